Context: an optimization exercise on an open-source flow, tuned for small area. The choices shown serve that exercise and are no tape-out recipe.
Where RTL was checked, it was by simulation tests only, not by an equivalence proof against the original.
The runs stand in the order in which they began. Some may have run side by side, so a run need not build on the results above it, and the first need not be the original design.
The series may have gaps, and a smaller design here may also do less where the tests do not look.
For runs 5 to 10, 15 and 16, only the layout was checked, not whether the RTL still works.
No driver is modelled on the clock port, so clocking that relies on it looks cheaper here than on a real chip.
Power is estimated from default activity; no workload was simulated.

===== constraint.sdc =====
create_clock -name core_clock -period 10.0 [get_ports {clk}]
set_input_delay 2.0000 -clock core_clock [delete_from_list [all_inputs] [get_ports {clk}]]
set_output_delay 2.0000 -clock core_clock [all_outputs]
set_load 0.01 [all_outputs]

===== run.sh =====
#!/bin/bash
# synth_recipe.tcl (not shown) runs the flow's synth.tcl, then flattens the netlist and writes it again
# the make line also repeats each setting of config.mk as NAME=value (left out here)
make -C /OpenROAD-flow-scripts/flow DESIGN_CONFIG=/design/flow/config.mk WORK_HOME=/design/flow/orfs CLKGATE_MAP_FILE= SYNTH_SCRIPT=/design/flow/synth_recipe.tcl finish

===== design.v =====
`timescale 1ns / 1ps
module rise_detect(
    input clk,
    input rst,
    input d,
    output rise
);
reg d_q;
always @(posedge clk) begin
    if(rst)
        d_q <= 0;
    else
        d_q <= d;
end
assign rise = d & ~d_q;
endmodule
`timescale 1ns / 1ps
module divider
#(parameter COUNT = 32'd499)
(
	input clk,
    input rst,
    input en,
    output divided_clk
    );
reg [31:0] count;
reg div_temp;
always @(posedge clk) begin
    if(rst) begin
        count <= 0;
        div_temp <= 0;
    end else if(en) begin
        count <= count + 1;
	    if(count == COUNT)
	    begin
	       count <= 0;
	       div_temp <= ~div_temp;
	    end
    end
end 
assign divided_clk = div_temp;
endmodule
`timescale 1ns / 1ps
module eight_bit_counter
#(parameter COUNT = 5)
(
    input wire clk,
    input wire rst,
    input wire tick,
    input wire reset_count,
    output wire rollover,
    output wire [7:0] count_out
);
reg int_rollover;
reg [7:0] int_count;
always @(posedge clk) begin
    if(rst || reset_count) begin
        int_count <= 0;
        int_rollover <= 0;
    end else if(tick) begin
        if(int_count == COUNT) begin
            int_count <= 0;
            int_rollover <= 1;
        end else begin
            int_count <= int_count + 1;
            int_rollover <= 0;
        end
    end 
end
assign rollover = int_rollover;
assign count_out = int_count;
endmodule
`timescale 1ns / 1ps
module bin_to_decimal(
	input [15:0] B,
	output reg [19:0] bcdout
	);
	reg [35:0] z;
	integer i;
always @(*)
  begin
    for(i = 0; i <= 35; i = i+1)
	z[i] = 0;
    z[18:3] = B;  
    repeat(13)
	 begin
	if(z[19:16] > 4)	
		z[19:16] = z[19:16] + 3;
	if(z[23:20] > 4) 	
		z[23:20] = z[23:20] + 3;
	if(z[27:24] > 4) 	
		z[27:24] = z[27:24] + 3;
	if(z[31:28] > 4) 	
		z[31:28] = z[31:28] + 3;
	if(z[35:32] > 4) 	
		z[35:32] = z[35:32] + 3;
	z[35:1] = z[34:0];
    end      
    bcdout = z[35:16]; 
  end         
endmodule
`timescale 1ns / 1ps
module increment_selector(
input selector,
input in_0,
input in_1,
output signal
    );
reg signal_temp;
always @(*) begin
    if(selector) begin
        signal_temp <= in_0;
    end else begin
        signal_temp <= in_1;
    end
end
assign signal = signal_temp;
endmodule
`timescale 1ns / 1ps
module count_time(
input master_clock,
input rst,
input set_time,
input increment_hours,
input increment_minutes,
output [5:0] raw_value_mins,
output [5:0] raw_value_hrs,
output [7:0] hours_bcd,
output [7:0] minutes_bcd,
output [7:0] seconds_bcd
    );
wire minutes_increment;
wire hours_increment;
wire seconds_ticker;
wire minutes_ticker;
wire hours_ticker;
wire [7:0] seconds_raw_value;
wire [7:0] minutes_raw_value;
wire [7:0] hours_raw_value;
wire seconds_tick;
wire minutes_tick;
wire hours_tick;
assign raw_value_hrs = hours_raw_value[5:0];
assign raw_value_mins = minutes_raw_value[5:0];
divider u1(
.clk(master_clock),
.rst(rst),
.en(1'b1),
.divided_clk(seconds_ticker)
);
rise_detect u1_edge(
.clk(master_clock),
.rst(rst),
.d(seconds_ticker),
.rise(seconds_tick)
);
eight_bit_counter #(.COUNT(59)) u2 (
.clk(master_clock),
.rst(rst),
.tick(seconds_tick),
.reset_count(1'b0),
.rollover(minutes_ticker),
.count_out(seconds_raw_value[7:0])
);
increment_selector u3(
.selector(set_time),
.in_0(increment_minutes),
.in_1(minutes_ticker),
.signal(minutes_increment)
);
rise_detect u3_edge(
.clk(master_clock),
.rst(rst),
.d(minutes_increment),
.rise(minutes_tick)
);
eight_bit_counter #(.COUNT(59)) u4 (
.clk(master_clock),
.rst(rst),
.tick(minutes_tick),
.reset_count(1'b0),
.count_out(minutes_raw_value[7:0]),
.rollover(hours_ticker)
);
increment_selector u5(
.selector(set_time),
.in_0(increment_hours),
.in_1(hours_ticker),
.signal(hours_increment)
);
rise_detect u5_edge(
.clk(master_clock),
.rst(rst),
.d(hours_increment),
.rise(hours_tick)
);
eight_bit_counter #(.COUNT(23)) u6 (
.clk(master_clock),
.rst(rst),
.tick(hours_tick),
.reset_count(1'b0),
.rollover(),
.count_out(hours_raw_value)
);
bin_to_decimal u7(
.B(seconds_raw_value[7:0]),
.bcdout(seconds_bcd)
);
bin_to_decimal u8(
.B(minutes_raw_value[7:0]),
.bcdout(minutes_bcd)
);
bin_to_decimal u9(
.B(hours_raw_value[7:0]),
.bcdout(hours_bcd)
);
endmodule
`timescale 1ns / 1ps
module debounce_button(
input clk,
input rst,
input debounce_in,
output debounce_out
    );
wire q_temp1;
wire q_temp2;
wire q_temp3;
wire q_temp3_bar;
wire slow_clk;
wire slow_tick;
assign q_temp3_bar = ~q_temp3;
assign debounce_out = q_temp3_bar & q_temp2;
d_flipflop u1(
.clk(clk),
.rst(rst),
.en(slow_tick),
.D(debounce_in),
.Q(q_temp1)
);
d_flipflop u2(
.clk(clk),
.rst(rst),
.en(slow_tick),
.D(q_temp1),
.Q(q_temp2)
);
d_flipflop u3(
.clk(clk),
.rst(rst),
.en(slow_tick),
.D(q_temp2),
.Q(q_temp3)
);
divider #(.COUNT(32'd15)) u4(
.clk(clk),
.rst(rst),
.en(1'b1),
.divided_clk(slow_clk)
);
rise_detect u4_edge(
.clk(clk),
.rst(rst),
.d(slow_clk),
.rise(slow_tick)
);
endmodule
module d_flipflop(
input clk,
input rst,
input en,
input D,
output reg Q
);
always @(posedge clk)begin
    if(rst)
        Q <= 0;
    else if(en)
        Q <= D;
end
endmodule
`timescale 1ns / 1ps
module set_time(
input master_clk,
input rst,
input change_selection,
input increment_selection,
output reg set_minutes,
output reg set_hours
    );
reg previous_change_selection_state;
reg previous_increment_selection_state;
reg mode;
always @(posedge master_clk) begin
    if(rst) begin
        mode <= 0;
        previous_change_selection_state <= 0;
    end else if(change_selection && !previous_change_selection_state) begin
        mode <= ~mode;
        previous_change_selection_state <= 1;
    end else if (!change_selection && previous_change_selection_state) begin
        mode <= mode;
        previous_change_selection_state <= 0;
    end else begin
        mode <= mode;
        previous_change_selection_state <= previous_change_selection_state;
    end
end
always @(posedge master_clk) begin
    if(rst) begin
        set_minutes <= 0;
        set_hours <= 0;
        previous_increment_selection_state <= 0;
    end else if(increment_selection && (!previous_increment_selection_state)) begin
        if(mode) begin
             set_minutes <= 1;
             set_hours <= 0;         
        end else begin
             set_minutes <= 0;
             set_hours <= 1;   
        end
        previous_increment_selection_state <= 1;
    end else if(!increment_selection && previous_increment_selection_state) begin
        set_minutes <= 0;
        set_hours <= 0; 
        previous_increment_selection_state <= 0;
    end else begin
        set_minutes <= 0;
        set_hours <= 0; 
        previous_increment_selection_state <= previous_increment_selection_state;
    end    
end    
endmodule
`timescale 1ns / 1ps
module stopwatch(
input master_clock,
input rst,
input enable,
input trigger,
input reset,
output [7:0] seconds_bcd,
output [7:0] milliseconds_bcd
    );
reg master_clock_mux;
reg trigger_enable;
reg previous_state;
wire milliseconds_tick;
wire seconds_tick;
wire milliseconds_ticker;
wire seconds_ticker;
wire [7:0] milliseconds_raw_value;
wire [7:0] seconds_raw_value;
always @(posedge master_clock) begin
    if(rst) begin
        trigger_enable <= 0;
        previous_state <= 0;
    end else if(trigger && !previous_state) begin
        trigger_enable <= ~trigger_enable;
        previous_state <= 1;
    end else if (!trigger && previous_state) begin
        trigger_enable <= trigger_enable;
        previous_state <= 0;
    end else begin
        trigger_enable <= trigger_enable;
        previous_state <= previous_state;
    end
end
always @(*) begin
    if(enable && trigger_enable) begin
        master_clock_mux = 1'b1;
    end
    else begin
        master_clock_mux = 1'b0;
    end
end
divider #(.COUNT(32'd4)) u1(
.clk(master_clock),
.rst(rst),
.en(master_clock_mux),
.divided_clk(milliseconds_ticker)
);
rise_detect u1_edge(
.clk(master_clock),
.rst(rst),
.d(milliseconds_ticker),
.rise(milliseconds_tick)
);
eight_bit_counter #(.COUNT(99)) u2 (
.clk(master_clock),
.rst(rst),
.tick(milliseconds_tick),
.reset_count(reset),
.count_out(milliseconds_raw_value[7:0]),
.rollover(seconds_ticker)
);
rise_detect u2_edge(
.clk(master_clock),
.rst(rst),
.d(seconds_ticker),
.rise(seconds_tick)
);
eight_bit_counter #(.COUNT(99)) u3 (
.clk(master_clock),
.rst(rst),
.tick(seconds_tick),
.rollover(),
.reset_count(reset),
.count_out(seconds_raw_value[7:0])
);
bin_to_decimal u4(
.B(milliseconds_raw_value[7:0]),
.bcdout(milliseconds_bcd)
);
bin_to_decimal u5(
.B(seconds_raw_value[7:0]),
.bcdout(seconds_bcd)
);
endmodule
`timescale 1ns / 1ps
module alarm(
input [5:0] alarm_mins,
input [5:0] alarm_hours,
input [5:0] mins_value,
input [5:0] hours_value,
output reg [15:0] flash
    );
always @(*) begin
    if((mins_value == alarm_mins) && (hours_value == alarm_hours)) begin
        flash <= 16'b1111111111111111;
    end else begin
        flash <= 0;
    end
end    
endmodule
`timescale 1ns / 1ps
module converter(
input [1:0] converter_input,
output reg [3:0] converter_output
    );
always @(*) begin
    case(converter_input)
        2'b00 : converter_output <= 4'b0001;
        2'b01 : converter_output <= 4'b0010;
        2'b10 : converter_output <= 4'b0100;
        default : converter_output <= 4'b1000;
    endcase
end   
endmodule
`timescale 1ns / 1ps
module mux
(
input selector,
input [15:0] group0,
input [15:0] group1,
output [15:0] group_out
);
reg [15:0] group_temp;    
assign group_out[15:0] = group_temp[15:0];  
always @(*) begin
    if(selector == 0) begin
        group_temp[15:0] <= group0[15:0];
    end
    else begin
        group_temp[15:0] <= group1[15:0];
    end
end    
endmodule
`timescale 1ns / 1ps
module display_demux(
input [1:0] mode,
input [15:0] clock_module_bcd,
input [15:0] stop_watch_bcd,
input [15:0] set_alarm_bcd,
output reg [15:0] output_bcd
);
always @(*) begin
    case(mode)
        2'b00 : output_bcd <= clock_module_bcd;
        2'b01 : output_bcd <= stop_watch_bcd;
        2'b10 : output_bcd <= clock_module_bcd;
        default : output_bcd <= set_alarm_bcd;
    endcase
end
endmodule
`timescale 1ns / 1ps
module seg7decimal(
	 input [15:0] x,
    input clk,
    input rst,
    input clr,
    output reg [6:0] a_to_g,
    output reg [3:0] an,
    output wire dp 
	 );
wire [1:0] s;	 
reg [3:0] digit;
wire [3:0] aen;
reg [3:0] clkdiv;
assign dp = 1;
assign s = clkdiv[3:2];
assign aen = 4'b1111;  
always @(posedge clk) 
	if (rst) digit <= 4'd0; else
	case(s)
	0:digit <= x[3:0];  
	1:digit <= x[7:4];  
	2:digit <= x[11:8];  
	3:digit <= x[15:12];  
	default:digit <= x[3:0];
	endcase
	always @(*)
case(digit)
0:a_to_g = 7'b1000000; 
1:a_to_g = 7'b1111001; 
2:a_to_g = 7'b0100100; 
3:a_to_g = 7'b0110000; 
4:a_to_g = 7'b0011001; 
5:a_to_g = 7'b0010010; 
6:a_to_g = 7'b0000010; 
7:a_to_g = 7'b1111000; 
8:a_to_g = 7'b0000000; 
9:a_to_g = 7'b0010000; 
'hA:a_to_g = 7'b0111111;  
'hB:a_to_g = 7'b1111111;  
'hC:a_to_g = 7'b1110111;
default: a_to_g = 7'b0000000;  
endcase
always @(*)begin
an=4'b1111;
if(aen[s] == 1)
an[s] = 0;
end
always @(posedge clk) begin
if ( clr == 1 || rst == 1)
clkdiv <= 0;
else
clkdiv <= clkdiv+1;
end
endmodule
`timescale 1ns / 1ps
 module Basys3_Abacus_Top(
	 input clk,
	 input rst,
    input btnC,
    input btnR,
    input btnU,
    input [15:0] sw,
     output [6:0] seg,
     output dp,
     output [3:0] an,
     output [15:0] led
 );
wire[15:0] seven_seg_input;
wire[15:0] clock_module_mux_output;
wire[15:0] joiner;
wire [7:0] hours_bcd;
wire [7:0] minutes_bcd;
wire [7:0] seconds_bcd;
wire [7:0] stopwatch_ms_bcd;
wire [7:0] stopwatch_s_bcd;
wire clock_mode;
wire stop_watch_mode;
wire set_time_mode;
wire set_alarm_mode;
wire set_time_inc_mins;
wire set_time_inc_hours;
wire [5:0] raw_value_mins;
wire [5:0] raw_value_hrs;
wire btnC_debounced;
wire btnU_debounced;
wire btnR_debounced;
debounce_button u_btnc(
.clk(clk),
.rst(rst),
.debounce_in(btnC),
.debounce_out(btnC_debounced)
);
debounce_button u_btnu(
.clk(clk),
.rst(rst),
.debounce_in(btnU),
.debounce_out(btnU_debounced)
);
debounce_button u_btnR(
.clk(clk),
.rst(rst),
.debounce_in(btnR),
.debounce_out(btnR_debounced)
);
converter u_mode(
.converter_input({sw[1],sw[0]}),
.converter_output({set_alarm_mode, set_time_mode, stop_watch_mode, clock_mode})
);
alarm u_alarm(
.alarm_mins(sw[9:4]),
.alarm_hours(sw[15:10]),
.mins_value(raw_value_mins),
.hours_value(raw_value_hrs),
.flash(led)
);
count_time u1(
.master_clock(clk),
.rst(rst),
.set_time(set_time_mode),
.increment_hours(set_time_inc_hours),
.increment_minutes(set_time_inc_mins),
.raw_value_mins(raw_value_mins),
.raw_value_hrs(raw_value_hrs),
.hours_bcd(hours_bcd),
.minutes_bcd(minutes_bcd),
.seconds_bcd(seconds_bcd)
);
mux u2(
.selector(btnC),
.group0({hours_bcd[7:0], minutes_bcd[7:0]}),
.group1(seconds_bcd[7:0]),
.group_out(clock_module_mux_output[15:0])
);
stopwatch u3
(
.master_clock(clk),
.rst(rst),
.enable(stop_watch_mode),
.trigger(btnC_debounced),
.reset(btnR_debounced),
.seconds_bcd(stopwatch_s_bcd),
.milliseconds_bcd(stopwatch_ms_bcd)
);
set_time u_set_time(
.master_clk(clk),
.rst(rst),
.change_selection(btnR_debounced),
.increment_selection(btnU_debounced),
.set_minutes(set_time_inc_mins),
.set_hours(set_time_inc_hours)
    );
display_demux u_display_demux(
.mode({sw[1],sw[0]}),
.clock_module_bcd(clock_module_mux_output),
.stop_watch_bcd({stopwatch_s_bcd, stopwatch_ms_bcd}),
.set_alarm_bcd(16'd0),
.output_bcd(seven_seg_input)
);
seg7decimal u5 (
.x(seven_seg_input[15:0]),
.clk(clk),
.rst(rst),
.clr(1'b0),
.a_to_g(seg),
.an(an),
.dp(dp)
);
endmodule

===== config.mk =====
export PLATFORM = sky130hd
export DESIGN_NAME = Basys3_Abacus_Top
export DESIGN_NICKNAME = Basys3_Abacus_Top
export VERILOG_FILES = /design/flow/design.v
export SDC_FILE = /design/flow/constraint.sdc
export NUM_CORES = 4
export LEC_CHECK = 0
export CAP_MARGIN = 20
export CORE_MARGIN = 2
export CORE_UTILIZATION = 40
export SLEW_MARGIN = 20

==> results of run 1 <==
-- stage by stage --
step | worst slack [ps] | area (um2) | hold slack [ps] | instances
2_1_floorplan | 4310 | 16100 | 402 | 2037
3_3_place_gp | 3770 | 16700 | 415 | 2504
3_5_place_dp | 3630 | 16700 | 432 | 2504
4_1_cts | 3580 | 17700 | 442 | 2557
5_1_grt | 3070 | 17700 | 480 | 2557
6_report | 3550 | 17700 | 439 | 2557
-- routing by layer --
layer | routed length [um] | global-route usage, % | part of all wire, %
met1 | 18600 | 24.7 | 50
met2 | 16200 | 28.0 | 43
met3 | 1580 | 2.78 | 4.3
met4 | 842 | 4.43 | 2.3
met5 | 0 | 0 | 0
-- cell type report --
type,instances,share of cell area [%]
clock buffer,45,5.00
clock inverter,8,0.557
inverter,79,1.67
multi-input combinational,1606,58.9
sequential,243,27.4
tap,525,3.70
timing repair buffer,51,2.76
-- final timing paths --
kind         slack [ps]                      end  depth (start not counted)
max                3550           seg[1]$_DFF_P_                         30
min                 440  u5.clkdiv[0]$_SDFF_PP0_                          1
max reg2reg        3550           seg[1]$_DFF_P_                         30
min reg2reg         440  u5.clkdiv[0]$_SDFF_PP0_                          1
-- sequential cells by signal, summed over array words and instances, names as in the netlist, 4 cells and up --
| name | flops |
|---|---|
| u1.u1.count | 32 |
| u3.u1.count | 32 |
| u_btnR.u4.count | 32 |
| u_btnc.u4.count | 32 |
| u_btnu.u4.count | 32 |
| u1.u2.int_count | 8 |
| u1.u4.int_count | 8 |
| u1.u6.int_count | 8 |
| u3.u2.int_count | 8 |
| u3.u3.int_count | 8 |
| seg | 7 |
| u5.clkdiv | 4 |
-- layout by cell type (no fill, tap or decap), types with 19 or more instances in the layout --
master           count
nand2b_1            29
ha_1                81
nor3_1              40
clkbuf_16           30
xor2_1             112
nand2_1            134
mux2i_1             41
nand3_1             94
nor2b_1             27
xnor2_1            100
nor2_1             318
or3_1               27
clkdlybuf4s50_1     44
nor4_1              45
o21ai_0             60
and3_1              45
dfxtp_1            243
a21oi_1             77
a31oi_1             19
inv_1               76
nand4_1             56
-- cells by family after synthesis --
logic type | share of synthesized area, %
xor gates and xnor gates | 12.2
buffers and inverters | 4.88
DFF | 30.2
adders and majority gates | 6.30
AOI/OAI and AO/OA | 15.8
other | 0.0233
muxes | 2.90
and+or+nand+nor | 27.7
-- power by group through the flow --
stage | combinational [mW] | clock (mW) | sequential (mW)
after floorplan | 0.0417 | 0 | 1.00
after global placement | 0.0651 | 0 | 1.00
after detailed placement | 0.0656 | 0 | 1.00
after CTS | 0.0660 | 1.10 | 0.981
after global routing | 0.0727 | 1.14 | 0.982
final | 0.0650 | 1.07 | 0.982
-- worst max-delay path: cells and delay by family, from the launching register on --
kind            cells  cell delay, ps
simple gates        8            1890
xor+xnor            2             350
compound gates      7            1310
mux                 2             390
buf+inv             4             400
fa+ha+maj           7            1570
flops               1             470
==> flow_metrics.py, run 1 <==
metrics = {
    "run_status": {
        "status": "no timing/DRC/antenna violations",
    },
    "routing": {
        "wl_per_cell_um": 14.6,
        "drt_iter0_drc": 962,
        "via_count": 14100,
        "dr.pass1.iters": 5,
        "wirelength_um": 37200,
        "drc": 0,
        "detail-route-antenna-nets": 0,
        "viasPerCell": 5.53,
    },
    "floorplanning": {
        "start_util_pct": 40.5,
        "die_area_um2": 41800,
        "dieHeight_um": 205,
        "ioPinCount": 49,
        "rows": 73,
        "core_area_um2": 39700,
        "die_w_um": 205,
    },
    "grt": {
        "antenna_found_initial": 0,
        "grt_pass1_vias": 13000,
        "overflow": 0,
        "grt_pass1_wl_um": 62700,
        "grt_use_total_pct": 17.6,
        "grt_max_degree": 60,
    },
    "timing": {
        "slew_violations": 0,
        "max_freq_mhz": 155,
        "rsz0062_at_grt": "no",
        "finalHoldViolations": 0,
        "max_slew_margin_pct": 33.7,
        "skew_ps": 40.0,
        "period_minus_slack_ps": 6450,
        "setup-tns-final_ps": 0,
        "fin_crit_sh_pct": 64.5,
        "worst_slew_pin_slew_ps": 992,
        "finalSetupViolCount": 0,
    },
    "finish": {
        "drive_gt1_share_pct": 4.87,
        "num-fill-cells": 3997,
        "antennaDiodeCount": 0,
        "multi_input_area_um2": 10400,
        "fin_util_pct": 44.6,
        "layout.area.seq_um2": 4860,
        "syn2layout_area_growth_pct": 10.2,
        "fin_nets": 2113,
    },
    "clocking": {
        "clk_pin_slew_ps": 60,
        "cts_tree": "built",
        "numClockSinks": 243,
        "htreeDepth": 1,
        "root_buffer": "clkbuf_16",
        "hold_buffers": 0,
        "ctsResizeCount": 0,
        "cts_made_buffers": 30,
        "cts_setup_buffers": 0,
        "clock_path_buffers": 3,
        "clock_latency_ps": 580,
    },
    "pwr": {
        "power_frac_comb_pct": 3.1,
        "switching_share_pct": 22.5,
        "worst_ir_drop_vdd_uv": 100,
        "p_seq_share_pct": 46.4,
        "intPower_mw": 1.64,
        "p_total_mw": 2.11,
        "p_per_area_nw_per_um2": 119,
        "p_sw_mw": 0.476,
        "power.leakage_nw": 6.49,
        "pwr-share-clk_pct": 50.5,
    },
    "synth": {
        "syn_inst": 2037,
        "syn_area_per_cell_um2": 7.90,
        "yosys.area.top_type": "dfxtp_1",
        "synth_edf_count": 0,
        "ys_ff_latch": 243,
        "yosys.cell_count.top_type": "nor2_1",
        "yosysWarnings": 28,
        "yosys.area.top_type_share_pct": 30.2,
        "synth.area.top_cells": "dfxtp_1 30%, nor2_1 7.4%, ha_1 6.3%",
        "yosysUniqueCellTypes": 101,
        "netlist_area_um2": 16100,
        "seq_area_frac_synth_pct": 30.2,
        "ys_async_sr_fraction_pct": 0,
        "synth_ff_type": "dfxtp_1",
        "synth_common_cells": "318 x nor2_1, 243 x dfxtp_1, 134 x nand2_1",
        "syn_nets": 2139,
    },
    "worst_setup_path": {
        "max_stage_delay_ps": 520,
        "cp_slowest_cell": "or4_1",
        "crit_path_frequent_cell": "ha_1",
        "critical_path_class": "reg -> reg",
        "r2r_start": "u3.u2.int_count[5]$_SDFFE_PP0P_",
        "crit_start": "u3.u2.int_count[5]$_SDFFE_PP0P_",
        "cp.required_ps": 10480,
        "crit_arrival_ps": 6930,
        "startpoint_type": "flop",
        "path_max_fanout": 8,
        "end_kind": "flop",
    },
    "flow_run": {
        "max_cap_viol_count": 0,
    },
    "placement": {
        "port_buffers": 45,
        "place_congestion": 0.851,
        "detailed_place_hpwl_um": 26700,
    },
    "hold_path": {
        "hold_class": "reg -> reg",
        "hp-start": "u5.clkdiv[0]$_SDFF_PP0_",
    },
}
==> inputs of run 2 (changes only) <==
==> design.v (replaced) <==
`timescale 1ns / 1ps
module Basys3_Abacus_Top(
    input clk,
    input rst,
    input btnC,
    input btnR,
    input btnU,
    input [15:0] sw,
    output [6:0] seg,
    output dp,
    output [3:0] an,
    output [15:0] led
);
reg [4:0] c;
reg [6:0] u;
always @(posedge clk) begin
    if (rst) c <= 5'd0;
    else c <= c + 5'd1;
end
always @(posedge clk) begin
    if (rst) u <= 7'd0;
    else if (c[2:0] == 3'd7) u <= (u == 7'd124) ? 7'd0 : u + 7'd1;
end
wire slow_tick = (c == 5'd16);    
wire deb_new   = (c == 5'd17);    
wire set_pulse = (c == 5'd18);    
wire sec_tick  = (u == 7'd62) && (c[2:0] == 3'd4);
reg [2:0] qc, qr, qu;
always @(posedge clk) begin
    if (rst) begin
        qc <= 3'd0; qr <= 3'd0; qu <= 3'd0;
    end else if (slow_tick) begin
        qc <= {qc[1:0], btnC};
        qr <= {qr[1:0], btnR};
        qu <= {qu[1:0], btnU};
    end
end
wire degC = qc[1] & ~qc[2];
wire degR = qr[1] & ~qr[2];
wire degU = qu[1] & ~qu[2];
wire set_time_mode = sw[1] & ~sw[0];
reg sel;
always @(posedge clk) begin
    if (rst) sel <= 1'b0;
    else if (degR & deb_new) sel <= ~sel;
end
wire sel_prev = sel ^ degR;
wire set_minutes = set_pulse & degU & sel_prev;
wire set_hours   = set_pulse & degU & ~sel_prev;
reg [5:0] sec, mn;
reg [4:0] hr;
reg sec_roll, mn_roll, mn_prev, hr_prev;
always @(posedge clk) begin
    if (rst) begin
        sec <= 6'd0; sec_roll <= 1'b0;
    end else if (sec_tick) begin
        if (sec == 6'd59) begin sec <= 6'd0; sec_roll <= 1'b1; end
        else begin sec <= sec + 6'd1; sec_roll <= 1'b0; end
    end
end
wire mn_inc = set_time_mode ? set_minutes : sec_roll;
wire mn_tick = mn_inc & ~mn_prev;
always @(posedge clk) begin
    if (rst) begin
        mn <= 6'd0; mn_roll <= 1'b0; mn_prev <= 1'b0;
    end else begin
        mn_prev <= mn_inc;
        if (mn_tick) begin
            if (mn == 6'd59) begin mn <= 6'd0; mn_roll <= 1'b1; end
            else begin mn <= mn + 6'd1; mn_roll <= 1'b0; end
        end
    end
end
wire hr_inc = set_time_mode ? set_hours : mn_roll;
wire hr_tick = hr_inc & ~hr_prev;
always @(posedge clk) begin
    if (rst) begin
        hr <= 5'd0; hr_prev <= 1'b0;
    end else begin
        hr_prev <= hr_inc;
        if (hr_tick) hr <= (hr == 5'd23) ? 5'd0 : hr + 5'd1;
    end
end
assign led = {16{(mn == sw[9:4]) && ({1'b0, hr} == sw[15:10])}};
reg run;
always @(posedge clk) begin
    if (rst) run <= 1'b0;
    else if (degC & deb_new) run <= ~run;
end
wire sw_en = ~sw[1] & sw[0] & run;
reg [2:0] dcnt;
reg dtmp, dq;
always @(posedge clk) begin
    if (rst) begin
        dcnt <= 3'd0; dtmp <= 1'b0; dq <= 1'b0;
    end else begin
        dq <= dtmp;
        if (sw_en) begin
            if (dcnt == 3'd4) begin dcnt <= 3'd0; dtmp <= ~dtmp; end
            else dcnt <= dcnt + 3'd1;
        end
    end
end
wire ms_tick = dtmp & ~dq;
reg [6:0] ms, ss;
reg ms_roll, ss_prev;
always @(posedge clk) begin
    if (rst || degR) begin
        ms <= 7'd0; ms_roll <= 1'b0;
    end else if (ms_tick) begin
        if (ms == 7'd99) begin ms <= 7'd0; ms_roll <= 1'b1; end
        else begin ms <= ms + 7'd1; ms_roll <= 1'b0; end
    end
end
always @(posedge clk) begin
    if (rst) ss_prev <= 1'b0;
    else ss_prev <= ms_roll;
end
wire ss_tick = ms_roll & ~ss_prev;
always @(posedge clk) begin
    if (rst || degR) ss <= 7'd0;
    else if (ss_tick) ss <= (ss == 7'd99) ? 7'd0 : ss + 7'd1;
end
wire [1:0] s = c[3:2];
reg [6:0] v;
always @(*) begin
    case (sw[1:0])
        2'b01: v = s[1] ? ss : ms;
        2'b11: v = 7'd0;
        default: v = btnC ? (s[1] ? 7'd0 : {1'b0, sec}) : (s[1] ? {2'b0, hr} : {1'b0, mn});
    endcase
end
wire [3:0] tens = v / 7'd10;
wire [3:0] ones = v % 7'd10;
reg [3:0] digit;
always @(posedge clk) begin
    if (rst) digit <= 4'd0;
    else digit <= s[0] ? tens : ones;
end
reg [6:0] a_to_g;
always @(*) begin
    case (digit)
        4'd0: a_to_g = 7'b1000000;
        4'd1: a_to_g = 7'b1111001;
        4'd2: a_to_g = 7'b0100100;
        4'd3: a_to_g = 7'b0110000;
        4'd4: a_to_g = 7'b0011001;
        4'd5: a_to_g = 7'b0010010;
        4'd6: a_to_g = 7'b0000010;
        4'd7: a_to_g = 7'b1111000;
        4'd8: a_to_g = 7'b0000000;
        4'd9: a_to_g = 7'b0010000;
        4'hA: a_to_g = 7'b0111111;
        4'hB: a_to_g = 7'b1111111;
        4'hC: a_to_g = 7'b1110111;
        default: a_to_g = 7'b0000000;
    endcase
end
assign seg = a_to_g;
assign dp = 1'b1;
assign an = ~(4'b0001 << s);
endmodule
==> flow_metrics.py, run 2 <==
metrics = {
    "finish": {
        "num-fill-cells": 1090,
        "layout.area.seq_um2": 1440,
        "drive_gt1_share_pct": 8.27,
        "syn2layout_area_growth_pct": 12.7,
        "stdcell_count": 684,
        "layout_common_cells": "72 x dfxtp_1, 50 x nand2_1, 50 x nor2_1",
        "fin_nets": 581,
        "antennaDiodeCount": 0,
        "design_area_um2": 4990,
        "final_common_cell": "dfxtp_1",
        "multi_input_area_um2": 2670,
    },
    "timing": {
        "finalSetupViolCount": 0,
        "max_slew_margin_pct": 43.4,
        "rsz0062_at_grt": "no",
        "max_freq_mhz": 143,
        "skew_ps": 11.3,
        "finalHoldViolations": 0,
        "fin_crit_sh_pct": 70.2,
        "slew_violations": 0,
        "setup-tns-final_ps": 0,
        "worst_slew_pin_slew_ps": 847,
        "period_minus_slack_ps": 7020,
    },
    "routing": {
        "wirelength_um": 9310,
        "wl_met2_um": 4610,
        "detail-route-antenna-nets": 0,
        "wl_per_cell_um": 13.6,
        "dr.pass1.iters": 5,
        "drt_iter0_drc": 120,
        "highest_layer": "met4",
        "drt-met1-wl_um": 4330,
        "via_count": 3611,
        "wl_met3_um": 275,
        "viasPerCell": 5.28,
        "drc": 0,
    },
    "grt": {
        "grt_max_degree": 45,
        "overflow": 0,
        "grt_pass1_wl_um": 15600,
        "grt_use_total_pct": 16.2,
        "antenna_found_initial": 0,
        "grt_pass1_vias": 3348,
    },
    "synth": {
        "syn_area_per_cell_um2": 8.52,
        "synth_edf_count": 0,
        "ys_async_sr_fraction_pct": 0,
        "yosys.area_share.simple_pct": 22.6,
        "yosys.cell_count.top_type": "dfxtp_1",
        "yosys.area.top_type_share_pct": 32.6,
        "ys_ff_latch": 72,
        "syn_inst": 519,
        "synth_compound_area_share_pct": 16.5,
        "seq_area_frac_synth_pct": 32.6,
        "synth_top_family_by_area": "simple AND/OR/NAND/NOR gates",
        "yosys.area.top_type": "dfxtp_1",
        "yosysWarnings": 1,
        "synth_ff_type": "dfxtp_1",
        "synthXorXnorAreaFrac_pct": 8.51,
        "syn_nets": 561,
        "yosysUniqueCellTypes": 73,
        "synth_fa_ha_area_share_pct": 6.17,
        "synth.area.top_cells": "dfxtp_1 33%, ha_1 5.9%, mux2i_1 5.0%",
        "netlist_area_um2": 4420,
        "synth_common_cells": "72 x dfxtp_1, 50 x nand2_1, 50 x nor2_1",
        "synthMuxAreaShare_pct": 6.39,
    },
    "clocking": {
        "numClockSinks": 72,
        "root_buffer": "clkbuf_8",
        "clk_pin_slew_ps": 80,
        "cts_made_buffers": 9,
        "hold_buffers": 0,
        "ctsResizeCount": 0,
        "htreeDepth": 3,
        "cts_tree": "built",
        "cts_setup_buffers": 0,
        "clock_path_buffers": 2,
        "clock_latency_ps": 340,
    },
    "floorplanning": {
        "core_area_um2": 10800,
        "start_util_pct": 41.0,
        "ioPinCount": 49,
        "dieHeight_um": 109,
        "die_w_um": 109,
        "rows": 38,
        "die_area_um2": 11900,
    },
    "placement": {
        "place_area_um2": 4810,
        "port_buffers": 45,
        "place_congestion": 0.840,
        "detailed_place_hpwl_um": 6920,
        "dp.cells": 668,
    },
    "pwr": {
        "p_sw_mw": 0.141,
        "pwr-share-clk_pct": 37.0,
        "p_seq_share_pct": 53.5,
        "p_per_area_nw_per_um2": 110,
        "intPower_mw": 0.407,
        "switching_share_pct": 25.8,
        "power_frac_comb_pct": 9.5,
        "worst_ir_drop_vdd_uv": 68.5,
        "power.leakage_nw": 1.72,
    },
    "worst_setup_path": {
        "crit_end": "seg[1]$_DFF_P_",
        "crit_cells": 16,
        "path_cells": "clkdlybuf4s50_1 > nor2b_1 > or2b_1 > o21a_1 > and3_1 > a31oi_1 > and3_1 > ha_1 > nor2_1 > a221oi_2 > a32o_2 > o211a_1 > mux2i_1 > o21ai_2 > mux2_2 > o31ai_1",
        "end_kind": "flop",
        "reg2reg_to": "seg[1]$_DFF_P_",
        "max_stage_delay_ps": 1020,
        "critical_path_class": "in -> reg",
        "critPathBufInv": 1,
        "crit_arrival_ps": 7270,
        "path_max_fanout": 21,
        "r2r_start": "c[3]$_SDFF_PP0_",
        "startpoint_type": "primary input",
        "cp.required_ps": 10250,
        "critPathTopFamily": "simple AND/OR/NAND/NOR gates",
        "rrSetupSlack_ps": 5080,
        "cp_slowest_cell": "clkdlybuf4s50_1",
        "reg2reg_depth": 18,
        "crit_start": "sw[0]",
        "crit_path_frequent_cell": "and3_1",
    },
    "run_status": {
        "status": "no timing/DRC/antenna violations",
    },
    "flow_run": {
        "max_cap_viol_count": 0,
    },
    "hold_path": {
        "hold_class": "reg -> reg",
    },
}
## run 2: cell count changes after synthesis, moves of 68 or more
cell and change:
xor2_1 -89, xnor2_1 -80, dfxtp_1 -171, nand3_1 -76
nand2_1 -84, nor2_1 -268, clkbuf_1 -68
## run 2: layout make-up
class	instances	share of cell area, %
timing repair buffer	48	9.49
tap	140	3.51
clock buffer	10	2.56
sequential	72	28.9
multi-input combinational	392	53.5
clock inverter	6	0.878
inverter	16	1.20
## run 2: kinds of logic (layout without fill, tap and decap cells)
group                      Yosys count  after routing
AOI/OAI and AO/OA                  100            100
xor gates and xnor gates            43             43
muxes                               27             27
adders and majority gates           22             22
other                                1              1
DFF                                 72             72
and+or+nand+nor                    199            199
buffers and inverters               55             80
## run 2: layer usage
metal  vias up  global-route usage [%]
li1       1857                       -
met1      1697                    20.9
met2        48                    27.2
met3         9                    3.35
met4         0                    5.13
met5         -                       0
## run 2: stage by stage
stage	util (%)	setup WS (ps)	power, mW	hold WS [ps]
2_1_floorplan	-	4050	0.332	430
3_3_place_gp	44.6	2780	0.352	437
3_5_place_dp	44.6	2720	0.353	445
4_1_cts	46.2	3060	0.557	457
5_1_grt	46.2	2720	0.577	492
6_report	46.2	2980	0.548	454
## run 2: worst min path at each step
stage	from	end	slack, ps	cells past startpoint
finish	qc[2]$_SDFFE_PP0N_	qc[2]$_SDFFE_PP0N_	450	2
global route	qu[2]$_SDFFE_PP0N_	qu[2]$_SDFFE_PP0N_	490	2
CTS	qc[2]$_SDFFE_PP0N_	qc[2]$_SDFFE_PP0N_	460	2
detailed placement	qc[0]$_SDFFE_PP0N_	qc[1]$_SDFFE_PP0N_	450	2
global placement	qc[0]$_SDFFE_PP0N_	qc[1]$_SDFFE_PP0N_	440	2
floorplan	c[0]$_SDFF_PP0_	c[0]$_SDFF_PP0_	430	1
## run 2: power by group through the flow
stage / Clock (mW) / Combinational [mW] / Sequential (mW)
CTS: 0.211 / 0.0524 / 0.294
detailed placement: 0 / 0.0521 / 0.300
floorplan: 0 / 0.0312 / 0.301
global placement: 0 / 0.0515 / 0.300
global route: 0.226 / 0.0572 / 0.294
finish: 0.203 / 0.0519 / 0.294
## run 2: worst reg2reg max path: stages (launching register included)
cell and delay (ps):
dfxtp_1 620, buf_4 360, mux2i_1 410, o32a_2 410
a21oi_2 120, or2_1 240, o221a_2 270, and3_1 170
ha_1 300, nor2_1 290, a221oi_2 120, a32o_2 310
a21bo_2 240, a31oi_4 240, inv_1 120, ha_1 260
nand3b_1 100, mux2_2 170, o31ai_1 70
==> inputs of run 3 (changes only) <==
==> flow/run.sh (new file) <==
#!/bin/bash
# Own layout flow: the standard synthesis, then the combinational logic re-mapped for
# area (registers untouched, equivalence proven by Yosys), then the standard layout.
set -euo pipefail
W=$PWD
R=$W/orfs/results/${FLOW_PLATFORM:-sky130hd}/Basys3_Abacus_Top/base
bash standard.sh synth > $W/standard_synth.log 2>&1
cp $R/1_2_yosys.v $W/std_netlist.v
if bash flow/reopt.sh $W/std_netlist.v $W/reopt_netlist.v $W/reopt > $W/reopt.log 2>&1 \
   && grep -q "Equivalence successfully proven" $W/reopt/equiv_yosys.log \
   && [[ ! -s $W/reopt/regs.diff ]]; then
  echo "using the re-mapped netlist" >> $W/reopt.log
  cp $W/reopt_netlist.v $R/1_2_yosys.v
  rm -f $R/1_synth.odb $R/1_synth.sdc
else
  echo "keeping the standard netlist" >> $W/reopt.log
fi
if [[ -f flow/port_buffer ]]; then
  export BUFFER_PORTS_ARGS="-buffer_cell $(cat flow/port_buffer)"
fi
bash standard.sh finish > $W/standard_finish.log 2>&1
==> flow/area.abc (new file) <==
strash
&get -n
&deepsyn -T 20
&put
dch -f
map -a
==> flow/dont_use.txt (new file) <==
sky130_fd_sc_hd__lpflow_bleeder_1
sky130_fd_sc_hd__lpflow_clkbufkapwr_1
sky130_fd_sc_hd__lpflow_clkbufkapwr_16
sky130_fd_sc_hd__lpflow_clkbufkapwr_2
sky130_fd_sc_hd__lpflow_clkbufkapwr_4
sky130_fd_sc_hd__lpflow_clkbufkapwr_8
sky130_fd_sc_hd__lpflow_clkinvkapwr_1
sky130_fd_sc_hd__lpflow_clkinvkapwr_16
sky130_fd_sc_hd__lpflow_clkinvkapwr_2
sky130_fd_sc_hd__lpflow_clkinvkapwr_4
sky130_fd_sc_hd__lpflow_clkinvkapwr_8
sky130_fd_sc_hd__lpflow_decapkapwr_12
sky130_fd_sc_hd__lpflow_decapkapwr_3
sky130_fd_sc_hd__lpflow_decapkapwr_4
sky130_fd_sc_hd__lpflow_decapkapwr_6
sky130_fd_sc_hd__lpflow_decapkapwr_8
sky130_fd_sc_hd__lpflow_inputiso0n_1
sky130_fd_sc_hd__lpflow_inputiso0p_1
sky130_fd_sc_hd__lpflow_inputiso1n_1
sky130_fd_sc_hd__lpflow_inputiso1p_1
sky130_fd_sc_hd__lpflow_inputisolatch_1
sky130_fd_sc_hd__lpflow_isobufsrc_1
sky130_fd_sc_hd__lpflow_isobufsrc_16
sky130_fd_sc_hd__lpflow_isobufsrc_2
sky130_fd_sc_hd__lpflow_isobufsrc_4
sky130_fd_sc_hd__lpflow_isobufsrc_8
sky130_fd_sc_hd__lpflow_isobufsrckapwr_16
sky130_fd_sc_hd__lpflow_lsbuf_lh_hl_isowell_tap_1
sky130_fd_sc_hd__lpflow_lsbuf_lh_hl_isowell_tap_2
sky130_fd_sc_hd__lpflow_lsbuf_lh_hl_isowell_tap_4
sky130_fd_sc_hd__lpflow_lsbuf_lh_isowell_4
sky130_fd_sc_hd__lpflow_lsbuf_lh_isowell_tap_1
sky130_fd_sc_hd__lpflow_lsbuf_lh_isowell_tap_2
sky130_fd_sc_hd__lpflow_lsbuf_lh_isowell_tap_4
sky130_fd_sc_hd__probe_p_8
sky130_fd_sc_hd__probec_p_8
==> flow/reopt.sh (new file) <==
#!/bin/bash
# Re-map the combinational logic of the standard synthesis netlist for area.
# Flip-flops are kept as black boxes, so their instance names and cell types stay as
# the standard synthesis made them.
# usage: reopt.sh IN.v OUT.v WORKDIR
set -euo pipefail
IN=$1; OUT=$2; D=$3
HERE=$(cd "$(dirname "$0")" && pwd)
YOSYS=${YOSYS_EXE:-/OpenROAD-flow-scripts/tools/install/yosys/bin/yosys}
LIB=${FLOW_HOME:-/OpenROAD-flow-scripts/flow}/platforms/sky130hd/lib/sky130_fd_sc_hd__tt_025C_1v80.lib
mkdir -p $D
SEQ=$(grep -o 'sky130_fd_sc_hd__[a-z0-9_]*' $IN | sort -u | grep -E '__(df|edf|sdf|dl|sdl|edfxbp)' || true)
DONT=""
for c in $(cat $HERE/dont_use.txt); do DONT="$DONT -dont_use $c"; done
cp $HERE/area.abc $D/area.abc
{
  echo "read_liberty -ignore_miss_func $LIB"
  for c in $SEQ; do echo "blackbox $c"; done
  echo "read_verilog $IN"
  echo "hierarchy -top Basys3_Abacus_Top"
  echo "flatten"
  echo "opt -purge"
  echo "abc -script $D/area.abc -liberty $LIB $DONT"
  echo "opt_clean -purge"
  echo "hilomap -singleton -hicell sky130_fd_sc_hd__conb_1 HI -locell sky130_fd_sc_hd__conb_1 LO"
  echo "insbuf -buf sky130_fd_sc_hd__buf_1 A X"
  echo "opt_clean -purge"
  echo "tee -o $D/reopt_stat.txt stat -liberty $LIB"
  echo "write_verilog -noattr -nohex -nodec $OUT"
} > $D/reopt.ys
$YOSYS -s $D/reopt.ys > $D/reopt_yosys.log 2>&1
# prove the new netlist equal to the standard one, register for register
{
  echo "read_liberty -ignore_miss_func $LIB"
  echo "read_verilog $IN"
  echo "rename Basys3_Abacus_Top gold"
  echo "read_verilog $OUT"
  echo "rename Basys3_Abacus_Top gate"
  echo "hierarchy -check"
  echo "flatten gold gate"
  echo "opt_clean"
  echo "equiv_make gold gate equiv"
  echo "hierarchy -top equiv"
  echo "equiv_simple -undef"
  echo "equiv_induct -undef"
  echo "equiv_status -assert"
} > $D/equiv.ys
$YOSYS -s $D/equiv.ys > $D/equiv_yosys.log 2>&1
# the same registers, by name and cell type
diff <(grep -E '^\s*sky130_fd_sc_hd__(df|edf|sdf|dl|sdl)' $IN | awk '{print $1, $2}' | sort) \
     <(grep -E '^\s*sky130_fd_sc_hd__(df|edf|sdf|dl|sdl)' $OUT | awk '{print $1, $2}' | sort) > $D/regs.diff
==> standard.sh (new file) <==
#!/bin/bash
# synth_recipe.tcl (not shown) runs the flow's synth.tcl, then flattens the netlist and writes it again
# the make line also repeats each setting of config.mk as NAME=value (left out here)
make -C /OpenROAD-flow-scripts/flow DESIGN_CONFIG=/design/flow/config.mk WORK_HOME=/design/flow/orfs CLKGATE_MAP_FILE= SYNTH_SCRIPT=/design/flow/synth_recipe.tcl "${@:-finish}"
--- a/config.mk
+++ b/config.mk
@@ -5,7 +5,9 @@
 export SDC_FILE = /design/flow/constraint.sdc
 export NUM_CORES = 4
 export LEC_CHECK = 0
+export ABC_AREA = 1
 export CAP_MARGIN = 20
 export CORE_MARGIN = 2
 export CORE_UTILIZATION = 40
+export CTS_BUF_LIST = sky130_fd_sc_hd__clkbuf_4
 export SLEW_MARGIN = 20
removed: run.sh
==> flow_metrics.py, run 3 <==
metrics = {
    "clocking": {
        "clock_path_buffers": 2,
        "numClockSinks": 72,
        "root_buffer": "clkbuf_4",
        "cts_tree": "built",
        "hold_buffers": 0,
        "clock_latency_ps": 420,
        "cts_made_buffers": 9,
        "htreeDepth": 3,
        "cts_setup_buffers": 0,
        "clk_pin_slew_ps": 110,
        "ctsResizeCount": 0,
    },
    "synth": {
        "yosysWarnings": 1,
        "syn_nets": 493,
        "netlist_area_um2": 3290,
        "syn_inst": 472,
        "syn_area_per_cell_um2": 6.97,
    },
    "timing": {
        "setup-tns-final_ps": 0,
        "worst_slew_pin_slew_ps": 755,
        "skew_ps": 16.6,
        "fin_crit_sh_pct": 62.1,
        "max_slew_margin_pct": 49.2,
        "period_minus_slack_ps": 6210,
        "finalHoldViolations": 0,
        "setup_ws_ps": 3790,
        "max_freq_mhz": 161,
        "rsz0062_at_grt": "no",
        "finalSetupViolCount": 0,
        "fin_hold_ws_ps": 447,
        "slew_violations": 0,
    },
    "pwr": {
        "pwr-share-clk_pct": 38.5,
        "power.leakage_nw": 1.32,
        "intPower_mw": 0.405,
        "p_per_area_nw_per_um2": 133,
        "p_sw_mw": 0.124,
        "worst_ir_drop_vdd_uv": 72.4,
        "switching_share_pct": 23.5,
        "p_seq_share_pct": 55.1,
        "power_frac_comb_pct": 6.4,
    },
    "floorplanning": {
        "die_w_um": 94.7,
        "dieHeight_um": 94.7,
        "start_util_pct": 40.7,
        "ioPinCount": 49,
        "die_area_um2": 8970,
        "core_area_um2": 8090,
        "rows": 33,
    },
    "grt": {
        "overflow": 0,
        "grt_pass1_vias": 2753,
        "antenna_found_initial": 0,
        "grt_max_degree": 25,
        "grt_pass1_wl_um": 12400,
        "grt_use_total_pct": 17.8,
    },
    "flow_run": {
        "max_cap_viol_count": 0,
    },
    "finish": {
        "syn2layout_area_growth_pct": 21.1,
        "final_common_cell": "nor2_1",
        "fin_nets": 534,
        "fin_util_pct": 49.3,
        "drive_gt1_share_pct": 4.26,
        "antennaDiodeCount": 0,
        "num-fill-cells": 834,
        "layout_common_cells": "88 x nor2_1, 82 x clkinv_1, 72 x dfxtp_1",
        "stdcell_count": 621,
    },
    "routing": {
        "via_count": 3090,
        "viasPerCell": 4.98,
        "drt_iter0_drc": 147,
        "wl_per_cell_um": 12.1,
        "dr.pass1.iters": 4,
        "wirelength_um": 7540,
        "detail-route-antenna-nets": 0,
        "drc": 0,
    },
    "placement": {
        "port_buffers": 45,
        "detailed_place_hpwl_um": 5800,
        "place_congestion": 0.824,
        "pre_cts_slack_ps": 3450,
        "dp.cells": 607,
    },
    "worst_setup_path": {
        "cp.required_ps": 8000,
        "startpoint_type": "primary input",
        "end_kind": "output pin",
        "crit_arrival_ps": 4210,
        "critical_path_class": "in -> out",
        "path_max_fanout": 16,
    },
    "hold_path": {
        "hold_class": "reg -> reg",
    },
    "run_status": {
        "status": "no timing/DRC/antenna violations",
    },
}
==> run 3: power by group through the flow <==
stage	clock, mW	sequential [mW]	combinational [mW]
after detailed placement	0	0.298	0.0337
after floorplan	0	0.299	0.0142
after global placement	0	0.298	0.0335
after CTS	0.211	0.292	0.0338
final	0.204	0.292	0.0338
after global routing	0.223	0.292	0.0377
==> run 3: worst paths after layout <==
check | from | endpoint | slack (ps) | cells past startpoint
setup / recovery | sw[4] | led[11] | 3790 | 6
hold / removal | ms_roll$_SDFFE_PP0P_ | ss_prev$_SDFF_PP0_ | 450 | 2
setup reg to reg | c[3]$_SDFF_PP0_ | seg[3]$_DFF_P_ | 6140 | 20
hold reg to reg | ms_roll$_SDFFE_PP0P_ | ss_prev$_SDFF_PP0_ | 450 | 2
==> run 3: cell type report <==
class | instances | area (um2) | area share (%)
Clock buffer | 9 | 67.6 | 1.69
Inverter | 82 | 308 | 7.72
Sequential cell | 72 | 1440 | 36.1
Multi-Input combinational cell | 302 | 1500 | 37.6
Clock inverter | 5 | 83.8 | 2.10
Timing Repair Buffer | 46 | 458 | 11.5
Tap cell | 105 | 131 | 3.29
==> run 3: routing by layer <==
metal	track usage (%)	wire length, um
met2	28.9	3580
met3	2.95	270
met5	0	0
met1	23.7	3610
met4	6.40	75
==> run 3: critical path, cell delays in order <==
cell and delay (ps):
clkdlybuf4s50_1 460, clkinv_1 80, a22oi_1 180, nand4_1 160, nor4_4 650, clkdlybuf4s50_1 680
==> run 3: metrics by stage <==
stage | instance area (um2) | power (mW)
after global placement | 3830 | 0.331
after detailed placement | 3830 | 0.332
after CTS | 3980 | 0.536
after floorplan | 3290 | 0.313
final | 3990 | 0.529
after global routing | 3990 | 0.552
==> inputs of run 4 (changes only) <==
--- a/design.v
+++ b/design.v
@@ -137,25 +137,14 @@
     if (rst) digit <= 4'd0;
     else digit <= s[0] ? tens : ones;
 end
-reg [6:0] a_to_g;
-always @(*) begin
-    case (digit)
-        4'd0: a_to_g = 7'b1000000;
-        4'd1: a_to_g = 7'b1111001;
-        4'd2: a_to_g = 7'b0100100;
-        4'd3: a_to_g = 7'b0110000;
-        4'd4: a_to_g = 7'b0011001;
-        4'd5: a_to_g = 7'b0010010;
-        4'd6: a_to_g = 7'b0000010;
-        4'd7: a_to_g = 7'b1111000;
-        4'd8: a_to_g = 7'b0000000;
-        4'd9: a_to_g = 7'b0010000;
-        4'hA: a_to_g = 7'b0111111;
-        4'hB: a_to_g = 7'b1111111;
-        4'hC: a_to_g = 7'b1110111;
-        default: a_to_g = 7'b0000000;
-    endcase
-end
+wire [6:0] a_to_g;
+assign a_to_g[0] = (digit[0] & ~digit[1] & ~digit[2] & ~digit[3]) | (~digit[0] & ~digit[1] & digit[2]);
+assign a_to_g[1] = (digit[0] & ~digit[1] & digit[2]) | (~digit[0] & digit[1] & digit[2]);
+assign a_to_g[2] = (~digit[0] & digit[1] & ~digit[2]);
+assign a_to_g[3] = (digit[0] & ~digit[1] & ~digit[2] & ~digit[3]) | (~digit[0] & ~digit[1] & digit[2]) | (digit[0] & digit[1] & digit[2]);
+assign a_to_g[4] = (digit[0]) | (~digit[1] & digit[2]);
+assign a_to_g[5] = (digit[0] & ~digit[2] & ~digit[3]) | (digit[1] & ~digit[2]) | (digit[0] & digit[1]);
+assign a_to_g[6] = (~digit[1] & ~digit[2] & ~digit[3]) | (digit[0] & digit[1] & digit[2]);
 assign seg = a_to_g;
 assign dp = 1'b1;
 assign an = ~(4'b0001 << s);
--- a/flow/run.sh
+++ b/flow/run.sh
@@ -8,6 +8,7 @@
 cp $R/1_2_yosys.v $W/std_netlist.v
 if bash flow/reopt.sh $W/std_netlist.v $W/reopt_netlist.v $W/reopt > $W/reopt.log 2>&1 \
    && grep -q "Equivalence successfully proven" $W/reopt/equiv_yosys.log \
+   && ! grep -q '\$' $W/reopt/reopt_stat.txt \
    && [[ ! -s $W/reopt/regs.diff ]]; then
   echo "using the re-mapped netlist" >> $W/reopt.log
   cp $W/reopt_netlist.v $R/1_2_yosys.v
@@ -15,6 +16,9 @@
 else
   echo "keeping the standard netlist" >> $W/reopt.log
 fi
+if [[ -f flow/cts_args ]]; then
+  export CTS_ARGS="$(cat flow/cts_args)"
+fi
 if [[ -f flow/port_buffer ]]; then
   export BUFFER_PORTS_ARGS="-buffer_cell $(cat flow/port_buffer)"
 fi
==> flow/area.abc (replaced) <==
strash
&get -n
&deepsyn -J 100
&dch -f
&nf -R 1000
&put
==> flow/cts_args (new file) <==
-sink_clustering_enable -repair_clock_nets -buf_list {sky130_fd_sc_hd__clkbuf_4 sky130_fd_sc_hd__clkbuf_8} -dont_use_dummy_load
==> flow/port_buffer (new file) <==
sky130_fd_sc_hd__buf_1
--- a/flow/reopt.sh
+++ b/flow/reopt.sh
@@ -12,7 +12,7 @@
 SEQ=$(grep -o 'sky130_fd_sc_hd__[a-z0-9_]*' $IN | sort -u | grep -E '__(df|edf|sdf|dl|sdl|edfxbp)' || true)
 DONT=""
 for c in $(cat $HERE/dont_use.txt); do DONT="$DONT -dont_use $c"; done
-cp $HERE/area.abc $D/area.abc
+cp ${ABC_SCRIPT:-$HERE/area.abc} $D/area.abc
 {
   echo "read_liberty -ignore_miss_func $LIB"
   for c in $SEQ; do echo "blackbox $c"; done
@@ -37,6 +37,7 @@
   echo "read_verilog $OUT"
   echo "rename Basys3_Abacus_Top gate"
   echo "hierarchy -check"
+  echo "rename -hide gold/w:_* gold/c:_* gate/w:_* gate/c:_*"
   echo "flatten gold gate"
   echo "opt_clean"
   echo "equiv_make gold gate equiv"
--- a/config.mk
+++ b/config.mk
@@ -9,5 +9,4 @@
 export CAP_MARGIN = 20
 export CORE_MARGIN = 2
 export CORE_UTILIZATION = 40
-export CTS_BUF_LIST = sky130_fd_sc_hd__clkbuf_4
 export SLEW_MARGIN = 20
==> flow_metrics.py, run 4 <==
metrics = {
    "timing": {
        "period_minus_slack_ps": 5820,
        "max_freq_mhz": 172,
        "setup-tns-final_ps": 0,
        "setup_ws_ps": 4180,
        "fin_crit_sh_pct": 58.2,
        "skew_ps": 22.4,
        "rsz0062_at_grt": "no",
        "finalSetupViolCount": 0,
        "slew_violations": 0,
        "finalHoldViolations": 0,
        "max_slew_margin_pct": 36.6,
        "worst_slew_pin_slew_ps": 943,
    },
    "grt": {
        "overflow": 0,
        "grt_use_total_pct": 16.6,
        "grt_max_degree": 26,
        "grt_pass1_wl_um": 11400,
        "grt_pass1_vias": 2514,
        "antenna_found_initial": 0,
    },
    "clocking": {
        "cts_made_buffers": 9,
        "clock_path_buffers": 2,
        "ctsResizeCount": 0,
        "clk_pin_slew_ps": 60,
        "cts_setup_buffers": 0,
        "root_buffer": "clkbuf_8",
        "htreeDepth": 3,
        "clock_latency_ps": 340,
        "hold_buffers": 0,
        "cts_tree": "built",
        "numClockSinks": 69,
    },
    "floorplanning": {
        "start_util_pct": 40.8,
        "core_area_um2": 7650,
        "ioPinCount": 49,
        "rows": 32,
        "dieHeight_um": 92.4,
        "die_w_um": 92.4,
        "die_area_um2": 8530,
    },
    "pwr": {
        "power.leakage_nw": 1.27,
        "worst_ir_drop_vdd_uv": 80.9,
        "p_per_area_nw_per_um2": 133,
    },
    "synth": {
        "syn_nets": 402,
        "syn_area_per_cell_um2": 8.20,
        "syn_inst": 381,
        "yosysWarnings": 1,
        "netlist_area_um2": 3120,
    },
    "finish": {
        "syn2layout_area_growth_pct": 12.2,
        "fin_nets": 444,
        "layout_common_cells": "69 x dfxtp_1, 46 x nor2_1, 45 x buf_1",
        "reg_top3": "ms x7, ss x7, u x7",
        "num-fill-cells": 779,
        "drive_gt1_share_pct": 2.85,
        "final_common_cell": "dfxtp_1",
        "antennaDiodeCount": 0,
    },
    "flow_run": {
        "max_cap_viol_count": 0,
    },
    "routing": {
        "viasPerCell": 5.28,
        "drt_iter0_drc": 187,
        "via_count": 2763,
        "drc": 0,
        "wl_per_cell_um": 12.9,
        "wirelength_um": 6770,
        "detail-route-antenna-nets": 0,
        "dr.pass1.iters": 4,
    },
    "worst_setup_path": {
        "cp.required_ps": 8000,
        "startpoint_type": "primary input",
        "path_max_fanout": 16,
        "crit_arrival_ps": 3820,
        "end_kind": "output pin",
        "critical_path_class": "in -> out",
    },
    "placement": {
        "detailed_place_hpwl_um": 5050,
        "place_congestion": 0.839,
        "pre_cts_slack_ps": 4160,
        "port_buffers": 45,
    },
    "run_status": {
        "status": "no timing/DRC/antenna violations",
    },
    "hold_path": {
        "hold_class": "reg -> reg",
    },
}
run 4: power breakdown:
part / internal [mW] / total [mW] / switching [mW] / leakage (nW)
Combinational: 0.00605 / 0.0181 / 0.0120 / 0.647
Sequential: 0.276 / 0.278 / 0.00257 / 0.556
Clock: 0.0801 / 0.169 / 0.0887 / 0.0647
Total: 0.362 / 0.465 / 0.103 / 1.27
run 4: path summary, 6_finish.rpt:
check                             from                    to  slack [ps]  cells after the start
setup / recovery                sw[11]                led[8]        4180                      6
hold / removal    dcnt[1]$_SDFFE_PP0P_  dcnt[1]$_SDFFE_PP0P_         470                      1
setup reg to reg       c[3]$_SDFF_PP0_   digit[2]$_SDFF_PP0_        6360                     13
hold reg to reg   dcnt[1]$_SDFFE_PP0P_  dcnt[1]$_SDFFE_PP0P_         470                      1
run 4: critical path, cell delays in order:
cell and delay (ps):
buf_1 80, clkinv_1 50, o22ai_1 60, or4_1 550, nor4_2 850, buf_1 220
run 4: layer usage:
layer  GRT usage, %  share of wire [%]  vias to the layer above
met5              0                  0                        -
met1           21.7                 49                     1269
met4           4.60               0.78                        0
met2           26.9                 46                       55
li1               -                  -                     1431
met3           4.72                4.4                        8
run 4: layout make-up:
cell class                      instances  area [um2]  share of cell area (%)
Multi-Input combinational cell        284        1640                    46.9
Sequential cell                        69        1380                    39.4
Timing Repair Buffer                   47         184                    5.25
Tap cell                              102         128                    3.64
Clock buffer                            9         124                    3.53
Inverter                               12        45.0                    1.29
run 4: stage by stage:
stage | instances | utilization, % | total power, mW | hold slack [ps] | area (um2)
2_1_floorplan | 381 | - | 0.294 | 439 | 3120
3_3_place_gp | 514 | 44.2 | 0.302 | 457 | 3380
3_5_place_dp | 514 | 44.2 | 0.303 | 456 | 3380
4_1_cts | 523 | 45.8 | 0.472 | 477 | 3500
5_1_grt | 523 | 45.8 | 0.485 | 503 | 3500
6_report | 523 | 45.8 | 0.465 | 472 | 3500
==> inputs of run 5 (changes only) <==
--- a/design.v
+++ b/design.v
@@ -25,19 +25,25 @@
 wire deb_new   = (c == 5'd17);    
 wire set_pulse = (c == 5'd18);    
 wire sec_tick  = (u == 7'd62) && (c[2:0] == 3'd4);
-reg [2:0] qc, qr, qu;
+reg [1:0] qc, qr, qu;
+reg qc3, qr3, qu3;
 always @(posedge clk) begin
     if (rst) begin
-        qc <= 3'd0; qr <= 3'd0; qu <= 3'd0;
+        qc <= 2'd0; qr <= 2'd0; qu <= 2'd0;
     end else if (slow_tick) begin
-        qc <= {qc[1:0], btnC};
-        qr <= {qr[1:0], btnR};
-        qu <= {qu[1:0], btnU};
+        qc <= {qc[0], btnC};
+        qr <= {qr[0], btnR};
+        qu <= {qu[0], btnU};
     end
 end
-wire degC = qc[1] & ~qc[2];
-wire degR = qr[1] & ~qr[2];
-wire degU = qu[1] & ~qu[2];
+always @(posedge clk) begin
+    if (slow_tick) begin
+        qc3 <= qc[1]; qr3 <= qr[1]; qu3 <= qu[1];
+    end
+end
+wire degC = qc[1] & ~qc3;
+wire degR = qr[1] & ~qr3;
+wire degU = qu[1] & ~qu3;
 wire set_time_mode = sw[1] & ~sw[0];
 reg sel;
 always @(posedge clk) begin
@@ -60,11 +66,11 @@
 end
 wire mn_inc = set_time_mode ? set_minutes : sec_roll;
 wire mn_tick = mn_inc & ~mn_prev;
+always @(posedge clk) mn_prev <= mn_inc;
 always @(posedge clk) begin
     if (rst) begin
-        mn <= 6'd0; mn_roll <= 1'b0; mn_prev <= 1'b0;
+        mn <= 6'd0; mn_roll <= 1'b0;
     end else begin
-        mn_prev <= mn_inc;
         if (mn_tick) begin
             if (mn == 6'd59) begin mn <= 6'd0; mn_roll <= 1'b1; end
             else begin mn <= mn + 6'd1; mn_roll <= 1'b0; end
@@ -73,11 +79,11 @@
 end
 wire hr_inc = set_time_mode ? set_hours : mn_roll;
 wire hr_tick = hr_inc & ~hr_prev;
+always @(posedge clk) hr_prev <= hr_inc;
 always @(posedge clk) begin
     if (rst) begin
-        hr <= 5'd0; hr_prev <= 1'b0;
+        hr <= 5'd0;
     end else begin
-        hr_prev <= hr_inc;
         if (hr_tick) hr <= (hr == 5'd23) ? 5'd0 : hr + 5'd1;
     end
 end
@@ -92,15 +98,15 @@
 reg dtmp, dq;
 always @(posedge clk) begin
     if (rst) begin
-        dcnt <= 3'd0; dtmp <= 1'b0; dq <= 1'b0;
+        dcnt <= 3'd0; dtmp <= 1'b0;
     end else begin
-        dq <= dtmp;
         if (sw_en) begin
             if (dcnt == 3'd4) begin dcnt <= 3'd0; dtmp <= ~dtmp; end
             else dcnt <= dcnt + 3'd1;
         end
     end
 end
+always @(posedge clk) dq <= dtmp;
 wire ms_tick = dtmp & ~dq;
 reg [6:0] ms, ss;
 reg ms_roll, ss_prev;
@@ -113,8 +119,7 @@
     end
 end
 always @(posedge clk) begin
-    if (rst) ss_prev <= 1'b0;
-    else ss_prev <= ms_roll;
+    ss_prev <= ms_roll;
 end
 wire ss_tick = ms_roll & ~ss_prev;
 always @(posedge clk) begin
==> flow/area.abc (replaced) <==
strash
&get -n
&deepsyn -J 100 -S @SEED@
&dch -f
&nf -R 1000
&put
==> flow/reopt.sh (replaced) <==
#!/bin/bash
# Re-map the combinational logic of the standard synthesis netlist for area.
# Flip-flops are kept as black boxes, so their instance names and cell types stay as
# the standard synthesis made them. ABC runs with a few fixed random seeds and the
# smallest result is kept; Yosys then proves it equal to the standard netlist.
# usage: reopt.sh IN.v OUT.v WORKDIR
set -euo pipefail
IN=$1; OUT=$2; D=$3
HERE=$(cd "$(dirname "$0")" && pwd)
YOSYS=${YOSYS_EXE:-/OpenROAD-flow-scripts/tools/install/yosys/bin/yosys}
LIB=${FLOW_HOME:-/OpenROAD-flow-scripts/flow}/platforms/sky130hd/lib/sky130_fd_sc_hd__tt_025C_1v80.lib
SEEDS=${REOPT_SEEDS:-"0 1 2 3 4 5 6 7"}
JOBS=${NUM_CORES:-4}
mkdir -p $D
SEQ=$(grep -o 'sky130_fd_sc_hd__[a-z0-9_]*' $IN | sort -u | grep -E '__(df|edf|sdf|dl|sdl)' || true)
DONT=""
for c in $(cat $HERE/dont_use.txt); do DONT="$DONT -dont_use $c"; done
run_seed() {
  local s=$1
  sed "s/@SEED@/$s/" ${ABC_SCRIPT:-$HERE/area.abc} > $D/area_$s.abc
  {
    echo "read_liberty -ignore_miss_func $LIB"
    for c in $SEQ; do echo "blackbox $c"; done
    echo "read_verilog $IN"
    echo "hierarchy -top Basys3_Abacus_Top"
    echo "flatten"
    echo "opt -purge"
    echo "abc -script $D/area_$s.abc -liberty $LIB $DONT"
    echo "opt_clean -purge"
    echo "hilomap -singleton -hicell sky130_fd_sc_hd__conb_1 HI -locell sky130_fd_sc_hd__conb_1 LO"
    echo "insbuf -buf sky130_fd_sc_hd__buf_1 A X"
    echo "opt_clean -purge"
    echo "tee -o $D/stat_$s.txt stat -liberty $LIB"
    echo "write_verilog -noattr -nohex -nodec $D/out_$s.v"
  } > $D/reopt_$s.ys
  $YOSYS -s $D/reopt_$s.ys > $D/reopt_yosys_$s.log 2>&1 || true
}
n=0
for s in $SEEDS; do
  run_seed $s &
  n=$((n+1))
  if (( n % JOBS == 0 )); then wait; fi
done
wait
# smallest fully mapped result first
: > $D/ranking.txt
for s in $SEEDS; do
  if [[ -f $D/stat_$s.txt ]] && ! grep -q '\$' $D/stat_$s.txt; then
    echo "$(grep 'Chip area' $D/stat_$s.txt | awk '{print $NF}') $s" >> $D/ranking.txt
  fi
done
sort -g -o $D/ranking.txt $D/ranking.txt
for s in $(awk '{print $2}' $D/ranking.txt); do
  # prove the candidate equal to the standard netlist, register for register
  {
    echo "read_liberty -ignore_miss_func $LIB"
    echo "read_verilog $IN"
    echo "rename Basys3_Abacus_Top gold"
    echo "read_verilog $D/out_$s.v"
    echo "rename Basys3_Abacus_Top gate"
    echo "hierarchy -check"
    echo "rename -hide gold/w:_* gold/c:_* gate/w:_* gate/c:_*"
    echo "flatten gold gate"
    echo "opt_clean"
    echo "equiv_make gold gate equiv"
    echo "hierarchy -top equiv"
    echo "equiv_simple -undef"
    echo "equiv_induct -undef"
    echo "equiv_status -assert"
  } > $D/equiv_$s.ys
  if $YOSYS -s $D/equiv_$s.ys > $D/equiv_yosys_$s.log 2>&1 \
     && grep -q "Equivalence successfully proven" $D/equiv_yosys_$s.log; then
    # the same registers, by name and cell type
    if diff <(grep -E '^\s*sky130_fd_sc_hd__(df|edf|sdf|dl|sdl)' $IN | awk '{print $1, $2}' | sort) \
            <(grep -E '^\s*sky130_fd_sc_hd__(df|edf|sdf|dl|sdl)' $D/out_$s.v | awk '{print $1, $2}' | sort) > $D/regs_$s.diff; then
      cp $D/out_$s.v $OUT
      cp $D/equiv_yosys_$s.log $D/equiv_yosys.log
      cp $D/stat_$s.txt $D/reopt_stat.txt
      : > $D/regs.diff
      echo "chosen seed $s"
      exit 0
    fi
  fi
done
echo "no re-mapped netlist passed"
exit 1
==> flow_metrics.py, run 5 <==
metrics = {
    "grt": {
        "antenna_found_initial": 0,
        "grt_pass1_wl_um": 10700,
        "grt_max_degree": 33,
        "grt_pass1_vias": 2395,
        "overflow": 0,
        "grt_use_total_pct": 16.1,
    },
    "clocking": {
        "numClockSinks": 69,
        "hold_buffers": 0,
        "ctsResizeCount": 0,
        "clock_latency_ps": 340,
        "cts_tree": "built",
        "cts_made_buffers": 9,
        "cts_setup_buffers": 0,
        "root_buffer": "clkbuf_8",
        "clk_pin_slew_ps": 50,
        "clock_path_buffers": 2,
        "htreeDepth": 3,
    },
    "placement": {
        "place_area_um2": 3340,
        "port_buffers": 45,
        "detailed_place_hpwl_um": 4800,
        "pre_cts_slack_ps": 4100,
        "place_congestion": 0.786,
        "dp.cells": 499,
    },
    "floorplanning": {
        "dieHeight_um": 91.9,
        "ioPinCount": 49,
        "rows": 32,
        "die_area_um2": 8450,
        "die_w_um": 91.9,
        "core_area_um2": 7610,
        "start_util_pct": 40.6,
    },
    "pwr": {
        "power_frac_comb_pct": 3.7,
        "pwr-share-clk_pct": 35.9,
        "power.leakage_nw": 1.25,
        "p_total_mw": 0.464,
        "p_sw_mw": 0.100,
        "p_seq_share_pct": 60.3,
        "worst_ir_drop_vdd_uv": 90.5,
        "intPower_mw": 0.364,
        "switching_share_pct": 21.6,
        "p_per_area_nw_per_um2": 133,
    },
    "worst_setup_path": {
        "path_max_fanout": 16,
        "crit_arrival_ps": 3640,
        "startpoint_type": "primary input",
        "rrSetupSlack_ps": 6140,
        "cp.required_ps": 8000,
        "critical_path_class": "in -> out",
        "end_kind": "output pin",
    },
    "timing": {
        "max_freq_mhz": 177,
        "finalHoldViolations": 0,
        "rsz0062_at_grt": "no",
        "fin_hold_ws_ps": 377,
        "skew_ps": 26.9,
        "slew_violations": 0,
        "finalSetupViolCount": 0,
        "max_slew_margin_pct": 41.3,
        "setup-tns-final_ps": 0,
        "fin_crit_sh_pct": 56.4,
        "period_minus_slack_ps": 5640,
        "setup_ws_ps": 4360,
        "worst_slew_pin_slew_ps": 872,
    },
    "finish": {
        "stdcell_count": 508,
        "reg_top3": "ms x7, ss x7, u x7",
        "final_common_cell": "dfxtp_1",
        "antennaDiodeCount": 0,
        "design_area_um2": 3480,
        "syn2layout_area_growth_pct": 12.5,
        "drive_gt1_share_pct": 2.71,
        "layout_common_cells": "66 x dfxtp_1, 45 x buf_1, 41 x nor2_1",
        "num-fill-cells": 767,
        "fin_util_pct": 45.7,
        "fin_nets": 429,
    },
    "routing": {
        "wirelength_um": 6500,
        "via_count": 2693,
        "dr.pass1.iters": 5,
        "wl_per_cell_um": 12.8,
        "viasPerCell": 5.30,
        "drc": 0,
        "detail-route-antenna-nets": 0,
        "drt_iter0_drc": 135,
    },
    "hold_path": {
        "hold_class": "reg -> reg",
    },
    "synth": {
        "yosysWarnings": 1,
        "netlist_area_um2": 3090,
        "syn_inst": 367,
        "syn_area_per_cell_um2": 8.42,
        "syn_nets": 388,
    },
    "run_status": {
        "status": "no timing/DRC/antenna violations",
    },
    "flow_run": {
        "max_cap_viol_count": 0,
    },
}
## run 5: cell type report
type / instances / area (um2) / share of cell area [%]
Clock buffer: 9 / 124 / 3.56
Timing Repair Buffer: 46 / 176 / 5.07
Tap cell: 102 / 128 / 3.67
Multi-Input combinational cell: 265 / 1580 / 45.3
Inverter: 17 / 63.8 / 1.83
Sequential cell: 69 / 1410 / 40.6
## run 5: routing by layer
layer	wire, um	track usage, %
met3	303	5.18
met1	2960	19.5
met5	0	0
met4	92	5.72
met2	3140	26.8
## run 5: path summary, 6_finish.rpt
check | from | cells past startpoint | end
worst max-delay path | sw[10] | 6 | led[0]
worst min-delay path | dtmp$_SDFFE_PP0P_ | 0 | dq$_DFF_P_
worst max register to register | c[3]$_SDFF_PP0_ | 14 | digit[2]$_SDFF_PP0_
worst min register to register | dtmp$_SDFFE_PP0P_ | 0 | dq$_DFF_P_
## run 5: critical path, cell delays in order
cell       delay, ps
buf_1             80
xor2_1           130
a2111oi_0        450
nand4_1          200
a2111oi_4        550
buf_1            220
## run 5: power groups by stage
stage,registers (mW),clock network [mW],logic [mW]
final,0.280,0.167,0.0173
after detailed placement,0.286,0,0.0172
after global routing,0.280,0.185,0.0193
after global placement,0.286,0,0.0168
after floorplan,0.285,0,0.00909
after CTS,0.280,0.175,0.0173
==> inputs of run 6 (changes only) <==
==> flow/cts_args (replaced) <==
-sink_clustering_enable -repair_clock_nets -buf_list {sky130_fd_sc_hd__clkbuf_4} -dont_use_dummy_load
--- a/config.mk
+++ b/config.mk
@@ -8,5 +8,6 @@
 export ABC_AREA = 1
 export CAP_MARGIN = 20
 export CORE_MARGIN = 2
-export CORE_UTILIZATION = 40
+export CORE_UTILIZATION = 70
+export PLACE_DENSITY = 0.8
 export SLEW_MARGIN = 20
==> flow_metrics.py, run 6 <==
metrics = {
    "worst_setup_path": {
        "crit_path_frequent_cell": "buf_1",
        "path_max_fanout": 16,
        "critPathTopFamily": "compound AO/OA/AOI/OAI gates",
        "crit_start": "sw[10]",
        "crit_arrival_ps": 3610,
        "cp.required_ps": 8000,
        "end_kind": "output pin",
        "max_stage_delay_ps": 570,
        "cp_slowest_cell": "a2111oi_4",
        "critPathBufInv": 2,
        "startpoint_type": "primary input",
        "r2r_start": "c[3]$_SDFF_PP0_",
        "critical_path_class": "in -> out",
        "path_cells": "buf_1 > xor2_1 > a2111oi_0 > nand4_1 > a2111oi_4 > buf_1",
    },
    "routing": {
        "dr.pass1.iters": 5,
        "wirelength_um": 6200,
        "drc": 0,
        "drt_iter0_drc": 171,
        "viasPerCell": 5.97,
        "wl_per_cell_um": 13.5,
        "detail-route-antenna-nets": 0,
        "via_count": 2736,
    },
    "finish": {
        "syn2layout_area_growth_pct": 8.66,
        "drive_gt1_share_pct": 2.71,
        "fin_util_pct": 78.2,
        "reg_top3": "ms x7, ss x7, u x7",
        "layout_common_cells": "66 x dfxtp_1, 45 x buf_1, 41 x nor2_1",
        "antennaDiodeCount": 0,
        "design_area_um2": 3360,
        "stdcell_count": 458,
        "final_common_cell": "dfxtp_1",
        "fin_nets": 429,
    },
    "grt": {
        "antenna_found_initial": 0,
        "grt_max_degree": 33,
        "grt_pass1_vias": 2498,
        "overflow": 0,
        "grt_pass1_wl_um": 10700,
        "grt_use_total_pct": 26.7,
    },
    "clocking": {
        "ctsResizeCount": 0,
        "clock_latency_ps": 400,
        "htreeDepth": 3,
        "clock_path_buffers": 2,
        "clk_pin_slew_ps": 110,
        "cts_made_buffers": 9,
        "hold_buffers": 0,
        "numClockSinks": 69,
        "cts_setup_buffers": 0,
        "cts_tree": "built",
        "root_buffer": "clkbuf_4",
    },
    "timing": {
        "max_slew_margin_pct": 40.6,
        "setup_ws_ps": 4390,
        "finalSetupViolCount": 0,
        "worst_slew_pin_slew_ps": 882,
        "finalHoldViolations": 0,
        "skew_ps": 34.4,
        "fin_crit_sh_pct": 56.1,
        "max_freq_mhz": 178,
        "slew_violations": 0,
        "period_minus_slack_ps": 5610,
        "rsz0062_at_grt": "no",
        "setup-tns-final_ps": 0,
    },
    "synth": {
        "netlist_area_um2": 3090,
        "syn_nets": 388,
        "syn_area_per_cell_um2": 8.42,
        "yosysWarnings": 1,
        "syn_inst": 367,
    },
    "placement": {
        "port_buffers": 45,
        "dp.cells": 449,
        "place_area_um2": 3280,
        "detailed_place_hpwl_um": 4720,
        "place_congestion": 0.828,
        "pre_cts_slack_ps": 4110,
    },
    "pwr": {
        "worst_ir_drop_vdd_uv": 104,
        "p_per_area_nw_per_um2": 125,
        "power.leakage_nw": 1.23,
    },
    "floorplanning": {
        "ioPinCount": 49,
        "dieHeight_um": 70.5,
        "die_w_um": 70.5,
        "rows": 24,
        "start_util_pct": 72.0,
        "die_area_um2": 4960,
        "core_area_um2": 4290,
    },
    "run_status": {
        "status": "no timing/DRC/antenna violations",
    },
    "hold_path": {
        "hp-start": "dtmp$_SDFFE_PP0P_",
        "hold_class": "reg -> reg",
    },
    "flow_run": {
        "max_cap_viol_count": 0,
    },
}
[run 6: metrics by stage]
step           power [mW]  hold slack, ps
6_report            0.421             387
4_1_cts             0.421             386
3_5_place_dp        0.303             369
2_1_floorplan       0.294             360
3_3_place_gp        0.302             366
5_1_grt             0.434             398
[run 6: final timing paths]
| check | to | slack, ps | depth (start not counted) |
|---|---|---|---|
| worst max-delay path | led[2] | 4390 | 6 |
| worst min-delay path | dq$_DFF_P_ | 390 | 0 |
| worst max register to register | digit[2]$_SDFF_PP0_ | 6210 | 14 |
| worst min register to register | dq$_DFF_P_ | 390 | 0 |
[run 6: cell type report]
type / count / area (um2)
repair buffers: 46 / 176
well taps: 52 / 65.1
flip-flops and latches: 69 / 1410
inverters: 17 / 63.8
clock buffers: 9 / 67.6
fillers: 322 / 935
multi-input cells: 265 / 1580
[run 6: power breakdown]
group / switching, mW / internal (mW) / total, mW
registers: 0.00257 / 0.277 / 0.280
logic: 0.0107 / 0.00626 / 0.0169
clock network: 0.0820 / 0.0419 / 0.124
[run 6: metal layers]
metal / routed length [um] / track usage, % / vias up
met3: 189 / 4.04 / 10
li1: - / - / 1406
met2: 3110 / 46.4 / 46
met5: 0 / 0 / -
met1: 2790 / 33.3 / 1274
met4: 108 / 10.3 / 0
==> inputs of run 7 (changes only) <==
==> flow/cts_args (replaced) <==
-sink_clustering_enable -repair_clock_nets -buf_list {sky130_fd_sc_hd__clkbuf_4 sky130_fd_sc_hd__clkbuf_8} -dont_use_dummy_load
==> flow_metrics.py, run 7 <==
metrics = {
    "run_status": {
        "status": "no timing/DRC/antenna violations",
    },
    "routing": {
        "wirelength_um": 6320,
        "dr.pass1.iters": 5,
        "via_count": 2742,
        "detail-route-antenna-nets": 0,
        "drt_iter0_drc": 173,
        "viasPerCell": 5.99,
        "drc": 0,
        "wl_per_cell_um": 13.8,
    },
    "timing": {
        "slew_violations": 0,
        "worst_slew_pin_slew_ps": 878,
        "rsz0062_at_grt": "no",
        "finalSetupViolCount": 0,
        "fin_crit_sh_pct": 56.2,
        "setup-tns-final_ps": 0,
        "fin_hold_ws_ps": 381,
        "max_slew_margin_pct": 40.9,
        "finalHoldViolations": 0,
        "period_minus_slack_ps": 5620,
        "setup_ws_ps": 4380,
        "skew_ps": 22.0,
        "max_freq_mhz": 178,
    },
    "floorplanning": {
        "dieHeight_um": 70.5,
        "ioPinCount": 49,
        "core_area_um2": 4290,
        "die_w_um": 70.5,
        "start_util_pct": 72.0,
        "die_area_um2": 4960,
        "rows": 24,
    },
    "clocking": {
        "cts_tree": "built",
        "hold_buffers": 0,
        "clock_latency_ps": 340,
        "htreeDepth": 3,
        "ctsResizeCount": 0,
        "clk_pin_slew_ps": 80,
        "clock_path_buffers": 2,
        "cts_made_buffers": 9,
        "numClockSinks": 69,
        "root_buffer": "clkbuf_8",
        "cts_setup_buffers": 0,
    },
    "placement": {
        "place_congestion": 0.828,
        "dp.cells": 449,
        "pre_cts_slack_ps": 4110,
        "port_buffers": 45,
        "detailed_place_hpwl_um": 4720,
        "place_area_um2": 3280,
    },
    "synth": {
        "syn_nets": 388,
        "yosysWarnings": 1,
        "netlist_area_um2": 3090,
        "syn_inst": 367,
        "syn_area_per_cell_um2": 8.42,
    },
    "finish": {
        "design_area_um2": 3420,
        "final_common_cell": "dfxtp_1",
        "layout_common_cells": "66 x dfxtp_1, 45 x buf_1, 41 x nor2_1",
        "antennaDiodeCount": 0,
        "syn2layout_area_growth_pct": 10.5,
        "fin_nets": 429,
        "num-fill-cells": 308,
        "reg_top3": "ms x7, ss x7, u x7",
        "drive_gt1_share_pct": 2.71,
        "stdcell_count": 458,
        "fin_util_pct": 79.5,
    },
    "pwr": {
        "switching_share_pct": 21.6,
        "power.leakage_nw": 1.25,
        "intPower_mw": 0.364,
        "p_per_area_nw_per_um2": 136,
        "p_total_mw": 0.464,
        "p_sw_mw": 0.100,
        "pwr-share-clk_pct": 36.0,
        "worst_ir_drop_vdd_uv": 153,
        "power_frac_comb_pct": 3.7,
        "p_seq_share_pct": 60.4,
    },
    "worst_setup_path": {
        "crit_path_frequent_cell": "buf_1",
        "path_max_fanout": 16,
        "path_cells": "buf_1 > xor2_1 > a2111oi_0 > nand4_1 > a2111oi_4 > buf_1",
        "reg2reg_depth": 14,
        "cp.required_ps": 8000,
        "critical_path_class": "in -> out",
        "r2r_start": "c[3]$_SDFF_PP0_",
        "rrSetupSlack_ps": 6230,
        "crit_arrival_ps": 3620,
        "end_kind": "output pin",
        "max_stage_delay_ps": 570,
        "startpoint_type": "primary input",
        "cp_slowest_cell": "a2111oi_4",
        "reg2reg_to": "digit[2]$_SDFF_PP0_",
    },
    "grt": {
        "grt_max_degree": 33,
        "grt_use_total_pct": 27.5,
        "grt_pass1_vias": 2519,
        "antenna_found_initial": 0,
        "grt_pass1_wl_um": 10900,
        "overflow": 0,
    },
    "hold_path": {
        "hold_depth": 0,
        "holdPathEnd": "dq$_DFF_P_",
        "hold_class": "reg -> reg",
        "hp-start": "dtmp$_SDFFE_PP0P_",
    },
    "flow_run": {
        "max_cap_viol_count": 0,
    },
}
==> run 7: cell types whose count changed in the layout (fill, tap and decap cells not counted) <==
cell      delta
clkbuf_4     -9
clkbuf_8     +9
==> run 7: metal layers <==
metal	share of wire [%]	GRT usage [%]	wire [um]
met5	0	0	0
met4	2.0	11.8	129
met3	3.7	4.04	233
met2	50	47.1	3190
met1	44	34.3	2770
==> run 7: worst max path at each step <==
stage / from / end / slack, ps
3_5_place_dp: sw[10] / led[2] / 4110
2_1_floorplan: sw[10] / led[10] / 3090
3_3_place_gp: sw[10] / led[0] / 4190
5_1_grt: sw[10] / led[0] / 4210
4_1_cts: sw[10] / led[2] / 4100
6_report: sw[10] / led[2] / 4380
==> run 7: power groups by stage <==
stage          registers (mW)  clock network (mW)  logic, mW
3_5_place_dp            0.286                   0     0.0167
6_report                0.280               0.167     0.0170
4_1_cts                 0.280               0.166     0.0168
3_3_place_gp            0.286                   0     0.0163
5_1_grt                 0.280               0.177     0.0189
2_1_floorplan           0.285                   0    0.00909
==> run 7: final cells by class <==
class | count | area (um2) | share of cell area, %
sequential | 69 | 1410 | 41.3
multi-input combinational | 265 | 1580 | 46.1
inverter | 17 | 63.8 | 1.87
timing repair buffer | 46 | 176 | 5.16
tap | 52 | 65.1 | 1.90
clock buffer | 9 | 124 | 3.63
==> run 7: critical path: cells and delay by family <==
family	cells	cell delay (ps)
buf+inv	2	300
compound gates	2	980
xor+xnor	1	130
simple gates	1	200
==> inputs of run 8 (changes only) <==
==> flow/cts_args (replaced) <==
-sink_clustering_enable -repair_clock_nets -buf_list {sky130_fd_sc_hd__clkbuf_4} -dont_use_dummy_load
--- a/config.mk
+++ b/config.mk
@@ -8,6 +8,6 @@
 export ABC_AREA = 1
 export CAP_MARGIN = 20
 export CORE_MARGIN = 2
-export CORE_UTILIZATION = 70
-export PLACE_DENSITY = 0.8
+export CORE_UTILIZATION = 85
+export PLACE_DENSITY = 0.92
 export SLEW_MARGIN = 20
==> flow_metrics.py, run 8 <==
metrics = {
    "synth": {
        "syn_area_per_cell_um2": 8.42,
        "yosysWarnings": 1,
        "syn_nets": 388,
        "syn_inst": 367,
        "netlist_area_um2": 3090,
    },
    "run_status": {
        "status": "did not finish",
        "error": "[ERROR GPL-0301] Utilization 103.780 % exceeds 100%.",
        "failing_step": "global placement without I/O (3_1_place_gp_skip_io)",
    },
    "floorplanning": {
        "start_util_pct": 90.5,
        "die_w_um": 64.3,
        "dieHeight_um": 64.3,
        "rows": 21,
    },
}
==> inputs of run 9 (changes only) <==
--- a/design.v
+++ b/design.v
@@ -18,13 +18,13 @@
     else c <= c + 5'd1;
 end
 always @(posedge clk) begin
-    if (rst) u <= 7'd0;
-    else if (c[2:0] == 3'd7) u <= (u == 7'd124) ? 7'd0 : u + 7'd1;
+    if (rst) u <= 7'b0000001;
+    else if (c[2:0] == 3'd7) u <= (u == 7'b1110000) ? 7'b0000001 : {u[5:0], u[6] ^ u[5]};
 end
 wire slow_tick = (c == 5'd16);    
 wire deb_new   = (c == 5'd17);    
 wire set_pulse = (c == 5'd18);    
-wire sec_tick  = (u == 7'd62) && (c[2:0] == 3'd4);
+wire sec_tick  = (u == 7'b1000100) && (c[2:0] == 3'd4);    
 reg [1:0] qc, qr, qu;
 reg qc3, qr3, qu3;
 always @(posedge clk) begin
--- a/config.mk
+++ b/config.mk
@@ -8,6 +8,6 @@
 export ABC_AREA = 1
 export CAP_MARGIN = 20
 export CORE_MARGIN = 2
-export CORE_UTILIZATION = 85
-export PLACE_DENSITY = 0.92
+export CORE_UTILIZATION = 70
+export PLACE_DENSITY = 0.8
 export SLEW_MARGIN = 20
==> flow_metrics.py, run 9 <==
metrics = {
    "worst_setup_path": {
        "cp.required_ps": 8000,
        "crit_arrival_ps": 3700,
        "path_max_fanout": 9,
        "rrSetupSlack_ps": 6670,
        "startpoint_type": "primary input",
        "reg2reg_to": "digit[0]$_SDFF_PP0_",
        "r2r_start": "c[3]$_SDFF_PP0_",
        "reg2reg_depth": 11,
        "end_kind": "output pin",
        "critical_path_class": "in -> out",
    },
    "clocking": {
        "clock_path_buffers": 2,
        "clk_pin_slew_ps": 70,
        "root_buffer": "clkbuf_4",
        "ctsResizeCount": 0,
        "cts_setup_buffers": 0,
        "cts_tree": "built",
        "clock_latency_ps": 410,
        "htreeDepth": 3,
        "hold_buffers": 0,
        "cts_made_buffers": 9,
        "numClockSinks": 69,
    },
    "floorplanning": {
        "rows": 24,
        "start_util_pct": 71.6,
        "ioPinCount": 49,
        "die_w_um": 70.3,
        "core_area_um2": 4290,
        "die_area_um2": 4940,
        "dieHeight_um": 70.3,
    },
    "finish": {
        "design_area_um2": 3340,
        "stdcell_count": 453,
        "drive_gt1_share_pct": 2.99,
        "final_common_cell": "dfxtp_1",
        "fin_util_pct": 77.7,
        "layout_common_cells": "66 x dfxtp_1, 45 x buf_1, 44 x nor2_1",
        "fin_nets": 424,
        "reg_top3": "ms x7, ss x7, u x7",
        "antennaDiodeCount": 0,
        "syn2layout_area_growth_pct": 8.46,
    },
    "synth": {
        "syn_inst": 361,
        "syn_nets": 382,
        "yosysWarnings": 1,
        "netlist_area_um2": 3080,
        "syn_area_per_cell_um2": 8.52,
    },
    "hold_path": {
        "hp-start": "dtmp$_SDFFE_PP0P_",
        "hold_class": "reg -> reg",
        "hold_depth": 0,
        "holdPathEnd": "dq$_DFF_P_",
    },
    "timing": {
        "skew_ps": 28.1,
        "fin_hold_ws_ps": 376,
        "max_freq_mhz": 175,
        "setup-tns-final_ps": 0,
        "worst_slew_pin_slew_ps": 842,
        "finalSetupViolCount": 0,
        "setup_ws_ps": 4300,
        "rsz0062_at_grt": "no",
        "fin_crit_sh_pct": 57.0,
        "max_slew_margin_pct": 43.3,
        "period_minus_slack_ps": 5700,
        "slew_violations": 0,
        "finalHoldViolations": 0,
    },
    "placement": {
        "dp.cells": 443,
        "place_area_um2": 3260,
        "place_congestion": 0.817,
        "pre_cts_slack_ps": 4200,
        "port_buffers": 45,
        "detailed_place_hpwl_um": 4850,
    },
    "grt": {
        "grt_pass1_wl_um": 11500,
        "grt_max_degree": 32,
        "grt_pass1_vias": 2641,
        "overflow": 0,
        "antenna_found_initial": 0,
        "grt_use_total_pct": 29.2,
    },
    "routing": {
        "drt_iter0_drc": 178,
        "via_count": 2787,
        "drc": 0,
        "detail-route-antenna-nets": 0,
        "viasPerCell": 6.15,
        "dr.pass1.iters": 5,
        "wirelength_um": 6550,
        "drt-met1-wl_um": 2950,
        "wl_per_cell_um": 14.4,
        "wl_met3_um": 374,
        "highest_layer": "met4",
        "wl_met2_um": 3090,
    },
    "pwr": {
        "p_per_area_nw_per_um2": 126,
        "p_total_mw": 0.422,
        "power.leakage_nw": 1.20,
        "worst_ir_drop_vdd_uv": 103,
    },
    "flow_run": {
        "max_cap_viol_count": 0,
    },
    "run_status": {
        "status": "no timing/DRC/antenna violations",
    },
}
## run 9: area by class of cell
type	count	area, um2
Sequential cell	69	1410
Tap cell	52	65.1
Fill cell	331	957
Multi-Input combinational cell	262	1560
Clock buffer	9	67.6
Timing Repair Buffer	47	181
Inverter	14	52.6
## run 9: report_power, final
group	switching, mW	internal [mW]
registers	0.00211	0.277
clock network	0.0818	0.0418
logic	0.0126	0.00650
total	0.0965	0.326
## run 9: worst max path at each step
stage / startpoint / endpoint
2_1_floorplan: sw[4] / led[10]
3_3_place_gp: sw[4] / led[11]
3_5_place_dp: sw[4] / led[14]
4_1_cts: sw[4] / led[14]
5_1_grt: sw[4] / led[5]
6_report: sw[4] / led[13]
## run 9: per-layer routing
layer	vias to the layer above	global-route usage, %
li1	1395	-
met1	1293	39.0
met2	85	44.0
met3	14	6.20
met4	0	15.8
met5	-	0
## run 9: critical path, cell delays in order
cell       delay, ps
buf_1             80
o2bb2ai_1        110
a2111oi_0        400
nand3_1          140
nor4_2           500
clkbuf_2         290
buf_1            170
==> inputs of run 10 (changes only) <==
--- a/config.mk
+++ b/config.mk
@@ -8,6 +8,6 @@
 export ABC_AREA = 1
 export CAP_MARGIN = 20
 export CORE_MARGIN = 2
-export CORE_UTILIZATION = 70
-export PLACE_DENSITY = 0.8
+export CORE_UTILIZATION = 75
+export PLACE_DENSITY = 0.95
 export SLEW_MARGIN = 20
==> flow_metrics.py, run 10 <==
metrics = {
    "run_status": {
        "status": "no timing/DRC/antenna violations",
    },
    "hold_path": {
        "hold_class": "reg -> reg",
    },
    "floorplanning": {
        "start_util_pct": 77.5,
        "dieHeight_um": 68.1,
        "die_w_um": 68.1,
        "ioPinCount": 49,
        "die_area_um2": 4630,
        "core_area_um2": 3970,
        "rows": 23,
    },
    "synth": {
        "yosysWarnings": 1,
        "syn_inst": 361,
        "netlist_area_um2": 3080,
        "syn_nets": 382,
        "syn_area_per_cell_um2": 8.52,
    },
    "clocking": {
        "hold_buffers": 0,
        "clock_path_buffers": 2,
        "clock_latency_ps": 420,
        "root_buffer": "clkbuf_4",
        "ctsResizeCount": 0,
        "clk_pin_slew_ps": 90,
        "cts_tree": "built",
        "cts_made_buffers": 9,
        "cts_setup_buffers": 0,
        "htreeDepth": 3,
        "numClockSinks": 69,
    },
    "worst_setup_path": {
        "crit_arrival_ps": 3630,
        "rrSetupSlack_ps": 6640,
        "cp.required_ps": 8000,
        "path_max_fanout": 16,
        "end_kind": "output pin",
        "critical_path_class": "in -> out",
        "startpoint_type": "primary input",
    },
    "finish": {
        "syn2layout_area_growth_pct": 8.50,
        "multi_input_area_um2": 1570,
        "reg_top3": "ms x7, ss x7, u x7",
        "fin_nets": 423,
        "drive_gt1_share_pct": 2.75,
        "final_common_cell": "dfxtp_1",
        "num-fill-cells": 254,
        "antennaDiodeCount": 0,
        "layout.area.seq_um2": 1410,
        "layout_common_cells": "66 x dfxtp_1, 45 x buf_1, 44 x nor2_1",
    },
    "placement": {
        "pre_cts_slack_ps": 4260,
        "detailed_place_hpwl_um": 5160,
        "port_buffers": 45,
        "place_congestion": 0.906,
    },
    "timing": {
        "max_slew_margin_pct": 38.5,
        "skew_ps": 14.0,
        "finalHoldViolations": 0,
        "finalSetupViolCount": 0,
        "slew_violations": 0,
        "setup-tns-final_ps": 0,
        "rsz0062_at_grt": "no",
        "fin_crit_sh_pct": 56.3,
        "setup_ws_ps": 4370,
        "period_minus_slack_ps": 5630,
        "max_freq_mhz": 178,
        "worst_slew_pin_slew_ps": 915,
    },
    "routing": {
        "detail-route-antenna-nets": 0,
        "via_count": 2881,
        "drt_iter0_drc": 382,
        "dr.pass1.iters": 5,
        "viasPerCell": 6.40,
        "wirelength_um": 7040,
        "wl_per_cell_um": 15.6,
        "drc": 0,
    },
    "pwr": {
        "power.leakage_nw": 1.19,
        "p_per_area_nw_per_um2": 127,
        "worst_ir_drop_vdd_uv": 95.3,
    },
    "grt": {
        "grt_pass1_vias": 2518,
        "grt_pass1_wl_um": 11000,
        "grt_max_degree": 32,
        "grt_use_total_pct": 32.3,
        "overflow": 0,
        "antenna_found_initial": 0,
    },
    "flow_run": {
        "max_cap_viol_count": 0,
    },
}
==> run 10: changes by cell type in the layout (fill, tap and decap cells not counted) <==
cell and delta:
clkbuf_2 -1, nor4_2 -1, nor4_4 +1
==> run 10: where the power goes <==
group / switching [mW] / internal [mW]
clock: 0.0837 / 0.0417
combinational: 0.0133 / 0.00653
sequential: 0.00214 / 0.277
total: 0.0991 / 0.326
==> run 10: critical path: stages <==
cell and delay [ps]:
buf_1 90, o2bb2ai_1 120, a2111oi_0 500, nand3_1 210
nor4_4 480, buf_1 230
==> run 10: area by class of cell <==
class                      count  share of cell area [%]
sequential                    69                    42.3
tap                           50                    1.87
inverter                      14                    1.57
clock buffer                   9                    2.02
multi-input combinational    262                    47.0
timing repair buffer          46                    5.28
==> run 10: layer usage <==
layer | routed length [um] | vias up | global-route usage [%] | part of all wire [%]
li1 | - | 1395 | - | -
met1 | 2990 | 1325 | 40.3 | 42
met2 | 3340 | 139 | 51.9 | 47
met3 | 563 | 22 | 8.39 | 8.0
met4 | 151 | 0 | 15.3 | 2.1
met5 | 0 | - | 0 | 0
==> run 10: worst paths after layout <==
kind                                   startpoint                  end  cells past startpoint
worst max-delay path                        sw[4]               led[0]                      6
worst min-delay path            dtmp$_SDFFE_PP0P_           dq$_DFF_P_                      0
worst max register to register    c[3]$_SDFF_PP0_  digit[0]$_SDFF_PP0_                     11
worst min register to register  dtmp$_SDFFE_PP0P_           dq$_DFF_P_                      0
==> run 10: per-stage QoR <==
step	hold WS [ps]	total power, mW	area, um2	cells	utilization (%)
6_report	377	0.425	3340	450	84.1
5_1_grt	388	0.439	3340	450	84.1
4_1_cts	378	0.423	3330	450	83.8
3_5_place_dp	366	0.305	3260	441	82.1
3_3_place_gp	363	0.304	3260	441	82.1
2_1_floorplan	359	0.296	3080	361	-
==> inputs of run 11 (changes only) <==
--- a/design.v
+++ b/design.v
@@ -95,19 +95,17 @@
 end
 wire sw_en = ~sw[1] & sw[0] & run;
 reg [2:0] dcnt;
-reg dtmp, dq;
+reg dtmp;
 always @(posedge clk) begin
     if (rst) begin
         dcnt <= 3'd0; dtmp <= 1'b0;
-    end else begin
-        if (sw_en) begin
-            if (dcnt == 3'd4) begin dcnt <= 3'd0; dtmp <= ~dtmp; end
-            else dcnt <= dcnt + 3'd1;
-        end
-    end
+    end else if (sw_en) begin
+        if (dcnt == 3'd7) dcnt <= 3'd1;
+        else if (dcnt == 3'd4) begin dcnt <= dtmp ? 3'd0 : 3'd7; dtmp <= ~dtmp; end
+        else dcnt <= dcnt + 3'd1;
+    end else if (dcnt == 3'd7) dcnt <= 3'd0;
 end
-always @(posedge clk) dq <= dtmp;
-wire ms_tick = dtmp & ~dq;
+wire ms_tick = (dcnt == 3'd7);
 reg [6:0] ms, ss;
 reg ms_roll, ss_prev;
 always @(posedge clk) begin
==> flow_metrics.py, run 11 <==
metrics = {
    "clocking": {
        "cts_made_buffers": 9,
        "root_buffer": "clkbuf_4",
        "htreeDepth": 3,
        "clk_pin_slew_ps": 100,
        "hold_buffers": 0,
        "clock_latency_ps": 410,
        "clock_path_buffers": 2,
        "cts_tree": "built",
        "cts_setup_buffers": 0,
        "ctsResizeCount": 0,
        "numClockSinks": 68,
    },
    "flow_run": {
        "max_cap_viol_count": 0,
    },
    "timing": {
        "max_slew_margin_pct": 44.4,
        "skew_ps": 25.0,
        "rsz0062_at_grt": "no",
        "fin_crit_sh_pct": 55.9,
        "worst_slew_pin_slew_ps": 827,
        "max_freq_mhz": 179,
        "setup-tns-final_ps": 0,
        "period_minus_slack_ps": 5590,
        "slew_violations": 0,
        "finalHoldViolations": 0,
        "finalSetupViolCount": 0,
        "setup_ws_ps": 4410,
    },
    "routing": {
        "drc": 0,
        "dr.pass1.iters": 4,
        "via_count": 2796,
        "wirelength_um": 6510,
        "drt_iter0_drc": 168,
        "wl_per_cell_um": 14.1,
        "detail-route-antenna-nets": 0,
        "viasPerCell": 6.08,
    },
    "grt": {
        "use_met2_pct": 52.7,
        "top_usage_layer": "met2",
        "grt_pass1_vias": 2392,
        "grt_use_met1_pct": 34.5,
        "antenna_found_initial": 0,
        "overflow": 0,
        "grt_max_degree": 30,
        "grtUsageMet3_pct": 10.0,
        "grt_pass1_wl_um": 10400,
        "grt_use_total_pct": 30.5,
    },
    "finish": {
        "reg_top3": "ms x7, ss x7, u x7",
        "layout_common_cells": "65 x dfxtp_1, 47 x nor2_1, 45 x buf_1",
        "layout.area.seq_um2": 1390,
        "num-fill-cells": 272,
        "syn2layout_area_growth_pct": 8.50,
        "fin_util_pct": 84.1,
        "stdcell_count": 460,
        "fin_nets": 433,
        "antennaDiodeCount": 0,
        "drive_gt1_share_pct": 2.68,
        "final_common_cell": "dfxtp_1",
        "multi_input_area_um2": 1590,
    },
    "synth": {
        "syn_inst": 371,
        "yosysWarnings": 1,
        "syn_nets": 392,
        "netlist_area_um2": 3080,
        "syn_area_per_cell_um2": 8.30,
    },
    "placement": {
        "detailed_place_hpwl_um": 4760,
        "place_congestion": 0.800,
        "port_buffers": 45,
        "dp.cells": 451,
        "pre_cts_slack_ps": 4190,
    },
    "floorplanning": {
        "die_area_um2": 4630,
        "rows": 23,
        "core_area_um2": 3970,
        "die_w_um": 68.1,
        "dieHeight_um": 68.1,
        "ioPinCount": 49,
        "start_util_pct": 77.5,
    },
    "worst_setup_path": {
        "crit_arrival_ps": 3590,
        "critical_path_class": "in -> out",
        "cp.required_ps": 8000,
        "end_kind": "output pin",
        "path_cells": "buf_1 > xor2_1 > a2111oi_0 > nand3_1 > nor4_4 > buf_1",
        "max_stage_delay_ps": 530,
        "cp_slowest_cell": "nor4_4",
        "critPathTopFamily": "simple AND/OR/NAND/NOR gates",
        "startpoint_type": "primary input",
        "path_max_fanout": 16,
        "critPathBufInv": 2,
        "crit_path_frequent_cell": "buf_1",
    },
    "run_status": {
        "status": "no timing/DRC/antenna violations",
    },
    "pwr": {
        "power.leakage_nw": 1.19,
        "p_per_area_nw_per_um2": 125,
        "worst_ir_drop_vdd_uv": 91.4,
    },
    "hold_path": {
        "hold_class": "reg -> reg",
    },
}
-- run 11: area by class of cell --
class | instances | area share [%]
flip-flops and latches | 68 | 41.7
inverters | 15 | 1.69
multi-input cells | 272 | 47.5
well taps | 50 | 1.87
clock buffers | 9 | 2.02
repair buffers | 46 | 5.28
-- run 11: metrics by stage --
stage                     area, um2  total power, mW  hold slack, ps
after global placement         3260            0.297             372
after floorplan                3080            0.290             360
after global routing           3340            0.429             399
final                          3340            0.417             389
after detailed placement       3260            0.298             377
after CTS                      3330            0.415             391
-- run 11: power by group --
group / leakage (nW) / switching (mW) / internal [mW] / total (mW)
Clock: 0.0414 / 0.0823 / 0.0418 / 0.124
Sequential: 0.559 / 0.00245 / 0.273 / 0.276
Combinational: 0.591 / 0.0111 / 0.00596 / 0.0171
Total: 1.19 / 0.0958 / 0.321 / 0.417
-- run 11: metal layers --
metal / share of wire [%] / vias up
li1: - / 1406
met2: 48 / 108
met4: 2.3 / 0
met5: 0 / -
met1: 42 / 1263
met3: 8.4 / 19
-- run 11: worst register-to-register path, cell delays in order (launching register included) --
cell,delay [ps]
dfxtp_1,570
nor2b_1,410
a22oi_1,150
a21oi_1,220
a221oi_1,80
and2_0,240
xnor2_1,170
nand3_1,100
o21ai_0,90
or2_0,280
a21oi_1,300
xnor2_1,200
nand2_1,90
and2_0,180
nor2_1,240
clkinv_1,100
a21oi_1,140
a31oi_1,50
o22ai_1,170
-- run 11: worst paths after layout --
kind / cells past startpoint / startpoint / slack, ps / to
max: 6 / sw[10] / 4410 / led[10]
min reg2reg: 0 / ms_roll$_SDFFE_PP0P_ / 390 / ss_prev$_DFF_P_
max reg2reg: 18 / c[3]$_SDFF_PP0_ / 6130 / digit[2]$_SDFF_PP0_
min: 0 / ms_roll$_SDFFE_PP0P_ / 390 / ss_prev$_DFF_P_
==> inputs of run 12 (changes only) <==
--- a/design.v
+++ b/design.v
@@ -107,19 +107,15 @@
 end
 wire ms_tick = (dcnt == 3'd7);
 reg [6:0] ms, ss;
-reg ms_roll, ss_prev;
+reg ss_tick;
 always @(posedge clk) begin
     if (rst || degR) begin
-        ms <= 7'd0; ms_roll <= 1'b0;
-    end else if (ms_tick) begin
-        if (ms == 7'd99) begin ms <= 7'd0; ms_roll <= 1'b1; end
-        else begin ms <= ms + 7'd1; ms_roll <= 1'b0; end
+        ms <= 7'd0; ss_tick <= 1'b0;
+    end else begin
+        ss_tick <= ms_tick && (ms == 7'd99);
+        if (ms_tick) ms <= (ms == 7'd99) ? 7'd0 : ms + 7'd1;
     end
 end
-always @(posedge clk) begin
-    ss_prev <= ms_roll;
-end
-wire ss_tick = ms_roll & ~ss_prev;
 always @(posedge clk) begin
     if (rst || degR) ss <= 7'd0;
     else if (ss_tick) ss <= (ss == 7'd99) ? 7'd0 : ss + 7'd1;
==> flow_metrics.py, run 12 <==
metrics = {
    "run_status": {
        "status": "no timing/DRC/antenna violations",
    },
    "pwr": {
        "p_per_area_nw_per_um2": 131,
        "worst_ir_drop_vdd_uv": 118,
        "power.leakage_nw": 1.22,
    },
    "timing": {
        "rsz0062_at_grt": "no",
        "skew_ps": 34.7,
        "fin_crit_sh_pct": 54.2,
        "max_freq_mhz": 185,
        "period_minus_slack_ps": 5420,
        "setup_ws_ps": 4580,
        "worst_slew_pin_slew_ps": 855,
        "setup-tns-final_ps": 0,
        "slew_violations": 0,
        "finalSetupViolCount": 0,
        "finalHoldViolations": 0,
        "max_slew_margin_pct": 42.5,
    },
    "hold_path": {
        "hp-start": "run$_SDFFE_PP0P_",
        "holdPathEnd": "run$_SDFFE_PP0P_",
        "hold_class": "reg -> reg",
        "hold_depth": 1,
    },
    "grt": {
        "overflow": 0,
        "grt_max_degree": 33,
        "grt_use_total_pct": 31.1,
        "grt_pass1_wl_um": 10600,
        "antenna_found_initial": 0,
        "grt_pass1_vias": 2411,
    },
    "worst_setup_path": {
        "startpoint_type": "primary input",
        "cp.required_ps": 8000,
        "reg2reg_to": "digit[2]$_SDFF_PP0_",
        "path_max_fanout": 16,
        "critical_path_class": "in -> out",
        "rrSetupSlack_ps": 6700,
        "crit_arrival_ps": 3420,
        "end_kind": "output pin",
        "r2r_start": "c[3]$_SDFF_PP0_",
        "reg2reg_depth": 12,
    },
    "finish": {
        "multi_input_area_um2": 1590,
        "final_common_cell": "dfxtp_1",
        "num-fill-cells": 254,
        "stdcell_count": 452,
        "reg_top3": "ms x7, ss x7, u x7",
        "fin_util_pct": 84.0,
        "antennaDiodeCount": 0,
        "drive_gt1_share_pct": 2.74,
        "layout_common_cells": "64 x dfxtp_1, 46 x nor2_1, 45 x buf_1",
        "layout.area.seq_um2": 1370,
        "fin_nets": 425,
        "syn2layout_area_growth_pct": 8.57,
    },
    "placement": {
        "pre_cts_slack_ps": 4360,
        "place_congestion": 0.890,
        "detailed_place_hpwl_um": 4980,
        "dp.cells": 443,
        "port_buffers": 45,
    },
    "synth": {
        "netlist_area_um2": 3050,
        "syn_area_per_cell_um2": 8.40,
        "syn_nets": 384,
        "yosysWarnings": 1,
        "syn_inst": 363,
    },
    "flow_run": {
        "max_cap_viol_count": 0,
    },
    "floorplanning": {
        "start_util_pct": 77.4,
        "die_w_um": 67.8,
        "rows": 23,
        "die_area_um2": 4590,
        "dieHeight_um": 67.8,
        "ioPinCount": 49,
        "core_area_um2": 3940,
    },
    "clocking": {
        "hold_buffers": 0,
        "cts_made_buffers": 9,
        "cts_setup_buffers": 0,
        "cts_tree": "built",
        "numClockSinks": 67,
        "htreeDepth": 3,
        "clock_latency_ps": 420,
        "clock_path_buffers": 2,
        "clk_pin_slew_ps": 90,
        "ctsResizeCount": 0,
        "root_buffer": "clkbuf_4",
    },
    "routing": {
        "drc": 0,
        "via_count": 2798,
        "dr.pass1.iters": 5,
        "drt_iter0_drc": 227,
        "detail-route-antenna-nets": 0,
        "viasPerCell": 6.19,
        "wl_per_cell_um": 15.2,
        "wirelength_um": 6870,
    },
}
## run 12: changes by cell type in the layout (fill, tap and decap cells not counted), moves of 5 or more
| cell | before | now |
|---|---|---|
| nor2b_1 | 9 | 3 |
| a221oi_1 | 8 | 1 |
| a21oi_1 | 36 | 30 |
| a222oi_1 | 0 | 5 |
| nor3b_1 | 3 | 8 |
## run 12: critical path, stage by stage
cell and delay (ps):
buf_1 80, xor2_1 160, nor4_1 310, nand3_1 170, nor4_4 480, buf_1 220
## run 12: how the worst max path moves through the flow
stage          endpoint  slack [ps]  start
3_3_place_gp     led[9]        4460  sw[5]
4_1_cts          led[3]        4360  sw[5]
3_5_place_dp     led[3]        4360  sw[5]
5_1_grt          led[7]        4360  sw[5]
6_report         led[3]        4580  sw[5]
2_1_floorplan   led[10]        4040  sw[7]
## run 12: final cells by class
cell class              instances  area share (%)
repair buffers                 46            5.33
well taps                      50            1.89
clock buffers                   9            2.04
flip-flops and latches         67            41.4
inverters                      13            1.47
multi-input cells             267            47.9
## run 12: routing by layer
layer	up-vias	GRT usage, %	wire length (um)
li1	1380	-	-
met1	1318	37.4	2830
met2	86	53.9	3520
met3	14	6.33	404
met4	0	13.0	120
met5	-	0	0
## run 12: per-stage QoR
stage          hold WS [ps]  total power [mW]  instance area [um2]
2_1_floorplan           420             0.303                 3050
3_3_place_gp            430             0.315                 3240
3_5_place_dp            439             0.317                 3240
4_1_cts                 452             0.432                 3300
5_1_grt                 489             0.448                 3310
6_report                450             0.434                 3310
## run 12: power by group
part / leakage [nW] / switching, mW / internal [mW]
Clock: 0.0414 / 0.0816 / 0.0418
Sequential: 0.542 / 0.00618 / 0.272
Combinational: 0.638 / 0.0207 / 0.0117
==> inputs of run 13 (changes only) <==
--- a/flow/run.sh
+++ b/flow/run.sh
@@ -19,6 +19,9 @@
 if [[ -f flow/cts_args ]]; then
   export CTS_ARGS="$(cat flow/cts_args)"
 fi
+if [[ -f flow/post_cts.tcl ]]; then
+  export POST_CTS_TCL="$W/flow/post_cts.tcl"
+fi
 if [[ -f flow/port_buffer ]]; then
   export BUFFER_PORTS_ARGS="-buffer_cell $(cat flow/port_buffer)"
 fi
==> flow/post_cts.tcl (new file) <==
proc upsize_slow_clock_buffers {limit_ns big} {
  estimate_parasitics -placement
  set changed 0
  foreach inst [get_cells clkbuf_*] {
    set mx 0
    foreach opin [get_pins -of_objects $inst -filter "direction==output"] {
      set net [get_nets -of_objects $opin]
      foreach p [get_pins -of_objects $net -filter "direction==input"] {
        set s [get_property $p slew_max]
        if {$s > $mx} { set mx $s }
      }
    }
    if {$mx > $limit_ns && [get_property $inst ref_name] ne $big} {
      puts "upsizing [get_full_name $inst] (clock slew [format %.3f $mx] ns) to $big"
      replace_cell $inst $big
      incr changed
    }
  }
  if {$changed > 0} {
    detailed_placement
    estimate_parasitics -placement
  }
  return $changed
}
set lim 0.095
if {[info exists ::env(CLK_SLEW_TARGET_NS)]} { set lim $::env(CLK_SLEW_TARGET_NS) }
upsize_slow_clock_buffers $lim sky130_fd_sc_hd__clkbuf_8
--- a/flow/reopt.sh
+++ b/flow/reopt.sh
@@ -9,7 +9,7 @@
 HERE=$(cd "$(dirname "$0")" && pwd)
 YOSYS=${YOSYS_EXE:-/OpenROAD-flow-scripts/tools/install/yosys/bin/yosys}
 LIB=${FLOW_HOME:-/OpenROAD-flow-scripts/flow}/platforms/sky130hd/lib/sky130_fd_sc_hd__tt_025C_1v80.lib
-SEEDS=${REOPT_SEEDS:-"0 1 2 3 4 5 6 7"}
+SEEDS=${REOPT_SEEDS:-"0 1 2 3 4 5 6 7 8 9 10 11 12 13 14 15"}
 JOBS=${NUM_CORES:-4}
 mkdir -p $D
 SEQ=$(grep -o 'sky130_fd_sc_hd__[a-z0-9_]*' $IN | sort -u | grep -E '__(df|edf|sdf|dl|sdl)' || true)
==> flow_metrics.py, run 13 <==
metrics = {
    "timing": {
        "max_slew_margin_pct": 42.3,
        "fin_crit_sh_pct": 54.1,
        "skew_ps": 21.4,
        "slew_violations": 0,
        "finalSetupViolCount": 0,
        "max_freq_mhz": 185,
        "period_minus_slack_ps": 5410,
        "fin_hold_ws_ps": 450,
        "setup-tns-final_ps": 0,
        "worst_slew_pin_slew_ps": 857,
        "finalHoldViolations": 0,
        "rsz0062_at_grt": "no",
    },
    "grt": {
        "grt_use_total_pct": 31.3,
        "grt_pass1_vias": 2427,
        "grt_max_degree": 33,
        "grt_pass1_wl_um": 10700,
        "antenna_found_initial": 0,
        "overflow": 0,
    },
    "routing": {
        "drt_iter0_drc": 178,
        "detail-route-antenna-nets": 0,
        "wirelength_um": 6880,
        "via_count": 2818,
        "dr.pass1.iters": 6,
        "viasPerCell": 6.23,
        "wl_per_cell_um": 15.2,
        "drc": 0,
    },
    "placement": {
        "place_congestion": 0.890,
        "place_area_um2": 3240,
        "port_buffers": 45,
        "detailed_place_hpwl_um": 4980,
    },
    "floorplanning": {
        "dieHeight_um": 67.8,
        "die_w_um": 67.8,
        "ioPinCount": 49,
        "core_area_um2": 3940,
        "start_util_pct": 77.4,
        "die_area_um2": 4590,
        "rows": 23,
    },
    "worst_setup_path": {
        "critPathBufInv": 2,
        "reg2reg_to": "digit[2]$_SDFF_PP0_",
        "end_kind": "output pin",
        "cp_slowest_cell": "nor4_4",
        "path_cells": "buf_1 > xor2_1 > nor4_1 > nand3_1 > nor4_4 > buf_1",
        "rrSetupSlack_ps": 6770,
        "crit_arrival_ps": 3410,
        "max_stage_delay_ps": 490,
        "cp.required_ps": 8000,
        "critical_path_class": "in -> out",
        "startpoint_type": "primary input",
        "crit_path_frequent_cell": "buf_1",
        "reg2reg_depth": 12,
        "critPathTopFamily": "simple AND/OR/NAND/NOR gates",
        "r2r_start": "c[3]$_SDFF_PP0_",
        "path_max_fanout": 16,
    },
    "synth": {
        "syn_area_per_cell_um2": 8.40,
        "syn_inst": 363,
        "netlist_area_um2": 3050,
        "yosysWarnings": 1,
        "syn_nets": 384,
    },
    "hold_path": {
        "hold_depth": 1,
        "holdPathEnd": "run$_SDFFE_PP0P_",
        "hp-start": "run$_SDFFE_PP0P_",
        "hold_class": "reg -> reg",
    },
    "finish": {
        "reg_top3": "ms x7, ss x7, u x7",
        "final_common_cell": "dfxtp_1",
        "layout.area.seq_um2": 1370,
        "design_area_um2": 3320,
        "drive_gt1_share_pct": 2.74,
        "syn2layout_area_growth_pct": 8.98,
        "antennaDiodeCount": 0,
        "multi_input_area_um2": 1590,
        "fin_nets": 425,
        "num-fill-cells": 249,
        "layout_common_cells": "64 x dfxtp_1, 46 x nor2_1, 45 x buf_1",
    },
    "pwr": {
        "worst_ir_drop_vdd_uv": 127,
        "p_per_area_nw_per_um2": 133,
        "power.leakage_nw": 1.23,
    },
    "clocking": {
        "numClockSinks": 67,
        "clock_latency_ps": 340,
        "cts_tree": "built",
        "clk_pin_slew_ps": 90,
    },
    "flow_run": {
        "max_cap_viol_count": 0,
    },
    "run_status": {
        "status": "no timing/DRC/antenna violations",
    },
}
[run 13: where the power goes]
part / switching, mW / internal [mW] / total (mW)
combinational: 0.0207 / 0.0117 / 0.0324
clock: 0.0808 / 0.0508 / 0.132
sequential: 0.00620 / 0.272 / 0.279
[run 13: worst max path at each step]
| stage | from | to | cells past startpoint |
|---|---|---|---|
| floorplan | sw[7] | led[10] | 5 |
| global placement | sw[5] | led[9] | 6 |
| detailed placement | sw[5] | led[3] | 6 |
| global route | sw[5] | led[7] | 6 |
| finish | sw[7] | led[3] | 6 |
[run 13: metal layers]
layer	up-vias	GRT usage (%)	part of all wire, %
li1	1377	-	-
met1	1329	37.1	41
met2	97	54.5	51
met3	15	6.33	5.4
met4	0	13.8	2.1
met5	-	0	0
[run 13: cell type report]
type,instances,area share [%]
multi-input combinational,267,47.7
inverter,13,1.47
tap,50,1.88
sequential,67,41.2
timing repair buffer,46,5.31
clock buffer,9,2.41
[run 13: worst reg2reg max path, delay by kind of cell, from the launching register on]
family           cells  cell delay (ps)
flip-flops           1              420
AO/OA/AOI/OAI        4              900
AND/OR/NAND/NOR      6             1490
XOR/XNOR             1              160
multiplexers         1              200
[run 13: through the flow]
stage | util [%] | setup WS, ps | power (mW) | cells
after detailed placement | 82.1 | 4360 | 0.317 | 443
after floorplan | - | 4040 | 0.303 | 363
after global routing | 84.3 | 4360 | 0.458 | 452
final | 84.3 | 4590 | 0.442 | 452
after global placement | 82.1 | 4460 | 0.315 | 443
==> inputs of run 14 (changes only) <==
--- a/design.v
+++ b/design.v
@@ -38,21 +38,21 @@
 end
 always @(posedge clk) begin
     if (slow_tick) begin
-        qc3 <= qc[1]; qr3 <= qr[1]; qu3 <= qu[1];
+        qr3 <= qr[1]; qu3 <= qu[1];
     end
 end
-wire degC = qc[1] & ~qc3;
+always @(posedge clk) qc3 <= qc[1];
+wire degC = qc[1] & ~qc3;    
 wire degR = qr[1] & ~qr3;
 wire degU = qu[1] & ~qu3;
 wire set_time_mode = sw[1] & ~sw[0];
 reg sel;
 always @(posedge clk) begin
     if (rst) sel <= 1'b0;
-    else if (degR & deb_new) sel <= ~sel;
+    else if (degR & set_pulse) sel <= ~sel;
 end
-wire sel_prev = sel ^ degR;
-wire set_minutes = set_pulse & degU & sel_prev;
-wire set_hours   = set_pulse & degU & ~sel_prev;
+wire set_minutes = set_pulse & degU & sel;
+wire set_hours   = set_pulse & degU & ~sel;
 reg [5:0] sec, mn;
 reg [4:0] hr;
 reg sec_roll, mn_roll, mn_prev, hr_prev;
==> flow_metrics.py, run 14 <==
metrics = {
    "run_status": {
        "status": "no timing/DRC/antenna violations",
    },
    "finish": {
        "final_common_cell": "dfxtp_1",
        "stdcell_count": 453,
        "num-fill-cells": 223,
        "syn2layout_area_growth_pct": 9.46,
        "layout_common_cells": "65 x dfxtp_1, 47 x nor2_1, 45 x buf_1",
        "design_area_um2": 3310,
        "drive_gt1_share_pct": 2.73,
        "fin_nets": 426,
        "reg_top3": "ms x7, ss x7, u x7",
        "antennaDiodeCount": 0,
    },
    "timing": {
        "finalHoldViolations": 0,
        "rsz0062_at_grt": "no",
        "worst_slew_pin_slew_ps": 918,
        "max_freq_mhz": 178,
        "max_slew_margin_pct": 38.2,
        "fin_crit_sh_pct": 56.3,
        "fin_hold_ws_ps": 376,
        "finalSetupViolCount": 0,
        "slew_violations": 0,
        "period_minus_slack_ps": 5630,
        "setup-tns-final_ps": 0,
        "skew_ps": 25.8,
    },
    "placement": {
        "detailed_place_hpwl_um": 4950,
        "place_area_um2": 3210,
        "dp.cells": 444,
        "port_buffers": 45,
        "place_congestion": 0.932,
    },
    "floorplanning": {
        "dieHeight_um": 67.5,
        "ioPinCount": 49,
        "die_area_um2": 4560,
        "die_w_um": 67.5,
        "start_util_pct": 76.8,
        "rows": 23,
        "core_area_um2": 3940,
    },
    "worst_setup_path": {
        "startpoint_type": "primary input",
        "cp.required_ps": 8000,
        "end_kind": "output pin",
        "crit_arrival_ps": 3630,
        "path_max_fanout": 16,
        "critical_path_class": "in -> out",
    },
    "flow_run": {
        "max_cap_viol_count": 0,
    },
    "routing": {
        "dr.pass1.iters": 5,
        "wl_per_cell_um": 15.4,
        "via_count": 2886,
        "detail-route-antenna-nets": 0,
        "viasPerCell": 6.37,
        "drt_iter0_drc": 347,
        "drc": 0,
        "wirelength_um": 6980,
    },
    "grt": {
        "grt_use_total_pct": 32.5,
        "grt_pass1_vias": 2552,
        "grt_pass1_wl_um": 10900,
        "grt_max_degree": 32,
        "antenna_found_initial": 0,
        "overflow": 0,
    },
    "pwr": {
        "power.leakage_nw": 1.17,
        "switching_share_pct": 22.8,
        "p_per_area_nw_per_um2": 130,
        "worst_ir_drop_vdd_uv": 137,
        "p_sw_mw": 0.0987,
        "p_seq_share_pct": 62.6,
        "p_total_mw": 0.432,
        "intPower_mw": 0.333,
        "pwr-share-clk_pct": 33.3,
        "power_frac_comb_pct": 4.1,
    },
    "synth": {
        "netlist_area_um2": 3030,
        "syn_area_per_cell_um2": 8.32,
        "syn_inst": 364,
        "syn_nets": 385,
        "yosysWarnings": 1,
    },
    "clocking": {
        "cts_tree": "built",
        "clk_pin_slew_ps": 60,
        "numClockSinks": 67,
        "clock_latency_ps": 360,
    },
    "hold_path": {
        "hold_class": "reg -> reg",
    },
}
==> run 14: worst paths after layout <==
check | from | cells past startpoint | slack [ps] | endpoint
worst max register to register | c[3]$_SDFF_PP0_ | 12 | 6820 | digit[3]$_SDFF_PP0_
worst min-delay path | qc[1]$_SDFFE_PP0N_ | 0 | 380 | qc3$_DFF_P_
worst min register to register | qc[1]$_SDFFE_PP0N_ | 0 | 380 | qc3$_DFF_P_
worst max-delay path | sw[8] | 7 | 4370 | led[14]
==> run 14: power groups by stage <==
stage	combinational [mW]	sequential, mW	clock [mW]
global route	0.0195	0.271	0.155
global placement	0.0164	0.276	0
finish	0.0177	0.270	0.144
floorplan	0.00899	0.276	0
detailed placement	0.0170	0.276	0
==> run 14: per-stage QoR <==
stage                     worst slack, ps  util (%)
final                                4370      84.1
after global routing                 4260      84.1
after detailed placement             4180      81.5
after global placement               4350      81.5
after floorplan                      3940         -
==> run 14: cell type report <==
cell class	instances	area [um2]	share of cell area, %
Multi-Input combinational cell	264	1560	47.0
Inverter	17	63.8	1.93
Timing Repair Buffer	46	176	5.32
Tap cell	50	62.6	1.89
Clock buffer	9	92.6	2.79
Sequential cell	67	1360	41.1
==> run 14: worst max-delay path, cell delays in order <==
cell	delay [ps]
buf_1	70
clkinv_1	80
a22o_1	200
nor4_1	260
o2111ai_1	240
nor4_4	530
buf_1	250
==> run 14: metal layers <==
| metal | part of all wire, % | track usage [%] |
|---|---|---|
| met1 | 41 | 39.0 |
| met2 | 47 | 51.7 |
| met3 | 8.0 | 9.67 |
| met4 | 3.2 | 18.4 |
| met5 | 0 | 0 |
==> inputs of run 15 (changes only) <==
--- a/design.v
+++ b/design.v
@@ -49,10 +49,11 @@
 reg sel;
 always @(posedge clk) begin
     if (rst) sel <= 1'b0;
-    else if (degR & set_pulse) sel <= ~sel;
+    else if (degR & deb_new) sel <= ~sel;
 end
-wire set_minutes = set_pulse & degU & sel;
-wire set_hours   = set_pulse & degU & ~sel;
+wire sel_prev = sel ^ degR;
+wire set_minutes = set_pulse & degU & sel_prev;
+wire set_hours   = set_pulse & degU & ~sel_prev;
 reg [5:0] sec, mn;
 reg [4:0] hr;
 reg sec_roll, mn_roll, mn_prev, hr_prev;
==> flow_metrics.py, run 15 <==
metrics = {
    "clocking": {
        "clk_pin_slew_ps": 70,
        "numClockSinks": 67,
        "clock_latency_ps": 340,
        "cts_tree": "built",
    },
    "floorplanning": {
        "die_area_um2": 4570,
        "dieHeight_um": 67.6,
        "die_w_um": 67.6,
        "rows": 23,
        "ioPinCount": 49,
        "core_area_um2": 3940,
        "start_util_pct": 76.9,
    },
    "worst_setup_path": {
        "startpoint_type": "primary input",
        "cp.required_ps": 8000,
        "rrSetupSlack_ps": 6880,
        "end_kind": "output pin",
        "crit_arrival_ps": 3560,
        "path_max_fanout": 16,
        "critical_path_class": "in -> out",
    },
    "timing": {
        "finalSetupViolCount": 0,
        "period_minus_slack_ps": 5560,
        "rsz0062_at_grt": "no",
        "fin_hold_ws_ps": 388,
        "slew_violations": 0,
        "finalHoldViolations": 0,
        "worst_slew_pin_slew_ps": 1070,
        "setup-tns-final_ps": 0,
        "max_slew_margin_pct": 28.0,
        "setup_ws_ps": 4440,
        "fin_crit_sh_pct": 55.6,
        "skew_ps": 23.2,
        "max_freq_mhz": 180,
    },
    "grt": {
        "overflow": 0,
        "grt_max_degree": 32,
        "antenna_found_initial": 0,
        "grt_pass1_vias": 2425,
        "grt_use_total_pct": 33.3,
        "grt_pass1_wl_um": 11100,
    },
    "finish": {
        "num-fill-cells": 250,
        "syn2layout_area_growth_pct": 9.25,
        "reg_top3": "ms x7, ss x7, u x7",
        "fin_nets": 433,
        "drive_gt1_share_pct": 2.68,
        "final_common_cell": "dfxtp_1",
        "fin_util_pct": 84.0,
        "stdcell_count": 460,
        "antennaDiodeCount": 0,
        "layout_common_cells": "65 x dfxtp_1, 51 x nor2_1, 45 x buf_1",
        "design_area_um2": 3310,
    },
    "hold_path": {
        "hold_class": "reg -> reg",
    },
    "routing": {
        "dr.pass1.iters": 5,
        "drt_iter0_drc": 344,
        "wl_per_cell_um": 15.8,
        "drc": 0,
        "wirelength_um": 7260,
        "detail-route-antenna-nets": 0,
        "via_count": 2933,
        "viasPerCell": 6.38,
    },
    "pwr": {
        "p_total_mw": 0.426,
        "pwr-share-clk_pct": 32.4,
        "p_per_area_nw_per_um2": 129,
        "power.leakage_nw": 1.15,
        "p_seq_share_pct": 63.5,
        "worst_ir_drop_vdd_uv": 119,
        "p_sw_mw": 0.0965,
        "power_frac_comb_pct": 4.1,
        "switching_share_pct": 22.7,
        "intPower_mw": 0.330,
    },
    "placement": {
        "port_buffers": 45,
        "place_area_um2": 3220,
        "dp.cells": 451,
        "place_congestion": 0.803,
        "pre_cts_slack_ps": 4220,
        "detailed_place_hpwl_um": 5150,
    },
    "flow_run": {
        "max_cap_viol_count": 0,
    },
    "synth": {
        "yosysWarnings": 1,
        "netlist_area_um2": 3030,
        "syn_nets": 392,
        "syn_inst": 371,
        "syn_area_per_cell_um2": 8.17,
    },
    "run_status": {
        "status": "no timing/DRC/antenna violations",
    },
}
-- run 15: critical path: stages --
cell	delay [ps]
buf_1	100
clkinv_1	90
a222oi_1	370
nand3_1	200
nor4_4	550
buf_1	240
-- run 15: final timing paths --
kind                       from                  end  depth (start not counted)
max                       sw[7]               led[1]                          6
min          qc[1]$_SDFFE_PP0N_          qc3$_DFF_P_                          0
max reg2reg     c[3]$_SDFF_PP0_  digit[2]$_SDFF_PP0_                         11
min reg2reg  qc[1]$_SDFFE_PP0N_          qc3$_DFF_P_                          0
-- run 15: power by group through the flow --
stage	combinational (mW)	sequential, mW	clock (mW)
final	0.0177	0.271	0.138
after global routing	0.0189	0.271	0.148
after detailed placement	0.0168	0.277	0
after global placement	0.0158	0.276	0
after floorplan	0.00866	0.276	0
-- run 15: layout make-up --
type | count | area [um2] | area share, %
Clock buffer | 9 | 86.3 | 2.61
Inverter | 20 | 75.1 | 2.27
Multi-Input combinational cell | 268 | 1550 | 46.8
Sequential cell | 67 | 1360 | 41.1
Tap cell | 50 | 62.6 | 1.89
Timing Repair Buffer | 46 | 176 | 5.33
-- run 15: routing by layer --
metal  vias to the layer above  GRT usage (%)  wire, um
met5                         -              0         0
met4                         0           17.3       195
met3                        24           7.33       399
met2                       117           56.5      3690
met1                      1369           39.3      2980
li1                       1423              -         -
==> inputs of run 16 (changes only) <==
==> flow/areaB.abc (new file) <==
strash
dc2
&get -n
&deepsyn -J 100 -S @SEED@
&dch -f
&nf -R 1000
&put
==> flow/areaC.abc (new file) <==
strash
&get -n
&deepsyn -J 100 -S @SEED@
&dch -f
&nf -R 1000
&put
strash
&get -n
&dch -f
&nf -R 1000
&put
--- a/flow/reopt.sh
+++ b/flow/reopt.sh
@@ -9,7 +9,7 @@
 HERE=$(cd "$(dirname "$0")" && pwd)
 YOSYS=${YOSYS_EXE:-/OpenROAD-flow-scripts/tools/install/yosys/bin/yosys}
 LIB=${FLOW_HOME:-/OpenROAD-flow-scripts/flow}/platforms/sky130hd/lib/sky130_fd_sc_hd__tt_025C_1v80.lib
-SEEDS=${REOPT_SEEDS:-"0 1 2 3 4 5 6 7 8 9 10 11 12 13 14 15"}
+SEEDS=${REOPT_SEEDS:-"$(echo {0..15} B_{0..15} C_{0..15})"}
 JOBS=${NUM_CORES:-4}
 mkdir -p $D
 SEQ=$(grep -o 'sky130_fd_sc_hd__[a-z0-9_]*' $IN | sort -u | grep -E '__(df|edf|sdf|dl|sdl)' || true)
@@ -17,7 +17,9 @@
 for c in $(cat $HERE/dont_use.txt); do DONT="$DONT -dont_use $c"; done
 run_seed() {
   local s=$1
-  sed "s/@SEED@/$s/" ${ABC_SCRIPT:-$HERE/area.abc} > $D/area_$s.abc
+  local scr=${ABC_SCRIPT:-$HERE/area.abc}
+  if [[ $s == *_* ]]; then scr=$HERE/area${s%%_*}.abc; fi
+  sed "s/@SEED@/${s##*_}/" $scr > $D/area_$s.abc
   {
     echo "read_liberty -ignore_miss_func $LIB"
     for c in $SEQ; do echo "blackbox $c"; done
==> flow_metrics.py, run 16 <==
metrics = {
    "pwr": {
        "p_seq_share_pct": 63.2,
        "pwr-share-clk_pct": 32.5,
        "worst_ir_drop_vdd_uv": 114,
        "p_sw_mw": 0.0981,
        "power_frac_comb_pct": 4.3,
        "p_per_area_nw_per_um2": 129,
        "switching_share_pct": 22.9,
        "power.leakage_nw": 1.19,
        "intPower_mw": 0.330,
    },
    "floorplanning": {
        "dieHeight_um": 67.5,
        "start_util_pct": 76.7,
        "ioPinCount": 49,
        "die_area_um2": 4560,
        "rows": 23,
        "die_w_um": 67.5,
        "core_area_um2": 3940,
    },
    "worst_setup_path": {
        "crit_path_frequent_cell": "buf_1",
        "path_cells": "buf_1 > xor2_1 > a2111oi_0 > nand3_1 > a2111oi_4 > buf_1",
        "end_kind": "output pin",
        "crit_start": "sw[5]",
        "crit_cells": 6,
        "crit_arrival_ps": 3670,
        "r2r_start": "c[3]$_SDFF_PP0_",
        "startpoint_type": "primary input",
        "crit_end": "led[8]",
        "critPathBufInv": 2,
        "rrSetupSlack_ps": 6640,
        "critical_path_class": "in -> out",
        "reg2reg_to": "digit[2]$_SDFF_PP0_",
        "cp_slowest_cell": "a2111oi_4",
        "reg2reg_depth": 13,
        "path_max_fanout": 16,
        "max_stage_delay_ps": 660,
        "critPathTopFamily": "compound AO/OA/AOI/OAI gates",
        "cp.required_ps": 8000,
    },
    "timing": {
        "max_freq_mhz": 176,
        "finalHoldViolations": 0,
        "rsz0062_at_grt": "no",
        "period_minus_slack_ps": 5680,
        "slew_violations": 0,
        "worst_slew_pin_slew_ps": 929,
        "max_slew_margin_pct": 37.5,
        "finalSetupViolCount": 0,
        "setup-tns-final_ps": 0,
        "skew_ps": 27.9,
        "fin_crit_sh_pct": 56.8,
    },
    "grt": {
        "antenna_found_initial": 0,
        "grt_pass1_vias": 2552,
        "grt_use_total_pct": 31.4,
        "grt_max_degree": 32,
        "grt_pass1_wl_um": 10700,
        "overflow": 0,
    },
    "finish": {
        "layout_common_cells": "65 x dfxtp_1, 45 x nor2_1, 45 x buf_1",
        "drive_gt1_share_pct": 2.72,
        "reg_top3": "ms x7, ss x7, u x7",
        "fin_nets": 427,
        "antennaDiodeCount": 0,
        "syn2layout_area_growth_pct": 9.39,
        "fin_util_pct": 83.9,
        "final_common_cell": "dfxtp_1",
    },
    "clocking": {
        "clk_pin_slew_ps": 90,
        "clock_latency_ps": 350,
        "cts_tree": "built",
        "numClockSinks": 67,
    },
    "synth": {
        "syn_nets": 386,
        "syn_area_per_cell_um2": 8.29,
        "netlist_area_um2": 3020,
        "syn_inst": 365,
        "yosysWarnings": 1,
    },
    "routing": {
        "drt_iter0_drc": 212,
        "detail-route-antenna-nets": 0,
        "wl_per_cell_um": 14.8,
        "dr.pass1.iters": 6,
        "via_count": 2829,
        "drc": 0,
        "wirelength_um": 6730,
        "viasPerCell": 6.23,
    },
    "run_status": {
        "status": "no timing/DRC/antenna violations",
    },
    "hold_path": {
        "hold_class": "reg -> reg",
    },
    "placement": {
        "place_congestion": 0.861,
        "detailed_place_hpwl_um": 4860,
        "port_buffers": 45,
    },
    "flow_run": {
        "max_cap_viol_count": 0,
    },
}
run 16: layout make-up:
type | count | area [um2]
multi-input cells | 266 | 1560
flip-flops and latches | 67 | 1360
fillers | 251 | 634
repair buffers | 46 | 176
clock buffers | 9 | 86.3
well taps | 50 | 62.6
inverters | 16 | 60.1
run 16: power by group through the flow:
stage	combinational, mW	sequential [mW]	clock [mW]
floorplan	0.00985	0.276	0
global placement	0.0172	0.277	0
detailed placement	0.0180	0.277	0
global route	0.0208	0.271	0.147
finish	0.0186	0.271	0.139
run 16: routing by layer:
metal / vias to the layer above / global-route usage, % / share of wire, %
li1: 1390 / - / -
met1: 1321 / 35.2 / 42
met2: 100 / 52.5 / 49
met3: 18 / 10.8 / 5.8
met4: 0 / 16.3 / 2.9
met5: - / 0 / 0
run 16: stage by stage:
step	instances	total power, mW	hold WS [ps]	instance area [um2]	setup WS [ps]
2_1_floorplan	365	0.286	351	3020	3060
3_3_place_gp	445	0.294	365	3210	4190
3_5_place_dp	445	0.295	364	3210	4040
5_1_grt	454	0.439	399	3310	4140
6_report	454	0.428	384	3310	4330
run 16: how the worst min path moves through the flow:
stage                  startpoint     endpoint  depth (start not counted)
2_1_floorplan  qc[1]$_SDFFE_PP0N_  qc3$_DFF_P_                          0
3_3_place_gp   qc[1]$_SDFFE_PP0N_  qc3$_DFF_P_                          0
3_5_place_dp   qc[1]$_SDFFE_PP0N_  qc3$_DFF_P_                          0
5_1_grt        qc[1]$_SDFFE_PP0N_  qc3$_DFF_P_                          0
6_report       qc[1]$_SDFFE_PP0N_  qc3$_DFF_P_                          0
==> inputs of run 17 (changes only) <==
--- a/design.v
+++ b/design.v
@@ -49,11 +49,10 @@
 reg sel;
 always @(posedge clk) begin
     if (rst) sel <= 1'b0;
-    else if (degR & deb_new) sel <= ~sel;
+    else if (degR & set_pulse) sel <= ~sel;
 end
-wire sel_prev = sel ^ degR;
-wire set_minutes = set_pulse & degU & sel_prev;
-wire set_hours   = set_pulse & degU & ~sel_prev;
+wire set_minutes = set_pulse & degU & sel;
+wire set_hours   = set_pulse & degU & ~sel;
 reg [5:0] sec, mn;
 reg [4:0] hr;
 reg sec_roll, mn_roll, mn_prev, hr_prev;
==> flow_metrics.py, run 17 <==
metrics = {
    "timing": {
        "skew_ps": 17.4,
        "max_freq_mhz": 171,
        "finalSetupViolCount": 0,
        "max_slew_margin_pct": 35.3,
        "worst_slew_pin_slew_ps": 963,
        "fin_crit_sh_pct": 58.3,
        "period_minus_slack_ps": 5830,
        "slew_violations": 0,
        "finalHoldViolations": 0,
        "setup-tns-final_ps": 0,
        "rsz0062_at_grt": "no",
    },
    "routing": {
        "drc": 0,
        "via_count": 2793,
        "detail-route-antenna-nets": 0,
        "viasPerCell": 6.29,
        "dr.pass1.iters": 5,
        "wirelength_um": 6850,
        "wl_per_cell_um": 15.4,
        "drt_iter0_drc": 235,
    },
    "placement": {
        "detailed_place_hpwl_um": 5010,
        "place_congestion": 0.878,
        "port_buffers": 45,
        "dp.cells": 435,
    },
    "clocking": {
        "cts_tree": "built",
        "clock_latency_ps": 340,
        "clk_pin_slew_ps": 80,
        "numClockSinks": 67,
    },
    "finish": {
        "antennaDiodeCount": 0,
        "final_common_cell": "dfxtp_1",
        "stdcell_count": 444,
        "layout_common_cells": "65 x dfxtp_1, 45 x buf_1, 38 x nor2_1",
        "num-fill-cells": 213,
        "fin_nets": 419,
        "multi_input_area_um2": 1530,
        "drive_gt1_share_pct": 2.78,
        "layout.area.seq_um2": 1360,
        "syn2layout_area_growth_pct": 8.98,
        "reg_top3": "ms x7, ss x7, u x7",
    },
    "grt": {
        "grt_pass1_vias": 2494,
        "overflow": 0,
        "grt_use_total_pct": 31.5,
        "grt_pass1_wl_um": 10700,
        "grt_max_degree": 33,
        "antenna_found_initial": 0,
    },
    "worst_setup_path": {
        "startpoint_type": "primary input",
        "path_cells": "buf_1 > clkinv_1 > a22o_1 > a2111oi_0 > o211ai_1 > nor4_2 > buf_1",
        "cp_slowest_cell": "nor4_2",
        "r2r_start": "c[3]$_SDFF_PP0_",
        "crit_arrival_ps": 3830,
        "end_kind": "output pin",
        "crit_path_frequent_cell": "buf_1",
        "path_max_fanout": 16,
        "crit_start": "sw[8]",
        "max_stage_delay_ps": 820,
        "cp.required_ps": 8000,
        "critical_path_class": "in -> out",
    },
    "pwr": {
        "p_total_mw": 0.424,
        "power.leakage_nw": 1.18,
        "worst_ir_drop_vdd_uv": 131,
        "p_per_area_nw_per_um2": 130,
    },
    "floorplanning": {
        "core_area_um2": 3740,
        "dieHeight_um": 67.2,
        "ioPinCount": 49,
        "die_w_um": 67.2,
        "rows": 22,
        "start_util_pct": 80.0,
        "die_area_um2": 4520,
    },
    "hold_path": {
        "hp-start": "qc[1]$_SDFFE_PP0N_",
        "hold_class": "reg -> reg",
    },
    "synth": {
        "syn_area_per_cell_um2": 8.39,
        "syn_inst": 357,
        "netlist_area_um2": 3000,
        "yosysWarnings": 1,
        "syn_nets": 378,
    },
    "flow_run": {
        "max_cap_viol_count": 0,
    },
    "run_status": {
        "status": "no timing/DRC/antenna violations",
    },
}
==> run 17: cell type report <==
type	instances	area share, %
Timing Repair Buffer	46	5.40
Clock buffer	9	2.64
Inverter	13	1.49
Tap cell	48	1.84
Sequential cell	67	41.7
Multi-Input combinational cell	261	46.9
==> run 17: critical path, delay by kind of cell <==
| family | cells | cell delay, ps |
|---|---|---|
| simple gates | 1 | 820 |
| buf+inv | 3 | 380 |
| compound gates | 3 | 620 |
==> run 17: path summary, 6_finish.rpt <==
check                                      endpoint  slack (ps)  depth (start not counted)
worst min register to register          qc3$_DFF_P_         380                          0
worst max register to register  digit[3]$_SDFF_PP0_        6740                         12
worst max-delay path                         led[3]        4170                          7
worst min-delay path                    qc3$_DFF_P_         380                          0
==> run 17: per-layer routing <==
metal  up-vias  global-route usage (%)  share of wire [%]
met4         0                    13.3                2.1
met5         -                       0                  0
met1      1296                    37.2                 41
met3        20                    7.83                6.3
li1       1380                       -                  -
met2        97                    54.6                 50
==> run 17: metrics by stage <==
| stage | util (%) | hold slack, ps | area, um2 | setup WS [ps] |
|---|---|---|---|---|
| final | 87.2 | 379 | 3260 | 4170 |
| after global routing | 87.2 | 387 | 3260 | 3730 |
| after detailed placement | 84.9 | 368 | 3180 | 4150 |
| after global placement | 84.9 | 365 | 3180 | 4230 |
| after floorplan | - | 351 | 3000 | 3840 |
==> run 17: power by group <==
part | internal (mW) | switching [mW] | leakage, nW | total (mW)
Sequential | 0.269 | 0.00176 | 0.540 | 0.270
Clock | 0.0550 | 0.0817 | 0.0492 | 0.137
Combinational | 0.00577 | 0.0109 | 0.593 | 0.0167
==> inputs of run 18 (changes only) <==
--- a/config.mk
+++ b/config.mk
@@ -8,6 +8,6 @@
 export ABC_AREA = 1
 export CAP_MARGIN = 20
 export CORE_MARGIN = 2
-export CORE_UTILIZATION = 75
+export CORE_UTILIZATION = 80
 export PLACE_DENSITY = 0.95
 export SLEW_MARGIN = 20
==> flow_metrics.py, run 18 <==
metrics = {
    "finish": {
        "drive_gt1_share_pct": 2.78,
        "final_common_cell": "dfxtp_1",
        "syn2layout_area_growth_pct": 9.19,
        "reg_top3": "ms x7, ss x7, u x7",
        "fin_nets": 419,
        "fin_util_pct": 90.0,
        "antennaDiodeCount": 0,
        "layout_common_cells": "65 x dfxtp_1, 45 x buf_1, 38 x nor2_1",
    },
    "synth": {
        "netlist_area_um2": 3000,
        "syn_nets": 378,
        "syn_area_per_cell_um2": 8.39,
        "syn_inst": 357,
        "yosysWarnings": 1,
    },
    "worst_setup_path": {
        "cp.required_ps": 8000,
        "path_max_fanout": 16,
        "critical_path_class": "in -> out",
        "crit_arrival_ps": 3840,
        "startpoint_type": "primary input",
        "end_kind": "output pin",
    },
    "floorplanning": {
        "dieHeight_um": 65.2,
        "ioPinCount": 49,
        "core_area_um2": 3630,
        "die_w_um": 65.2,
        "die_area_um2": 4250,
        "start_util_pct": 82.4,
        "rows": 22,
    },
    "timing": {
        "setup_ws_ps": 4160,
        "max_slew_margin_pct": 36.8,
        "setup-tns-final_ps": 0,
        "worst_slew_pin_slew_ps": 940,
        "fin_hold_ws_ps": 396,
        "rsz0062_at_grt": "no",
        "fin_crit_sh_pct": 58.4,
        "finalSetupViolCount": 0,
        "period_minus_slack_ps": 5840,
        "slew_violations": 0,
        "finalHoldViolations": 0,
        "skew_ps": 30.5,
        "max_freq_mhz": 171,
    },
    "grt": {
        "grt_pass1_wl_um": 12000,
        "overflow": 0,
        "grt_max_degree": 33,
        "grt_use_total_pct": 37.2,
        "antenna_found_initial": 0,
        "grt_pass1_vias": 2697,
    },
    "routing": {
        "dr.pass1.iters": 7,
        "detail-route-antenna-nets": 0,
        "drc": 0,
        "viasPerCell": 6.53,
        "wl_per_cell_um": 16.7,
        "wirelength_um": 7430,
        "via_count": 2898,
        "drt_iter0_drc": 317,
    },
    "pwr": {
        "switching_share_pct": 22.9,
        "intPower_mw": 0.334,
        "power.leakage_nw": 1.18,
        "worst_ir_drop_vdd_uv": 104,
        "p_seq_share_pct": 62.5,
        "p_sw_mw": 0.0992,
        "power_frac_comb_pct": 4.1,
        "pwr-share-clk_pct": 33.4,
        "p_total_mw": 0.433,
        "p_per_area_nw_per_um2": 132,
    },
    "clocking": {
        "clock_latency_ps": 360,
        "cts_tree": "built",
        "clk_pin_slew_ps": 100,
        "numClockSinks": 67,
    },
    "placement": {
        "pre_cts_slack_ps": 4110,
        "place_congestion": 0.905,
        "detailed_place_hpwl_um": 5040,
        "port_buffers": 45,
    },
    "flow_run": {
        "max_cap_viol_count": 0,
    },
    "hold_path": {
        "hold_class": "reg -> reg",
    },
    "run_status": {
        "status": "no timing/DRC/antenna violations",
    },
}
-- run 18: through the flow --
step | area [um2] | std cells
global route | 3270 | 444
floorplan | 3000 | 357
detailed placement | 3180 | 435
finish | 3270 | 444
global placement | 3180 | 435
-- run 18: worst max-delay path, cell delays in order --
cell and delay [ps]:
buf_1 100, clkinv_1 70, a22o_1 190, a2111oi_0 270, o211ai_1 180, nor4_2 810
buf_1 220
-- run 18: area by class of cell --
type	instances	area (um2)
Clock buffer	9	92.6
Tap cell	48	60.1
Fill cell	176	363
Sequential cell	67	1360
Timing Repair Buffer	46	176
Multi-Input combinational cell	261	1530
Inverter	13	48.8
-- run 18: metal layers --
layer | global-route usage, % | vias to the layer above | share of wire [%]
met5 | 0 | - | 0
met4 | 21.1 | 0 | 4.3
met3 | 9.93 | 43 | 8.1
met2 | 62.5 | 169 | 48
met1 | 42.8 | 1319 | 39
li1 | - | 1367 | -
-- run 18: final timing paths --
kind / start / endpoint / slack (ps) / cells past startpoint
max reg2reg: c[3]$_SDFF_PP0_ / digit[3]$_SDFF_PP0_ / 6790 / 11
min: qc[1]$_SDFFE_PP0N_ / qc3$_DFF_P_ / 400 / 0
max: sw[8] / led[15] / 4160 / 7
min reg2reg: qc[1]$_SDFFE_PP0N_ / qc3$_DFF_P_ / 400 / 0
-- run 18: power groups by stage --
stage	Combinational [mW]	Clock, mW	Sequential [mW]
finish	0.0176	0.145	0.271
global route	0.0191	0.154	0.271
detailed placement	0.0167	0	0.277
global placement	0.0157	0	0.277
floorplan	0.00877	0	0.276
==> inputs of run 19 (changes only) <==
--- a/config.mk
+++ b/config.mk
@@ -8,6 +8,6 @@
 export ABC_AREA = 1
 export CAP_MARGIN = 20
 export CORE_MARGIN = 2
-export CORE_UTILIZATION = 80
-export PLACE_DENSITY = 0.95
+export CORE_UTILIZATION = 68
+export PLACE_DENSITY = 0.9
 export SLEW_MARGIN = 20
==> flow_metrics.py, run 19 <==
metrics = {
    "grt": {
        "overflow": 0,
        "grt_max_degree": 33,
        "grt_use_met1_pct": 33.5,
        "use_met2_pct": 44.0,
        "grt_use_total_pct": 27.4,
        "top_usage_layer": "met2",
        "grt_pass1_vias": 2452,
        "antenna_found_initial": 0,
        "grt_pass1_wl_um": 10600,
        "grtUsageMet3_pct": 6.20,
    },
    "worst_setup_path": {
        "end_kind": "output pin",
        "cp.required_ps": 8000,
        "critPathTopFamily": "simple AND/OR/NAND/NOR gates",
        "crit_start": "sw[8]",
        "path_max_fanout": 16,
        "r2r_start": "c[3]$_SDFF_PP0_",
        "path_cells": "buf_1 > clkinv_1 > a22o_1 > a2111oi_0 > o211ai_1 > nor4_2 > buf_1",
        "crit_path_frequent_cell": "buf_1",
        "cp_slowest_cell": "nor4_2",
        "max_stage_delay_ps": 800,
        "critical_path_class": "in -> out",
        "critPathBufInv": 3,
        "crit_arrival_ps": 3910,
        "startpoint_type": "primary input",
    },
    "finish": {
        "antennaDiodeCount": 0,
        "num-fill-cells": 309,
        "syn2layout_area_growth_pct": 8.94,
        "multi_input_area_um2": 1530,
        "drive_gt1_share_pct": 2.78,
        "fin_nets": 419,
        "layout_common_cells": "65 x dfxtp_1, 45 x buf_1, 38 x nor2_1",
        "final_common_cell": "dfxtp_1",
        "reg_top3": "ms x7, ss x7, u x7",
        "fin_util_pct": 76.0,
        "layout.area.seq_um2": 1360,
        "design_area_um2": 3260,
        "stdcell_count": 448,
    },
    "placement": {
        "place_area_um2": 3180,
        "dp.cells": 439,
        "place_congestion": 0.898,
        "pre_cts_slack_ps": 4150,
        "port_buffers": 45,
        "detailed_place_hpwl_um": 4690,
    },
    "timing": {
        "rsz0062_at_grt": "no",
        "skew_ps": 27.1,
        "setup_ws_ps": 4090,
        "max_freq_mhz": 169,
        "worst_slew_pin_slew_ps": 923,
        "setup-tns-final_ps": 0,
        "fin_hold_ws_ps": 380,
        "fin_crit_sh_pct": 59.1,
        "period_minus_slack_ps": 5910,
        "max_slew_margin_pct": 37.9,
        "slew_violations": 0,
        "finalSetupViolCount": 0,
        "finalHoldViolations": 0,
    },
    "clocking": {
        "clk_pin_slew_ps": 90,
        "clock_latency_ps": 340,
        "numClockSinks": 67,
        "cts_tree": "built",
    },
    "floorplanning": {
        "start_util_pct": 69.8,
        "die_area_um2": 4950,
        "rows": 24,
        "core_area_um2": 4290,
        "dieHeight_um": 70.4,
        "die_w_um": 70.4,
        "ioPinCount": 49,
    },
    "flow_run": {
        "max_cap_viol_count": 0,
    },
    "routing": {
        "detail-route-antenna-nets": 0,
        "drt_iter0_drc": 224,
        "viasPerCell": 6.21,
        "wl_per_cell_um": 14.4,
        "dr.pass1.iters": 6,
        "wirelength_um": 6460,
        "drc": 0,
        "via_count": 2784,
    },
    "synth": {
        "yosysWarnings": 1,
        "syn_inst": 357,
        "netlist_area_um2": 3000,
        "syn_area_per_cell_um2": 8.39,
        "syn_nets": 378,
    },
    "pwr": {
        "power.leakage_nw": 1.18,
        "worst_ir_drop_vdd_uv": 108,
        "p_per_area_nw_per_um2": 129,
        "p_total_mw": 0.420,
    },
    "hold_path": {
        "hold_class": "reg -> reg",
        "hp-start": "qc[1]$_SDFFE_PP0N_",
    },
    "run_status": {
        "status": "no timing/DRC/antenna violations",
    },
}
[run 19: report_power, final]
group          internal, mW  switching [mW]  total (mW)
Combinational       0.00577          0.0111      0.0168
Sequential            0.269         0.00175       0.270
Clock                0.0508          0.0821       0.133
Total                 0.325          0.0949       0.420
[run 19: worst paths after layout]
path | slack (ps) | depth (start not counted) | to
max reg2reg | 6780 | 11 | digit[3]$_SDFF_PP0_
min reg2reg | 380 | 0 | qc3$_DFF_P_
min | 380 | 0 | qc3$_DFF_P_
max | 4090 | 7 | led[0]
[run 19: area by class of cell]
class                      count  share of cell area (%)
clock buffer                   9                    2.45
timing repair buffer          46                    5.41
multi-input combinational    261                    46.9
inverter                      13                    1.50
tap                           52                    1.99
sequential                    67                    41.7
[run 19: worst register-to-register path, cell delays in order, from the launching register on]
cell and delay (ps):
dfxtp_1 450, nor3b_1 680, a222oi_1 200, nand2_1 180, or2_0 220, nand2_1 100, o21ai_0 330, xor2_1 340
nor2_1 150, nand2_1 110, nor3_1 50, or3_1 300
[run 19: routing by layer]
layer,vias up,wire length (um)
li1,1378,-
met1,1290,2850
met2,93,3050
met3,23,355
met4,0,205
met5,-,0
==> inputs of run 20 (changes only) <==
--- a/flow/post_cts.tcl
+++ b/flow/post_cts.tcl
@@ -22,6 +22,6 @@
   }
   return $changed
 }
-set lim 0.095
+set lim 0.105
 if {[info exists ::env(CLK_SLEW_TARGET_NS)]} { set lim $::env(CLK_SLEW_TARGET_NS) }
 upsize_slow_clock_buffers $lim sky130_fd_sc_hd__clkbuf_8
==> flow_metrics.py, run 20 <==
metrics = {
    "run_status": {
        "status": "no timing/DRC/antenna violations",
    },
    "finish": {
        "antennaDiodeCount": 0,
        "final_common_cell": "dfxtp_1",
        "reg_top3": "ms x7, ss x7, u x7",
        "layout_common_cells": "65 x dfxtp_1, 45 x buf_1, 38 x nor2_1",
        "fin_nets": 419,
        "drive_gt1_share_pct": 2.78,
        "syn2layout_area_growth_pct": 8.73,
    },
    "floorplanning": {
        "die_area_um2": 4950,
        "dieHeight_um": 70.4,
        "core_area_um2": 4290,
        "start_util_pct": 69.8,
        "die_w_um": 70.4,
        "rows": 24,
        "ioPinCount": 49,
    },
    "timing": {
        "setup-tns-final_ps": 0,
        "finalHoldViolations": 0,
        "period_minus_slack_ps": 5910,
        "setup_ws_ps": 4090,
        "max_slew_margin_pct": 37.9,
        "finalSetupViolCount": 0,
        "worst_slew_pin_slew_ps": 923,
        "fin_hold_ws_ps": 381,
        "fin_crit_sh_pct": 59.1,
        "slew_violations": 0,
        "rsz0062_at_grt": "no",
        "skew_ps": 22.9,
        "max_freq_mhz": 169,
    },
    "synth": {
        "yosysWarnings": 1,
        "syn_inst": 357,
        "syn_area_per_cell_um2": 8.39,
        "syn_nets": 378,
        "netlist_area_um2": 3000,
    },
    "grt": {
        "grt_pass1_wl_um": 10600,
        "grt_max_degree": 33,
        "grt_pass1_vias": 2452,
        "overflow": 0,
        "grt_use_total_pct": 27.4,
        "antenna_found_initial": 0,
    },
    "placement": {
        "port_buffers": 45,
        "place_congestion": 0.898,
        "detailed_place_hpwl_um": 4690,
        "pre_cts_slack_ps": 4150,
    },
    "worst_setup_path": {
        "cp_slowest_cell": "nor4_2",
        "crit_path_frequent_cell": "buf_1",
        "max_stage_delay_ps": 800,
        "end_kind": "output pin",
        "path_cells": "buf_1 > clkinv_1 > a22o_1 > a2111oi_0 > o211ai_1 > nor4_2 > buf_1",
        "startpoint_type": "primary input",
        "critical_path_class": "in -> out",
        "crit_arrival_ps": 3910,
        "path_max_fanout": 16,
        "cp.required_ps": 8000,
    },
    "pwr": {
        "p_per_area_nw_per_um2": 127,
        "power.leakage_nw": 1.18,
        "worst_ir_drop_vdd_uv": 107,
    },
    "clocking": {
        "cts_tree": "built",
        "clk_pin_slew_ps": 90,
        "clock_latency_ps": 340,
        "numClockSinks": 67,
    },
    "hold_path": {
        "hold_class": "reg -> reg",
    },
    "routing": {
        "wirelength_um": 6430,
        "wl_per_cell_um": 14.4,
        "drt_iter0_drc": 224,
        "viasPerCell": 6.16,
        "via_count": 2760,
        "detail-route-antenna-nets": 0,
        "drc": 0,
        "dr.pass1.iters": 5,
    },
    "flow_run": {
        "max_cap_viol_count": 0,
    },
}
run 20: cell type report:
cell class                      instances  area [um2]
Multi-Input combinational cell        261        1530
Sequential cell                        67        1360
Fill cell                             311        1040
Timing Repair Buffer                   46         176
Clock buffer                            9        73.8
Tap cell                               52        65.1
Inverter                               13        48.8
run 20: worst paths after layout:
kind                            from                   to  slack (ps)  cells after the start
setup / recovery               sw[8]               led[0]        4090                      7
hold / removal    qc[1]$_SDFFE_PP0N_          qc3$_DFF_P_         380                      0
setup reg to reg     c[3]$_SDFF_PP0_  digit[3]$_SDFF_PP0_        6820                     11
hold reg to reg   qc[1]$_SDFFE_PP0N_          qc3$_DFF_P_         380                      0
run 20: report_power, final:
group	leakage [nW]	switching, mW	total, mW	internal, mW
logic	0.593	0.0111	0.0169	0.00577
registers	0.540	0.00175	0.270	0.269
clock network	0.0440	0.0812	0.128	0.0465
total	1.18	0.0940	0.415	0.321
run 20: stage by stage:
stage / util, % / power [mW] / std cells / instance area (um2)
6_report: 75.8 / 0.415 / 448 / 3260
2_1_floorplan: - / 0.285 / 357 / 3000
5_1_grt: 75.8 / 0.430 / 448 / 3260
3_5_place_dp: 74.1 / 0.293 / 439 / 3180
3_3_place_gp: 74.1 / 0.292 / 439 / 3180
run 20: critical path, delay by kind of cell:
kind / cells / cell delay (ps)
AOI/OAI and AO/OA: 3 / 730
buffers and inverters: 3 / 370
and+or+nand+nor: 1 / 800
run 20: routing by layer:
layer | GRT usage, % | routed length, um | part of all wire (%)
met2 | 44.0 | 3050 | 47
met1 | 33.5 | 2870 | 45
met4 | 15.8 | 182 | 2.8
met5 | 0 | 0 | 0
met3 | 6.20 | 329 | 5.1

-- static timing again, ports no longer ideal --
No port has a modelled driver above. Below, the same layouts with a new extraction and two added sets of constraints.
Step 1, drivers: a clkbuf_16 drives clk and a buf_2 each remaining input, both assumed.
Step 2 adds t to the input delays and takes it off the output delays; t is the mean of the earliest and latest rising clock arrival at the registers after step 1. Input paths then give back, and output paths get back, about the clock's delay inside the block.
Slacks: ideal / step 1 / step 2; pairs: ideal / step 1.
| run | t (ns) | setup WS [ns] | hold slack, ns | clock arrival spread, ns |
|---|---|---|---|---|
| run 1 | 0.621 | 3.549 / 3.549 / 3.549 | 0.439 / 0.439 / 0.439 | 0.044 / 0.043 |
| run 2 | 0.366 | 2.985 / 2.996 / 2.629 | 0.454 / 0.454 / 0.454 | 0.011 / 0.011 |
| run 3 | 0.436 | 3.789 / 3.765 / 3.765 | 0.447 / 0.447 / 0.447 | 0.017 / 0.017 |
| run 4 | 0.355 | 4.178 / 4.157 / 4.157 | 0.472 / 0.472 / 0.472 | 0.023 / 0.023 |
| run 5 | 0.357 | 4.359 / 4.336 / 4.336 | 0.377 / 0.377 / 0.377 | 0.027 / 0.027 |
| run 6 | 0.403 | 4.393 / 4.373 / 4.373 | 0.387 / 0.387 / 0.387 | 0.034 / 0.034 |
| run 7 | 0.353 | 4.385 / 4.365 / 4.365 | 0.381 / 0.381 / 0.381 | 0.022 / 0.023 |
| run 9 | 0.422 | 4.301 / 4.275 / 4.275 | 0.376 / 0.376 / 0.376 | 0.028 / 0.029 |
| run 10 | 0.441 | 4.368 / 4.348 / 4.348 | 0.377 / 0.377 / 0.377 | 0.014 / 0.014 |
| run 11 | 0.423 | 4.412 / 4.386 / 4.386 | 0.389 / 0.389 / 0.389 | 0.025 / 0.026 |
| run 12 | 0.430 | 4.582 / 4.562 / 4.562 | 0.450 / 0.450 / 0.450 | 0.035 / 0.035 |
| run 13 | 0.354 | 4.590 / 4.571 / 4.571 | 0.450 / 0.450 / 0.450 | 0.022 / 0.021 |
| run 14 | 0.371 | 4.369 / 4.341 / 4.341 | 0.376 / 0.376 / 0.376 | 0.025 / 0.026 |
| run 15 | 0.358 | 4.435 / 4.399 / 4.399 | 0.388 / 0.388 / 0.388 | 0.025 / 0.026 |
| run 16 | 0.366 | 4.325 / 4.303 / 4.303 | 0.384 / 0.384 / 0.384 | 0.028 / 0.028 |
| run 17 | 0.365 | 4.165 / 4.142 / 4.142 | 0.379 / 0.379 / 0.379 | 0.017 / 0.018 |
| run 18 | 0.368 | 4.163 / 4.142 / 4.142 | 0.396 / 0.396 / 0.396 | 0.030 / 0.030 |
| run 19 | 0.356 | 4.094 / 4.068 / 4.068 | 0.380 / 0.380 / 0.380 | 0.027 / 0.027 |
| run 20 | 0.358 | 4.094 / 4.068 / 4.068 | 0.381 / 0.381 / 0.381 | 0.024 / 0.023 |
After both steps every run listed still meets setup and hold. The setup slack of run 2, which loses most, moves by +0.011 ns with the drivers and by -0.356 ns with both steps.
